Background: an optimization exercise with open tools, aiming at small area, a short achievable clock period and few clock cycles per item. Do not read the settings as production practice. At most, simulation tests tie the RTL to the original design; equivalence was not proved. The runs stand in the order in which they began. Some may have run side by side, so a run need not build on the results above it, and the first need not be the original design. The series may have gaps, and a smaller design here may also do less where the tests do not look. Function not checked in runs 4 to 10, 12 to 14 and 17: the RTL went through the layout flow alone. The flow treats the clock pin as an ideal source, which a real chip does not have. Power and IR drop assume default switching activity.

<file path="design/flow/run.sh">
#!/bin/bash
# synth_recipe.tcl (not shown) runs the flow's synth.tcl, then flattens the netlist and writes it again
# the make line also repeats each setting of config.mk as NAME=value (left out here)
make -C /OpenROAD-flow-scripts/flow DESIGN_CONFIG=/design/flow/config.mk WORK_HOME=/design/flow/orfs CLKGATE_MAP_FILE= SYNTH_SCRIPT=/design/flow/synth_recipe.tcl finish
</file>
<file path="design/flow/config.mk">
export PLATFORM = sky130hd
export DESIGN_NAME = router_switch
export DESIGN_NICKNAME = router_switch
export VERILOG_FILES = /design/flow/design.v
export SDC_FILE = /design/flow/constraint.sdc
export NUM_CORES = 8
export LEC_CHECK = 0
export CAP_MARGIN = 20
export CORE_AREA = 5 5 645 645
export DIE_AREA = 0 0 650 650
export SLEW_MARGIN = 20
</file>
<file path="design/flow/constraint.sdc">
create_clock -name core_clock -period 5.0 [get_ports {clk}]
set_input_delay 1.0000 -clock core_clock [delete_from_list [all_inputs] [get_ports {clk}]]
set_output_delay 1.0000 -clock core_clock [all_outputs]
set_load 0.01 [all_outputs]
</file>
<file path="design/flow/design.v">
module switch
#(
    parameter ROUTER_WIDTH = 2,
    parameter AURORA_WIDTH = 256
)(
    input clk,
    input rst_n,
    input [ROUTER_WIDTH - 1:0] src_router,
    input empty_input_port_0,
    input [AURORA_WIDTH - 1:0] data_in_port_0,
    output reg rd_input_port_0,
    input empty_ack_fifo,
    input [AURORA_WIDTH - 1:0] ack_data,
    output reg rd_ack_fifo,
    input empty_input_port_1,
    input [AURORA_WIDTH - 1:0] data_in_port_1,
    output reg rd_input_port_1,
    input empty_input_port_2,
    input [AURORA_WIDTH - 1:0] data_in_port_2,
    output reg rd_input_port_2,
    output reg we_output_port_0,
    output reg [AURORA_WIDTH - 1:0] data_out_port_0,
    output reg we_output_port_1,
    output reg [AURORA_WIDTH - 1:0] data_out_port_1,
    output reg we_output_port_2,
    output reg [AURORA_WIDTH - 1:0] data_out_port_2,
    input [ROUTER_WIDTH - 1:0] next_router,
    output reg [ROUTER_WIDTH - 1:0] pkt_dst_router
);
reg [3:0] current_state;
reg [3:0] next_state;
localparam IDLE = 4'b0000;
localparam READ_ACK_FIFO = 4'b0001;
localparam READ_ACK_FIFO_DELAY = 4'b0010;
localparam READ_FIFO_IN0 = 4'b0011;
localparam READ_FIFO_IN0_DELAY = 4'b0100;
localparam READ_FIFO_IN1 = 4'b0101;
localparam READ_FIFO_IN1_DELAY = 4'b0110;
localparam READ_FIFO_IN2 = 4'b0111;
localparam READ_FIFO_IN2_DELAY = 4'b1000;
localparam PROCESS = 4'b1001;
localparam ROUTER0 = 2'b00;
localparam ROUTER1 = 2'b01;
localparam ROUTER2 = 2'b10;
localparam ROUTER3 = 2'b11;
always @(posedge clk or negedge rst_n) begin
    if(!rst_n) begin
        current_state <= IDLE;
    end
    else begin
        current_state <= next_state;
    end
end
always @(*) begin
    case(current_state)
        IDLE: begin
            if(!empty_input_port_2) begin
                next_state = READ_FIFO_IN2;
            end
            else if(!empty_input_port_1) begin
                next_state = READ_FIFO_IN1;
            end
            else if(!empty_ack_fifo) begin
                next_state = READ_ACK_FIFO;
            end
            else if(!empty_input_port_0) begin
                next_state = READ_FIFO_IN0;
            end
            else begin
                next_state = IDLE;
            end
        end
        READ_FIFO_IN2: begin
            next_state = READ_FIFO_IN2_DELAY;
        end
        READ_FIFO_IN2_DELAY: begin
            next_state = PROCESS;
        end
        READ_FIFO_IN1: begin
            next_state = READ_FIFO_IN1_DELAY;
        end
        READ_FIFO_IN1_DELAY: begin
            next_state = PROCESS;
        end
        READ_ACK_FIFO: begin
            next_state = READ_ACK_FIFO_DELAY;
        end
        READ_ACK_FIFO_DELAY: begin
            next_state = PROCESS;
        end
        READ_FIFO_IN0: begin
            next_state = READ_FIFO_IN0_DELAY;
        end
        READ_FIFO_IN0_DELAY: begin
            next_state = PROCESS;
        end
        PROCESS: begin
            next_state = IDLE;
        end
        default: next_state = IDLE;
    endcase
end
always @(posedge clk or negedge rst_n) begin
    if(!rst_n) begin
        rd_ack_fifo <= 0;
        rd_input_port_0 <= 0;
        rd_input_port_1 <= 0;
        rd_input_port_2 <= 0;
    end
    else begin
        case (current_state)
            IDLE: begin
                if(!empty_input_port_2) begin
                    rd_ack_fifo <= 0;
                    rd_input_port_0 <= 0;
                    rd_input_port_1 <= 0;
                    rd_input_port_2 <= 1;
                end
                else if(!empty_input_port_1) begin
                    rd_ack_fifo <= 0;
                    rd_input_port_0 <= 0;
                    rd_input_port_1 <= 1;
                    rd_input_port_2 <= 0;
                end
                else if(!empty_ack_fifo) begin
                    rd_ack_fifo <= 1;
                    rd_input_port_0 <= 0;
                    rd_input_port_1 <= 0;
                    rd_input_port_2 <= 0;
                end
                else if(!empty_input_port_0) begin
                    rd_ack_fifo <= 0;
                    rd_input_port_0 <= 1;
                    rd_input_port_1 <= 0;
                    rd_input_port_2 <= 0;
                end
                else begin
                    rd_ack_fifo <= 0;
                    rd_input_port_0 <= 0;
                    rd_input_port_1 <= 0;
                    rd_input_port_2 <= 0;
                end
            end
            default: begin
                rd_ack_fifo <= 0;
                rd_input_port_0 <= 0;
                rd_input_port_1 <= 0;
                rd_input_port_2 <= 0;
            end
        endcase
    end
end
reg [AURORA_WIDTH - 1:0] fifo_data_reg;
always @(posedge clk or negedge rst_n) begin
    if (!rst_n) begin
        fifo_data_reg <= 0;
    end
    else begin
        case(current_state)
            READ_FIFO_IN2_DELAY: begin
                fifo_data_reg <= data_in_port_2;
            end
            READ_FIFO_IN1_DELAY: begin
                fifo_data_reg <= data_in_port_1;
            end
            READ_ACK_FIFO_DELAY: begin
                fifo_data_reg <= ack_data;
            end
            READ_FIFO_IN0_DELAY: begin
                fifo_data_reg <= data_in_port_0;
            end
            default: fifo_data_reg <= 0;
        endcase
    end
end
always @(*) begin
    pkt_dst_router = fifo_data_reg[3:2];
end
always @(posedge clk or negedge rst_n) begin
    if(!rst_n) begin
        we_output_port_0 <= 0;
        data_out_port_0 <= 0;
        we_output_port_1 <= 0;
        data_out_port_1 <= 0;
        we_output_port_2 <= 0;
        data_out_port_2 <= 0;
    end
    else begin
        case (current_state)
            PROCESS: begin
                if(next_router == src_router + 2'd1) begin
                    we_output_port_0 <= 0;
                    data_out_port_0 <= 0;
                    we_output_port_1 <= 0;
                    data_out_port_1 <= 0;
                    we_output_port_2 <= 1;
                    data_out_port_2 <= fifo_data_reg;
                end
                else if(next_router == src_router - 2'd1) begin
                    we_output_port_0 <= 0;
                    data_out_port_0 <= 0;
                    we_output_port_1 <= 1;
                    data_out_port_1 <= fifo_data_reg;
                    we_output_port_2 <= 0;
                    data_out_port_2 <= 0;
                end
                else if(next_router == src_router) begin
                    we_output_port_0 <= 1;
                    data_out_port_0 <= fifo_data_reg;
                    we_output_port_1 <= 0;
                    data_out_port_1 <= 0;
                    we_output_port_2 <= 0;
                    data_out_port_2 <= 0;
                end
                else begin
                    we_output_port_0 <= 0;
                    data_out_port_0 <= 0;
                    we_output_port_1 <= 0;
                    data_out_port_1 <= 0;
                    we_output_port_2 <= 0;
                    data_out_port_2 <= 0;
                end
            end
            default: begin
                we_output_port_0 <= 0;
                data_out_port_0 <= 0;
                we_output_port_1 <= 0;
                data_out_port_1 <= 0;
                we_output_port_2 <= 0;
                data_out_port_2 <= 0;
            end
        endcase
    end
end
endmodule
module routing_table
#(
    parameter ROUTER_WIDTH = 2
)(
    input [ROUTER_WIDTH - 1:0] src_router,
    input [ROUTER_WIDTH - 1:0] pkt_dst_router,
    output reg [ROUTER_WIDTH - 1:0] next_router
);
localparam ROUTER0 = 2'b00;
localparam ROUTER1 = 2'b01;
localparam ROUTER2 = 2'b10;
localparam ROUTER3 = 2'b11;
always @(*) begin
    case (src_router)
        ROUTER0: begin
            if (pkt_dst_router == ROUTER1) begin
                next_router = ROUTER1; 
            end
            else if (pkt_dst_router == ROUTER2) begin
                next_router = ROUTER1; 
            end
            else if (pkt_dst_router == ROUTER3) begin
                next_router = ROUTER3; 
            end
            else begin
                next_router = ROUTER0; 
            end
        end
        ROUTER1: begin
            if (pkt_dst_router == ROUTER0) begin
                next_router = ROUTER0; 
            end
            else if (pkt_dst_router == ROUTER2) begin
                next_router = ROUTER2;
            end
            else if (pkt_dst_router == ROUTER3) begin
                next_router = ROUTER2;
            end
            else begin
                next_router = ROUTER1;
            end
        end
        ROUTER2: begin
            if (pkt_dst_router == ROUTER0) begin
                next_router = ROUTER3;
            end
            else if (pkt_dst_router == ROUTER1) begin
                next_router = ROUTER1;
            end
            else if (pkt_dst_router == ROUTER3) begin
                next_router = ROUTER3;
            end
            else begin
                next_router = ROUTER2;
            end
        end
        ROUTER3: begin
            if (pkt_dst_router == ROUTER0) begin
                next_router = ROUTER0;
            end
            else if (pkt_dst_router == ROUTER1) begin
                next_router = ROUTER0;
            end
            else if (pkt_dst_router == ROUTER2) begin
                next_router = ROUTER2;
            end
            else begin
                next_router = ROUTER3;
            end
        end
        default: begin
            next_router = src_router;  
        end
    endcase
end
endmodule
module router_switch
#(
    parameter ROUTER_WIDTH = 2,
    parameter AURORA_WIDTH = 256
)(
    input clk,
    input rst_n,
    input [ROUTER_WIDTH - 1:0] src_router,
    input empty_input_port_0,
    input [AURORA_WIDTH - 1:0] data_in_port_0,
    output rd_input_port_0,
    input empty_ack_fifo,
    input [AURORA_WIDTH - 1:0] ack_data,
    output rd_ack_fifo,
    input empty_input_port_1,
    input [AURORA_WIDTH - 1:0] data_in_port_1,
    output rd_input_port_1,
    input empty_input_port_2,
    input [AURORA_WIDTH - 1:0] data_in_port_2,
    output rd_input_port_2,
    output we_output_port_0,
    output [AURORA_WIDTH - 1:0] data_out_port_0,
    output we_output_port_1,
    output [AURORA_WIDTH - 1:0] data_out_port_1,
    output we_output_port_2,
    output [AURORA_WIDTH - 1:0] data_out_port_2
);
wire [ROUTER_WIDTH - 1:0] pkt_dst_router;
wire [ROUTER_WIDTH - 1:0] next_router;
switch #(
    .ROUTER_WIDTH(ROUTER_WIDTH),
    .AURORA_WIDTH(AURORA_WIDTH)
) switch_i (
    .clk(clk),
    .rst_n(rst_n),
    .src_router(src_router),
    .empty_input_port_0(empty_input_port_0),
    .data_in_port_0(data_in_port_0),
    .rd_input_port_0(rd_input_port_0),
    .empty_ack_fifo(empty_ack_fifo),
    .ack_data(ack_data),
    .rd_ack_fifo(rd_ack_fifo),
    .empty_input_port_1(empty_input_port_1),
    .data_in_port_1(data_in_port_1),
    .rd_input_port_1(rd_input_port_1),
    .empty_input_port_2(empty_input_port_2),
    .data_in_port_2(data_in_port_2),
    .rd_input_port_2(rd_input_port_2),
    .we_output_port_0(we_output_port_0),
    .data_out_port_0(data_out_port_0),
    .we_output_port_1(we_output_port_1),
    .data_out_port_1(data_out_port_1),
    .we_output_port_2(we_output_port_2),
    .data_out_port_2(data_out_port_2),
    .next_router(next_router),
    .pkt_dst_router(pkt_dst_router)
);
routing_table #(
    .ROUTER_WIDTH(ROUTER_WIDTH)
) routing_table_i (
    .src_router(src_router),
    .pkt_dst_router(pkt_dst_router),
    .next_router(next_router)
);
endmodule
</file>
==> impl_metrics.tcl, run 1 <==
set metrics [dict create \
    htree_levels 4 \
    grt_antenna_before_repair 121 \
    required_ns 5.64 \
    grt_use_met1_pct 18.11 \
    status "no timing/DRC/antenna violations" \
    cts_root_buffer "clkbuf_16" \
    fp.dieH_um 650 \
    ir_drop_v 0.0003331 \
    num-nets-final 6026 \
    grt_pass1_vias 38250 \
    clockPowerShare_pct 33.4 \
    start_kind "input pin" \
    syn_to_final_growth_pct 69.66 \
    top_usage_layer "met2" \
    routed_wl_um 330500 \
    synth_nets 4324 \
    layout_worst_path_cycle_share_pct 80.69 \
    post-route-min-period_ns 4.035 \
    clockBufferDepth 4 \
    regToRegSetupSlack_ns 1.46 \
    yosysWarnings 2 \
    syn_avg_cell_area_um2 13.01 \
    drv_slew 0 \
    final_common_cell "clkdlybuf4s50_1" \
    cts-hold-fix-buffers 0 \
    worst-path-max-fanout 47 \
    switchingPower_mw 11.77 \
    syn_inst 3288 \
    maxCapViolations 0 \
    place_area_mm2 0.06795 \
    crit_arrival_ns 4.67 \
    grt_use_met3_pct 3.919 \
    path_buf_inv 4 \
    clock-sinks 1035 \
    grt-ovfl-total 0 \
    p_seq_share_pct 33.9 \
    timing.rr.end "switch_i.data_out_port_0[253]" \
    hold_path.class "in2async" \
    ant_nets 0 \
    ios 1807 \
    p_leak_nw 34.21 \
    crit_slowest_cell "clkdlybuf4s50_1" \
    internal_power_mw 18.70 \
    wl_per_cell_um 31.24 \
    async_flop_share_pct 100.0 \
    max_slew_margin_pct 17.66 \
    detailed_place_hpwl_um 269600 \
    slowest_delay_ns 0.95 \
    mappedNetlistArea_mm2 0.04278 \
    timing.hold.ws_ns 0.1773 \
    clk_pin_slew_worst_paths_ns 0.06 \
    finalSetupViolCount 0 \
    drc 0 \
    core_region_area_mm2 0.4090 \
    cts.repair.resized 0 \
    stdcell_area_mm2 0.07258 \
    final_cells 10580 \
    post-cts-setup-buffers 0 \
    crit_path_end_kind "register" \
    swShare_pct 38.64 \
    critPathKind "in2reg" \
    initial_core_util_pct 10.46 \
    vias_per_cell 3.551 \
    fmax_mhz 247.9 \
    grt_pass1_wl_um 417800 \
    fin_skew_ns 0.07659 \
    drt-pass1-iter-count 7 \
    rows 235 \
    port_buffers 1806 \
    tritoncts "yes" \
    crit_chain "clkdlybuf4s50_1 > inv_1 > ha_1 > or4_1 > o211ai_1 > xnor2_4 > buf_12 > buf_12 > nor4b_1" \
    die-area_mm2 0.4225 \
    gp_congestion 0.9211 \
    yosys_most_used_dff "dfrtp_1" \
    synth-seq-cells 1035 \
    grt_max_degree 113 \
    fin_setup_tns_ns 0 \
    gr-usage-met2_pct 25.43 \
    power_density_mw_per_mm2 419.9 \
    hold_viol 0 \
    rsz0062_at_grt "no" \
    worstRegToRegCells 5 \
    max_slew.worst_pin.slew_ns 1.201 \
    clk_latency_ns 0.84 \
    cpMostUsedCell "buf_12" \
    vias 37570 \
    synth-edff-count 0 \
    num-fill-cells 44930 \
    yosysSeqAreaShare_pct 60.54 \
    reg2reg_from "switch_i.current_state[1]" \
    cts-buffers-inserted 139 \
    die_w_um 650 \
    grt_usage_pct 14.91 \
    drt_iter0_drc 3499 \
    post-place-cells 10300 \
    final_cell_mix "clkdlybuf4s50_1 (1803), dfrtp_1 (1033), o211a_1 (412), nor2_1 (262)" \
    p_comb_share_pct 32.7 \
    crit_family "buffers and inverters" \
    drive_above_1_share_pct 8.569 \
    synth_cell_types 42 \
]
## cell type report
cell class,count,area (µm²),share of cell area (%)
Sequential cell,1035,25910,35.70
Inverter,4,15.01,0.02069
Antenna cell,41,102.6,0.1414
Timing Repair Buffer,1961,19960,27.50
Tap cell,5451,6820,9.397
Clock inverter,61,651.9,0.8982
Clock buffer,178,3876,5.341
Multi-Input combinational cell,1849,15250,21.01
## worst register-to-register path, cell delays in order, from the launching register on
cell      delay (ns)
dfrtp_4         0.65
nand2b_1        0.31
nor3b_4         0.51
buf_12          0.31
and2_1          0.88
nor4b_1         0.69
## cell usage after synthesis (all sizes together) (2+ instances only)
cell type	n	share of area, %
and2	205	3.0
o211a	412	9.6
nor2	263	2.3
inv	4	0.035
ha	4	0.12
nor4b	208	4.4
or2	2	0.029
nor3b	3	0.064
buf	205	2.3
or4	2	0.035
nor4	54	0.80
o31a	2	0.041
mux2i	256	6.0
a221o	256	6.0
nand2b	2	0.029
a211oi	103	2.1
nor3	2	0.023
nor2b	2	0.029
clkbuf	195	1.7
dfrtp	1035	61
a21oi	3	0.035
nand2	56	0.49
and3	2	0.029
nand3b	2	0.035
## layer usage
| layer | part of all wire [%] | wire length, µm |
|---|---|---|
| met1 | 40 | 132700 |
| met2 | 48 | 160300 |
| met3 | 7.3 | 24110 |
| met4 | 4.0 | 13340 |
| met5 | 0.022 | 72 |
## worst max path at each step
stage	startpoint	end	cells after the start
2_1_floorplan	src_router[0]	switch_i.data_out_port_0[100]	8
3_3_place_gp	src_router[0]	switch_i.data_out_port_0[192]	9
3_5_place_dp	src_router[0]	switch_i.data_out_port_0[174]	9
4_1_cts	src_router[0]	switch_i.data_out_port_0[174]	9
5_1_grt	src_router[0]	switch_i.data_out_port_0[192]	9
6_report	src_router[0]	switch_i.data_out_port_0[192]	9
## logic make-up after synthesis
kind of cell | share of synthesized area, %
adder cells (fa/ha/maj) | 0.1170
AO/OA/AOI/OAI | 17.92
flip-flops | 60.54
AND/OR/NAND/NOR | 11.34
multiplexers | 5.990
XOR/XNOR | 0.02048
buffers and inverters | 4.077
## power by group through the flow
stage	Sequential [mW]	Clock (mW)	Combinational, mW
finish	10.3	10.2	9.97
global route	10.4	10.9	10.5
CTS	10.4	10.6	10.2
detailed placement	10.5	0	10.1
global placement	10.5	0	10.2
floorplan	9.83	0	4.92
## through the flow
step / power (mW) / utilization [%] / setup slack [ns]
floorplan: 14.75 / - / 2.092
global placement: 20.69 / 16.61 / 0.1044
detailed placement: 20.69 / 16.61 / 0.2088
CTS: 31.22 / 17.72 / 1.113
global route: 31.88 / 17.73 / 1.004
finish: 30.47 / 17.75 / 0.9654
Testbench counts, summed over its fixed seeds: cycles 7,680, items 1,920.
==> run 2: changes to the inputs <==
==> design/flow/design.v (replaced) <==
module switch
#(
    parameter ROUTER_WIDTH = 2,
    parameter AURORA_WIDTH = 256
)(
    input clk,
    input rst_n,
    input [ROUTER_WIDTH - 1:0] src_router,
    input empty_input_port_0,
    input [AURORA_WIDTH - 1:0] data_in_port_0,
    output rd_input_port_0,
    input empty_ack_fifo,
    input [AURORA_WIDTH - 1:0] ack_data,
    output rd_ack_fifo,
    input empty_input_port_1,
    input [AURORA_WIDTH - 1:0] data_in_port_1,
    output rd_input_port_1,
    input empty_input_port_2,
    input [AURORA_WIDTH - 1:0] data_in_port_2,
    output rd_input_port_2,
    output we_output_port_0,
    output [AURORA_WIDTH - 1:0] data_out_port_0,
    output we_output_port_1,
    output [AURORA_WIDTH - 1:0] data_out_port_1,
    output we_output_port_2,
    output [AURORA_WIDTH - 1:0] data_out_port_2
);
wire [AURORA_WIDTH - 1:0] din [0:3];
assign din[0] = data_in_port_0;
assign din[1] = ack_data;
assign din[2] = data_in_port_1;
assign din[3] = data_in_port_2;
wire [3:0] empty = {empty_input_port_2, empty_input_port_1, empty_ack_fifo, empty_input_port_0};
reg [3:0] held;    
reg [3:0] sel_a;   
reg [3:0] sel_b;   
reg [1:0] ptr;     
wire [3:0] is0, is1, is2;
genvar g;
generate
    for (g = 0; g < 4; g = g + 1) begin : g_route
        wire [1:0] rel = din[g][3:2] - src_router;
        assign is0[g] = (rel == 2'd0);
        assign is1[g] = (rel == 2'd3);
        assign is2[g] = rel[1] ^ rel[0];
    end
endgenerate
wire [3:0] wa  = sel_a & held & is2;
wire [3:0] wb0 = sel_b & held & is0;
wire [3:0] wb1 = sel_b & held & is1;
wire [3:0] wr  = wa | wb0 | wb1;
wire [3:0] rd  = ~held | wr;
assign rd_input_port_0 = rd[0];
assign rd_ack_fifo     = rd[1];
assign rd_input_port_1 = rd[2];
assign rd_input_port_2 = rd[3];
assign we_output_port_2 = |wa;
assign we_output_port_0 = |wb0;
assign we_output_port_1 = |wb1;
reg [AURORA_WIDTH - 1:0] out_a, out_b;
integer k;
always @(*) begin
    out_a = {AURORA_WIDTH{1'b0}};
    out_b = {AURORA_WIDTH{1'b0}};
    for (k = 0; k < 4; k = k + 1) begin
        out_a = out_a | (din[k] & {AURORA_WIDTH{sel_a[k]}});
        out_b = out_b | (din[k] & {AURORA_WIDTH{sel_b[k]}});
    end
end
assign data_out_port_2 = out_a;
assign data_out_port_0 = out_b;
assign data_out_port_1 = out_b;
wire [3:0] pop  = rd & ~empty;
wire [3:0] kept = held & ~wr;
wire [3:0] cand_a = kept & is2;
wire [3:0] cand_b = kept & ~is2;
function [3:0] pick_first(input [3:0] req, input [1:0] p);
    reg [7:0] d;
    reg [3:0] r, o;
    begin
        d = {req, req} >> p;
        r = d[3:0];
        o = r & ~(r - 4'd1);
        d = {o, o} << p;
        pick_first = d[7:4];
    end
endfunction
function [3:0] pick_last(input [3:0] req, input [1:0] p);
    reg [7:0] d;
    reg [3:0] r, o;
    begin
        d = {req, req} >> p;
        r = d[3:0];
        o = r[3] ? 4'b1000 : r[2] ? 4'b0100 : r[1] ? 4'b0010 : r[0] ? 4'b0001 : 4'b0000;
        d = {o, o} << p;
        pick_last = d[7:4];
    end
endfunction
wire [3:0] next_a = pick_first((|cand_a) ? cand_a : pop, ptr);
wire [3:0] next_b = (|cand_b) ? pick_first(cand_b, ptr) : pick_last(pop, ptr);
always @(posedge clk or negedge rst_n) begin
    if (!rst_n) begin
        held  <= 4'd0;
        sel_a <= 4'd0;
        sel_b <= 4'd0;
        ptr   <= 2'd0;
    end else begin
        held  <= pop | kept;
        sel_a <= next_a;
        sel_b <= next_b;
        ptr   <= ptr + 2'd1;
    end
end
endmodule
module routing_table
#(
    parameter ROUTER_WIDTH = 2
)(
    input [ROUTER_WIDTH - 1:0] src_router,
    input [ROUTER_WIDTH - 1:0] pkt_dst_router,
    output reg [ROUTER_WIDTH - 1:0] next_router
);
localparam ROUTER0 = 2'b00;
localparam ROUTER1 = 2'b01;
localparam ROUTER2 = 2'b10;
localparam ROUTER3 = 2'b11;
always @(*) begin
    case (src_router)
        ROUTER0: begin
            if (pkt_dst_router == ROUTER1) begin
                next_router = ROUTER1; 
            end
            else if (pkt_dst_router == ROUTER2) begin
                next_router = ROUTER1; 
            end
            else if (pkt_dst_router == ROUTER3) begin
                next_router = ROUTER3; 
            end
            else begin
                next_router = ROUTER0; 
            end
        end
        ROUTER1: begin
            if (pkt_dst_router == ROUTER0) begin
                next_router = ROUTER0; 
            end
            else if (pkt_dst_router == ROUTER2) begin
                next_router = ROUTER2;
            end
            else if (pkt_dst_router == ROUTER3) begin
                next_router = ROUTER2;
            end
            else begin
                next_router = ROUTER1;
            end
        end
        ROUTER2: begin
            if (pkt_dst_router == ROUTER0) begin
                next_router = ROUTER3;
            end
            else if (pkt_dst_router == ROUTER1) begin
                next_router = ROUTER1;
            end
            else if (pkt_dst_router == ROUTER3) begin
                next_router = ROUTER3;
            end
            else begin
                next_router = ROUTER2;
            end
        end
        ROUTER3: begin
            if (pkt_dst_router == ROUTER0) begin
                next_router = ROUTER0;
            end
            else if (pkt_dst_router == ROUTER1) begin
                next_router = ROUTER0;
            end
            else if (pkt_dst_router == ROUTER2) begin
                next_router = ROUTER2;
            end
            else begin
                next_router = ROUTER3;
            end
        end
        default: begin
            next_router = src_router;  
        end
    endcase
end
endmodule
module router_switch
#(
    parameter ROUTER_WIDTH = 2,
    parameter AURORA_WIDTH = 256
)(
    input clk,
    input rst_n,
    input [ROUTER_WIDTH - 1:0] src_router,
    input empty_input_port_0,
    input [AURORA_WIDTH - 1:0] data_in_port_0,
    output rd_input_port_0,
    input empty_ack_fifo,
    input [AURORA_WIDTH - 1:0] ack_data,
    output rd_ack_fifo,
    input empty_input_port_1,
    input [AURORA_WIDTH - 1:0] data_in_port_1,
    output rd_input_port_1,
    input empty_input_port_2,
    input [AURORA_WIDTH - 1:0] data_in_port_2,
    output rd_input_port_2,
    output we_output_port_0,
    output [AURORA_WIDTH - 1:0] data_out_port_0,
    output we_output_port_1,
    output [AURORA_WIDTH - 1:0] data_out_port_1,
    output we_output_port_2,
    output [AURORA_WIDTH - 1:0] data_out_port_2
);
switch #(
    .ROUTER_WIDTH(ROUTER_WIDTH),
    .AURORA_WIDTH(AURORA_WIDTH)
) switch_i (
    .clk(clk),
    .rst_n(rst_n),
    .src_router(src_router),
    .empty_input_port_0(empty_input_port_0),
    .data_in_port_0(data_in_port_0),
    .rd_input_port_0(rd_input_port_0),
    .empty_ack_fifo(empty_ack_fifo),
    .ack_data(ack_data),
    .rd_ack_fifo(rd_ack_fifo),
    .empty_input_port_1(empty_input_port_1),
    .data_in_port_1(data_in_port_1),
    .rd_input_port_1(rd_input_port_1),
    .empty_input_port_2(empty_input_port_2),
    .data_in_port_2(data_in_port_2),
    .rd_input_port_2(rd_input_port_2),
    .we_output_port_0(we_output_port_0),
    .data_out_port_0(data_out_port_0),
    .we_output_port_1(we_output_port_1),
    .data_out_port_1(data_out_port_1),
    .we_output_port_2(we_output_port_2),
    .data_out_port_2(data_out_port_2)
);
endmodule
--- a/design/flow/config.mk
+++ b/design/flow/config.mk
@@ -8,4 +8,4 @@
 export CAP_MARGIN = 20
-export CORE_AREA = 5 5 645 645
-export DIE_AREA = 0 0 650 650
+export CORE_AREA = 5 5 295 295
+export DIE_AREA = 0 0 300 300
 export SLEW_MARGIN = 20
==> impl_metrics.tcl, run 2 <==
set metrics [dict create \
    status "did not finish" \
    haltStage "3_2_place_iop" \
    stop_error "[ERROR PPL-0024] Number of IO pins (1807) exceeds maximum number of available positions (1082). Increase the die perimeter from 1200.00um to 2457.52um." \
    synth-adder-area-share_pct 1.074 \
    fp.dieH_um 300 \
    die_w_um 300 \
    async_flop_share_pct 100.0 \
    synth_cell_types 53 \
    initial_core_util_pct 16.74 \
    mappedNetlistArea_mm2 0.01398 \
    yosys_most_used_dff "dfrtp_1" \
    synth_top_family_by_area "compound AO/OA/AOI/OAI gates" \
    synth_compound_area_share_pct 58.44 \
    yosysWarnings 1 \
    yosysSeqAreaShare_pct 2.505 \
    synth_mux_area_share_pct 0 \
    synthXorXnorAreaFrac_pct 0.5011 \
    synth_top_area_share_pct 55.03 \
    rows 106 \
    synth_nets 3261 \
    yosysTopAreaCell "a22oi_1" \
    syn_avg_cell_area_um2 6.307 \
    synthSimpleGateAreaFrac_pct 16.76 \
    netlist_top_cells_count "a22oi_1 (1025), nand2_1 (526), buf_4 (261), clkbuf_1 (207), buf_1 (21)" \
    synth.area.top_cells "a22oi_1 (55%), nand2_1 (14%), buf_4 (14%)" \
    synth-edff-count 0 \
    yosysMostFrequentCell "a22oi_1" \
    syn_inst 2217 \
    synth-seq-cells 14 \
]
run 2: changes by cell type after synthesis, sizes merged, moves of 16 or more:
cell    previous run  this run
a22oi              0      1025
dfrtp           1035        14
nand2             56       527
o211a            412         0
mux2i            256         0
a221o            256         1
nor2             263        12
nor4b            208         0
and2             205         1
a211oi           103         6
buf              205       287
nor4              54         1
nand3              1        18
o21ai              1        17
run 2: cell families after synthesis:
logic type      after synthesis
simple gates                586
fa+ha+maj                    12
buf+inv                     509
xor+xnor                      8
flops                        14
compound gates             1088
Testbench counts for the RTL of run 2, summed over its fixed seeds: cycles 1,175, items 1,920.
==> run 3: changes to the inputs <==
--- a/design/flow/config.mk
+++ b/design/flow/config.mk
@@ -8,4 +8,4 @@
 export CAP_MARGIN = 20
-export CORE_AREA = 5 5 295 295
-export DIE_AREA = 0 0 300 300
+export CORE_AREA = 5 5 645 645
+export DIE_AREA = 0 0 650 650
 export SLEW_MARGIN = 20
==> impl_metrics.tcl, run 3 <==
set metrics [dict create \
    status "no timing/DRC/antenna violations" \
    tritoncts "yes" \
    rsz0062_at_grt "no" \
    fp.dieH_um 650 \
    cpMostUsedCell "clkdlybuf4s50_1" \
    synth_nets 3261 \
    cts-hold-fix-buffers 0 \
    clockBufferDepth 2 \
    grt_pass1_vias 26770 \
    top_regs "switch_i.held: 4 flops, switch_i.sel_a: 4 flops, switch_i.sel_b: 4 flops" \
    detailed_place_hpwl_um 395200 \
    die_w_um 650 \
    worst-path-max-fanout 2 \
    yosysMostFrequentCell "a22oi_1" \
    fmax_mhz 220.0 \
    vias 28910 \
    crit_path_end_kind "primary output" \
    grt-ovfl-total 0 \
    fin_skew_ns 0.007313 \
    critPathKind "in2out" \
    initial_core_util_pct 3.419 \
    cts.repair.resized 0 \
    place_area_mm2 0.03755 \
    gp_congestion 1.040 \
    netlist_top_cells_count "a22oi_1 (1025), nand2_1 (526), buf_4 (261), clkbuf_1 (207), buf_1 (21)" \
    num-nets-final 4757 \
    clk_latency_ns 0.25 \
    ios 1807 \
    stdcell_area_mm2 0.03785 \
    maxCapViolations 0 \
    p_leak_nw 12.76 \
    syn_inst 2217 \
    htree_levels 1 \
    max_slew.worst_pin.slew_ns 1.145 \
    hold_viol 0 \
    post-route-min-period_ns 4.546 \
    grt_usage_pct 18.96 \
    finalSetupViolCount 0 \
    slowest_delay_ns 0.85 \
    synth-seq-cells 14 \
    syn_avg_cell_area_um2 6.307 \
    yosys_most_used_dff "dfrtp_1" \
    drc 0 \
    total_power_mw 30.51 \
    grt_max_degree 81 \
    ant_nets 0 \
    synth_cell_types 53 \
    drive_above_1_share_pct 8.324 \
    vias_per_cell 3.127 \
    drv_slew 0 \
    grt_pass1_wl_um 484200 \
    die-area_mm2 0.4225 \
    rows 235 \
    layout_worst_path_cycle_share_pct 90.93 \
    hold_path.class "reg2reg" \
    final_cell_mix "clkdlybuf4s50_1 (1713), a22oi_1 (1025), nand2_1 (526), buf_4 (242), buf_12 (29)" \
    max_slew_margin_pct 23.68 \
    async_flop_share_pct 100.0 \
    ir_drop_v 0.0004647 \
    final_common_cell "clkdlybuf4s50_1" \
    cts_root_buffer "clkbuf_16" \
    clock-sinks 14 \
    drt_iter0_drc 3648 \
    crit_chain "clkdlybuf4s50_1 > a22oi_1 > nand2_1 > clkdlybuf4s50_1" \
    yosysTopAreaCell "a22oi_1" \
    power_density_mw_per_mm2 806.3 \
    crit_slowest_cell "a22oi_1" \
    synth-edff-count 0 \
    crit_arrival_ns 3.55 \
    yosysWarnings 1 \
    post-cts-setup-buffers 0 \
    clk_pin_slew_worst_paths_ns 0.06 \
    yosysSeqAreaShare_pct 2.505 \
    core_region_area_mm2 0.4090 \
    mappedNetlistArea_mm2 0.01398 \
    required_ns 4.00 \
    drt-pass1-iter-count 6 \
    final_cells 9244 \
    post-place-cells 9159 \
    synth_top_area_share_pct 55.03 \
    grt_antenna_before_repair 290 \
    fin_setup_tns_ns 0 \
    wl_per_cell_um 45.82 \
    routed_wl_um 423600 \
    synth.area.top_cells "a22oi_1 (55%), nand2_1 (14%), buf_4 (14%)" \
    cts-buffers-inserted 3 \
    syn_to_final_growth_pct 170.7 \
    start_kind "input pin" \
    port_buffers 1806 \
]
[run 3: kinds of logic after synthesis]
family                     share of synthesized area [%]
buffers and inverters                              20.72
DFF                                                2.505
adders and majority gates                          1.074
and+or+nand+nor                                    16.76
xor gates and xnor gates                          0.5011
AOI/OAI and AO/OA                                  58.44
[run 3: final cells by class]
class                           count  area, µm²
Multi-Input combinational cell   1694      10740
Fill cell                       47840     371200
Timing Repair Buffer             1986      19570
Tap cell                         5451       6820
Inverter                           14      52.55
Clock buffer                        4      88.84
Antenna cell                       81      202.7
Sequential cell                    14      380.4
[run 3: path summary, 6_finish.rpt]
kind	startpoint	end	slack, ns	cells past startpoint
worst max-delay path	data_in_port_1[247]	data_out_port_1[247]	0.45	4
worst min-delay path	switch_i.held[0]	switch_i.held[0]	0.71	2
worst max register to register	switch_i.sel_a[3]	switch_i.sel_b[0]	2.15	8
worst min register to register	switch_i.held[0]	switch_i.held[0]	0.71	2
max in group asynchronous	rst_n	switch_i.sel_b[2]	3.24	1
min in group asynchronous	rst_n	switch_i.held[1]	1.19	1
[run 3: through the flow]
| step | utilization [%] | setup slack, ns | hold slack, ns |
|---|---|---|---|
| global route | 9.220 | 0.4021 | 0.7570 |
| detailed placement | 9.182 | 0.3744 | 0.6896 |
| global placement | 9.177 | 0.3876 | 0.7243 |
| floorplan | - | 1.817 | 0.6683 |
| finish | 9.253 | 0.4536 | 0.7139 |
| CTS | 9.204 | 0.3743 | 0.7042 |
[run 3: power by group]
part           internal [mW]  total, mW  switching (mW)
registers              0.161      0.661           0.500
clock network          0.122      0.179          0.0571
logic                   9.68       29.7            20.0
total                   9.96       30.5            20.5
[run 3: per-layer routing]
metal	vias to the layer above	track usage [%]	share of wire, %
met5	-	0	0.25
met4	166	3.827	2.8
met3	589	11.64	14
met2	2425	33.71	49
met1	14230	18.81	33
li1	11500	-	-
[run 3: critical path: cells and delay by family]
| kind | cells | cell delay, ns |
|---|---|---|
| buffers and inverters | 2 | 1.25 |
| AOI/OAI and AO/OA | 1 | 0.85 |
| and+or+nand+nor | 1 | 0.42 |
==> run 4: changes to the inputs <==
--- a/design/flow/design.v
+++ b/design/flow/design.v
@@ -37,3 +37,12 @@
 reg [1:0] ptr;     
-wire [3:0] is0, is1, is2;
+reg [3:0] to2, to1;   
+always @(*) begin
+    case (src_router)
+        2'd0: begin to2 = 4'b0110; to1 = 4'b1000; end
+        2'd1: begin to2 = 4'b1100; to1 = 4'b0001; end
+        2'd2: begin to2 = 4'b1001; to1 = 4'b0010; end
+        default: begin to2 = 4'b0011; to1 = 4'b0100; end
+    endcase
+end
+wire [3:0] is1, is2;
 genvar g;
@@ -41,11 +50,9 @@
     for (g = 0; g < 4; g = g + 1) begin : g_route
-        wire [1:0] rel = din[g][3:2] - src_router;
-        assign is0[g] = (rel == 2'd0);
-        assign is1[g] = (rel == 2'd3);
-        assign is2[g] = rel[1] ^ rel[0];
+        assign is2[g] = to2[din[g][3:2]];
+        assign is1[g] = to1[din[g][3:2]];
     end
 endgenerate
-wire [3:0] wa  = sel_a & held & is2;
-wire [3:0] wb0 = sel_b & held & is0;
-wire [3:0] wb1 = sel_b & held & is1;
+wire [3:0] wa  = sel_a & is2;
+wire [3:0] wb1 = sel_b & is1;
+wire [3:0] wb0 = sel_b & ~is2 & ~is1;
 wire [3:0] wr  = wa | wb0 | wb1;
==> design/flow/flow/run.sh (new file) <==
#!/bin/bash
# Own layout flow: the standard ORFS flow with
#  - minimum-size port buffers (every port still gets its own buffer),
#  - pins grouped per data bit: bit j of the four inputs and three outputs
#    sit next to each other, so each bit's mux stays local.
set -euo pipefail
here=$(pwd)
export BUFFER_PORTS_ARGS="-buffer_cell sky130_fd_sc_hd__buf_1"
export PRE_IO_PLACEMENT_TCL="$here/flow/pins.tcl"
bash standard.sh > "$here/standard.log" 2>&1
==> design/flow/flow/pins.tcl (new file) <==
# Group the pins of each data bit so its mux can be placed next to them.
for {set j 0} {$j < 256} {incr j} {
  set names {}
  foreach p {data_in_port_0 ack_data data_in_port_1 data_in_port_2 data_out_port_2 data_out_port_0 data_out_port_1} {
    lappend names "$p\[$j\]"
  }
  set_io_pin_constraint -group -order -pin_names $names
}
==> design/flow/standard.sh (new file) <==
#!/bin/bash
# synth_recipe.tcl (not shown) runs the flow's synth.tcl, then flattens the netlist and writes it again
# the make line also repeats each setting of config.mk as NAME=value (left out here)
make -C /OpenROAD-flow-scripts/flow DESIGN_CONFIG=/design/flow/config.mk WORK_HOME=/design/flow/orfs CLKGATE_MAP_FILE= SYNTH_SCRIPT=/design/flow/synth_recipe.tcl "${@:-finish}"
--- a/design/flow/config.mk
+++ b/design/flow/config.mk
@@ -10,2 +10,3 @@
 export DIE_AREA = 0 0 650 650
+export SETUP_SLACK_MARGIN = 2.4
 export SLEW_MARGIN = 20
removed: design/flow/run.sh
==> impl_metrics.tcl, run 4 <==
set metrics [dict create \
    status "no timing/DRC/antenna violations" \
    die-area_mm2 0.4225 \
    syn_to_final_growth_pct 181.4 \
    gp_congestion 0.7148 \
    worst-path-max-fanout 4 \
    grt_usage_pct 6.567 \
    clockBufferDepth 2 \
    core_region_area_mm2 0.4090 \
    final_core_util_pct 9.714 \
    routed_wl_um 166100 \
    top_usage_layer "met2" \
    critPathKind "in2out" \
    timing.hold.ws_ns 0.7067 \
    top_regs "switch_i.held: 4 flops, switch_i.sel_a: 4 flops, switch_i.sel_b: 4 flops" \
    finalSetupViolCount 0 \
    yosysSeqAreaShare_pct 2.482 \
    clock-sinks 14 \
    clk_pin_slew_worst_paths_ns 0.05 \
    yosysWarnings 1 \
    num-nets-final 5013 \
    num-fill-cells 47120 \
    drv_slew 0 \
    reg2reg_from "switch_i.sel_b[0]" \
    initial_core_util_pct 3.452 \
    fp.dieH_um 650 \
    grt_use_met3_pct 1.680 \
    synth_top_area_share_pct 54.45 \
    grt-ovfl-total 0 \
    diodes 0 \
    tritoncts "yes" \
    port_buffers 1806 \
    synth-seq-cells 14 \
    rsz0062_at_grt "yes" \
    crit_path_end_kind "primary output" \
    fmax_mhz 245.3 \
    vias_per_cell 3.017 \
    grt_pass1_vias 27190 \
    hold_viol 0 \
    grt_use_met1_pct 7.370 \
    hold_path.class "reg2reg" \
    yosysTopAreaCell "a22oi_1" \
    yosysMostFrequentCell "a22oi_1" \
    total_power_mw 25.91 \
    drc 0 \
    drt-pass1-iter-count 6 \
    seq_area_um2 380.4 \
    grt_pass1_wl_um 199000 \
    htree_levels 1 \
    max_slew.worst_pin.slew_ns 1.021 \
    ant_nets 0 \
    ir_drop_v 0.0004389 \
    max_slew_margin_pct 31.96 \
    multi_input_area_mm2 0.01524 \
    final_common_cell "buf_1" \
    p_leak_nw 13.66 \
    drive_above_1_share_pct 50.29 \
    yosys_most_used_dff "dfrtp_1" \
    cts-hold-fix-buffers 0 \
    post-route-min-period_ns 4.076 \
    maxCapViolations 0 \
    worstRegToRegCells 10 \
    startpoint "src_router[0]" \
    synth.area.top_cells "a22oi_1 (54%), nand2_1 (14%), buf_4 (14%)" \
    endpoint "we_output_port_0" \
    syn_inst 2231 \
    start_kind "input pin" \
    grt_max_degree 53 \
    grt_antenna_before_repair 8 \
    synth-edff-count 0 \
    syn_avg_cell_area_um2 6.328 \
    cts-buffers-inserted 3 \
    drt_iter0_drc 2502 \
    required_ns 4.00 \
    regToRegSetupSlack_ns 2.22 \
    fin_skew_ns 0.002931 \
    timing.rr.end "switch_i.sel_b[2]" \
    netlist_top_cells_count "a22oi_1 (1024), nand2_1 (530), buf_4 (256), clkbuf_1 (216), buf_1 (21)" \
    cts_root_buffer "clkbuf_16" \
    wl_per_cell_um 17.62 \
    gr-usage-met2_pct 11.81 \
    synth_cell_types 73 \
    mappedNetlistArea_mm2 0.01412 \
    power_density_mw_per_mm2 652.1 \
    detailed_place_hpwl_um 62510 \
    synth_nets 3268 \
    fin_setup_tns_ns 0 \
    vias 28440 \
    ios 1807 \
    async_flop_share_pct 100.0 \
    crit_arrival_ns 3.08 \
    final_cell_mix "buf_1 (1119), a22oi_2 (779), nand2_1 (519), buf_2 (454), a22oi_1 (245)" \
    die_w_um 650 \
    rows 235 \
    layout_worst_path_cycle_share_pct 81.53 \
    clk_latency_ns 0.25 \
]
==> run 4: power by group <==
| part | switching, mW | internal (mW) | total, mW | leakage [nW] |
|---|---|---|---|---|
| logic | 13.9 | 11.6 | 25.5 | 13.5 |
| registers | 0.0888 | 0.169 | 0.258 | 0.155 |
| clock network | 0.0507 | 0.108 | 0.159 | 0.0382 |
| total | 14.1 | 11.9 | 25.9 | 13.7 |
==> run 4: stage by stage <==
stage | cells | setup slack [ns] | cell area, µm²
floorplan | 2231 | 1.618 | 14320
global placement | 9020 | 0.2727 | 25510
detailed placement | 9020 | 0.2444 | 25510
CTS | 9346 | 0.8221 | 36200
global route | 9426 | 0.8199 | 39730
finish | 9426 | 0.9237 | 39730
==> run 4: what timing repair did <==
action,CTS,global route
cloned,181,28
setup endpoints to repair,780,783
pin swaps,212,433
buffers inserted,141,52
gates resized for setup,1225,886
==> run 4: critical path, stage by stage <==
cell      delay, ns
buf_12         0.11
inv_12         0.03
buf_4          0.12
ha_1           0.24
o21bai_4       0.27
a211oi_4       0.11
or4b_4         0.58
nand4_1        0.37
buf_12         0.21
==> run 4: cells by family (layout without fill, tap and decap cells) <==
family,count (synthesis),in the layout,synth area share (%)
AOI/OAI and AO/OA,1098,1098,58.70
muxes,6,6,0.8686
and+or+nand+nor,595,595,16.90
buffers and inverters,510,2254,20.42
DFF,14,14,2.482
xor gates and xnor gates,3,3,0.1862
adders and majority gates,5,5,0.4431
==> run 4: metal layers <==
metal | up-vias | part of all wire [%]
li1 | 12100 | -
met1 | 13560 | 35
met2 | 2337 | 49
met3 | 440 | 11
met4 | 0 | 5.4
met5 | - | 0
==> run 4: worst min-delay path by stage <==
stage,cells after the start,from,endpoint,slack [ns]
global route,2,switch_i.held[1],switch_i.held[1],0.73
finish,2,switch_i.held[3],switch_i.held[3],0.71
CTS,2,switch_i.held[3],switch_i.held[3],0.68
floorplan,1,switch_i.ptr[0],switch_i.ptr[0],0.51
global placement,2,switch_i.held[1],switch_i.held[1],0.63
detailed placement,2,switch_i.held[1],switch_i.held[1],0.62
==> run 4: area by class of cell <==
type	count	area share [%]
inverter	11	0.1543
tap	5451	17.17
sequential	14	0.9574
clock buffer	4	0.1984
multi-input combinational	1707	38.37
timing repair buffer	2239	43.15
==> run 5: changes to the inputs <==
--- a/design/flow/flow/run.sh
+++ b/design/flow/flow/run.sh
@@ -8,2 +8,3 @@
 export BUFFER_PORTS_ARGS="-buffer_cell sky130_fd_sc_hd__buf_1"
+export PLACE_PINS_ARGS="-min_distance 1 -min_distance_in_tracks"
 export PRE_IO_PLACEMENT_TCL="$here/flow/pins.tcl"
--- a/design/flow/config.mk
+++ b/design/flow/config.mk
@@ -8,5 +8,4 @@
 export CAP_MARGIN = 20
-export CORE_AREA = 5 5 645 645
-export DIE_AREA = 0 0 650 650
-export SETUP_SLACK_MARGIN = 2.4
+export CORE_AREA = 5 5 355 355
+export DIE_AREA = 0 0 360 360
 export SLEW_MARGIN = 20
==> impl_metrics.tcl, run 5 <==
set metrics [dict create \
    die_w_um 360 \
    place_area_mm2 0.02064 \
    port_buffers 1806 \
    gp_congestion 0.9226 \
    grt-ovfl-total 2 \
    syn_avg_cell_area_um2 6.328 \
    syn_inst 2231 \
    clockBufferDepth 2 \
    yosys_most_used_dff "dfrtp_1" \
    cts-hold-fix-buffers 0 \
    grt_pass1_vias 26160 \
    htree_levels 1 \
    stop_error "[ERROR GRT-0116] Global routing finished with congestion. Check the congestion regions in the DRC Viewer." \
    initial_core_util_pct 11.60 \
    yosysWarnings 1 \
    cts_root_buffer "clkbuf_16" \
    mappedNetlistArea_mm2 0.01412 \
    async_flop_share_pct 100.0 \
    netlist_top_cells_count "a22oi_1 (1024), nand2_1 (530), buf_4 (256), clkbuf_1 (216), buf_1 (21)" \
    ios 1807 \
    synth-seq-cells 14 \
    detailed_place_hpwl_um 64120 \
    status "did not finish" \
    yosysSeqAreaShare_pct 2.482 \
    haltStage "5_1_grt" \
    yosysMostFrequentCell "a22oi_1" \
    post-place-cells 5206 \
    synth-edff-count 0 \
    rows 128 \
    yosysTopAreaCell "a22oi_1" \
    cts-buffers-inserted 3 \
    grt_pass1_wl_um 136200 \
    post-cts-setup-buffers 0 \
    clock-sinks 14 \
    synth_top_area_share_pct 54.45 \
    grt_usage_pct 12.56 \
    synth_cell_types 73 \
    synth_nets 3268 \
    fp.dieH_um 360 \
    cts.repair.resized 0 \
    grt_max_degree 133 \
    synth.area.top_cells "a22oi_1 (54%), nand2_1 (14%), buf_4 (14%)" \
]
[run 5: how the worst min path moves through the flow]
stage | endpoint | slack (ns) | depth (start not counted)
after global placement | switch_i.held[3] | 0.65 | 2
after detailed placement | switch_i.held[3] | 0.65 | 2
after CTS | switch_i.held[3] | 0.66 | 2
after floorplan | switch_i.ptr[0] | 0.51 | 1
[run 5: kinds of logic after synthesis]
logic type      count (synthesis)  share of synthesized area [%]
buf+inv                       510                          20.42
mux                             6                         0.8686
fa+ha+maj                       5                         0.4431
flops                          14                          2.482
compound gates               1098                          58.70
xor+xnor                        3                         0.1862
simple gates                  595                          16.90
[run 5: power groups by stage]
stage | clock (mW) | sequential (mW) | combinational [mW]
4_1_cts | 0.170 | 0.660 | 11.8
3_5_place_dp | 0 | 0.665 | 11.8
2_1_floorplan | 0 | 0.167 | 9.19
3_3_place_gp | 0 | 0.669 | 11.7
[run 5: per-stage QoR]
stage                     power, mW  setup slack (ns)
after floorplan               9.360             1.351
after global placement        12.40            0.8594
after detailed placement      12.47            0.8534
after CTS                     12.68            0.8395
[run 5: routing by layer]
metal / overflow / GRT usage (%)
met5: 0 / 1.235
met3: 0 / 5.906
met1: 0 / 14.22
met2: 2 / 18.21
met4: 0 / 9.388
==> run 6: changes to the inputs <==
--- a/design/flow/design.v
+++ b/design/flow/design.v
@@ -58,3 +58,4 @@
 wire [3:0] wr  = wa | wb0 | wb1;
-wire [3:0] rd  = ~held | wr;
+reg  [3:0] rd_a, rd_b;
+wire [3:0] rd  = (is2 & rd_a) | (~is2 & rd_b);
 assign rd_input_port_0 = rd[0];
@@ -113,2 +114,4 @@
         ptr   <= 2'd0;
+        rd_a  <= 4'b1111;
+        rd_b  <= 4'b1111;
     end else begin
@@ -118,2 +121,4 @@
         ptr   <= ptr + 2'd1;
+        rd_a  <= ~(pop | kept) | next_a;
+        rd_b  <= ~(pop | kept) | next_b;
     end
--- a/design/flow/flow/run.sh
+++ b/design/flow/flow/run.sh
@@ -8,3 +8,2 @@
 export BUFFER_PORTS_ARGS="-buffer_cell sky130_fd_sc_hd__buf_1"
-export PLACE_PINS_ARGS="-min_distance 1 -min_distance_in_tracks"
 export PRE_IO_PLACEMENT_TCL="$here/flow/pins.tcl"
--- a/design/flow/config.mk
+++ b/design/flow/config.mk
@@ -8,4 +8,5 @@
 export CAP_MARGIN = 20
-export CORE_AREA = 5 5 355 355
-export DIE_AREA = 0 0 360 360
+export CORE_AREA = 5 5 645 645
+export DIE_AREA = 0 0 650 650
+export SETUP_SLACK_MARGIN = 2.0
 export SLEW_MARGIN = 20
==> impl_metrics.tcl, run 6 <==
set metrics [dict create \
    status "no timing/DRC/antenna violations" \
    drc 0 \
    grt_max_degree 122 \
    syn_to_final_growth_pct 90.60 \
    syn_avg_cell_area_um2 6.395 \
    finalSetupViolCount 0 \
    ir_drop_v 0.0005223 \
    swShare_pct 63.30 \
    port_buffers 1806 \
    initial_core_util_pct 3.548 \
    yosysSeqAreaShare_pct 3.863 \
    grt_pass1_wl_um 116300 \
    p_comb_share_pct 95.1 \
    max_slew.worst_pin.slew_ns 0.8839 \
    p_leak_nw 8.023 \
    async_flop_share_pct 100.0 \
    path_buf_inv 4 \
    grt-ovfl-total 0 \
    yosysMostFrequentCell "a22oi_1" \
    fp.dieH_um 650 \
    switchingPower_mw 9.127 \
    clk_pin_slew_worst_paths_ns 0.06 \
    core_region_area_mm2 0.4090 \
    routed_wl_um 89920 \
    post-route-min-period_ns 3.597 \
    power_density_mw_per_mm2 521.3 \
    detailed_place_hpwl_um 62880 \
    multi_input_area_mm2 0.01167 \
    tritoncts "yes" \
    yosysTopAreaCell "a22oi_1" \
    cpMostUsedCell "buf_12" \
    rows 235 \
    dpl_worst_slack_ns 0.5458 \
    htree_levels 1 \
    grt_usage_pct 3.207 \
    drt_iter0_drc 1785 \
    layout_worst_path_cycle_share_pct 71.95 \
    final_cell_mix "buf_1 (1793), a22oi_1 (998), nand2_1 (536), buf_4 (69), a22oi_2 (29)" \
    fin_setup_tns_ns 0 \
    start_kind "input pin" \
    die-area_mm2 0.4225 \
    num-nets-final 4739 \
    ios 1807 \
    internal_power_mw 5.291 \
    hold_viol 0 \
    slowest_delay_ns 0.40 \
    num-fill-cells 48260 \
    diodes 0 \
    gp_congestion 0.7499 \
    synth_nets 3307 \
    wl_per_cell_um 9.827 \
    mappedNetlistArea_mm2 0.01451 \
    synth.area.top_cells "a22oi_1 (53%), nand2_1 (14%), buf_4 (13%)" \
    clockPowerShare_pct 1.6 \
    drive_above_1_share_pct 7.027 \
    clk_latency_ns 0.26 \
    worst-path-max-fanout 8 \
    final_common_cell "buf_1" \
    rsz0062_at_grt "yes" \
    fin_skew_ns 0.006122 \
    drt-pass1-iter-count 6 \
    seq_area_um2 590.6 \
    required_ns 4.00 \
    yosys_most_used_dff "dfrtp_1" \
    crit_family "simple AND/OR/NAND/NOR gates" \
    grt_pass1_vias 23070 \
    maxCapViolations 0 \
    clock-sinks 22 \
    synth_cell_types 60 \
    crit_arrival_ns 2.60 \
    syn_inst 2269 \
    hold_path.class "reg2reg" \
    crit_slowest_cell "or3_4" \
    vias 24340 \
    p_seq_share_pct 3.4 \
    yosysWarnings 1 \
    clockBufferDepth 2 \
    cts-buffers-inserted 3 \
    critPathKind "in2out" \
    fmax_mhz 278.0 \
    setup_slack_ns 1.403 \
    synth_top_area_share_pct 53.13 \
    synth-seq-cells 22 \
    max_slew_margin_pct 41.08 \
    crit_chain "buf_12 > inv_8 > ha_4 > or3_4 > a21oi_4 > nor2_4 > buf_12 > mux2_4 > buf_12" \
    vias_per_cell 2.659 \
    crit_path_end_kind "primary output" \
    ant_nets 0 \
    drv_slew 0 \
    cts_root_buffer "clkbuf_16" \
    grt_antenna_before_repair 6 \
    synth-edff-count 0 \
    die_w_um 650 \
    netlist_top_cells_count "a22oi_1 (1027), nand2_1 (543), buf_4 (257), clkbuf_1 (210), buf_1 (23)" \
]
==> run 6: repair_timing <==
action / 4_1_cts / 5_1_grt
pin swaps: 29 / 60
endpoints found under the setup margin: 436 / 214
resized for setup: 76 / 82
hold buffers: 0 / 0
buffers inserted: 37 / 41
endpoints found under the hold margin: 0 / 0
cloned: 1 / 8
==> run 6: worst reg2reg max path, delay by kind of cell (launching register included) <==
kind | cells | cell delay, ns
DFF | 1 | 0.92
and+or+nand+nor | 1 | 0.37
buffers and inverters | 1 | 0.46
AOI/OAI and AO/OA | 4 | 0.80
==> run 6: logic make-up after synthesis <==
| family | after synthesis | synth area share, % |
|---|---|---|
| and+or+nand+nor | 619 | 16.93 |
| buffers and inverters | 504 | 19.84 |
| DFF | 22 | 3.863 |
| muxes | 14 | 1.578 |
| adders and majority gates | 6 | 0.5174 |
| AOI/OAI and AO/OA | 1104 | 57.27 |
==> run 6: worst paths after layout <==
kind / start / end / slack (ns) / depth (start not counted)
hold / removal: switch_i.held[0] / switch_i.held[0] / 0.58 / 1
max in group asynchronous: rst_n / switch_i.rd_b[1] / 4.01 / 2
min in group asynchronous: rst_n / switch_i.sel_a[2] / 0.72 / 2
setup reg to reg: switch_i.ptr[1] / switch_i.sel_b[2] / 2.31 / 6
hold reg to reg: switch_i.held[0] / switch_i.held[0] / 0.58 / 1
setup / recovery: src_router[0] / rd_ack_fifo / 1.40 / 9
==> run 6: area by class of cell <==
class	instances	area share (%)
Timing Repair Buffer	1923	30.44
Tap cell	5451	24.66
Inverter	8	0.1945
Multi-Input combinational cell	1743	42.19
Sequential cell	22	2.135
Clock inverter	1	0.1086
Clock buffer	3	0.2714
==> run 6: metal layers <==
layer  global-route usage [%]  up-vias  wire [µm]
met4                   0.6362        2        992
met2                    6.336     1544      49270
met1                    3.615    11200      31850
met5                        0        -         13
met3                   0.4204      102       7798
li1                         -    11490          -
==> run 6: power by group through the flow <==
stage	registers, mW	clock network (mW)	logic (mW)
floorplan	0.303	0	9.62
global placement	0.609	0	12.2
detailed placement	0.605	0	12.3
CTS	0.499	0.227	13.0
global route	0.519	0.238	15.0
finish	0.486	0.224	13.7
==> run 6: stage by stage <==
stage | power (mW) | cell area (µm²) | std cells | hold WS [ns] | utilization [%]
after global routing | 15.78 | 27660 | 9151 | 0.5923 | 6.762
after detailed placement | 12.92 | 25900 | 9060 | 0.5490 | 6.332
after floorplan | 9.920 | 14650 | 2269 | 0.5039 | -
after global placement | 12.83 | 25900 | 9060 | 0.5757 | 6.332
after CTS | 13.71 | 26710 | 9102 | 0.5717 | 6.530
final | 14.42 | 27660 | 9151 | 0.5794 | 6.762
==> run 7: changes to the inputs <==
--- a/design/flow/config.mk
+++ b/design/flow/config.mk
@@ -10,3 +10,3 @@
 export DIE_AREA = 0 0 650 650
-export SETUP_SLACK_MARGIN = 2.0
+export SETUP_SLACK_MARGIN = 2.3
 export SLEW_MARGIN = 20
==> impl_metrics.tcl, run 7 <==
set metrics [dict create \
    status "no timing/DRC/antenna violations" \
    syn_avg_cell_area_um2 6.395 \
    hold_viol 0 \
    final_cell_mix "buf_1 (1126), a22oi_2 (704), nand2_1 (525), buf_2 (454), a22oi_1 (323)" \
    initial_core_util_pct 3.548 \
    max_slew_margin_pct 42.18 \
    drt-pass1-iter-count 6 \
    syn_inst 2269 \
    rsz0062_at_grt "yes" \
    regToRegSetupSlack_ns 2.21 \
    multi_input_area_mm2 0.01503 \
    yosysSeqAreaShare_pct 3.863 \
    fmax_mhz 273.9 \
    detailed_place_hpwl_um 63700 \
    grt_max_degree 60 \
    timing.rr.end "switch_i.sel_b[1]" \
    routed_wl_um 152600 \
    tritoncts "yes" \
    reg2reg_from "switch_i.sel_b[0]" \
    critPathKind "in2out" \
    post-place-cells 9058 \
    clk_latency_ns 0.26 \
    cts-buffers-inserted 3 \
    synth-seq-cells 22 \
    whs_path_depth 2 \
    drive_above_1_share_pct 47.02 \
    grt_pass1_wl_um 183100 \
    power_density_mw_per_mm2 623.0 \
    core_region_area_mm2 0.4090 \
    worstRegToRegCells 11 \
    grt-ovfl-total 0 \
    synth.area.top_cells "a22oi_1 (53%), nand2_1 (14%), buf_4 (13%)" \
    seq_area_um2 590.6 \
    vias_per_cell 2.929 \
    hp-start "switch_i.held[3]" \
    yosys_most_used_dff "dfrtp_1" \
    wl_per_cell_um 16.22 \
    clock-sinks 22 \
    final_common_cell "buf_1" \
    crit_arrival_ns 2.65 \
    synth_cell_types 60 \
    rows 235 \
    fp.dieH_um 650 \
    final_core_util_pct 9.314 \
    grt_antenna_before_repair 12 \
    clk_pin_slew_worst_paths_ns 0.06 \
    cts-hold-fix-buffers 0 \
    num-fill-cells 47380 \
    post-route-min-period_ns 3.651 \
    port_buffers 1806 \
    grt_pass1_vias 26450 \
    num-nets-final 4984 \
    ant_nets 0 \
    fin_setup_tns_ns 0 \
    clockBufferDepth 2 \
    grt_usage_pct 5.909 \
    start_kind "input pin" \
    setup_slack_ns 1.349 \
    drv_slew 0 \
    yosysWarnings 1 \
    async_flop_share_pct 100.0 \
    netlist_top_cells_count "a22oi_1 (1027), nand2_1 (543), buf_4 (257), clkbuf_1 (210), buf_1 (23)" \
    mappedNetlistArea_mm2 0.01451 \
    layout_worst_path_cycle_share_pct 73.01 \
    finalSetupViolCount 0 \
    yosysMostFrequentCell "a22oi_1" \
    holdPathEnd "switch_i.held[3]" \
    hold_path.class "reg2reg" \
    drt_iter0_drc 2133 \
    final_cells 9411 \
    p_leak_nw 13.13 \
    yosysTopAreaCell "a22oi_1" \
    ir_drop_v 0.0004222 \
    timing.hold.ws_ns 0.6136 \
    synth-edff-count 0 \
    synth_nets 3307 \
    gp_congestion 0.7426 \
    vias 27570 \
    worst-path-max-fanout 8 \
    ios 1807 \
    cts_root_buffer "clkbuf_16" \
    die_w_um 650 \
    drc 0 \
    fin_skew_ns 0.002276 \
    required_ns 4.00 \
    maxCapViolations 0 \
    die-area_mm2 0.4225 \
    syn_to_final_growth_pct 162.5 \
    synth_top_area_share_pct 53.13 \
    htree_levels 1 \
    crit_path_end_kind "primary output" \
    max_slew.worst_pin.slew_ns 0.8673 \
    dpl_worst_slack_ns 0.6300 \
]
==> run 7: changes by cell type in the layout (fill, tap and decap cells not counted), sizes merged <==
cell,change
diode,+15
clkbuf,+224
bufbuf,+1
buf,+20
==> run 7: worst max-delay path, cell delays in order <==
cell	delay (ns)
buf_12	0.13
ha_4	0.20
buf_4	0.14
mux4_2	0.48
nor2_1	0.16
a22oi_1	0.12
nand2_2	0.24
buf_6	0.15
==> run 7: worst max-delay path by stage <==
stage	start	to	slack [ns]	cells past startpoint
floorplan	src_router[0]	we_output_port_0	1.77	8
global placement	src_router[0]	we_output_port_0	0.67	9
detailed placement	src_router[0]	we_output_port_0	0.63	9
CTS	src_router[1]	rd_input_port_1	1.39	8
global route	src_router[1]	we_output_port_0	1.32	9
finish	src_router[1]	we_output_port_0	1.35	8
==> run 7: layout make-up <==
class	instances	share of cell area, %
clock buffers	3	0.1971
inverters	8	0.1544
repair buffers	2168	40.55
multi-input cells	1743	39.46
clock inverters	1	0.07883
diodes	15	0.09854
well taps	5451	17.90
flip-flops and latches	22	1.550
==> run 7: timing repair <==
| action | 4_1_cts | 5_1_grt |
|---|---|---|
| resized for setup | 1128 | 798 |
| buffers inserted | 135 | 30 |
| pin swaps | 416 | 460 |
| setup endpoints to repair | 795 | 789 |
| gates cloned | 134 | 35 |
==> run 7: layer usage <==
| layer | up-vias | track usage (%) | share of wire [%] |
|---|---|---|---|
| met4 | 0 | 2.322 | 3.8 |
| met3 | 248 | 0.6614 | 7.6 |
| met5 | - | 0 | 0 |
| met1 | 13330 | 6.726 | 37 |
| li1 | 12080 | - | - |
| met2 | 1910 | 11.14 | 52 |
==> run 7: cell families (layout without fill, tap and decap cells) <==
| kind of cell | count (synthesis) | after routing | share of synthesized area, % |
|---|---|---|---|
| adders and majority gates | 6 | 6 | 0.5174 |
| AOI/OAI and AO/OA | 1104 | 1104 | 57.27 |
| other | 0 | 15 | 0 |
| muxes | 14 | 14 | 1.578 |
| DFF | 22 | 22 | 3.863 |
| buffers and inverters | 504 | 2180 | 19.84 |
| and+or+nand+nor | 619 | 619 | 16.93 |
==> run 7: per-stage QoR <==
step | total power [mW] | area, µm²
after detailed placement | 12.89 | 25890
final | 23.73 | 38090
after global placement | 12.81 | 25890
after CTS | 21.47 | 35000
after floorplan | 9.946 | 14690
after global routing | 25.10 | 38090
==> run 7: power breakdown <==
group          internal, mW  switching, mW  leakage [nW]
logic                  10.2           12.9          12.8
clock network         0.159         0.0711        0.0512
registers             0.299         0.0870         0.245
total                  10.7           13.0          13.1
==> run 8: changes to the inputs <==
--- a/design/flow/design.v
+++ b/design/flow/design.v
@@ -38,8 +38,9 @@
 reg [3:0] to2, to1;   
+reg [3:0] to2_n, to1_n;
 always @(*) begin
     case (src_router)
-        2'd0: begin to2 = 4'b0110; to1 = 4'b1000; end
-        2'd1: begin to2 = 4'b1100; to1 = 4'b0001; end
-        2'd2: begin to2 = 4'b1001; to1 = 4'b0010; end
-        default: begin to2 = 4'b0011; to1 = 4'b0100; end
+        2'd0: begin to2_n = 4'b0110; to1_n = 4'b1000; end
+        2'd1: begin to2_n = 4'b1100; to1_n = 4'b0001; end
+        2'd2: begin to2_n = 4'b1001; to1_n = 4'b0010; end
+        default: begin to2_n = 4'b0011; to1_n = 4'b0100; end
     endcase
@@ -116,2 +117,4 @@
         rd_b  <= 4'b1111;
+        to2   <= 4'd0;
+        to1   <= 4'd0;
     end else begin
@@ -123,2 +126,4 @@
         rd_b  <= ~(pop | kept) | next_b;
+        to2   <= to2_n;
+        to1   <= to1_n;
     end
--- a/design/flow/config.mk
+++ b/design/flow/config.mk
@@ -10,3 +10,2 @@
 export DIE_AREA = 0 0 650 650
-export SETUP_SLACK_MARGIN = 2.3
 export SLEW_MARGIN = 20
==> impl_metrics.tcl, run 8 <==
set metrics [dict create \
    status "no timing/DRC/antenna violations" \
    slowest_delay_ns 0.63 \
    synth_nets 3286 \
    fin_setup_tns_ns 0 \
    mappedNetlistArea_mm2 0.01446 \
    yosysTopAreaCell "a22oi_1" \
    drive_above_1_share_pct 2.386 \
    tritoncts "yes" \
    grt_usage_pct 3.083 \
    crit_chain "buf_1 > mux4_2 > mux2i_1 > inv_1 > clkbuf_2" \
    crit_path_end_kind "primary output" \
    synth_top_area_share_pct 53.26 \
    fin_skew_ns 0.006075 \
    yosys_most_used_dff "dfrtp_1" \
    detailed_place_hpwl_um 63640 \
    grt-ovfl-total 0 \
    die-area_mm2 0.4225 \
    die_w_um 650 \
    wl_per_cell_um 8.487 \
    ant_nets 0 \
    power_density_mw_per_mm2 484.4 \
    drc 0 \
    cts-buffers-inserted 5 \
    grt_max_degree 119 \
    maxCapViolations 0 \
    cts.repair.resized 0 \
    ios 1807 \
    fmax_mhz 253.0 \
    async_flop_share_pct 100.0 \
    synth-edff-count 0 \
    place_area_mm2 0.02575 \
    final_core_util_pct 6.338 \
    required_ns 4.00 \
    num-nets-final 4640 \
    vias_per_cell 2.585 \
    vias 23410 \
    gr-usage-met2_pct 6.260 \
    final_common_cell "buf_1" \
    grt_pass1_wl_um 112500 \
    routed_wl_um 76860 \
    drt-pass1-iter-count 6 \
    ir_drop_v 0.0004383 \
    synth_cell_types 57 \
    gp_congestion 0.7213 \
    layout_worst_path_cycle_share_pct 79.05 \
    p_leak_nw 7.352 \
    crit_slowest_cell "mux4_2" \
    clk_pin_slew_worst_paths_ns 0.05 \
    yosysWarnings 1 \
    clockBufferDepth 2 \
    synth-seq-cells 30 \
    post-cts-setup-buffers 0 \
    yosysSeqAreaShare_pct 5.260 \
    crit_arrival_ns 2.95 \
    rsz0062_at_grt "no" \
    max_slew.worst_pin.slew_ns 1.086 \
    synth.area.top_cells "a22oi_1 (53%), nand2_1 (14%), buf_4 (13%)" \
    clock-sinks 30 \
    syn_to_final_growth_pct 79.23 \
    port_buffers 1806 \
    top_usage_layer "met2" \
    rows 235 \
    critPathKind "in2out" \
    drv_slew 0 \
    clk_latency_ns 0.28 \
    max_slew_margin_pct 27.62 \
    initial_core_util_pct 3.536 \
    grt_antenna_before_repair 6 \
    final_cell_mix "buf_1 (1802), a22oi_1 (1026), nand2_1 (533), nor2_1 (26), buf_4 (19)" \
    start_kind "input pin" \
    syn_avg_cell_area_um2 6.431 \
    cts-hold-fix-buffers 0 \
    core_region_area_mm2 0.4090 \
    netlist_top_cells_count "a22oi_1 (1026), nand2_1 (533), buf_4 (257), clkbuf_1 (217), nor2_1 (26)" \
    syn_inst 2249 \
    fp.dieH_um 650 \
    yosysMostFrequentCell "a22oi_1" \
    cts_root_buffer "clkbuf_16" \
    grt_pass1_vias 22500 \
    grt_use_met3_pct 0.4686 \
    htree_levels 2 \
    post-route-min-period_ns 3.953 \
    hold_path.class "reg2reg" \
    stdcell_area_mm2 0.02592 \
    drt_iter0_drc 1488 \
    grt_use_met1_pct 3.354 \
    finalSetupViolCount 0 \
    hold_viol 0 \
    worst-path-max-fanout 6 \
]
-- run 8: cell type report --
type | instances | area [µm²]
fill | 48450 | 383100
multi-input combinational | 1705 | 10810
timing repair buffer | 1843 | 7295
tap | 5451 | 6820
sequential | 30 | 790.8
clock buffer | 6 | 128.9
inverter | 18 | 67.56
clock inverter | 2 | 10.01
antenna | 1 | 2.502
-- run 8: power by group --
part           internal (mW)  switching, mW  total [mW]
registers              0.361          0.369       0.731
logic                   3.94           7.60        11.5
clock network          0.182          0.105       0.287
-- run 8: stage by stage --
stage | hold WS, ns | worst slack, ns | std cells | total power, mW
global route | 0.6096 | 0.8327 | 9055 | 13.84
detailed placement | 0.5564 | 0.9291 | 9046 | 12.37
global placement | 0.5572 | 0.9367 | 9046 | 12.31
floorplan | 0.5144 | 1.974 | 2249 | 9.345
finish | 0.5684 | 1.047 | 9056 | 12.56
CTS | 0.5671 | 0.9262 | 9054 | 12.69
-- run 8: cells by family after synthesis --
logic type / synth area share [%]
AOI/OAI and AO/OA: 56.29
xor gates and xnor gates: 0.06057
adders and majority gates: 0.4326
buffers and inverters: 20.02
DFF: 5.260
muxes: 1.575
and+or+nand+nor: 16.37
-- run 8: path summary, 6_finish.rpt --
| path | start | endpoint | slack (ns) | cells past startpoint |
|---|---|---|---|---|
| min | switch_i.held[1] | switch_i.held[1] | 0.57 | 1 |
| max in group asynchronous | rst_n | switch_i.rd_b[2] | 3.92 | 2 |
| min in group asynchronous | rst_n | switch_i.to2[0] | 0.75 | 2 |
| max | data_in_port_0[2] | rd_input_port_0 | 1.05 | 5 |
| min reg2reg | switch_i.held[1] | switch_i.held[1] | 0.57 | 1 |
| max reg2reg | switch_i.to2[3] | switch_i.rd_a[1] | 2.29 | 7 |
-- run 8: worst max-delay path: cells and delay by family --
family,cells,cell delay [ns]
muxes,2,1.10
buffers and inverters,3,0.81
-- run 8: layer usage --
| metal | part of all wire (%) | vias up | routed length, µm |
|---|---|---|---|
| met4 | 0.66 | 0 | 509 |
| met3 | 9.2 | 54 | 7056 |
| met2 | 54 | 1343 | 41750 |
| li1 | - | 11230 | - |
| met5 | 0 | - | 0 |
| met1 | 36 | 10790 | 27540 |
==> run 9: changes to the inputs <==
--- a/design/flow/config.mk
+++ b/design/flow/config.mk
@@ -10,2 +10,3 @@
 export DIE_AREA = 0 0 650 650
+export SETUP_SLACK_MARGIN = 2.0
 export SLEW_MARGIN = 20
==> impl_metrics.tcl, run 9 <==
set metrics [dict create \
    path_buf_inv 4 \
    max_slew.worst_pin.slew_ns 1.098 \
    synth_top_area_share_pct 53.26 \
    vias 24210 \
    final_cell_mix "buf_1 (1793), a22oi_1 (1005), nand2_1 (526), buf_4 (67), buf_12 (30)" \
    vias_per_cell 2.644 \
    drt-pass1-iter-count 6 \
    final_core_util_pct 6.812 \
    cts-hold-fix-buffers 0 \
    synth_mux_area_share_pct 1.575 \
    fin_setup_tns_ns 0 \
    hold_viol 0 \
    htree_levels 2 \
    clk_latency_ns 0.28 \
    yosysSeqAreaShare_pct 5.260 \
    layout_worst_path_cycle_share_pct 69.89 \
    fin_skew_ns 0.008601 \
    tritoncts "yes" \
    synthSimpleGateAreaFrac_pct 16.37 \
    final_common_cell "buf_1" \
    die_w_um 650 \
    crit_arrival_ns 2.49 \
    p_leak_nw 8.184 \
    crit_path_end_kind "primary output" \
    drive_above_1_share_pct 7.077 \
    required_ns 4.00 \
    yosys_most_used_dff "dfrtp_1" \
    synth_top_family_by_area "compound AO/OA/AOI/OAI gates" \
    synthXorXnorAreaFrac_pct 0.06056 \
    regToRegSetupSlack_ns 2.05 \
    netlist_top_cells_count "a22oi_1 (1026), nand2_1 (533), buf_4 (257), clkbuf_1 (217), nor2_1 (26)" \
    synth-adder-area-share_pct 0.4326 \
    finalSetupViolCount 0 \
    slowest_delay_ns 0.54 \
    synth.area.top_cells "a22oi_1 (53%), nand2_1 (14%), buf_4 (13%)" \
    crit_chain "buf_8 > mux4_2 > buf_6 > mux2i_4 > clkinvlp_4 > clkbuf_16" \
    core_region_area_mm2 0.4090 \
    status "no timing/DRC/antenna violations" \
    yosysMostFrequentCell "a22oi_1" \
    timing.hold.ws_ns 0.6169 \
    grt_pass1_wl_um 125700 \
    crit_family "multiplexers" \
    rows 235 \
    fp.dieH_um 650 \
    clk_pin_slew_worst_paths_ns 0.05 \
    yosysWarnings 1 \
    drv_slew 0 \
    initial_core_util_pct 3.536 \
    rsz0062_at_grt "yes" \
    grt_usage_pct 3.610 \
    cts_root_buffer "clkbuf_16" \
    drc 0 \
    die-area_mm2 0.4225 \
    fmax_mhz 286.2 \
    gp_congestion 0.7251 \
    syn_to_final_growth_pct 92.64 \
    final_cells 9156 \
    grt_pass1_vias 23270 \
    dpl_worst_slack_ns 0.9155 \
    synth_compound_area_share_pct 56.29 \
    grt_antenna_before_repair 8 \
    place_area_mm2 0.02574 \
    worst-path-max-fanout 4 \
    async_flop_share_pct 100.0 \
    synth_cell_types 57 \
    wl_per_cell_um 10.47 \
    port_buffers 1806 \
    hold_path.class "reg2reg" \
    clock-sinks 30 \
    synth-seq-cells 30 \
    drt_iter0_drc 1776 \
    power_density_mw_per_mm2 518.1 \
    post-route-min-period_ns 3.494 \
    max_slew_margin_pct 26.81 \
    routed_wl_um 95870 \
    syn_inst 2249 \
    critPathKind "in2out" \
    ant_nets 0 \
    syn_avg_cell_area_um2 6.431 \
    synth_nets 3286 \
    mappedNetlistArea_mm2 0.01446 \
    yosysTopAreaCell "a22oi_1" \
    post-place-cells 9044 \
    maxCapViolations 0 \
    ios 1807 \
    crit_slowest_cell "mux4_2" \
    start_kind "input pin" \
    stdcell_area_mm2 0.02786 \
    grt-ovfl-total 0 \
    synth-edff-count 0 \
    num-nets-final 4738 \
    cts-buffers-inserted 5 \
    setup_slack_ns 1.506 \
    ir_drop_v 0.0003784 \
    clockBufferDepth 2 \
    total_power_mw 14.44 \
    detailed_place_hpwl_um 64000 \
    grt_max_degree 113 \
]
## run 9: changes by cell type in the layout (fill, tap and decap cells not counted), sizes merged, moves of 2 or more
cell	before	now
bufinv	0	2
clkinv	3	1
clkbuf	10	22
diode	1	3
buf	1839	1925
## run 9: metal layers
metal  track usage [%]  routed length, µm  vias to the layer above  part of all wire (%)
li1                  -                  -                    11440                     -
met3            0.6207               8884                      136                   9.3
met2             7.109              50730                     1477                    53
met1             3.977              34400                    11160                    36
met5                 0                  0                        -                     0
met4            0.7708               1856                        0                   1.9
## run 9: worst paths after layout
path                       cells after the start               from           endpoint
min in group asynchronous                      2              rst_n  switch_i.sel_a[2]
max reg2reg                                    7    switch_i.ptr[1]   switch_i.rd_b[2]
max in group asynchronous                      2              rst_n   switch_i.rd_a[2]
max                                            6  data_in_port_1[2]    rd_input_port_1
min reg2reg                                    1   switch_i.held[1]   switch_i.held[1]
min                                            1   switch_i.held[1]   switch_i.held[1]
## run 9: logic make-up after synthesis
kind of cell,count (synthesis)
AOI/OAI and AO/OA,1087
and+or+nand+nor,600
buffers and inverters,514
DFF,30
muxes,12
adders and majority gates,5
xor gates and xnor gates,1
## run 9: area by class of cell
type	instances	area, µm²
clock buffer	6	138.9
inverter	18	71.32
clock inverter	2	60.06
fill	48250	381100
sequential	30	790.8
multi-input combinational	1705	11190
tap	5451	6820
timing repair buffer	1941	8786
antenna	3	7.507
## run 9: worst reg2reg max path: stages, from the launching register on
cell and delay, ns:
dfrtp_1 1.06, inv_1 0.50, nand2_1 0.25, nor3_1 0.11, or3_4 0.41, o22ai_2 0.27, a21oi_2 0.11, o21ai_1 0.18
## run 9: repair_timing
action                     CTS  global route
gates cloned                 1            13
gates resized for setup     83            67
pin swaps                   17            33
setup buffers               63            24
setup endpoints to repair  711           296
## run 9: where the power goes
part           internal, mW  switching, mW
Clock                 0.299          0.111
Sequential            0.369          0.108
Combinational          4.80           8.75
Total                  5.47           8.97
==> run 10: changes to the inputs <==
--- a/design/flow/design.v
+++ b/design/flow/design.v
@@ -47,2 +47,3 @@
 end
+wire [3:0] dec [0:3];
 wire [3:0] is1, is2;
@@ -51,4 +52,6 @@
     for (g = 0; g < 4; g = g + 1) begin : g_route
-        assign is2[g] = to2[din[g][3:2]];
-        assign is1[g] = to1[din[g][3:2]];
+        assign dec[g] = {din[g][3:2] == 2'd3, din[g][3:2] == 2'd2,
+                         din[g][3:2] == 2'd1, din[g][3:2] == 2'd0};
+        assign is2[g] = |(to2 & dec[g]);
+        assign is1[g] = |(to1 & dec[g]);
     end
@@ -59,4 +62,20 @@
 wire [3:0] wr  = wa | wb0 | wb1;
-reg  [3:0] rd_a, rd_b;
-wire [3:0] rd  = (is2 & rd_a) | (~is2 & rd_b);
+reg  [3:0] rd_tab [0:3];
+wire [3:0] rd;
+generate
+    for (g = 0; g < 4; g = g + 1) begin : g_rd
+        assign rd[g] = |(rd_tab[g] & dec[g]);
+    end
+endgenerate
+wire [3:0] to0 = ~to2 & ~to1;
+reg we2, we1, we0;
+integer m;
+always @(*) begin
+    we2 = 1'b0; we1 = 1'b0; we0 = 1'b0;
+    for (m = 0; m < 4; m = m + 1) begin
+        we2 = we2 | |(dec[m] & to2 & {4{sel_a[m]}});
+        we1 = we1 | |(dec[m] & to1 & {4{sel_b[m]}});
+        we0 = we0 | |(dec[m] & to0 & {4{sel_b[m]}});
+    end
+end
 assign rd_input_port_0 = rd[0];
@@ -65,5 +84,5 @@
 assign rd_input_port_2 = rd[3];
-assign we_output_port_2 = |wa;
-assign we_output_port_0 = |wb0;
-assign we_output_port_1 = |wb1;
+assign we_output_port_2 = we2;
+assign we_output_port_0 = we0;
+assign we_output_port_1 = we1;
 reg [AURORA_WIDTH - 1:0] out_a, out_b;
@@ -83,2 +102,3 @@
 wire [3:0] kept = held & ~wr;
+wire [3:0] held_n = pop | kept;
 wire [3:0] cand_a = kept & is2;
@@ -115,4 +135,3 @@
         ptr   <= 2'd0;
-        rd_a  <= 4'b1111;
-        rd_b  <= 4'b1111;
+        for (m = 0; m < 4; m = m + 1) rd_tab[m] <= 4'b1111;
         to2   <= 4'd0;
@@ -120,3 +139,3 @@
     end else begin
-        held  <= pop | kept;
+        held  <= held_n;
         sel_a <= next_a;
@@ -124,4 +143,4 @@
         ptr   <= ptr + 2'd1;
-        rd_a  <= ~(pop | kept) | next_a;
-        rd_b  <= ~(pop | kept) | next_b;
+        for (m = 0; m < 4; m = m + 1)
+            rd_tab[m] <= {4{~held_n[m]}} | (to2_n & {4{next_a[m]}}) | (~to2_n & {4{next_b[m]}});
         to2   <= to2_n;
==> design/flow/flow/run.sh (replaced) <==
#!/bin/bash
# Own layout flow: the standard ORFS flow with
#  - minimum-size port buffers (every port still gets its own buffer),
#  - pins grouped per data bit, so each bit's mux stays local, and the
#    destination bits grouped with the control pins,
#  - balanced fanout trees for the path-select registers.
set -euo pipefail
here=$(pwd)
export BUFFER_PORTS_ARGS="-buffer_cell sky130_fd_sc_hd__buf_1"
export PRE_IO_PLACEMENT_TCL="$here/flow/pins.tcl"
export PRE_RESIZE_TCL="$here/flow/resize_pre.tcl"
bash standard.sh > "$here/standard.log" 2>&1
==> design/flow/flow/pins.tcl (replaced) <==
# Group the pins of each data bit so its mux can be placed next to them.
# Bits 2 and 3 (the destination) go with the control pins.
proc bit_pins {j} {
  set names {}
  foreach p {data_in_port_0 ack_data data_in_port_1 data_in_port_2 data_out_port_2 data_out_port_0 data_out_port_1} {
    lappend names "$p\[$j\]"
  }
  return $names
}
for {set j 0} {$j < 256} {incr j} {
  if {$j == 2 || $j == 3} continue
  set_io_pin_constraint -group -order -pin_names [bit_pins $j]
}
set ctl [bit_pins 2]
foreach p {empty_input_port_0 rd_input_port_0 empty_ack_fifo rd_ack_fifo src_router[0] clk rst_n src_router[1]
           we_output_port_0 we_output_port_1 we_output_port_2 empty_input_port_1 rd_input_port_1 empty_input_port_2 rd_input_port_2} {
  lappend ctl $p
}
set ctl [concat $ctl [bit_pins 3]]
set_io_pin_constraint -group -order -pin_names $ctl
==> design/flow/flow/resize_pre.tcl (new file) <==
# Before repair_design: rebuild the select registers' fanout trees.
source [file join [file dirname [info script]] seltree.tcl]
foreach p {a b} {
  for {set i 0} {$i < 4} {incr i} {
    st_build "switch_i.sel_${p}\\\[$i\\\]" 16 sky130_fd_sc_hd__buf_4 4 sky130_fd_sc_hd__buf_8 sky130_fd_sc_hd__buf_16
  }
}
==> design/flow/flow/seltree.tcl (new file) <==
# Rebuild the buffer trees of the path-select registers: loads are sorted
# around the die (the data bits sit along its edge) and cut into runs, each
# driven by a buffer at the run's centre; the runs' buffers are grouped again.
proc st_is_buf {inst} {
  set m [[$inst getMaster] getName]
  return [regexp {__(buf|clkbuf)_[0-9]+$} $m]
}
proc st_sinks {net bufs_var} {
  upvar $bufs_var bufs
  set out {}
  foreach it [$net getITerms] {
    if {![$it isInputSignal]} continue
    set inst [$it getInst]
    if {[st_is_buf $inst] && ![string match "input*" [$inst getName]] && ![string match "output*" [$inst getName]]} {
      lappend bufs $inst
      foreach o [$inst getITerms] {
        if {[$o isOutputSignal] && [$o getNet] ne "NULL"} { set out [concat $out [st_sinks [$o getNet] bufs]] }
      }
    } else {
      lappend out $it
    }
  }
  return $out
}
proc st_angle_sort {items cx cy} {
  # items: list of {name x y}
  set k {}
  foreach it $items {
    lassign $it n x y
    lappend k [list [expr {atan2($y - $cy, $x - $cx)}] $it]
  }
  set r {}
  foreach e [lsort -real -index 0 $k] { lappend r [lindex $e 1] }
  return $r
}
proc st_centroid {items} {
  set sx 0; set sy 0
  foreach it $items { set sx [expr {$sx + [lindex $it 1]}]; set sy [expr {$sy + [lindex $it 2]}] }
  set n [llength $items]
  return [list [expr {$sx / $n}] [expr {$sy / $n}]]
}
proc st_build {netname leaf_size leaf_cell mid_size mid_cell {root_cell ""}} {
  set mids {}
  set block [ord::get_db_block]
  set dbu [$block getDbUnitsPerMicron]
  set die [$block getDieArea]
  set cx [expr {([$die xMin] + [$die xMax]) / 2.0 / $dbu}]
  set cy [expr {([$die yMin] + [$die yMax]) / 2.0 / $dbu}]
  set net [$block findNet $netname]
  set bufs {}
  st_sinks $net bufs
  if {[llength $bufs] > 0} {
    set names {}
    foreach b $bufs { lappend names [$b getName] }
    remove_buffers {*}$names
  }
  set net [$block findNet $netname]
  set items {}
  foreach it [$net getITerms] {
    if {![$it isInputSignal]} continue
    set inst [$it getInst]
    set b [$inst getBBox]
    lappend items [list "[$inst getName]/[[$it getMTerm] getName]" [expr {([$b xMin] + [$b xMax]) / 2.0 / $dbu}] [expr {([$b yMin] + [$b yMax]) / 2.0 / $dbu}]]
  }
  set items [st_angle_sort $items $cx $cy]
  set n [llength $items]
  set nleaf [expr {int(ceil(double($n) / $leaf_size))}]
  set leaves {}
  for {set g 0} {$g < $nleaf} {incr g} {
    set lo [expr {int(round(double($g) * $n / $nleaf))}]
    set hi [expr {int(round(double($g + 1) * $n / $nleaf)) - 1}]
    set chunk [lrange $items $lo $hi]
    set pins {}
    foreach c $chunk { lappend pins [lindex $c 0] }
    lassign [st_centroid $chunk] x y
    set bname "seltree_[regsub -all {[^A-Za-z0-9]} $netname _]_l$g"
    set rb [insert_buffer -buffer_cell $leaf_cell -net [get_nets $netname] -load_pins [get_pins $pins] -location [list $x $y] -buffer_name $bname]
    lappend leaves [list "[get_full_name $rb]/A" $x $y]
  }
  if {$mid_size > 0 && [llength $leaves] > $mid_size} {
    set leaves [st_angle_sort $leaves $cx $cy]
    set n [llength $leaves]
    set nmid [expr {int(ceil(double($n) / $mid_size))}]
    for {set g 0} {$g < $nmid} {incr g} {
      set lo [expr {int(round(double($g) * $n / $nmid))}]
      set hi [expr {int(round(double($g + 1) * $n / $nmid)) - 1}]
      set chunk [lrange $leaves $lo $hi]
      set pins {}
      foreach c $chunk { lappend pins [lindex $c 0] }
      lassign [st_centroid $chunk] x y
      set bname "seltree_[regsub -all {[^A-Za-z0-9]} $netname _]_m$g"
      set rb [insert_buffer -buffer_cell $mid_cell -net [get_nets $netname] -load_pins [get_pins $pins] -location [list $x $y] -buffer_name $bname]
      lappend mids [list "[get_full_name $rb]/A" $x $y]
    }
    if {$root_cell ne ""} {
      set pins {}
      foreach c $mids { lappend pins [lindex $c 0] }
      lassign [st_centroid $mids] x y
      set bname "seltree_[regsub -all {[^A-Za-z0-9]} $netname _]_r"
      insert_buffer -buffer_cell $root_cell -net [get_nets $netname] -load_pins [get_pins $pins] -location [list $x $y] -buffer_name $bname
    }
  }
}
--- a/design/flow/config.mk
+++ b/design/flow/config.mk
@@ -10,3 +10,2 @@
 export DIE_AREA = 0 0 650 650
-export SETUP_SLACK_MARGIN = 2.0
 export SLEW_MARGIN = 20
==> impl_metrics.tcl, run 10 <==
set metrics [dict create \
    status "no timing/DRC/antenna violations" \
    port_buffers 1806 \
    largest-register "switch_i.rd_tab" \
    cts_root_buffer "clkbuf_16" \
    post-cts-setup-buffers 0 \
    maxCapViolations 0 \
    num-fill-cells 48320 \
    clk_latency_ns 0.28 \
    drive_above_1_share_pct 6.649 \
    clk_pin_slew_worst_paths_ns 0.06 \
    final_common_cell "buf_1" \
    ant_nets 0 \
    yosys_most_used_dff "dfrtp_1" \
    mappedNetlistArea_mm2 0.01500 \
    fin_skew_ns 0.002661 \
    yosysMostFrequentCell "a22oi_1" \
    final_cells 9226 \
    place_area_mm2 0.02762 \
    yosysWarnings 2 \
    detailed_place_hpwl_um 86440 \
    netlist_top_cells_count "a22oi_1 (1028), nand2_1 (538), buf_4 (256), clkbuf_1 (222), dfrtp_1 (22)" \
    num-nets-final 4810 \
    timing.hold.ws_ns 0.6520 \
    synth.area.top_cells "a22oi_1 (51%), nand2_1 (13%), buf_4 (13%)" \
    drt-pass1-iter-count 6 \
    final_cell_mix "buf_1 (1805), a22oi_1 (1028), nand2_1 (538), buf_4 (136), buf_8 (40)" \
    fmax_mhz 291.7 \
    reg2reg_from "switch_i.sel_b[2]" \
    syn_to_final_growth_pct 85.16 \
    synth_nets 3312 \
    stdcell_area_mm2 0.02777 \
    setup_slack_ns 1.572 \
    rsz0062_at_grt "no" \
    post-place-cells 9218 \
    drv_slew 0 \
    routed_wl_um 101300 \
    worst-path-max-fanout 10 \
    syn_avg_cell_area_um2 6.590 \
    crit_path_end_kind "register" \
    cts.repair.resized 0 \
    max_slew_margin_pct 36.21 \
    diodes 0 \
    hp-start "switch_i.held[1]" \
    grt_usage_pct 4.200 \
    grt_pass1_vias 23920 \
    grt-ovfl-total 0 \
    p_leak_nw 8.376 \
    fp.dieH_um 650 \
    layout_worst_path_cycle_share_pct 68.56 \
    grt_max_degree 39 \
    ios 1807 \
    initial_core_util_pct 3.667 \
    syn_inst 2276 \
    hold_path.class "reg2reg" \
    grt_pass1_wl_um 140200 \
    rows 235 \
    wl_per_cell_um 10.98 \
    synth-edff-count 0 \
    max_slew.worst_pin.slew_ns 0.9569 \
    synth_cell_types 62 \
    final_core_util_pct 6.790 \
    total_power_mw 14.52 \
    die-area_mm2 0.4225 \
    hold_viol 0 \
    drc 0 \
    synth-seq-cells 38 \
    finalSetupViolCount 0 \
    cts-buffers-inserted 5 \
    clockBufferDepth 2 \
    required_ns 5.19 \
    htree_levels 2 \
    vias 24760 \
    synth_top_area_share_pct 51.46 \
    post-route-min-period_ns 3.428 \
    dpl_worst_slack_ns 1.295 \
    tritoncts "yes" \
    ir_drop_v 0.0002735 \
    gp_congestion 0.7699 \
    cts-hold-fix-buffers 0 \
    critPathKind "in2reg" \
    async_flop_share_pct 100.0 \
    clock-sinks 38 \
    crit_arrival_ns 3.62 \
    power_density_mw_per_mm2 522.8 \
    core_region_area_mm2 0.4090 \
    drt_iter0_drc 2141 \
    yosysTopAreaCell "a22oi_1" \
    vias_per_cell 2.684 \
    startpoint "ack_data[2]" \
    yosysSeqAreaShare_pct 6.474 \
    largest_reg_flops 16 \
    die_w_um 650 \
    grt_antenna_before_repair 4 \
    start_kind "input pin" \
    fin_setup_tns_ns 0 \
]
run 10: worst max-delay path: stages:
cell	delay (ns)
buf_1	0.33
mux4_2	0.61
nor3_2	0.50
nor4_2	0.20
a211oi_2	0.37
a211oi_2	0.08
a211oi_2	0.40
mux2i_1	0.13
run 10: cell type report:
class	instances	area [µm²]	share of cell area, %
flip-flops and latches	38	1001	3.604
inverters	15	56.30	0.2027
clock inverters	2	12.51	0.04506
repair buffers	1990	8622	31.05
clock buffers	6	138.9	0.5001
well taps	5451	6820	24.56
multi-input cells	1724	11120	40.04
run 10: logic make-up (layout without fill, tap and decap cells):
family,Yosys count,count (layout),share of synthesized area [%]
compound gates,1100,1100,55.13
simple gates,593,593,15.68
flops,38,38,6.474
fa+ha+maj,4,4,0.3337
mux,26,26,2.937
buf+inv,514,2013,19.39
xor+xnor,1,1,0.05841
run 10: power by group:
group	internal, mW	total, mW	switching [mW]	leakage, nW
Combinational	4.73	13.5	8.80	7.88
Sequential	0.493	0.669	0.176	0.428
Clock	0.197	0.321	0.124	0.0729
Total	5.42	14.5	9.10	8.38
run 10: path summary, 6_finish.rpt:
path                       slack (ns)  depth (start not counted)                     to
max                              1.57                          8  switch_i.rd_tab[0][0]
min                              0.65                          1       switch_i.held[1]
max reg2reg                      1.88                         10  switch_i.rd_tab[1][3]
min reg2reg                      0.65                          1       switch_i.held[1]
max in group asynchronous        3.43                          1      switch_i.sel_a[3]
min in group asynchronous        0.86                          1        switch_i.ptr[0]
run 10: routing by layer:
| metal | share of wire (%) | up-vias | track usage [%] |
|---|---|---|---|
| li1 | - | 11670 | - |
| met1 | 39 | 11510 | 5.145 |
| met2 | 52 | 1493 | 7.895 |
| met3 | 7.4 | 93 | 0.4204 |
| met4 | 1.5 | 0 | 0.8026 |
| met5 | 0 | - | 0 |
==> run 11: changes to the inputs <==
==> design/flow/design.v: back to that of run 2 <==
==> design/flow/flow/run.sh (replaced) <==
#!/bin/bash
# Own layout flow: the standard ORFS flow with
#  - minimum-size port buffers (every port still gets its own buffer),
#  - pins grouped per data bit: bit j of the four inputs and three outputs
#    sit next to each other, so each bit's mux stays local.
set -euo pipefail
here=$(pwd)
export BUFFER_PORTS_ARGS="-buffer_cell sky130_fd_sc_hd__buf_1"
export PRE_IO_PLACEMENT_TCL="$here/flow/pins.tcl"
bash standard.sh > "$here/standard.log" 2>&1
==> design/flow/flow/pins.tcl (replaced) <==
# Group the pins of each data bit so its mux can be placed next to them.
for {set j 0} {$j < 256} {incr j} {
  set names {}
  foreach p {data_in_port_0 ack_data data_in_port_1 data_in_port_2 data_out_port_2 data_out_port_0 data_out_port_1} {
    lappend names "$p\[$j\]"
  }
  set_io_pin_constraint -group -order -pin_names $names
}
removed: design/flow/flow/resize_pre.tcl
removed: design/flow/flow/seltree.tcl
==> impl_metrics.tcl, run 11 <==
set metrics [dict create \
    startpoint "data_in_port_1[2]" \
    max_slew_margin_pct 23.19 \
    grt_use_met3_pct 0.4294 \
    synth_cell_types 53 \
    setup_slack_ns 1.118 \
    mappedNetlistArea_mm2 0.01398 \
    regToRegSetupSlack_ns 2.16 \
    port_buffers 1806 \
    hold_viol 0 \
    drive_above_1_share_pct 2.103 \
    syn_avg_cell_area_um2 6.307 \
    multi_input_area_mm2 0.01074 \
    tritoncts "yes" \
    vias_per_cell 2.571 \
    crit_family "buffers and inverters" \
    clk_latency_ns 0.25 \
    critical_path_depth 9 \
    finalSetupViolCount 0 \
    num-fill-cells 48450 \
    grt_use_met1_pct 3.438 \
    die_w_um 650 \
    gp_congestion 0.7052 \
    yosysSeqAreaShare_pct 2.505 \
    synth-seq-cells 14 \
    die-area_mm2 0.4225 \
    grt_pass1_wl_um 110600 \
    maxCapViolations 0 \
    ios 1807 \
    rows 235 \
    p_leak_nw 7.044 \
    synth.area.top_cells "a22oi_1 (55%), nand2_1 (14%), buf_4 (14%)" \
    routed_wl_um 76080 \
    wl_per_cell_um 8.435 \
    worstRegToRegCells 7 \
    status "no timing/DRC/antenna violations" \
    start_kind "input pin" \
    clk_pin_slew_worst_paths_ns 0.05 \
    timing.rr.end "switch_i.sel_b[0]" \
    fmax_mhz 257.6 \
    seq_area_um2 380.4 \
    initial_core_util_pct 3.419 \
    cts-buffers-inserted 3 \
    syn_inst 2217 \
    layout_worst_path_cycle_share_pct 77.65 \
    synth-edff-count 0 \
    syn_to_final_growth_pct 81.05 \
    vias 23190 \
    clock-sinks 14 \
    crit_chain "buf_1 > inv_1 > ha_1 > xnor2_1 > xnor2_1 > ha_1 > nand2_1 > nand3_1 > buf_1" \
    num-nets-final 4612 \
    ant_nets 0 \
    grt_antenna_before_repair 6 \
    grt_usage_pct 3.041 \
    drt_iter0_drc 1689 \
    core_region_area_mm2 0.4090 \
    post-cts-setup-buffers 0 \
    top_usage_layer "met2" \
    yosys_most_used_dff "dfrtp_1" \
    ir_drop_v 0.0004442 \
    yosysMostFrequentCell "a22oi_1" \
    grt_pass1_vias 22200 \
    grt-ovfl-total 0 \
    netlist_top_cells_count "a22oi_1 (1025), nand2_1 (526), buf_4 (261), clkbuf_1 (207), buf_1 (21)" \
    cts-hold-fix-buffers 0 \
    cts_root_buffer "clkbuf_16" \
    crit_path_end_kind "primary output" \
    power_density_mw_per_mm2 494.4 \
    htree_levels 1 \
    yosysWarnings 1 \
    crit_slowest_cell "buf_1" \
    required_ns 4.00 \
    detailed_place_hpwl_um 63110 \
    final_cell_mix "buf_1 (1802), a22oi_1 (1025), nand2_1 (526), buf_4 (21), nand3_1 (18)" \
    rsz0062_at_grt "no" \
    cts.repair.resized 0 \
    post-route-min-period_ns 3.882 \
    dpl_worst_slack_ns 0.9509 \
    crit_arrival_ns 2.88 \
    fin_setup_tns_ns 0 \
    drv_slew 0 \
    fp.dieH_um 650 \
    reg2reg_from "switch_i.sel_a[1]" \
    clockBufferDepth 2 \
    hold_path.class "reg2reg" \
    drt-pass1-iter-count 6 \
    fin_skew_ns 0.003495 \
    path_buf_inv 3 \
    max_slew.worst_pin.slew_ns 1.152 \
    synth_top_area_share_pct 55.03 \
    synth_nets 3261 \
    top_regs "switch_i.held: 4 flops, switch_i.sel_a: 4 flops, switch_i.sel_b: 4 flops" \
    grt_max_degree 126 \
    final_common_cell "buf_1" \
    yosysTopAreaCell "a22oi_1" \
    endpoint "rd_input_port_1" \
    worst-path-max-fanout 4 \
    slowest_delay_ns 0.55 \
    gr-usage-met2_pct 5.763 \
    critPathKind "in2out" \
    async_flop_share_pct 100.0 \
    drc 0 \
]
-- run 11: changes by cell type after synthesis, sizes merged, moves of 11 or more --
| cell | delta |
|---|---|
| clkbuf | -14 |
| dfstp | -16 |
| mux2i | -11 |
| mux4 | -14 |
| nand2 | -11 |
| nand3 | +14 |
| o211ai | -12 |
-- run 11: cell families (layout without fill, tap and decap cells) --
family          after synthesis  count (layout)  share of synthesized area [%]
compound gates             1088            1088                          58.44
xor+xnor                      8               8                         0.5011
flops                        14              14                          2.505
simple gates                586             586                          16.76
buf+inv                     509            1859                          20.72
fa+ha+maj                    12              12                          1.074
other cells                   0               1                              0
-- run 11: worst register-to-register path, cell delays in order (launching register included) --
cell and delay (ns):
dfrtp_4 0.79, buf_12 0.35, nand2_1 0.30, a31oi_2 0.39
nor3_1 0.09, a211o_1 0.32, a2111o_1 0.36, o221a_2 0.12
-- run 11: metal layers --
metal  part of all wire, %  vias to the layer above
met5                     0                        -
met1                    37                    10710
met3                   8.5                       53
met2                    52                     1304
met4                   2.9                        0
li1                      -                    11120
-- run 11: cell type report --
class                   instances  area share [%]
well taps                    5451           26.94
clock buffers                   4          0.3509
diodes                          1        0.009884
multi-input cells            1694           42.40
inverters                      14          0.2076
repair buffers               1841           28.59
flip-flops and latches         14           1.502
-- run 11: power breakdown --
group | internal [mW] | switching, mW
clock | 0.121 | 0.0490
sequential | 0.160 | 0.519
combinational | 3.97 | 7.70
total | 4.25 | 8.27
-- run 11: worst min-delay path by stage --
stage | start | to | cells after the start
2_1_floorplan | switch_i.held[2] | switch_i.held[2] | 2
3_3_place_gp | switch_i.held[2] | switch_i.held[2] | 2
3_5_place_dp | switch_i.held[2] | switch_i.held[2] | 2
4_1_cts | switch_i.held[2] | switch_i.held[2] | 2
5_1_grt | switch_i.held[2] | switch_i.held[2] | 2
6_report | switch_i.held[2] | switch_i.held[2] | 2
-- run 11: per-stage QoR --
step / hold slack [ns] / cell area, µm² / power [mW] / instances / util [%]
after global routing: 0.7320 / 25310 / 13.78 / 9018 / 6.189
after CTS: 0.6930 / 25310 / 12.66 / 9018 / 6.189
after global placement: 0.6655 / 25230 / 12.37 / 9014 / 6.168
after detailed placement: 0.6828 / 25230 / 12.45 / 9014 / 6.168
after floorplan: 0.6683 / 13980 / 9.433 / 2217 / -
final: 0.6881 / 25320 / 12.52 / 9019 / 6.190
Testbench counts for the RTL of run 11, summed over its fixed seeds: cycles 1,175, items 1,920.
==> run 12: changes to the inputs <==
==> design/flow/design.v: back to that of run 10 <==
==> design/flow/flow/run.sh (replaced) <==
#!/bin/bash
# Own layout flow: the standard ORFS flow with
#  - minimum-size port buffers (every port still gets its own buffer),
#  - pins grouped per data bit, so each bit's mux stays local, and the
#    destination bits grouped with the control pins,
#  - balanced fanout trees for the path-select registers.
set -euo pipefail
here=$(pwd)
export BUFFER_PORTS_ARGS="-buffer_cell sky130_fd_sc_hd__buf_1"
export IO_PLACER_V="met2 met4"
export PRE_IO_PLACEMENT_TCL="$here/flow/pins.tcl"
export PRE_RESIZE_TCL="$here/flow/resize_pre.tcl"
bash standard.sh > "$here/standard.log" 2>&1
==> design/flow/flow/pins.tcl (replaced) <==
# Group the pins of each data bit so its mux can be placed next to them.
# Bits 2 and 3 (the destination) go with the control pins.
proc bit_pins {j} {
  set names {}
  foreach p {data_in_port_0 ack_data data_in_port_1 data_in_port_2 data_out_port_2 data_out_port_0 data_out_port_1} {
    lappend names "$p\[$j\]"
  }
  return $names
}
for {set j 0} {$j < 256} {incr j} {
  if {$j == 2 || $j == 3} continue
  set_io_pin_constraint -group -order -pin_names [bit_pins $j]
}
set ctl [bit_pins 2]
foreach p {empty_input_port_0 rd_input_port_0 empty_ack_fifo rd_ack_fifo src_router[0] clk rst_n src_router[1]
           we_output_port_0 we_output_port_1 we_output_port_2 empty_input_port_1 rd_input_port_1 empty_input_port_2 rd_input_port_2} {
  lappend ctl $p
}
set ctl [concat $ctl [bit_pins 3]]
set_io_pin_constraint -group -order -pin_names $ctl
==> design/flow/flow/resize_pre.tcl (new file) <==
# Before repair_design: rebuild the select registers' fanout trees.
source [file join [file dirname [info script]] seltree.tcl]
foreach p {a b} {
  for {set i 0} {$i < 4} {incr i} {
    st_build "switch_i.sel_${p}\\\[$i\\\]" 16 sky130_fd_sc_hd__buf_4 4 sky130_fd_sc_hd__buf_8 sky130_fd_sc_hd__buf_16
  }
}
==> design/flow/flow/seltree.tcl: back to that of run 10 <==
--- a/design/flow/config.mk
+++ b/design/flow/config.mk
@@ -8,4 +8,4 @@
 export CAP_MARGIN = 20
-export CORE_AREA = 5 5 645 645
-export DIE_AREA = 0 0 650 650
+export CORE_AREA = 5 5 445 445
+export DIE_AREA = 0 0 450 450
 export SLEW_MARGIN = 20
==> impl_metrics.tcl, run 12 <==
set metrics [dict create \
    status "did not finish" \
    haltStage "3_2_place_iop" \
    stop_error "[ERROR PPL-0086] Pin group of size 7 was not assigned." \
    yosysTopAreaCell "a22oi_1" \
    synthSimpleGateAreaFrac_pct 15.68 \
    netlist_top_cells_count "a22oi_1 (1028), nand2_1 (538), buf_4 (256), clkbuf_1 (222), dfrtp_1 (22)" \
    async_flop_share_pct 100.0 \
    synth-edff-count 0 \
    die_w_um 450 \
    synthXorXnorAreaFrac_pct 0.05840 \
    initial_core_util_pct 7.788 \
    synth-adder-area-share_pct 0.3337 \
    syn_avg_cell_area_um2 6.590 \
    synth_top_area_share_pct 51.46 \
    synth_top_family_by_area "compound AO/OA/AOI/OAI gates" \
    synth.area.top_cells "a22oi_1 (51%), nand2_1 (13%), buf_4 (13%)" \
    yosysMostFrequentCell "a22oi_1" \
    yosys_most_used_dff "dfrtp_1" \
    synth_cell_types 62 \
    mappedNetlistArea_mm2 0.01500 \
    synth-seq-cells 38 \
    rows 161 \
    yosysWarnings 2 \
    fp.dieH_um 450 \
    synth_nets 3312 \
    yosysSeqAreaShare_pct 6.474 \
    synth_mux_area_share_pct 2.937 \
    syn_inst 2276 \
    synth_compound_area_share_pct 55.13 \
]
## run 12: changes by cell type after synthesis, sizes merged, moves of 8 or more
cell	change
o211ai	+12
dfstp	+16
mux2i	+11
nand3	-14
nand2	+11
clkbuf	+14
mux4	+14
buf	-10
ha	-8
dfrtp	+8
xnor2	-8
## run 12: cells by family after synthesis
logic type | count (synthesis)
AOI/OAI and AO/OA | 1100
xor gates and xnor gates | 1
adders and majority gates | 4
buffers and inverters | 514
DFF | 38
muxes | 26
and+or+nand+nor | 593
==> run 13: changes to the inputs <==
--- a/design/flow/design.v
+++ b/design/flow/design.v
@@ -52,4 +52,3 @@
     for (g = 0; g < 4; g = g + 1) begin : g_route
-        assign dec[g] = {din[g][3:2] == 2'd3, din[g][3:2] == 2'd2,
-                         din[g][3:2] == 2'd1, din[g][3:2] == 2'd0};
+        dst_decode dec_i (.dst(din[g][3:2]), .dec(dec[g]));
         assign is2[g] = |(to2 & dec[g]);
@@ -149,2 +148,8 @@
 end
+endmodule
+module dst_decode (
+    input [1:0] dst,
+    output [3:0] dec
+);
+assign dec = {dst == 2'd3, dst == 2'd2, dst == 2'd1, dst == 2'd0};
 endmodule
--- a/design/flow/flow/run.sh
+++ b/design/flow/flow/run.sh
@@ -9,3 +9,2 @@
 export BUFFER_PORTS_ARGS="-buffer_cell sky130_fd_sc_hd__buf_1"
-export IO_PLACER_V="met2 met4"
 export PRE_IO_PLACEMENT_TCL="$here/flow/pins.tcl"
==> design/flow/flow/resize_pre.tcl (replaced) <==
# Before repair_design: rebuild the select registers' fanout trees.
source [file join [file dirname [info script]] seltree.tcl]
foreach p {a b} {
  for {set i 0} {$i < 4} {incr i} {
    st_build "switch_i.sel_${p}\\\[$i\\\]" 32 sky130_fd_sc_hd__buf_4 4 sky130_fd_sc_hd__buf_8 sky130_fd_sc_hd__buf_16
  }
}
--- a/design/flow/config.mk
+++ b/design/flow/config.mk
@@ -8,4 +8,5 @@
 export CAP_MARGIN = 20
-export CORE_AREA = 5 5 445 445
-export DIE_AREA = 0 0 450 450
+export CORE_AREA = 5 5 645 645
+export DIE_AREA = 0 0 650 650
 export SLEW_MARGIN = 20
+export SYNTH_HIERARCHICAL = 1
==> impl_metrics.tcl, run 13 <==
set metrics [dict create \
    vias_per_cell 2.717 \
    reg2reg_from "switch_i.sel_b[0]" \
    startpoint "data_in_port_0[2]" \
    gp_congestion 0.7912 \
    fmax_mhz 271.7 \
    die-area_mm2 0.4225 \
    drv_slew 0 \
    drc 0 \
    grt-ovfl-total 0 \
    stdcell_area_mm2 0.02732 \
    rows 235 \
    fin_setup_tns_ns 0 \
    regToRegSetupSlack_ns 1.62 \
    synth_nets 3378 \
    cts-hold-fix-buffers 0 \
    timing.rr.end "switch_i.rd_tab[3][2]" \
    drive_above_1_share_pct 4.176 \
    tritoncts "yes" \
    post-place-cells 9203 \
    total_power_mw 15.76 \
    power_density_mw_per_mm2 576.7 \
    cts-buffers-inserted 5 \
    ios 1807 \
    synth_top_area_share_pct 52.40 \
    synth-seq-cells 38 \
    synth.area.top_cells "a22oi_1 (52%), nand2_1 (13%), buf_4 (13%)" \
    crit_arrival_ns 2.68 \
    routed_wl_um 99800 \
    clockBufferDepth 2 \
    layout_worst_path_cycle_share_pct 73.61 \
    status "no timing/DRC/antenna violations" \
    max_slew.worst_pin.slew_ns 0.9592 \
    slowest_delay_ns 0.58 \
    core_region_area_mm2 0.4090 \
    endpoint "we_output_port_1" \
    yosysMostFrequentCell "a22oi_1" \
    htree_levels 2 \
    start_kind "input pin" \
    crit_slowest_cell "o21ai_0" \
    crit_chain "buf_1 > and2b_2 > a22o_1 > o21ai_0 > nand4_1 > buf_1" \
    hold_path.class "reg2reg" \
    required_ns 4.00 \
    crit_path_end_kind "primary output" \
    finalSetupViolCount 0 \
    yosysWarnings 9 \
    grt_antenna_before_repair 11 \
    rsz0062_at_grt "no" \
    cpMostUsedCell "buf_1" \
    final_cells 9217 \
    initial_core_util_pct 3.717 \
    grt_pass1_wl_um 137900 \
    largest_reg_flops 16 \
    detailed_place_hpwl_um 84740 \
    max_slew_margin_pct 36.05 \
    place_area_mm2 0.02711 \
    grt_pass1_vias 24110 \
    syn_inst 2341 \
    yosysTopAreaCell "a22oi_1" \
    syn_avg_cell_area_um2 6.493 \
    largest-register "switch_i.rd_tab" \
    fp.dieH_um 650 \
    synth-edff-count 0 \
    async_flop_share_pct 100.0 \
    hold_viol 0 \
    maxCapViolations 0 \
    p_leak_nw 8.114 \
    critPathKind "in2out" \
    final_common_cell "buf_1" \
    drt_iter0_drc 2256 \
    post-cts-setup-buffers 0 \
    fin_skew_ns 0.009932 \
    synth_cell_types 62 \
    grt_max_degree 39 \
    clk_latency_ns 0.29 \
    post-route-min-period_ns 3.680 \
    drt-pass1-iter-count 8 \
    netlist_top_cells_count "a22oi_1 (1061), nand2_1 (535), buf_4 (256), clkbuf_1 (217), nor2_1 (27)" \
    cts_root_buffer "clkbuf_16" \
    clock-sinks 38 \
    cts.repair.resized 0 \
    port_buffers 1806 \
    clk_pin_slew_worst_paths_ns 0.06 \
    num-nets-final 4796 \
    ant_nets 0 \
    yosysSeqAreaShare_pct 6.387 \
    wl_per_cell_um 10.83 \
    final_cell_mix "buf_1 (1805), a22oi_1 (1061), nand2_1 (535), buf_4 (72), nor2_1 (27)" \
    worst-path-max-fanout 6 \
    ir_drop_v 0.0002588 \
    worstRegToRegCells 9 \
    syn_to_final_growth_pct 79.72 \
    grt_usage_pct 4.070 \
    vias 25050 \
    mappedNetlistArea_mm2 0.01520 \
    yosys_most_used_dff "dfrtp_1" \
    die_w_um 650 \
    num-fill-cells 48450 \
]
run 13: how the worst min path moves through the flow:
stage / start / to / cells after the start
3_3_place_gp: switch_i.held[3] / switch_i.held[3] / 2
6_report: switch_i.held[3] / switch_i.held[3] / 2
4_1_cts: switch_i.held[3] / switch_i.held[3] / 2
3_5_place_dp: switch_i.held[3] / switch_i.held[3] / 2
2_1_floorplan: switch_i.ptr[0] / switch_i.ptr[0] / 1
5_1_grt: switch_i.held[0] / switch_i.held[0] / 2
run 13: metal layers:
layer	vias to the layer above	GRT usage [%]	share of wire (%)	wire length [µm]
met1	11670	4.599	36	36290
met3	100	0.4023	7.8	7763
met4	8	0.6803	1.0	1030
met2	1486	8.186	55	54680
met5	-	0	0.039	39
li1	11780	-	-	-
run 13: cells by family (layout without fill, tap and decap cells):
| kind of cell | count (synthesis) | in the layout | synth area share, % |
|---|---|---|---|
| other cells | 0 | 6 | 0 |
| simple gates | 618 | 618 | 16.37 |
| buf+inv | 515 | 1934 | 19.10 |
| compound gates | 1162 | 1162 | 57.54 |
| mux | 3 | 3 | 0.1976 |
| fa+ha+maj | 5 | 5 | 0.4116 |
| flops | 38 | 38 | 6.387 |
run 13: cell type report:
cell class	count	area, µm²	share of cell area, %
Clock inverter	3	68.82	0.2519
Sequential cell	38	1001	3.664
Clock buffer	5	125.1	0.4580
Timing Repair Buffer	1910	7901	28.92
Antenna cell	6	15.01	0.05496
Tap cell	5451	6820	24.97
Multi-Input combinational cell	1788	11330	41.46
Inverter	16	60.06	0.2198
run 13: where the power goes:
group	switching [mW]	internal, mW
registers	0.230	0.494
clock network	0.131	0.287
logic	9.80	4.82
run 13: worst max-delay path: cells and delay by family:
| kind | cells | cell delay (ns) |
|---|---|---|
| and+or+nand+nor | 2 | 0.51 |
| buffers and inverters | 2 | 0.36 |
| AOI/OAI and AO/OA | 2 | 0.80 |
run 13: metrics by stage:
stage / utilization, % / setup WS (ns) / hold slack, ns
2_1_floorplan: - / 1.778 / 0.4896
3_3_place_gp: 6.471 / 1.432 / 0.7348
3_5_place_dp: 6.628 / 1.397 / 0.7363
4_1_cts: 6.676 / 1.367 / 0.7486
5_1_grt: 6.676 / 1.247 / 0.8032
6_report: 6.679 / 1.320 / 0.7654
==> run 14: changes to the inputs <==
--- a/design/flow/design.v
+++ b/design/flow/design.v
@@ -63,18 +63,17 @@
 wire [3:0] rd;
+wire [3:0] to0 = ~to2 & ~to1;
+wire [15:0] dec_all = {dec[3], dec[2], dec[1], dec[0]};
+wire [15:0] t2 = {to2 & {4{sel_a[3]}}, to2 & {4{sel_a[2]}}, to2 & {4{sel_a[1]}}, to2 & {4{sel_a[0]}}};
+wire [15:0] t1 = {to1 & {4{sel_b[3]}}, to1 & {4{sel_b[2]}}, to1 & {4{sel_b[1]}}, to1 & {4{sel_b[0]}}};
+wire [15:0] t0 = {to0 & {4{sel_b[3]}}, to0 & {4{sel_b[2]}}, to0 & {4{sel_b[1]}}, to0 & {4{sel_b[0]}}};
+wire we2, we1, we0;
+and_or #(.N(16)) we2_i (.t(t2), .s(dec_all), .y(we2));
+and_or #(.N(16)) we1_i (.t(t1), .s(dec_all), .y(we1));
+and_or #(.N(16)) we0_i (.t(t0), .s(dec_all), .y(we0));
 generate
     for (g = 0; g < 4; g = g + 1) begin : g_rd
-        assign rd[g] = |(rd_tab[g] & dec[g]);
+        and_or #(.N(4)) rd_i (.t(rd_tab[g]), .s(dec[g]), .y(rd[g]));
     end
 endgenerate
-wire [3:0] to0 = ~to2 & ~to1;
-reg we2, we1, we0;
 integer m;
-always @(*) begin
-    we2 = 1'b0; we1 = 1'b0; we0 = 1'b0;
-    for (m = 0; m < 4; m = m + 1) begin
-        we2 = we2 | |(dec[m] & to2 & {4{sel_a[m]}});
-        we1 = we1 | |(dec[m] & to1 & {4{sel_b[m]}});
-        we0 = we0 | |(dec[m] & to0 & {4{sel_b[m]}});
-    end
-end
 assign rd_input_port_0 = rd[0];
@@ -154,2 +153,11 @@
 assign dec = {dst == 2'd3, dst == 2'd2, dst == 2'd1, dst == 2'd0};
+endmodule
+module and_or #(
+    parameter N = 4
+) (
+    input [N-1:0] t,
+    input [N-1:0] s,
+    output y
+);
+assign y = |(t & s);
 endmodule
--- a/design/flow/flow/run.sh
+++ b/design/flow/flow/run.sh
@@ -5,3 +5,4 @@
 #    destination bits grouped with the control pins,
-#  - balanced fanout trees for the path-select registers.
+#  - balanced fanout trees for the path-select registers,
+#  - after CTS, a timing repair of the control and select paths only.
 set -euo pipefail
@@ -11,2 +12,4 @@
 export PRE_RESIZE_TCL="$here/flow/resize_pre.tcl"
+export POST_CTS_TCL="$here/flow/cts_post.tcl"
+export TUNE_MARGIN=2.3
 bash standard.sh > "$here/standard.log" 2>&1
==> design/flow/flow/cts_post.tcl (new file) <==
# After CTS: repair the control and select paths toward a tighter target
# than the clock needs, holding the per-bit data-path cells as they are.
source [file join [file dirname [info script]] tune.tcl]
tn_hold_data_path
estimate_parasitics -placement
repair_timing -setup -setup_margin $::env(TUNE_MARGIN) -sequence "sizeup,swap" -verbose
tn_release
detailed_placement
estimate_parasitics -placement
report_wns
==> design/flow/flow/resize_pre.tcl (replaced) <==
# Before repair_design: rebuild the select registers' fanout trees.
source [file join [file dirname [info script]] seltree.tcl]
foreach p {a b} {
  for {set i 0} {$i < 4} {incr i} {
    st_build "switch_i.sel_${p}\\\[$i\\\]" 32 sky130_fd_sc_hd__buf_8 8 sky130_fd_sc_hd__buf_12
  }
}
==> design/flow/flow/tune.tcl (new file) <==
# Timing repair aimed at the control and select paths only: the data-path
# cells (port buffers and the per-bit mux gates) are held as they are, the
# rest is repaired toward a tighter target than the clock needs.
proc tn_driver_inst {net} {
  foreach it [$net getITerms] {
    if {[$it isOutputSignal]} { return [$it getInst] }
  }
  return ""
}
proc tn_hold_data_path {} {
  set block [ord::get_db_block]
  set held 0
  foreach bt [$block getBTerms] {
    set name [$bt getName]
    set net [$bt getNet]
    if {$net eq "NULL"} continue
    if {[regexp {^data_out_port_[0-9]\[([0-9]+)\]$} $name -> bit]} {
      # output buffer, the gate driving it, and that gate's drivers
      set ob [tn_driver_inst $net]
      if {$ob eq ""} continue
      set todo [list $ob]
      set level 0
      set frontier [list $ob]
      while {$level < 2} {
        set next {}
        foreach inst $frontier {
          foreach it [$inst getITerms] {
            if {![$it isInputSignal]} continue
            set n [$it getNet]
            if {$n eq "NULL"} continue
            set d [tn_driver_inst $n]
            if {$d ne "" && [[$d getMaster] isSequential] == 0 && ![string match "seltree*" [$d getName]] && [llength [$n getITerms]] <= 4} {
              lappend next $d
            }
          }
        }
        set todo [concat $todo $next]
        set frontier $next
        incr level
      }
      foreach inst $todo { $inst setDoNotTouch 1; incr held }
    } elseif {[regexp {^(data_in_port_[0-9]|ack_data)\[([0-9]+)\]$} $name -> p bit]} {
      if {$bit == 2 || $bit == 3} continue
      foreach it [$net getITerms] { [$it getInst] setDoNotTouch 1; incr held }
    }
  }
  puts "tune: holding $held data-path instances"
}
proc tn_release {} {
  foreach inst [[ord::get_db_block] getInsts] { if {[$inst isDoNotTouch]} { $inst setDoNotTouch 0 } }
}
==> impl_metrics.tcl, run 14 <==
set metrics [dict create \
    internal_power_mw 6.275 \
    crit_arrival_ns 3.57 \
    detailed_place_hpwl_um 82220 \
    syn_inst 2406 \
    ios 1807 \
    maxCapViolations 0 \
    stdcell_area_mm2 0.02928 \
    die-area_mm2 0.4225 \
    core_region_area_mm2 0.4090 \
    crit_path_end_kind "register" \
    port_buffers 1806 \
    final_cell_mix "buf_1 (1790), a22oi_1 (1046), nand2_1 (531), buf_16 (53), and2_1 (45)" \
    syn_to_final_growth_pct 86.06 \
    ant_nets 0 \
    synth-seq-cells 38 \
    diodes 0 \
    required_ns 5.20 \
    slowest_delay_ns 0.52 \
    layout_worst_path_cycle_share_pct 67.47 \
    finalSetupViolCount 0 \
    vias 25370 \
    drt-pass1-iter-count 6 \
    grt-ovfl-total 0 \
    fp.dieH_um 650 \
    clk_pin_slew_worst_paths_ns 0.06 \
    p_comb_share_pct 92.0 \
    crit_slowest_cell "nand4b_1" \
    final_common_cell "buf_1" \
    gp_congestion 0.8005 \
    place_area_mm2 0.02786 \
    async_flop_share_pct 100.0 \
    synth.area.top_cells "a22oi_1 (50%), nand2_1 (13%), buf_4 (12%)" \
    routed_wl_um 98870 \
    largest_reg_flops 16 \
    initial_core_util_pct 3.847 \
    p_seq_share_pct 5.3 \
    drv_slew 0 \
    worst-path-max-fanout 11 \
    fin_skew_ns 0.009372 \
    post-place-cells 9241 \
    swShare_pct 61.02 \
    drt_iter0_drc 2012 \
    p_leak_nw 8.708 \
    die_w_um 650 \
    post-route-min-period_ns 3.374 \
    grt_usage_pct 4.072 \
    timing.rr.end "switch_i.rd_tab[2][3]" \
    yosysWarnings 9 \
    num-fill-cells 48230 \
    timing.hold.ws_ns 0.7655 \
    clock-sinks 38 \
    wl_per_cell_um 10.69 \
    clk_latency_ns 0.29 \
    hp-start "switch_i.held[3]" \
    grt_pass1_wl_um 140000 \
    status "no timing/DRC/antenna violations" \
    clockPowerShare_pct 2.7 \
    hold_viol 0 \
    netlist_top_cells_count "a22oi_1 (1056), nand2_1 (535), buf_4 (256), clkbuf_1 (212), and2_1 (51)" \
    drc 0 \
    holdPathEnd "switch_i.held[3]" \
    rows 235 \
    reg2reg_from "switch_i.sel_b[0]" \
    ir_drop_v 0.0002820 \
    tritoncts "yes" \
    synth_top_area_share_pct 50.38 \
    grt_max_degree 39 \
    mappedNetlistArea_mm2 0.01574 \
    num-nets-final 4834 \
    yosysTopAreaCell "a22oi_1" \
    max_slew.worst_pin.slew_ns 0.8884 \
    start_kind "input pin" \
    drive_above_1_share_pct 6.082 \
    whs_path_depth 2 \
    hold_path.class "reg2reg" \
    final_cells 9249 \
    power_density_mw_per_mm2 549.9 \
    max_slew_margin_pct 40.78 \
    grt_antenna_before_repair 1 \
    fmax_mhz 296.4 \
    synth_nets 3443 \
    grt_pass1_vias 24590 \
    vias_per_cell 2.743 \
    critPathKind "in2reg" \
    worstRegToRegCells 8 \
    regToRegSetupSlack_ns 1.78 \
    synth_cell_types 69 \
    synth-edff-count 0 \
    yosysMostFrequentCell "a22oi_1" \
    switchingPower_mw 9.825 \
    syn_avg_cell_area_um2 6.540 \
    rsz0062_at_grt "no" \
    largest-register "switch_i.rd_tab" \
    crit_chain "buf_8 > and2b_2 > a22oi_2 > nand4b_1 > nor2_2 > a311oi_2 > nor4_4 > o32ai_4 > a22oi_1" \
    fin_setup_tns_ns 0 \
    yosysSeqAreaShare_pct 6.170 \
    yosys_most_used_dff "dfrtp_1" \
]
-- run 14: power by group through the flow --
stage | clock [mW] | combinational, mW | sequential (mW)
2_1_floorplan | 0 | 9.86 | 0.499
3_5_place_dp | 0 | 14.2 | 0.915
5_1_grt | 0.448 | 16.2 | 0.900
3_3_place_gp | 0 | 12.3 | 1.29
6_report | 0.430 | 14.8 | 0.851
-- run 14: through the flow --
step	power (mW)	setup slack (ns)	utilization, %
6_report	16.10	1.626	7.158
5_1_grt	17.60	1.469	7.158
3_5_place_dp	15.07	1.173	6.812
3_3_place_gp	13.60	1.240	6.628
2_1_floorplan	10.36	1.818	-
-- run 14: how the worst max path moves through the flow --
stage / from / endpoint / cells past startpoint
2_1_floorplan: ack_data[2] / switch_i.rd_tab[2][3] / 10
3_3_place_gp: data_in_port_1[2] / switch_i.rd_tab[0][3] / 11
3_5_place_dp: data_in_port_1[2] / switch_i.rd_tab[0][1] / 11
5_1_grt: data_in_port_0[2] / switch_i.rd_tab[0][1] / 9
6_report: data_in_port_0[2] / switch_i.rd_tab[2][3] / 9
-- run 14: cell families (layout without fill, tap and decap cells) --
group,count (synthesis),count (layout),synth area share [%]
AO/OA/AOI/OAI,1158,1158,56.46
adder cells (fa/ha/maj),5,5,0.3976
buffers and inverters,527,1919,18.88
flip-flops,38,38,6.170
multiplexers,1,1,0.1431
AND/OR/NAND/NOR,677,677,17.95
-- run 14: critical path: cells and delay by family --
kind	cells	cell delay [ns]
AND/OR/NAND/NOR	4	1.64
AO/OA/AOI/OAI	4	0.83
buffers and inverters	1	0.09
-- run 14: area by class of cell, without the clock buffers --
| class | instances | area, µm² | share of cell area, % |
|---|---|---|---|
| Multi-Input combinational cell | 1841 | 12160 | 41.54 |
| Sequential cell | 38 | 1002 | 3.423 |
| Timing Repair Buffer | 1894 | 9034 | 30.86 |
| Clock inverter | 3 | 68.82 | 0.2351 |
| Inverter | 17 | 63.81 | 0.2180 |
| Tap cell | 5451 | 6820 | 23.30 |
-- run 14: layer usage --
layer / global-route usage [%] / share of wire [%] / vias up
met5: 0 / 0 / -
met4: 0.7733 / 1.5 / 0
met3: 0.3993 / 6.8 / 117
met2: 7.699 / 52 / 1396
met1: 4.960 / 39 / 11920
li1: - / - / 11930
==> run 15: changes to the inputs <==
--- a/design/flow/design.v
+++ b/design/flow/design.v
@@ -33,7 +33,8 @@
 wire [3:0] empty = {empty_input_port_2, empty_input_port_1, empty_ack_fifo, empty_input_port_0};
-reg [3:0] held;    
-reg [3:0] sel_a;   
-reg [3:0] sel_b;   
-reg [1:0] ptr;     
-reg [3:0] to2, to1;   
+reg [3:0] held;     
+reg [3:0] sel_a;    
+reg [3:0] sel_b;    
+reg [3:0] first;    
+reg [3:0] rd_tab [0:3];   
+reg [3:0] to2, to1;       
 reg [3:0] to2_n, to1_n;
@@ -47,4 +48,5 @@
 end
+wire [3:0] to0 = ~to2 & ~to1;
 wire [3:0] dec [0:3];
-wire [3:0] is1, is2;
+wire [3:0] is2;
 genvar g;
@@ -53,13 +55,5 @@
         dst_decode dec_i (.dst(din[g][3:2]), .dec(dec[g]));
-        assign is2[g] = |(to2 & dec[g]);
-        assign is1[g] = |(to1 & dec[g]);
+        and_or #(.N(4)) is2_i (.t(to2), .s(dec[g]), .y(is2[g]));
     end
 endgenerate
-wire [3:0] wa  = sel_a & is2;
-wire [3:0] wb1 = sel_b & is1;
-wire [3:0] wb0 = sel_b & ~is2 & ~is1;
-wire [3:0] wr  = wa | wb0 | wb1;
-reg  [3:0] rd_tab [0:3];
-wire [3:0] rd;
-wire [3:0] to0 = ~to2 & ~to1;
 wire [15:0] dec_all = {dec[3], dec[2], dec[1], dec[0]};
@@ -68,6 +62,6 @@
 wire [15:0] t0 = {to0 & {4{sel_b[3]}}, to0 & {4{sel_b[2]}}, to0 & {4{sel_b[1]}}, to0 & {4{sel_b[0]}}};
-wire we2, we1, we0;
-and_or #(.N(16)) we2_i (.t(t2), .s(dec_all), .y(we2));
-and_or #(.N(16)) we1_i (.t(t1), .s(dec_all), .y(we1));
-and_or #(.N(16)) we0_i (.t(t0), .s(dec_all), .y(we0));
+and_or #(.N(16)) we2_i (.t(t2), .s(dec_all), .y(we_output_port_2));
+and_or #(.N(16)) we1_i (.t(t1), .s(dec_all), .y(we_output_port_1));
+and_or #(.N(16)) we0_i (.t(t0), .s(dec_all), .y(we_output_port_0));
+wire [3:0] rd;
 generate
@@ -77,3 +71,2 @@
 endgenerate
-integer m;
 assign rd_input_port_0 = rd[0];
@@ -82,5 +75,2 @@
 assign rd_input_port_2 = rd[3];
-assign we_output_port_2 = we2;
-assign we_output_port_0 = we0;
-assign we_output_port_1 = we1;
 reg [AURORA_WIDTH - 1:0] out_a, out_b;
@@ -98,31 +88,30 @@
 assign data_out_port_1 = out_b;
-wire [3:0] pop  = rd & ~empty;
-wire [3:0] kept = held & ~wr;
-wire [3:0] held_n = pop | kept;
-wire [3:0] cand_a = kept & is2;
-wire [3:0] cand_b = kept & ~is2;
-function [3:0] pick_first(input [3:0] req, input [1:0] p);
-    reg [7:0] d;
-    reg [3:0] r, o;
-    begin
-        d = {req, req} >> p;
-        r = d[3:0];
-        o = r & ~(r - 4'd1);
-        d = {o, o} << p;
-        pick_first = d[7:4];
-    end
-endfunction
-function [3:0] pick_last(input [3:0] req, input [1:0] p);
-    reg [7:0] d;
-    reg [3:0] r, o;
-    begin
-        d = {req, req} >> p;
-        r = d[3:0];
-        o = r[3] ? 4'b1000 : r[2] ? 4'b0100 : r[1] ? 4'b0010 : r[0] ? 4'b0001 : 4'b0000;
-        d = {o, o} << p;
-        pick_last = d[7:4];
-    end
-endfunction
-wire [3:0] next_a = pick_first((|cand_a) ? cand_a : pop, ptr);
-wire [3:0] next_b = (|cand_b) ? pick_first(cand_b, ptr) : pick_last(pop, ptr);
+wire [3:0] ka  = held & ~sel_a & is2;
+wire [3:0] kb  = held & ~sel_b & ~is2;
+wire [3:0] pop = ~empty & (~held | (is2 & sel_a) | (~is2 & sel_b));
+reg [3:0] ahead [0:3];    
+integer i, j, c;
+always @(*) begin
+    for (i = 0; i < 4; i = i + 1)
+        for (j = 0; j < 4; j = j + 1) begin
+            ahead[i][j] = 1'b0;
+            for (c = 0; c < 4; c = c + 1)
+                if (((j - c) & 3) < ((i - c) & 3))
+                    ahead[i][j] = ahead[i][j] | first[c];
+        end
+end
+reg [3:0] ka_first, kb_first, pop_first, pop_last;
+always @(*) begin
+    for (i = 0; i < 4; i = i + 1) begin
+        ka_first[i]  = ka[i]  & ~|(ka  & ahead[i]);
+        kb_first[i]  = kb[i]  & ~|(kb  & ahead[i]);
+        pop_first[i] = pop[i] & ~|(pop & ahead[i]);
+        pop_last[i]  = pop[i];
+        for (j = 0; j < 4; j = j + 1)
+            if (j != i) pop_last[i] = pop_last[i] & ~(pop[j] & ahead[j][i]);
+    end
+end
+wire [3:0] next_a = ka_first | ({4{~|ka}} & pop_first);
+wire [3:0] next_b = kb_first | ({4{~|kb}} & pop_last);
+wire [3:0] held_n = pop | ka | kb;
 always @(posedge clk or negedge rst_n) begin
@@ -132,6 +121,6 @@
         sel_b <= 4'd0;
-        ptr   <= 2'd0;
-        for (m = 0; m < 4; m = m + 1) rd_tab[m] <= 4'b1111;
+        first <= 4'b0001;
         to2   <= 4'd0;
         to1   <= 4'd0;
+        for (i = 0; i < 4; i = i + 1) rd_tab[i] <= 4'b1111;
     end else begin
@@ -140,7 +129,7 @@
         sel_b <= next_b;
-        ptr   <= ptr + 2'd1;
-        for (m = 0; m < 4; m = m + 1)
-            rd_tab[m] <= {4{~held_n[m]}} | (to2_n & {4{next_a[m]}}) | (~to2_n & {4{next_b[m]}});
+        first <= {first[2:0], first[3]};
         to2   <= to2_n;
         to1   <= to1_n;
+        for (i = 0; i < 4; i = i + 1)
+            rd_tab[i] <= {4{~held_n[i]}} | (to2_n & {4{next_a[i]}}) | (~to2_n & {4{next_b[i]}});
     end
--- a/design/flow/flow/run.sh
+++ b/design/flow/flow/run.sh
@@ -13,3 +13,3 @@
 export POST_CTS_TCL="$here/flow/cts_post.tcl"
-export TUNE_MARGIN=2.3
+export TUNE_MARGIN=2.2
 bash standard.sh > "$here/standard.log" 2>&1
==> impl_metrics.tcl, run 15 <==
set metrics [dict create \
    post-route-min-period_ns 3.298 \
    diodes 0 \
    num-fill-cells 48320 \
    timing.hold.ws_ns 0.5163 \
    worst-path-max-fanout 29 \
    fmax_mhz 303.2 \
    drt-pass1-iter-count 8 \
    clockPowerShare_pct 2.3 \
    yosys_most_used_dff "dfrtp_1" \
    grt_antenna_before_repair 0 \
    synth_nets 3386 \
    start_kind "register" \
    p_comb_share_pct 92.3 \
    maxCapViolations 0 \
    syn_inst 2349 \
    syn_avg_cell_area_um2 6.603 \
    layout_worst_path_cycle_share_pct 65.96 \
    hp-start "switch_i.first[0]" \
    fin_setup_tns_ns 0 \
    grt_pass1_wl_um 135100 \
    clock-sinks 40 \
    crit_slowest_cell "dfrtp_4" \
    clk_pin_slew_worst_paths_ns 0.06 \
    final_cell_mix "buf_1 (1792), a22oi_1 (1054), nand2_1 (524), and2_1 (47), buf_12 (43)" \
    yosysSeqAreaShare_pct 6.591 \
    p_leak_nw 8.411 \
    synth.area.top_cells "a22oi_1 (51%), nand2_1 (13%), buf_4 (12%)" \
    swShare_pct 61.81 \
    final_cells 9204 \
    grt-ovfl-total 0 \
    gp_congestion 0.7540 \
    vias_per_cell 2.685 \
    grt_max_degree 41 \
    status "no timing/DRC/antenna violations" \
    yosysWarnings 11 \
    post-place-cells 9196 \
    mappedNetlistArea_mm2 0.01551 \
    core_region_area_mm2 0.4090 \
    fin_skew_ns 0.006762 \
    routed_wl_um 95940 \
    die_w_um 650 \
    num-nets-final 4789 \
    power_density_mw_per_mm2 558.2 \
    max_slew.worst_pin.slew_ns 0.8792 \
    rows 235 \
    hold_path.class "reg2reg" \
    largest_reg_flops 16 \
    required_ns 4.00 \
    synth_top_area_share_pct 51.11 \
    internal_power_mw 6.065 \
    crit_path_end_kind "primary output" \
    setup_slack_ns 1.702 \
    critPathKind "reg2out" \
    switchingPower_mw 9.814 \
    ir_drop_v 0.0004702 \
    crit_chain "buf_16 > buf_16 > and2_1 > a22o_1 > a221oi_2 > nand4_1 > buf_2" \
    wl_per_cell_um 10.42 \
    die-area_mm2 0.4225 \
    cpMostUsedCell "buf_16" \
    grt_pass1_vias 23920 \
    vias 24710 \
    p_seq_share_pct 5.4 \
    hold_viol 0 \
    largest-register "switch_i.rd_tab" \
    syn_to_final_growth_pct 83.41 \
    final_common_cell "buf_1" \
    synth_cell_types 55 \
    ios 1807 \
    finalSetupViolCount 0 \
    ant_nets 0 \
    netlist_top_cells_count "a22oi_1 (1056), nand2_1 (528), buf_4 (258), clkbuf_1 (221), and2_1 (50)" \
    max_slew_margin_pct 41.39 \
    drv_slew 0 \
    synth-edff-count 0 \
    yosysTopAreaCell "a22oi_1" \
    dpl_worst_slack_ns 1.580 \
    rsz0062_at_grt "no" \
    tritoncts "yes" \
    slowest_delay_ns 0.61 \
    drc 0 \
    crit_arrival_ns 2.30 \
    port_buffers 1806 \
    drive_above_1_share_pct 5.516 \
    clk_latency_ns 0.28 \
    detailed_place_hpwl_um 79950 \
    reg2reg_from "switch_i.sel_a[2]" \
    synth-seq-cells 40 \
    yosysMostFrequentCell "a22oi_1" \
    async_flop_share_pct 100.0 \
    startpoint "switch_i.sel_a[2]" \
    grt_usage_pct 3.938 \
    final_core_util_pct 6.955 \
    drt_iter0_drc 1861 \
    fp.dieH_um 650 \
    initial_core_util_pct 3.792 \
]
## run 15: layer usage
metal  vias up  GRT usage, %  share of wire (%)
met3        81        0.4023                7.3
li1      11720             -                  -
met5         -             0                  0
met1     11490         4.810                 40
met2      1423         7.489                 52
met4         0        0.5922               0.99
## run 15: stage by stage
stage | power, mW | area [µm²]
3_3_place_gp | 13.35 | 26670
5_1_grt | 17.42 | 28450
3_5_place_dp | 15.35 | 27700
6_report | 15.88 | 28450
2_1_floorplan | 10.31 | 15510
## run 15: logic make-up after synthesis
family	after synthesis	synth area share, %
simple gates	653	17.90
buf+inv	516	18.78
flops	40	6.591
fa+ha+maj	5	0.4034
mux	8	0.5647
compound gates	1127	55.76
## run 15: final cells by class, without the clock buffers
| class | instances | area [µm²] | area share (%) |
|---|---|---|---|
| multi-input cells | 1793 | 11690 | 41.11 |
| flip-flops and latches | 40 | 1052 | 3.699 |
| well taps | 5451 | 6820 | 23.98 |
| clock inverters | 3 | 46.29 | 0.1627 |
| repair buffers | 1895 | 8645 | 30.39 |
| inverters | 17 | 63.81 | 0.2243 |
## run 15: path summary, 6_finish.rpt
path / end / depth (start not counted) / slack, ns
setup / recovery: we_output_port_2 / 7 / 1.70
hold / removal: switch_i.first[1] / 0 / 0.52
setup reg to reg: switch_i.rd_tab[0][2] / 7 / 2.39
hold reg to reg: switch_i.first[1] / 0 / 0.52
max in group asynchronous: switch_i.sel_a[3] / 1 / 3.51
min in group asynchronous: switch_i.to1[3] / 1 / 0.84
## run 15: power by group through the flow
stage	clock [mW]	sequential (mW)	combinational (mW)
after floorplan	0	0.525	9.78
after global placement	0	1.03	12.3
after detailed placement	0	0.948	14.4
after global routing	0.384	0.925	16.1
final	0.368	0.856	14.7
## run 15: worst max-delay path: cells and delay by family (launching register included)
family                 cells  cell delay, ns
flip-flops                 1            0.61
buffers and inverters      3            0.65
AO/OA/AOI/OAI              2            0.38
AND/OR/NAND/NOR            2            0.31
Testbench counts for the RTL of run 15, summed over its fixed seeds: cycles 1,175, items 1,920.
==> run 16: changes to the inputs <==
--- a/design/flow/flow/run.sh
+++ b/design/flow/flow/run.sh
@@ -3,4 +3,5 @@
 #  - minimum-size port buffers (every port still gets its own buffer),
-#  - pins grouped per data bit, so each bit's mux stays local, and the
-#    destination bits grouped with the control pins,
+#  - every pin placed by hand at one track pitch on a small die: the data
+#    bits in order around the edge, each bit's pins side by side, and the
+#    destination bits with the control pins,
 #  - balanced fanout trees for the path-select registers,
@@ -11,2 +12,3 @@
 export PRE_IO_PLACEMENT_TCL="$here/flow/pins.tcl"
+export PP_CORNER=5
 export PRE_RESIZE_TCL="$here/flow/resize_pre.tcl"
==> design/flow/flow/pinplace.tcl (new file) <==
# Place every pin by hand around the die: the data bits in order around the
# edge, each bit's seven pins side by side, and the control pins with the
# destination bits (2 and 3) in the middle of the bottom edge. One routing
# track between pins; the clock pin gets free tracks on both sides.
proc pp_bit_pins {j} {
  set names {}
  foreach p {data_in_port_0 ack_data data_in_port_1 data_in_port_2 data_out_port_2 data_out_port_0 data_out_port_1} {
    lappend names "$p\[$j\]"
  }
  return $names
}
proc pp_place_all {} {
  set block [ord::get_db_block]
  set dbu [$block getDbUnitsPerMicron]
  set die [$block getDieArea]
  set W [expr {double([$die xMax]) / $dbu}]
  set H [expr {double([$die yMax]) / $dbu}]
  set tech [ord::get_db_tech]
  set m2 [$tech findLayer met2]
  set m3 [$tech findLayer met3]
  # track grids
  set g2 [$block findTrackGrid $m2]
  set g3 [$block findTrackGrid $m3]
  set xs {}
  foreach x [$g2 getGridX] { lappend xs [expr {double($x) / $dbu}] }
  set ys {}
  foreach y [$g3 getGridY] { lappend ys [expr {double($y) / $dbu}] }
  set margin $::env(PP_CORNER)
  # slots counterclockwise from the middle of the bottom edge:
  # bottom (left to right from middle), right (bottom to top), top (right
  # to left), left (top to bottom), bottom (left to middle)
  set bot {}
  foreach x $xs { if {$x > $margin && $x < $W - $margin} { lappend bot $x } }
  set side {}
  foreach y $ys { if {$y > $margin && $y < $H - $margin} { lappend side $y } }
  set nb [llength $bot]
  set mid [expr {$nb / 2}]
  set slots {}
  foreach x [lrange $bot $mid end] { lappend slots [list met2 $x 0 B] }
  foreach y $side { lappend slots [list met3 $W $y R] }
  foreach x [lreverse $bot] { lappend slots [list met2 $x $H T] }
  foreach y [lreverse $side] { lappend slots [list met3 0 $y L] }
  foreach x [lrange $bot 0 [expr {$mid - 1}]] { lappend slots [list met2 $x 0 B] }
  set ns [llength $slots]
  # pin order: control group first (centred at the start), then the bits
  set ctl [pp_bit_pins 2]
  foreach p {empty_input_port_0 rd_input_port_0 empty_ack_fifo rd_ack_fifo src_router[0] - clk - rst_n src_router[1]
             we_output_port_0 we_output_port_1 we_output_port_2 empty_input_port_1 rd_input_port_1 empty_input_port_2 rd_input_port_2} {
    lappend ctl $p
  }
  set ctl [concat $ctl [pp_bit_pins 3]]
  set order {}
  for {set j 4} {$j < 256} {incr j} { set order [concat $order [pp_bit_pins $j]] }
  set order [concat $order [pp_bit_pins 0] [pp_bit_pins 1]]
  set n [expr {[llength $ctl] + [llength $order]}]
  if {$n > $ns} { error "pinplace: $n pins, $ns slots" }
  # spread the bit pins evenly over the slots left after the control group
  set nc [llength $ctl]
  set half [expr {$nc / 2}]
  set placed {}
  # control group: slots ns-half .. ns-1 and 0 .. nc-half-1
  for {set k 0} {$k < $nc} {incr k} {
    set s [expr {($ns - $half + $k) % $ns}]
    lappend placed [list [lindex $ctl $k] $s]
  }
  set first [expr {$nc - $half}]
  set last [expr {$ns - $half - 1}]
  set avail [expr {$last - $first + 1}]
  set nbits [llength $order]
  set nbit_groups [expr {$nbits / 7}]
  # each bit group keeps its pins on adjacent slots; groups are spread evenly
  set spare [expr {$avail - $nbits}]
  for {set gi 0} {$gi < $nbit_groups} {incr gi} {
    set base [expr {$first + $gi * 7 + int(double($gi) * $spare / $nbit_groups)}]
    for {set k 0} {$k < 7} {incr k} {
      lappend placed [list [lindex $order [expr {$gi * 7 + $k}]] [expr {$base + $k}]]
    }
  }
  foreach pr $placed {
    lassign $pr name s
    if {$name eq "-"} continue
    lassign [lindex $slots $s] layer x y edge
    if {$layer eq "met2"} { set sz {0.14 0.8} } else { set sz {0.8 0.3} }
    place_pin -pin_name $name -layer $layer -location [list $x $y] -pin_size $sz -force_to_die_boundary
  }
  puts "pinplace: placed [llength $placed] pins on $ns slots"
}
==> design/flow/flow/pins.tcl (replaced) <==
# Place every pin by hand (see pinplace.tcl); place_pins then has none left.
source [file join [file dirname [info script]] pinplace.tcl]
pp_place_all
--- a/design/flow/flow/seltree.tcl
+++ b/design/flow/flow/seltree.tcl
@@ -23,2 +23,21 @@
   return $out
+}
+# a load that belongs to a data bit's mux: its gate feeds one gate that
+# drives an output port buffer
+proc st_out_loads {inst} {
+  set r {}
+  foreach o [$inst getITerms] {
+    if {[$o isOutputSignal] && [$o getNet] ne "NULL"} {
+      foreach l [[$o getNet] getITerms] { if {[$l isInputSignal]} { lappend r [$l getInst] } }
+    }
+  }
+  return $r
+}
+proc st_is_data_load {inst} {
+  set l1 [st_out_loads $inst]
+  if {[llength $l1] != 1} { return 0 }
+  foreach l2 [st_out_loads [lindex $l1 0]] {
+    if {[string match "output*" [$l2 getName]]} { return 1 }
+  }
+  return 0
 }
@@ -61,2 +80,3 @@
     set inst [$it getInst]
+    if {![st_is_data_load $inst]} continue
     set b [$inst getBBox]
@@ -79,3 +99,3 @@
   }
-  if {$mid_size > 0 && [llength $leaves] > $mid_size} {
+  if {$mid_size > 0 && [llength $leaves] >= $mid_size} {
     set leaves [st_angle_sort $leaves $cx $cy]
--- a/design/flow/config.mk
+++ b/design/flow/config.mk
@@ -8,4 +8,4 @@
 export CAP_MARGIN = 20
-export CORE_AREA = 5 5 645 645
-export DIE_AREA = 0 0 650 650
+export CORE_AREA = 5 5 315 315
+export DIE_AREA = 0 0 320 320
 export SLEW_MARGIN = 20
==> impl_metrics.tcl, run 16 <==
set metrics [dict create \
    clk_pin_slew_worst_paths_ns 0.06 \
    num-fill-cells 10630 \
    die-area_mm2 0.1024 \
    synth-seq-cells 40 \
    syn_inst 2349 \
    fin_setup_tns_ns 0 \
    critPathKind "in2out" \
    grt_max_degree 41 \
    clk_latency_ns 0.28 \
    reg2reg_from "switch_i.to2[2]" \
    max_slew.worst_pin.slew_ns 0.9009 \
    hold_path.class "reg2reg" \
    yosysSeqAreaShare_pct 6.591 \
    die_w_um 320 \
    async_flop_share_pct 100.0 \
    largest-register "switch_i.rd_tab" \
    vias_per_cell 5.185 \
    port_buffers 1806 \
    max_slew_margin_pct 39.94 \
    timing.rr.end "switch_i.rd_tab[0][3]" \
    wl_per_cell_um 18.12 \
    vias 25940 \
    detailed_place_hpwl_um 69350 \
    setup_slack_ns 1.927 \
    synth_cell_types 55 \
    synth_top_area_share_pct 51.11 \
    start_kind "input pin" \
    clock-sinks 40 \
    drive_above_1_share_pct 4.524 \
    hold_viol 0 \
    rows 113 \
    grt_antenna_before_repair 0 \
    synth-edff-count 0 \
    whs_path_depth 0 \
    yosysTopAreaCell "a22oi_1" \
    drt-pass1-iter-count 13 \
    finalSetupViolCount 0 \
    rsz0062_at_grt "no" \
    grt_usage_pct 15.04 \
    fin_skew_ns 0.01066 \
    maxCapViolations 0 \
    ant_nets 0 \
    drc 0 \
    ios 0 \
    final_core_util_pct 23.78 \
    regToRegSetupSlack_ns 2.66 \
    post-route-min-period_ns 3.073 \
    yosysWarnings 11 \
    drt_iter0_drc 2564 \
    required_ns 4.00 \
    worstRegToRegCells 7 \
    grt_pass1_vias 24410 \
    core_region_area_mm2 0.09515 \
    crit_arrival_ns 2.07 \
    crit_path_end_kind "primary output" \
    total_power_mw 15.11 \
    grt_pass1_wl_um 130700 \
    initial_core_util_pct 16.30 \
    num-nets-final 4772 \
    routed_wl_um 90650 \
    layout_worst_path_cycle_share_pct 61.46 \
    fp.dieH_um 320 \
    dpl_worst_slack_ns 1.640 \
    p_leak_nw 8.184 \
    netlist_top_cells_count "a22oi_1 (1056), nand2_1 (528), buf_4 (258), clkbuf_1 (221), and2_1 (50)" \
    synth_nets 3386 \
    status "no timing/DRC/antenna violations" \
    grt-ovfl-total 0 \
    tritoncts "yes" \
    gp_congestion 0.9586 \
    syn_avg_cell_area_um2 6.603 \
    ir_drop_v 0.0004710 \
    power_density_mw_per_mm2 667.5 \
    largest_reg_flops 16 \
    fmax_mhz 325.4 \
    yosysMostFrequentCell "a22oi_1" \
    holdPathEnd "switch_i.first[1]" \
    drv_slew 0 \
    mappedNetlistArea_mm2 0.01551 \
    syn_to_final_growth_pct 45.92 \
    hp-start "switch_i.first[0]" \
    yosys_most_used_dff "dfrtp_1" \
    final_cell_mix "buf_1 (1792), a22oi_1 (1056), nand2_1 (528), and2_1 (50), buf_8 (40)" \
    worst-path-max-fanout 6 \
    synth.area.top_cells "a22oi_1 (51%), nand2_1 (13%), buf_4 (12%)" \
    final_common_cell "buf_1" \
    timing.hold.ws_ns 0.5162 \
]
## run 16: metal layers
layer	wire length [µm]	part of all wire, %	GRT usage [%]	vias to the layer above
met5	0	0	0	-
met3	9407	10	2.839	439
met4	6207	6.8	9.285	0
met1	31690	35	17.34	11830
li1	-	-	-	11680
met2	43350	48	25.75	1993
## run 16: how the worst max path moves through the flow
stage | end | cells past startpoint | slack [ns] | startpoint
detailed placement | switch_i.rd_tab[3][3] | 9 | 1.64 | data_in_port_0[2]
global placement | switch_i.rd_tab[3][3] | 9 | 1.64 | data_in_port_0[2]
global route | switch_i.rd_tab[3][3] | 9 | 1.80 | data_in_port_0[3]
floorplan | switch_i.rd_tab[3][0] | 8 | 2.18 | data_in_port_0[2]
finish | we_output_port_0 | 6 | 1.93 | data_in_port_0[2]
## run 16: cells by family (layout without fill, tap and decap cells)
| kind of cell | count (synthesis) | after routing | share of synthesized area, % |
|---|---|---|---|
| AOI/OAI and AO/OA | 1127 | 1127 | 55.76 |
| adders and majority gates | 5 | 5 | 0.4034 |
| and+or+nand+nor | 653 | 653 | 17.90 |
| DFF | 40 | 40 | 6.591 |
| other | 0 | 2 | 0 |
| muxes | 8 | 8 | 0.5647 |
| buffers and inverters | 516 | 1903 | 18.78 |
## run 16: critical path, stage by stage
cell,delay [ns]
buf_8,0.08
and2b_2,0.26
a22o_1,0.25
a221oi_2,0.16
nand4_1,0.14
buf_2,0.17
## run 16: area by class of cell, without the clock buffers
type                            count  area, µm²  area share, %
Sequential cell                    40       1052          4.649
Multi-Input combinational cell   1793      11630          51.40
Timing Repair Buffer             1878       8154          36.03
Tap cell                         1265       1583          6.994
Antenna cell                        2      5.005        0.02211
Clock inverter                      1      8.758        0.03870
Inverter                           17      63.81         0.2820
## run 16: stage by stage
stage,std cells,instance area (µm²)
2_1_floorplan,2349,15510
3_3_place_gp,4980,21730
3_5_place_dp,4993,22180
5_1_grt,5001,22630
6_report,5003,22630
## run 16: power breakdown
part           switching (mW)  leakage [nW]  total, mW  internal (mW)
sequential              0.244         0.451      0.751          0.507
clock                   0.123        0.0681      0.309          0.186
combinational            9.15          7.67       14.0           4.90
==> run 17: changes to the inputs <==
--- a/design/flow/design.v
+++ b/design/flow/design.v
@@ -37,13 +37,13 @@
 reg [3:0] first;    
-reg [3:0] rd_tab [0:3];   
-reg [3:0] to2, to1;       
-reg [3:0] to2_n, to1_n;
+reg [3:0] to2;            
+reg [3:0] to2_n;
 always @(*) begin
     case (src_router)
-        2'd0: begin to2_n = 4'b0110; to1_n = 4'b1000; end
-        2'd1: begin to2_n = 4'b1100; to1_n = 4'b0001; end
-        2'd2: begin to2_n = 4'b1001; to1_n = 4'b0010; end
-        default: begin to2_n = 4'b0011; to1_n = 4'b0100; end
+        2'd0: to2_n = 4'b0110;
+        2'd1: to2_n = 4'b1100;
+        2'd2: to2_n = 4'b1001;
+        default: to2_n = 4'b0011;
     endcase
 end
+wire [3:0] to1 = {to2[2:0], to2[3]} & ~to2;
 wire [3:0] to0 = ~to2 & ~to1;
@@ -65,3 +65,9 @@
 and_or #(.N(16)) we0_i (.t(t0), .s(dec_all), .y(we_output_port_0));
+wire [3:0] rd_tab [0:3];
 wire [3:0] rd;
+generate
+    for (g = 0; g < 4; g = g + 1) begin : g_rd_tab
+        assign rd_tab[g] = {4{~held[g]}} | (to2 & {4{sel_a[g]}}) | (~to2 & {4{sel_b[g]}});
+    end
+endgenerate
 generate
@@ -123,4 +129,2 @@
         to2   <= 4'd0;
-        to1   <= 4'd0;
-        for (i = 0; i < 4; i = i + 1) rd_tab[i] <= 4'b1111;
     end else begin
@@ -131,5 +135,2 @@
         to2   <= to2_n;
-        to1   <= to1_n;
-        for (i = 0; i < 4; i = i + 1)
-            rd_tab[i] <= {4{~held_n[i]}} | (to2_n & {4{next_a[i]}}) | (~to2_n & {4{next_b[i]}});
     end
==> impl_metrics.tcl, run 17 <==
set metrics [dict create \
    timing.hold.ws_ns 0.4926 \
    hold_path.class "reg2reg" \
    status "no timing/DRC/antenna violations" \
    p_comb_share_pct 95.7 \
    final_core_util_pct 22.79 \
    drt-pass1-iter-count 8 \
    crit_family "compound AO/OA/AOI/OAI gates" \
    num-nets-final 4721 \
    crit_arrival_ns 2.07 \
    die-area_mm2 0.1024 \
    layout_worst_path_cycle_share_pct 61.37 \
    rsz0062_at_grt "no" \
    p_seq_share_pct 2.8 \
    final_cell_mix "buf_1 (1792), a22oi_1 (1035), nand2_1 (532), buf_8 (49), and2_1 (35)" \
    crit_slowest_cell "a221oi_2" \
    slowest_delay_ns 0.23 \
    vias 25810 \
    hold_viol 0 \
    clk_pin_slew_worst_paths_ns 0.06 \
    async_flop_share_pct 100.0 \
    post-route-min-period_ns 3.069 \
    netlist_top_cells_count "a22oi_1 (1040), nand2_1 (534), buf_4 (258), clkbuf_1 (218)" \
    synth-seq-cells 20 \
    wl_per_cell_um 17.98 \
    die_w_um 320 \
    finalSetupViolCount 0 \
    num-fill-cells 10770 \
    synth_nets 3338 \
    fin_skew_ns 0.004684 \
    yosysMostFrequentCell "a22oi_1" \
    crit_chain "buf_2 > and2_4 > a22o_1 > a221oi_2 > nand4_1 > buf_2" \
    total_power_mw 14.19 \
    ant_nets 0 \
    drt_iter0_drc 2407 \
    final_common_cell "buf_1" \
    fmax_mhz 325.9 \
    grt-ovfl-total 0 \
    rows 113 \
    yosysWarnings 9 \
    yosysTopAreaCell "a22oi_1" \
    detailed_place_hpwl_um 67950 \
    synth_top_area_share_pct 53.25 \
    routed_wl_um 89000 \
    swShare_pct 64.26 \
    p_leak_nw 7.859 \
    syn_inst 2302 \
    mappedNetlistArea_mm2 0.01466 \
    grt_pass1_vias 24180 \
    synth-edff-count 0 \
    fp.dieH_um 320 \
    grt_usage_pct 14.63 \
    drc 0 \
    clock-sinks 20 \
    grt_max_degree 33 \
    ir_drop_v 0.0004411 \
    max_slew.worst_pin.slew_ns 0.7500 \
    yosys_most_used_dff "dfrtp_1" \
    drive_above_1_share_pct 4.180 \
    internal_power_mw 5.072 \
    ios 0 \
    gp_congestion 0.9433 \
    clockPowerShare_pct 1.6 \
    synth_cell_types 54 \
    tritoncts "yes" \
    clk_latency_ns 0.26 \
    syn_to_final_growth_pct 47.90 \
    initial_core_util_pct 15.41 \
    max_slew_margin_pct 49.30 \
    yosysSeqAreaShare_pct 3.422 \
    worst-path-max-fanout 6 \
    maxCapViolations 0 \
    fin_setup_tns_ns 0 \
    grt_antenna_before_repair 0 \
    cpMostUsedCell "buf_2" \
    synth.area.top_cells "a22oi_1 (53%), nand2_1 (14%), buf_4 (13%)" \
    syn_avg_cell_area_um2 6.370 \
    core_region_area_mm2 0.09515 \
    path_buf_inv 2 \
    power_density_mw_per_mm2 654.4 \
    critPathKind "in2out" \
    vias_per_cell 5.213 \
    port_buffers 1806 \
    grt_pass1_wl_um 127300 \
    drv_slew 0 \
    crit_path_end_kind "primary output" \
    required_ns 4.00 \
    start_kind "input pin" \
    switchingPower_mw 9.120 \
]
==> run 17: logic make-up after synthesis <==
kind of cell	count (synthesis)	share of synthesized area, %
flip-flops	20	3.422
adder cells (fa/ha/maj)	4	0.3413
AO/OA/AOI/OAI	1115	57.94
buffers and inverters	512	19.83
AND/OR/NAND/NOR	650	18.40
multiplexers	1	0.06827
==> run 17: stage by stage <==
stage / area, µm² / setup slack, ns / instances
2_1_floorplan: 14660 / 2.112 / 2302
3_3_place_gp: 20800 / 1.691 / 4920
3_5_place_dp: 21320 / 1.701 / 4945
5_1_grt: 21680 / 1.877 / 4949
6_report: 21690 / 1.931 / 4950
==> run 17: final cells by class, without the clock buffers <==
class | count | area (µm²) | area share (%)
clock inverters | 1 | 30.03 | 0.1385
multi-input cells | 1770 | 11360 | 52.38
diodes | 1 | 2.502 | 0.01154
repair buffers | 1879 | 8060 | 37.17
flip-flops and latches | 20 | 534.3 | 2.464
well taps | 1265 | 1583 | 7.299
inverters | 11 | 41.29 | 0.1904
==> run 17: worst register-to-register path: stages (launching register included) <==
cell     delay, ns
dfrtp_1       0.64
a22oi_1       0.15
nand2_2       0.18
nor3b_4       0.09
or4_1         0.59
a221o_1       0.33
o41ai_2       0.31
==> run 17: metal layers <==
layer  share of wire (%)  track usage (%)
met1                  35            16.63
met2                  48            25.44
met3                  10            2.732
met4                 6.6            8.839
met5                   0                0
==> run 17: path summary, 6_finish.rpt <==
check | from | end | slack (ns) | cells past startpoint
hold / removal | switch_i.first[2] | switch_i.first[3] | 0.49 | 0
max in group asynchronous | rst_n | switch_i.first[0] | 4.01 | 2
setup / recovery | ack_data[3] | we_output_port_2 | 1.93 | 6
setup reg to reg | switch_i.to2[1] | switch_i.sel_b[3] | 2.60 | 6
min in group asynchronous | rst_n | switch_i.held[0] | 0.70 | 2
hold reg to reg | switch_i.first[2] | switch_i.first[3] | 0.49 | 0
==> run 17: power groups by stage <==
stage | Combinational, mW | Sequential (mW) | Clock (mW)
detailed placement | 13.3 | 0.386 | 0
global placement | 12.1 | 0.935 | 0
finish | 13.6 | 0.393 | 0.222
floorplan | 9.49 | 0.222 | 0
global route | 14.6 | 0.403 | 0.233
==> run 18: changes to the inputs <==
--- a/design/flow/design.v
+++ b/design/flow/design.v
@@ -81,15 +81,10 @@
 assign rd_input_port_2 = rd[3];
-reg [AURORA_WIDTH - 1:0] out_a, out_b;
-integer k;
-always @(*) begin
-    out_a = {AURORA_WIDTH{1'b0}};
-    out_b = {AURORA_WIDTH{1'b0}};
-    for (k = 0; k < 4; k = k + 1) begin
-        out_a = out_a | (din[k] & {AURORA_WIDTH{sel_a[k]}});
-        out_b = out_b | (din[k] & {AURORA_WIDTH{sel_b[k]}});
-    end
-end
-assign data_out_port_2 = out_a;
-assign data_out_port_0 = out_b;
-assign data_out_port_1 = out_b;
+genvar b;
+generate
+    for (b = 0; b < AURORA_WIDTH; b = b + 1) begin : g_bit
+        mux4_onehot mux_a (.d({din[3][b], din[2][b], din[1][b], din[0][b]}), .s(sel_a), .y(data_out_port_2[b]));
+        mux4_onehot mux_b (.d({din[3][b], din[2][b], din[1][b], din[0][b]}), .s(sel_b), .y(data_out_port_0[b]));
+    end
+endgenerate
+assign data_out_port_1 = data_out_port_0;
 wire [3:0] ka  = held & ~sel_a & is2;
@@ -152,2 +147,27 @@
 assign y = |(t & s);
+endmodule
+module mux4_onehot (
+    input [3:0] d,
+    input [3:0] s,
+    output y
+);
+wire n012;
+wire n3;
+nor_and3 g0 (.d(d[2:0]), .s(s[2:0]), .y(n012));
+nand_2 g1 (.a(d[3]), .b(s[3]), .y(n3));
+assign y = ~(n012 & n3);
+endmodule
+module nand_2 (
+    input a,
+    input b,
+    output y
+);
+assign y = ~(a & b);
+endmodule
+module nor_and3 (
+    input [2:0] d,
+    input [2:0] s,
+    output y
+);
+assign y = ~|(d & s);
 endmodule
==> impl_metrics.tcl, run 18 <==
set metrics [dict create \
    yosysMostFrequentCell "nand2_1" \
    async_flop_share_pct 100.0 \
    yosys_most_used_dff "dfrtp_1" \
    haltStage "3_4_place_resized" \
    synth-adder-area-share_pct 0.3805 \
    synthXorXnorAreaFrac_pct 0 \
    fp.dieH_um 320 \
    synth_top_area_share_pct 38.96 \
    rows 113 \
    die_w_um 320 \
    synth_top_family_by_area "compound AO/OA/AOI/OAI gates" \
    initial_core_util_pct 13.82 \
    gp_congestion 0.9713 \
    yosysSeqAreaShare_pct 3.815 \
    synth-edff-count 0 \
    synth_nets 3106 \
    yosysTopAreaCell "a222oi_1" \
    syn_avg_cell_area_um2 6.354 \
    stop_error "Error: resize.tcl, 5 invalid command name \"NULL\"" \
    synth-seq-cells 20 \
    syn_inst 2070 \
    synth_compound_area_share_pct 45.11 \
    port_buffers 1806 \
    synth_mux_area_share_pct 0.07610 \
    synth_cell_types 54 \
    ios 0 \
    synth.area.top_cells "a222oi_1 (39%), nand2_1 (30%), buf_4 (15%)" \
    synthSimpleGateAreaFrac_pct 35.25 \
    yosysWarnings 9 \
    netlist_top_cells_count "nand2_1 (1046), a222oi_1 (512), buf_4 (256), and2_1 (35), nor2_1 (35)" \
    mappedNetlistArea_mm2 0.01315 \
    status "did not finish" \
]
==> run 18: cell count changes after synthesis, moves of 6 or more <==
cell / before / now
a22oi_1: 1040 / 16
a222oi_1: 0 / 512
buf_1: 16 / 0
buf_2: 8 / 2
clkbuf_1: 218 / 10
nand2_1: 534 / 1046
==> run 18: how the worst max path moves through the flow <==
stage | slack (ns) | from | endpoint
2_1_floorplan | 0.84 | switch_i.sel_b[3] | we_output_port_0
3_3_place_gp | 1.74 | ack_data[3] | switch_i.sel_b[3]
==> run 18: power groups by stage <==
| stage | clock, mW | combinational [mW] | sequential (mW) |
|---|---|---|---|
| after global placement | 0 | 11.9 | 0.742 |
| after floorplan | 0 | 7.80 | 1.62 |
==> run 18: metrics by stage <==
step | hold slack (ns) | instance area, µm²
after floorplan | 0.4101 | 13160
after global placement | 0.5033 | 19940
==> run 18: cells by family after synthesis <==
group / count (synthesis)
simple gates: 1162
fa+ha+maj: 4
mux: 1
flops: 20
compound gates: 603
buf+inv: 280
==> run 18: per-module statistics from Yosys (local to each module, per instance), a selection <==
| module | copies in the design | area [µm²] | cells |
|---|---|---|---|
| mux4_onehot | 512 | 3.754 | 1 |
| nand_2 | 512 | 3.754 | 1 |
| nor_and3 | 512 | 10.01 | 1 |
| dst_decode | 4 | 26.28 | 4 |
Testbench counts for the RTL of run 18, summed over its fixed seeds: cycles 1,175, items 1,920.
==> run 19: changes to the inputs <==
==> design/flow/flow/resize_pre.tcl (replaced) <==
# Before repair_design: rebuild the select registers' fanout trees.
source [file join [file dirname [info script]] seltree.tcl]
foreach inst [[ord::get_db_block] getInsts] {
  if {![regexp {^switch_i\.sel_[ab]\\\[[0-3]\\\]\$_DFF} [$inst getName]]} continue
  foreach it [$inst getITerms] {
    if {[$it isOutputSignal] && [$it getNet] ne "NULL"} {
      st_build [[$it getNet] getName] 32 sky130_fd_sc_hd__buf_8 8 sky130_fd_sc_hd__buf_12
    }
  }
}
==> impl_metrics.tcl, run 19 <==
set metrics [dict create \
    status "no timing/DRC/antenna violations" \
    whs_path_depth 0 \
    required_ns 4.00 \
    yosysWarnings 9 \
    finalSetupViolCount 0 \
    crit_arrival_ns 2.08 \
    reg2reg_from "switch_i.to2[1]" \
    drt-pass1-iter-count 17 \
    grt_antenna_before_repair 1 \
    dpl_worst_slack_ns 1.696 \
    start_kind "input pin" \
    p_leak_nw 7.762 \
    regToRegSetupSlack_ns 2.59 \
    worst-path-max-fanout 6 \
    die_w_um 320 \
    clk_latency_ns 0.25 \
    hold_path.class "reg2reg" \
    synth-seq-cells 20 \
    crit_slowest_cell "and2b_2" \
    drt_iter0_drc 4744 \
    mappedNetlistArea_mm2 0.01315 \
    clk_pin_slew_worst_paths_ns 0.06 \
    layout_worst_path_cycle_share_pct 61.65 \
    core_region_area_mm2 0.09515 \
    crit_family "compound AO/OA/AOI/OAI gates" \
    synth_cell_types 54 \
    maxCapViolations 0 \
    ant_nets 0 \
    grt-ovfl-total 0 \
    netlist_top_cells_count "nand2_1 (1046), a222oi_1 (512), buf_4 (256), and2_1 (35), nor2_1 (35)" \
    yosysTopAreaCell "a222oi_1" \
    synth_nets 3106 \
    path_buf_inv 2 \
    vias_per_cell 5.284 \
    syn_inst 2070 \
    grt_pass1_vias 24410 \
    drc 0 \
    worstRegToRegCells 6 \
    die-area_mm2 0.1024 \
    port_buffers 1806 \
    timing.rr.end "switch_i.sel_b[2]" \
    grt_max_degree 33 \
    rows 113 \
    grt_usage_pct 14.47 \
    fin_setup_tns_ns 0 \
    async_flop_share_pct 100.0 \
    wl_per_cell_um 17.99 \
    fmax_mhz 324.4 \
    holdPathEnd "switch_i.first[1]" \
    yosysSeqAreaShare_pct 3.815 \
    gp_congestion 0.9713 \
    yosysMostFrequentCell "nand2_1" \
    drv_slew 0 \
    fin_skew_ns 0.003861 \
    vias 26160 \
    synth_top_area_share_pct 38.96 \
    ios 0 \
    syn_to_final_growth_pct 59.56 \
    tritoncts "yes" \
    grt_pass1_wl_um 126300 \
    crit_path_end_kind "primary output" \
    fp.dieH_um 320 \
    initial_core_util_pct 13.82 \
    final_cell_mix "buf_1 (1793), nand2_1 (1044), a222oi_1 (512), buf_8 (60), and2_1 (35)" \
    setup_slack_ns 1.918 \
    num-nets-final 4721 \
    synth.area.top_cells "a222oi_1 (39%), nand2_1 (30%), buf_4 (15%)" \
    timing.hold.ws_ns 0.5166 \
    ir_drop_v 0.0004451 \
    syn_avg_cell_area_um2 6.354 \
    clock-sinks 20 \
    post-route-min-period_ns 3.082 \
    max_slew_margin_pct 55.25 \
    hp-start "switch_i.first[0]" \
    yosys_most_used_dff "dfrtp_1" \
    critPathKind "in2out" \
    max_slew.worst_pin.slew_ns 0.6661 \
    crit_chain "buf_8 > and2b_2 > a22o_1 > a221oi_2 > nand4_1 > buf_2" \
    power_density_mw_per_mm2 666.9 \
    final_common_cell "buf_1" \
    drive_above_1_share_pct 4.072 \
    detailed_place_hpwl_um 66800 \
    hold_viol 0 \
    slowest_delay_ns 0.24 \
    synth-edff-count 0 \
    rsz0062_at_grt "no" \
    routed_wl_um 89060 \
]
-- run 19: area by class of cell, without the clock buffers --
class	instances	area [µm²]
multi-input cells	1770	10720
well taps	1265	1583
diodes	1	2.502
fillers	10740	74170
inverters	11	41.29
repair buffers	1879	8014
flip-flops and latches	20	533.0
-- run 19: worst max path at each step --
stage | from | end | depth (start not counted)
3_3_place_gp | ack_data[3] | switch_i.sel_b[3] | 8
2_1_floorplan | switch_i.sel_b[3] | we_output_port_0 | 5
5_1_grt | switch_i.to2[1] | we_output_port_0 | 7
3_5_place_dp | data_in_port_1[2] | switch_i.sel_b[3] | 8
6_report | data_in_port_0[2] | we_output_port_2 | 6
-- run 19: metrics by stage --
step	area, µm²	std cells	total power, mW	utilization (%)
final	20990	4950	14.00	22.06
after global routing	20990	4950	14.93	22.06
after detailed placement	20690	4945	13.49	21.75
after global placement	19940	4897	12.63	20.95
after floorplan	13160	2070	9.422	-
-- run 19: report_power, final --
part           total (mW)  internal (mW)  switching [mW]
clock               0.181          0.122          0.0588
sequential          0.395          0.225           0.170
combinational        13.4           4.58            8.84
-- run 19: cells by family after synthesis --
logic type / count (synthesis) / share of synthesized area [%]
buffers and inverters: 280 / 15.37
AOI/OAI and AO/OA: 603 / 45.11
muxes: 1 / 0.07611
adders and majority gates: 4 / 0.3805
and+or+nand+nor: 1162 / 35.25
DFF: 20 / 3.815
-- run 19: modules after synthesis (local to each module, per instance), excerpt --
| module | cell area (µm²) | cells inside | copies in the design | flops+latches |
|---|---|---|---|---|
| dst_decode | 26.28 | 4 | 4 | 0 |
| nor_and3 | 10.01 | 1 | 512 | 0 |
| mux4_onehot | 3.754 | 1 | 512 | 0 |
| nand_2 | 3.754 | 1 | 512 | 0 |
-- run 19: layer usage --
metal | wire length [µm] | GRT usage, %
met5 | 0 | 0
met3 | 11000 | 2.985
met1 | 29570 | 16.05
met4 | 6099 | 9.285
met2 | 42390 | 25.18
==> run 20: changes to the inputs <==
--- a/design/flow/flow/run.sh
+++ b/design/flow/flow/run.sh
@@ -15,3 +15,3 @@
 export POST_CTS_TCL="$here/flow/cts_post.tcl"
-export TUNE_MARGIN=2.2
+export TUNE_MARGIN=1.97
 bash standard.sh > "$here/standard.log" 2>&1
--- a/design/flow/flow/resize_pre.tcl
+++ b/design/flow/flow/resize_pre.tcl
@@ -6,3 +6,3 @@
     if {[$it isOutputSignal] && [$it getNet] ne "NULL"} {
-      st_build [[$it getNet] getName] 32 sky130_fd_sc_hd__buf_8 8 sky130_fd_sc_hd__buf_12
+      st_build [[$it getNet] getName] 64 sky130_fd_sc_hd__buf_8 4 sky130_fd_sc_hd__buf_8
     }
==> impl_metrics.tcl, run 20 <==
set metrics [dict create \
    clk_latency_ns 0.25 \
    die_w_um 320 \
    rows 113 \
    maxCapViolations 0 \
    worst-path-max-fanout 6 \
    grt_pass1_vias 24100 \
    grt-ovfl-total 0 \
    yosysWarnings 9 \
    num-nets-final 4689 \
    clockPowerShare_pct 1.4 \
    grt_usage_pct 13.89 \
    switchingPower_mw 8.864 \
    max_slew_margin_pct 42.71 \
    regToRegSetupSlack_ns 2.50 \
    gp_congestion 0.9713 \
    p_comb_share_pct 95.7 \
    final_common_cell "buf_1" \
    whs_path_depth 0 \
    p_seq_share_pct 2.9 \
    power_density_mw_per_mm2 659.0 \
    fin_skew_ns 0.001311 \
    slowest_delay_ns 0.23 \
    reg2reg_from "switch_i.to2[3]" \
    rsz0062_at_grt "no" \
    final_cell_mix "buf_1 (1800), nand2_1 (1046), a222oi_1 (512), buf_8 (42)" \
    die-area_mm2 0.1024 \
    wl_per_cell_um 17.49 \
    holdPathEnd "switch_i.first[1]" \
    detailed_place_hpwl_um 64630 \
    drt_iter0_drc 4893 \
    drive_above_1_share_pct 2.601 \
    start_kind "input pin" \
    internal_power_mw 4.514 \
    synth_top_area_share_pct 38.96 \
    worstRegToRegCells 6 \
    max_slew.worst_pin.slew_ns 0.8529 \
    mappedNetlistArea_mm2 0.01315 \
    synth-edff-count 0 \
    syn_avg_cell_area_um2 6.354 \
    yosysTopAreaCell "a222oi_1" \
    synth.area.top_cells "a222oi_1 (39%), nand2_1 (30%), buf_4 (15%)" \
    clk_pin_slew_worst_paths_ns 0.05 \
    post-route-min-period_ns 3.129 \
    tritoncts "yes" \
    synth_cell_types 54 \
    synth_nets 3106 \
    crit_chain "buf_1 > nor2_1 > a22o_1 > a221oi_2 > nand4_1 > buf_2" \
    ant_nets 0 \
    ir_drop_v 0.0004650 \
    fp.dieH_um 320 \
    initial_core_util_pct 13.82 \
    hold_path.class "reg2reg" \
    crit_arrival_ns 2.13 \
    startpoint "data_in_port_2[2]" \
    vias 25990 \
    crit_slowest_cell "a221oi_2" \
    core_region_area_mm2 0.09515 \
    yosys_most_used_dff "dfrtp_1" \
    required_ns 4.00 \
    fin_setup_tns_ns 0 \
    layout_worst_path_cycle_share_pct 62.58 \
    hold_viol 0 \
    grt_pass1_wl_um 122800 \
    total_power_mw 13.38 \
    crit_path_end_kind "primary output" \
    p_leak_nw 7.458 \
    timing.rr.end "switch_i.sel_b[2]" \
    grt_max_degree 65 \
    drv_slew 0 \
    port_buffers 1806 \
    finalSetupViolCount 0 \
    syn_to_final_growth_pct 54.36 \
    fmax_mhz 319.6 \
    netlist_top_cells_count "nand2_1 (1046), a222oi_1 (512), buf_4 (256), and2_1 (35), nor2_1 (35)" \
    swShare_pct 66.26 \
    drt-pass1-iter-count 22 \
    yosysSeqAreaShare_pct 3.815 \
    critPathKind "in2out" \
    routed_wl_um 86040 \
    clock-sinks 20 \
    grt_antenna_before_repair 1 \
    ios 0 \
    vias_per_cell 5.285 \
    hp-start "switch_i.first[0]" \
    syn_inst 2070 \
    synth-seq-cells 20 \
    yosysMostFrequentCell "nand2_1" \
    status "no timing/DRC/antenna violations" \
    async_flop_share_pct 100.0 \
    drc 0 \
]
run 20: routing by layer:
| metal | GRT usage [%] | part of all wire (%) | up-vias |
|---|---|---|---|
| met5 | 0 | 0 | - |
| met4 | 9.130 | 7.1 | 0 |
| met3 | 2.820 | 13 | 491 |
| met2 | 24.13 | 48 | 2492 |
| met1 | 15.38 | 33 | 11600 |
| li1 | - | - | 11410 |
run 20: logic make-up after synthesis:
kind of cell | count (synthesis) | synth area share (%)
simple gates | 1162 | 35.25
compound gates | 603 | 45.11
buf+inv | 280 | 15.37
flops | 20 | 3.815
fa+ha+maj | 4 | 0.3805
mux | 1 | 0.07611
run 20: worst max-delay path: cells and delay by family:
kind | cells | cell delay [ns]
compound gates | 2 | 0.44
simple gates | 2 | 0.32
buf+inv | 2 | 0.37
run 20: worst max-delay path by stage:
stage | end | slack [ns] | cells past startpoint
5_1_grt | switch_i.sel_a[0] | 1.75 | 8
2_1_floorplan | we_output_port_0 | 0.84 | 5
3_5_place_dp | switch_i.sel_b[3] | 1.69 | 8
3_3_place_gp | switch_i.sel_b[3] | 1.74 | 8
6_report | we_output_port_2 | 1.87 | 6
run 20: power groups by stage:
| stage | logic, mW | registers, mW | clock network [mW] |
|---|---|---|---|
| floorplan | 7.80 | 1.62 | 0 |
| global route | 13.7 | 0.397 | 0.194 |
| global placement | 11.9 | 0.742 | 0 |
| finish | 12.8 | 0.391 | 0.181 |
| detailed placement | 12.5 | 0.391 | 0 |
run 20: cell type report, without the clock buffers:
class                      instances  area [µm²]
inverter                          11       41.29
multi-input combinational       1770       10640
timing repair buffer            1847        7415
antenna                            1       2.502
fill                           10870       74850
tap                             1265        1583
sequential                        20       531.8
run 20: metrics by stage:
stage          worst slack [ns]  hold slack (ns)  utilization (%)  area, µm²  std cells
3_5_place_dp              1.693           0.5025            21.20      20170       4913
6_report                  1.871           0.5190            21.34      20300       4918
3_3_place_gp              1.745           0.5033            20.95      19940       4897
5_1_grt                   1.754           0.5307            21.34      20300       4918
2_1_floorplan            0.8382           0.4101                -      13160       2070
run 20: modules after synthesis, one instance, submodules excluded, excerpt:
| module | flops+latches | cell area (µm²) |
|---|---|---|
| nor_and3 | 0 | 10.01 |
| mux4_onehot | 0 | 3.754 |
| nand_2 | 0 | 3.754 |
| dst_decode | 0 | 26.28 |
==> run 21: changes to the inputs <==
--- a/design/flow/flow/run.sh
+++ b/design/flow/flow/run.sh
@@ -3,3 +3,3 @@
 #  - minimum-size port buffers (every port still gets its own buffer),
-#  - every pin placed by hand at one track pitch on a small die: the data
+#  - every pin placed by hand, close together on a small die: the data
 #    bits in order around the edge, each bit's pins side by side, and the
@@ -13,2 +13,4 @@
 export PP_CORNER=5
+export PP_STEP2=1
+export PP_STEP3=1
 export PRE_RESIZE_TCL="$here/flow/resize_pre.tcl"
--- a/design/flow/flow/pinplace.tcl
+++ b/design/flow/flow/pinplace.tcl
@@ -3,3 +3,4 @@
 # destination bits (2 and 3) in the middle of the bottom edge. One routing
-# track between pins; the clock pin gets free tracks on both sides.
+# track (or PP_STEP2 / PP_STEP3 tracks on met2 / met3) between pins; the
+# clock pin gets free slots on both sides.
 proc pp_bit_pins {j} {
@@ -31,6 +32,10 @@
   # to left), left (top to bottom), bottom (left to middle)
+  set step2 $::env(PP_STEP2)
+  set step3 $::env(PP_STEP3)
   set bot {}
-  foreach x $xs { if {$x > $margin && $x < $W - $margin} { lappend bot $x } }
+  set k 0
+  foreach x $xs { if {$x > $margin && $x < $W - $margin} { if {$k % $step2 == 0} { lappend bot $x }; incr k } }
   set side {}
-  foreach y $ys { if {$y > $margin && $y < $H - $margin} { lappend side $y } }
+  set k 0
+  foreach y $ys { if {$y > $margin && $y < $H - $margin} { if {$k % $step3 == 0} { lappend side $y }; incr k } }
   set nb [llength $bot]
--- a/design/flow/config.mk
+++ b/design/flow/config.mk
@@ -10,2 +10,3 @@
 export DIE_AREA = 0 0 320 320
+export PLACE_DENSITY = 0.35
 export SLEW_MARGIN = 20
==> impl_metrics.tcl, run 21 <==
set metrics [dict create \
    status "no timing/DRC/antenna violations" \
    post-route-min-period_ns 3.145 \
    ios 0 \
    grt_usage_pct 18.94 \
    vias 26120 \
    fin_skew_ns 0.005747 \
    detailed_place_hpwl_um 85720 \
    fp.dieH_um 320 \
    clk_latency_ns 0.26 \
    fmax_mhz 318.0 \
    max_slew_margin_pct 52.53 \
    core_region_area_mm2 0.09515 \
    fin_setup_tns_ns 0 \
    num-fill-cells 11180 \
    netlist_top_cells_count "nand2_1 (1046), a222oi_1 (512), buf_4 (256), and2_1 (35), nor2_1 (35)" \
    yosys_most_used_dff "dfrtp_1" \
    drive_above_1_share_pct 2.875 \
    hold_path.class "reg2reg" \
    final_cell_mix "buf_1 (1796), nand2_1 (1045), a222oi_1 (512), and2_1 (35), nor2_1 (33)" \
    ant_nets 0 \
    drt-pass1-iter-count 19 \
    stdcell_area_mm2 0.02057 \
    maxCapViolations 0 \
    critical_path_depth 6 \
    dpl_worst_slack_ns 1.595 \
    hold_viol 0 \
    drv_slew 0 \
    path_buf_inv 2 \
    die_w_um 320 \
    crit_slowest_cell "and2b_2" \
    initial_core_util_pct 13.82 \
    ir_drop_v 0.0004106 \
    yosysSeqAreaShare_pct 3.815 \
    clock-sinks 20 \
    crit_family "compound AO/OA/AOI/OAI gates" \
    start_kind "input pin" \
    startpoint "data_in_port_0[2]" \
    yosysWarnings 9 \
    regToRegSetupSlack_ns 2.56 \
    yosysMostFrequentCell "nand2_1" \
    syn_inst 2070 \
    crit_arrival_ns 2.14 \
    timing.hold.ws_ns 0.5051 \
    seq_area_um2 531.8 \
    reg2reg_from "switch_i.to2[3]" \
    grt_max_degree 65 \
    synth.area.top_cells "a222oi_1 (39%), nand2_1 (30%), buf_4 (15%)" \
    die-area_mm2 0.1024 \
    crit_chain "buf_8 > and2b_2 > a22o_1 > a221oi_2 > nand4_1 > buf_2" \
    worstRegToRegCells 6 \
    worst-path-max-fanout 6 \
    p_leak_nw 7.500 \
    drc 0 \
    multi_input_area_mm2 0.01066 \
    wl_per_cell_um 22.66 \
    async_flop_share_pct 100.0 \
    tritoncts "yes" \
    synthXorXnorAreaFrac_pct 0 \
    port_buffers 1806 \
    num-nets-final 4689 \
    max_slew.worst_pin.slew_ns 0.7120 \
    finalSetupViolCount 0 \
    routed_wl_um 113000 \
    syn_to_final_growth_pct 56.42 \
    grt-ovfl-total 0 \
    rsz0062_at_grt "no" \
    endpoint "we_output_port_0" \
    synth_nets 3106 \
    crit_path_end_kind "primary output" \
    drt_iter0_drc 4543 \
    grt_pass1_wl_um 155000 \
    synthSimpleGateAreaFrac_pct 35.25 \
    synth_cell_types 54 \
    synth-adder-area-share_pct 0.3805 \
    clk_pin_slew_worst_paths_ns 0.06 \
    final_common_cell "buf_1" \
    layout_worst_path_cycle_share_pct 62.90 \
    setup_slack_ns 1.855 \
    synth-edff-count 0 \
    yosysTopAreaCell "a222oi_1" \
    syn_avg_cell_area_um2 6.354 \
    synth-seq-cells 20 \
    required_ns 4.00 \
    critPathKind "in2out" \
    mappedNetlistArea_mm2 0.01315 \
    timing.rr.end "switch_i.sel_a[2]" \
    vias_per_cell 5.237 \
    gp_congestion 0.9760 \
    total_power_mw 14.11 \
    synth_compound_area_share_pct 45.11 \
    synth_mux_area_share_pct 0.07610 \
    synth_top_family_by_area "compound AO/OA/AOI/OAI gates" \
    place_area_mm2 0.02017 \
    grt_antenna_before_repair 58 \
    slowest_delay_ns 0.25 \
    power_density_mw_per_mm2 686.0 \
    rows 113 \
    synth_top_area_share_pct 38.96 \
    grt_pass1_vias 24360 \
]
run 21: cell counts after synthesis:
Identical to the previous run, type by type.
run 21: kinds of logic after synthesis:
| kind of cell | Yosys count |
|---|---|
| fa+ha+maj | 4 |
| flops | 20 |
| simple gates | 1162 |
| compound gates | 603 |
| mux | 1 |
| buf+inv | 280 |
run 21: worst min path at each step:
stage | from | endpoint | slack (ns) | cells after the start
2_1_floorplan | switch_i.first[0] | switch_i.first[1] | 0.41 | 0
3_3_place_gp | switch_i.first[0] | switch_i.first[1] | 0.53 | 0
3_5_place_dp | switch_i.first[2] | switch_i.first[3] | 0.49 | 0
5_1_grt | switch_i.first[2] | switch_i.first[3] | 0.52 | 0
6_report | switch_i.first[2] | switch_i.first[3] | 0.51 | 0
run 21: power by group:
| group | switching [mW] | internal [mW] |
|---|---|---|
| combinational | 9.29 | 4.22 |
| clock | 0.0626 | 0.159 |
| sequential | 0.153 | 0.225 |
| total | 9.51 | 4.61 |
run 21: per-layer routing:
metal  up-vias  track usage, %  routed length (µm)
met4         0           13.69                8099
met5         -               0                   0
met3       357           4.091               11270
met1     12310           20.18               37490
met2      1960           33.10               56160
li1      11500               -                   -
run 21: area by class of cell, without the clock buffers:
| cell class | instances | area share (%) |
|---|---|---|
| multi-input cells | 1770 | 51.83 |
| well taps | 1265 | 7.693 |
| flip-flops and latches | 20 | 2.585 |
| clock inverters | 1 | 0.1460 |
| inverters | 11 | 0.2007 |
| diodes | 71 | 0.8636 |
| repair buffers | 1847 | 36.31 |
run 21: per-module statistics from Yosys, one instance, submodules excluded, excerpt:
module	flops+latches	area [µm²]	times used
dst_decode	0	26.28	4
nor_and3	0	10.01	512
mux4_onehot	0	3.754	512
nand_2	0	3.754	512
run 21: metrics by stage:
step	util (%)	std cells
2_1_floorplan	-	2070
3_3_place_gp	21.07	4905
3_5_place_dp	21.20	4913
5_1_grt	21.59	4975
6_report	21.62	4988
run 21: worst reg2reg max path: cells and delay by family, from the launching register on:
kind,cells,cell delay (ns)
DFF,1,0.57
and+or+nand+nor,3,1.02
AOI/OAI and AO/OA,3,0.77
==> run 22: changes to the inputs <==
--- a/design/flow/flow/run.sh
+++ b/design/flow/flow/run.sh
@@ -3,3 +3,3 @@
 #  - minimum-size port buffers (every port still gets its own buffer),
-#  - every pin placed by hand, close together on a small die: the data
+#  - every pin placed by hand at one track pitch on a small die: the data
 #    bits in order around the edge, each bit's pins side by side, and the
@@ -13,7 +13,5 @@
 export PP_CORNER=5
-export PP_STEP2=1
-export PP_STEP3=1
 export PRE_RESIZE_TCL="$here/flow/resize_pre.tcl"
 export POST_CTS_TCL="$here/flow/cts_post.tcl"
-export TUNE_MARGIN=1.97
+export TUNE_MARGIN=2.1
 bash standard.sh > "$here/standard.log" 2>&1
--- a/design/flow/flow/pinplace.tcl
+++ b/design/flow/flow/pinplace.tcl
@@ -3,4 +3,3 @@
 # destination bits (2 and 3) in the middle of the bottom edge. One routing
-# track (or PP_STEP2 / PP_STEP3 tracks on met2 / met3) between pins; the
-# clock pin gets free slots on both sides.
+# track between pins; the clock pin gets free tracks on both sides.
 proc pp_bit_pins {j} {
@@ -32,10 +31,6 @@
   # to left), left (top to bottom), bottom (left to middle)
-  set step2 $::env(PP_STEP2)
-  set step3 $::env(PP_STEP3)
   set bot {}
-  set k 0
-  foreach x $xs { if {$x > $margin && $x < $W - $margin} { if {$k % $step2 == 0} { lappend bot $x }; incr k } }
+  foreach x $xs { if {$x > $margin && $x < $W - $margin} { lappend bot $x } }
   set side {}
-  set k 0
-  foreach y $ys { if {$y > $margin && $y < $H - $margin} { if {$k % $step3 == 0} { lappend side $y }; incr k } }
+  foreach y $ys { if {$y > $margin && $y < $H - $margin} { lappend side $y } }
   set nb [llength $bot]
--- a/design/flow/flow/resize_pre.tcl
+++ b/design/flow/flow/resize_pre.tcl
@@ -6,3 +6,3 @@
     if {[$it isOutputSignal] && [$it getNet] ne "NULL"} {
-      st_build [[$it getNet] getName] 64 sky130_fd_sc_hd__buf_8 4 sky130_fd_sc_hd__buf_8
+      st_build [[$it getNet] getName] 32 sky130_fd_sc_hd__buf_8 8 sky130_fd_sc_hd__buf_12
     }
--- a/design/flow/config.mk
+++ b/design/flow/config.mk
@@ -10,3 +10,2 @@
 export DIE_AREA = 0 0 320 320
-export PLACE_DENSITY = 0.35
 export SLEW_MARGIN = 20
==> impl_metrics.tcl, run 22 <==
set metrics [dict create \
    crit_arrival_ns 2.08 \
    start_kind "input pin" \
    gp_congestion 0.9713 \
    maxCapViolations 0 \
    die_w_um 320 \
    hold_path.class "reg2reg" \
    max_slew_margin_pct 53.85 \
    clock-sinks 20 \
    num-fill-cells 10740 \
    mappedNetlistArea_mm2 0.01315 \
    layout_worst_path_cycle_share_pct 61.69 \
    fmax_mhz 324.2 \
    synth_top_area_share_pct 38.96 \
    synth_nets 3106 \
    finalSetupViolCount 0 \
    hp-start "switch_i.first[0]" \
    fin_skew_ns 0.003146 \
    drc 0 \
    rsz0062_at_grt "no" \
    status "no timing/DRC/antenna violations" \
    ir_drop_v 0.0004455 \
    fin_setup_tns_ns 0 \
    vias 26170 \
    drive_above_1_share_pct 3.827 \
    max_slew.worst_pin.slew_ns 0.6869 \
    netlist_top_cells_count "nand2_1 (1046), a222oi_1 (512), buf_4 (256), and2_1 (35), nor2_1 (35)" \
    holdPathEnd "switch_i.first[1]" \
    worst-path-max-fanout 6 \
    syn_to_final_growth_pct 59.03 \
    grt_max_degree 33 \
    port_buffers 1806 \
    ant_nets 0 \
    syn_inst 2070 \
    tritoncts "yes" \
    post-route-min-period_ns 3.085 \
    fp.dieH_um 320 \
    num-nets-final 4721 \
    initial_core_util_pct 13.82 \
    detailed_place_hpwl_um 66800 \
    whs_path_depth 0 \
    die-area_mm2 0.1024 \
    grt_usage_pct 14.43 \
    drt-pass1-iter-count 17 \
    synth-edff-count 0 \
    final_common_cell "buf_1" \
    yosys_most_used_dff "dfrtp_1" \
    timing.rr.end "switch_i.sel_a[2]" \
    total_power_mw 13.97 \
    syn_avg_cell_area_um2 6.354 \
    crit_path_end_kind "primary output" \
    regToRegSetupSlack_ns 2.62 \
    crit_slowest_cell "and2b_2" \
    routed_wl_um 88950 \
    critPathKind "in2out" \
    slowest_delay_ns 0.24 \
    hold_viol 0 \
    synth-seq-cells 20 \
    clk_pin_slew_worst_paths_ns 0.05 \
    crit_family "compound AO/OA/AOI/OAI gates" \
    yosysTopAreaCell "a222oi_1" \
    final_cell_mix "buf_1 (1795), nand2_1 (1045), a222oi_1 (512), buf_8 (58), and2_1 (35)" \
    core_region_area_mm2 0.09515 \
    vias_per_cell 5.286 \
    path_buf_inv 2 \
    critical_path_depth 6 \
    rows 113 \
    reg2reg_from "switch_i.to2[1]" \
    clk_latency_ns 0.26 \
    crit_chain "buf_8 > and2b_2 > a22o_1 > a221oi_2 > nand4_1 > buf_2" \
    grt-ovfl-total 0 \
    drt_iter0_drc 4452 \
    yosysWarnings 9 \
    grt_antenna_before_repair 1 \
    grt_pass1_vias 24400 \
    drv_slew 0 \
    power_density_mw_per_mm2 668.1 \
    yosysSeqAreaShare_pct 3.815 \
    grt_pass1_wl_um 126000 \
    worstRegToRegCells 6 \
    async_flop_share_pct 100.0 \
    synth_cell_types 54 \
    required_ns 4.00 \
    wl_per_cell_um 17.97 \
    yosysMostFrequentCell "nand2_1" \
    p_leak_nw 7.745 \
    synth.area.top_cells "a222oi_1 (39%), nand2_1 (30%), buf_4 (15%)" \
    ios 0 \
]
==> run 22: modules after synthesis, one instance, submodules excluded, excerpt <==
module	cell area [µm²]	flops+latches	copies in the design
nor_and3	10.01	0	512
mux4_onehot	3.754	0	512
dst_decode	26.28	0	4
nand_2	3.754	0	512
==> run 22: power breakdown <==
group	internal [mW]	leakage (nW)	switching, mW
clock network	0.122	0.0442	0.0587
logic	4.57	7.47	8.83
registers	0.225	0.231	0.170
==> run 22: worst max path at each step <==
stage                           start                 to  slack (ns)
floorplan           switch_i.sel_b[3]   we_output_port_0        0.84
finish              data_in_port_0[2]   we_output_port_2        1.92
global route          switch_i.to2[1]   we_output_port_0        1.86
detailed placement  data_in_port_1[2]  switch_i.sel_b[3]        1.70
global placement          ack_data[3]  switch_i.sel_b[3]        1.74
==> run 22: kinds of logic (layout without fill, tap and decap cells) <==
family,count (synthesis),after routing,share of synthesized area [%]
adder cells (fa/ha/maj),4,4,0.3805
flip-flops,20,20,3.815
AND/OR/NAND/NOR,1162,1162,35.25
other,0,1,0
multiplexers,1,1,0.07611
buffers and inverters,280,1894,15.37
AO/OA/AOI/OAI,603,603,45.11
==> run 22: final cells by class, without the clock buffers <==
cell class / count / area (µm²) / area share [%]
Antenna cell: 1 / 2.502 / 0.01196
Inverter: 11 / 41.29 / 0.1974
Multi-Input combinational cell: 1770 / 10680 / 51.06
Sequential cell: 20 / 533.0 / 2.548
Tap cell: 1265 / 1583 / 7.567
Timing Repair Buffer: 1879 / 7989 / 38.19
==> run 22: per-layer routing <==
layer / global-route usage [%] / routed length (µm)
met1: 15.98 / 29530
met2: 25.06 / 42310
met3: 3.016 / 11140
met4: 9.382 / 5976
met5: 0 / 0
==> run 22: stage by stage <==
step / instance area (µm²) / utilization, % / setup slack, ns / hold slack, ns / cells
after detailed placement: 20690 / 21.75 / 1.696 / 0.5009 / 4945
after floorplan: 13160 / - / 0.8382 / 0.4101 / 2070
after global routing: 20920 / 21.98 / 1.864 / 0.5220 / 4950
after global placement: 19940 / 20.95 / 1.745 / 0.5033 / 4897
final: 20920 / 21.98 / 1.915 / 0.5110 / 4950
==> run 23: changes to the inputs <==
--- a/design/flow/flow/run.sh
+++ b/design/flow/flow/run.sh
@@ -15,3 +15,3 @@
 export POST_CTS_TCL="$here/flow/cts_post.tcl"
-export TUNE_MARGIN=2.1
+export TUNE_MARGIN=2.15
 bash standard.sh > "$here/standard.log" 2>&1
--- a/design/flow/flow/resize_pre.tcl
+++ b/design/flow/flow/resize_pre.tcl
@@ -6,3 +6,3 @@
     if {[$it isOutputSignal] && [$it getNet] ne "NULL"} {
-      st_build [[$it getNet] getName] 32 sky130_fd_sc_hd__buf_8 8 sky130_fd_sc_hd__buf_12
+      st_build [[$it getNet] getName] 64 sky130_fd_sc_hd__buf_8 4 sky130_fd_sc_hd__buf_8
     }
==> impl_metrics.tcl, run 23 <==
set metrics [dict create \
    grt_pass1_wl_um 123000 \
    crit_family "compound AO/OA/AOI/OAI gates" \
    required_ns 4.00 \
    regToRegSetupSlack_ns 2.60 \
    synth.area.top_cells "a222oi_1 (39%), nand2_1 (30%), buf_4 (15%)" \
    crit_slowest_cell "a22o_1" \
    drive_above_1_share_pct 3.039 \
    rows 113 \
    critPathKind "in2out" \
    async_flop_share_pct 100.0 \
    tritoncts "yes" \
    final_cell_mix "buf_1 (1794), nand2_1 (1044), a222oi_1 (512), and2_1 (35), nor2_1 (33)" \
    grt_antenna_before_repair 1 \
    final_common_cell "buf_1" \
    fin_skew_ns 0.001950 \
    wl_per_cell_um 17.51 \
    maxCapViolations 0 \
    ant_nets 0 \
    drv_slew 0 \
    clk_latency_ns 0.25 \
    rsz0062_at_grt "no" \
    yosysSeqAreaShare_pct 3.815 \
    crit_path_end_kind "primary output" \
    max_slew.worst_pin.slew_ns 0.6350 \
    dpl_worst_slack_ns 1.693 \
    synth_nets 3106 \
    path_buf_inv 2 \
    hold_path.class "reg2reg" \
    netlist_top_cells_count "nand2_1 (1046), a222oi_1 (512), buf_4 (256), and2_1 (35), nor2_1 (35)" \
    slowest_delay_ns 0.24 \
    ios 0 \
    vias_per_cell 5.261 \
    port_buffers 1806 \
    max_slew_margin_pct 57.34 \
    fin_setup_tns_ns 0 \
    vias 25870 \
    routed_wl_um 86100 \
    post-route-min-period_ns 3.098 \
    yosysMostFrequentCell "nand2_1" \
    drc 0 \
    hold_viol 0 \
    synth_cell_types 54 \
    yosys_most_used_dff "dfrtp_1" \
    p_leak_nw 7.536 \
    syn_to_final_growth_pct 56.02 \
    mappedNetlistArea_mm2 0.01315 \
    detailed_place_hpwl_um 64630 \
    initial_core_util_pct 13.82 \
    die_w_um 320 \
    crit_arrival_ns 2.10 \
    die-area_mm2 0.1024 \
    fp.dieH_um 320 \
    status "no timing/DRC/antenna violations" \
    core_region_area_mm2 0.09515 \
    power_density_mw_per_mm2 660.3 \
    drt-pass1-iter-count 20 \
    setup_slack_ns 1.902 \
    synth-seq-cells 20 \
    crit_chain "buf_8 > and2b_2 > a22o_1 > a221oi_2 > nand4_1 > buf_2" \
    syn_inst 2070 \
    yosysTopAreaCell "a222oi_1" \
    num-nets-final 4689 \
    yosysWarnings 9 \
    synth-edff-count 0 \
    syn_avg_cell_area_um2 6.354 \
    layout_worst_path_cycle_share_pct 61.97 \
    drt_iter0_drc 4754 \
    ir_drop_v 0.0004671 \
    grt_max_degree 65 \
    clk_pin_slew_worst_paths_ns 0.05 \
    grt-ovfl-total 0 \
    synth_top_area_share_pct 38.96 \
    final_cells 4918 \
    post-place-cells 4913 \
    clock-sinks 20 \
    fmax_mhz 322.8 \
    start_kind "input pin" \
    worst-path-max-fanout 6 \
    gp_congestion 0.9713 \
    grt_usage_pct 13.90 \
    finalSetupViolCount 0 \
    grt_pass1_vias 24110 \
]
## run 23: per-layer routing
layer  vias up  part of all wire [%]  GRT usage (%)
met5         -                     0              0
met4         0                   6.9          9.236
met3       444                    12          2.814
met2      2411                    48          24.09
met1     11610                    33          15.39
li1      11410                     -              -
## run 23: area by class of cell, without the clock buffers
cell class | instances | area (µm²)
fill | 10850 | 74630
multi-input combinational | 1770 | 10700
timing repair buffer | 1847 | 7577
tap | 1265 | 1583
sequential | 20 | 533.0
inverter | 11 | 41.29
antenna | 1 | 2.502
## run 23: modules after synthesis, one instance, submodules excluded, a selection
module	flops+latches	area, µm²	cells
mux4_onehot	0	3.754	1
nor_and3	0	10.01	1
nand_2	0	3.754	1
dst_decode	0	26.28	4
## run 23: worst register-to-register path: stages, from the launching register on
cell and delay, ns:
dfrtp_1 0.55, a22oi_1 0.25, nand2_1 0.12, nor3b_2 0.48, nor3_1 0.23, a2111oi_0 0.49
a32o_1 0.21
## run 23: kinds of logic after synthesis
kind of cell             after synthesis  synth area share (%)
adder cells (fa/ha/maj)                4                0.3805
flip-flops                            20                 3.815
multiplexers                           1               0.07611
AO/OA/AOI/OAI                        603                 45.11
AND/OR/NAND/NOR                     1162                 35.25
buffers and inverters                280                 15.37
## run 23: worst paths after layout
kind / cells after the start / from / to
max in group asynchronous: 2 / rst_n / switch_i.first[0]
hold / removal: 0 / switch_i.first[0] / switch_i.first[1]
setup / recovery: 6 / data_in_port_0[3] / we_output_port_2
hold reg to reg: 0 / switch_i.first[0] / switch_i.first[1]
setup reg to reg: 6 / switch_i.to2[1] / switch_i.sel_b[2]
min in group asynchronous: 2 / rst_n / switch_i.held[0]
## run 23: power by group
group	switching (mW)	internal [mW]
logic	8.66	4.32
registers	0.165	0.225
clock network	0.0580	0.122
total	8.89	4.66
## run 23: through the flow
stage	hold WS [ns]	area [µm²]	util (%)	total power, mW
floorplan	0.4101	13160	-	9.422
global placement	0.5033	19940	20.95	12.63
detailed placement	0.5025	20170	21.20	12.93
global route	0.5307	20520	21.57	14.47
finish	0.5189	20520	21.57	13.55
==> run 24: changes to the inputs <==
--- a/design/flow/design.v
+++ b/design/flow/design.v
@@ -68,9 +68,5 @@
 generate
-    for (g = 0; g < 4; g = g + 1) begin : g_rd_tab
-        assign rd_tab[g] = {4{~held[g]}} | (to2 & {4{sel_a[g]}}) | (~to2 & {4{sel_b[g]}});
-    end
-endgenerate
-generate
     for (g = 0; g < 4; g = g + 1) begin : g_rd
-        and_or #(.N(4)) rd_i (.t(rd_tab[g]), .s(dec[g]), .y(rd[g]));
+        assign rd_tab[g] = (to2 & {4{sel_a[g]}}) | (~to2 & {4{sel_b[g]}});
+        and_or_or #(.N(4)) rd_i (.t(rd_tab[g]), .s(dec[g]), .e(~held[g]), .y(rd[g]));
     end
@@ -173,2 +169,12 @@
 endmodule
+module and_or_or #(
+    parameter N = 4
+) (
+    input [N-1:0] t,
+    input [N-1:0] s,
+    input e,
+    output y
+);
+assign y = |(t & s) | e;
+endmodule
 module routing_table
--- a/design/flow/flow/run.sh
+++ b/design/flow/flow/run.sh
@@ -15,3 +15,3 @@
 export POST_CTS_TCL="$here/flow/cts_post.tcl"
-export TUNE_MARGIN=2.15
+export TUNE_MARGIN=1.97
 bash standard.sh > "$here/standard.log" 2>&1
==> impl_metrics.tcl, run 24 <==
set metrics [dict create \
    yosysMostFrequentCell "nand2_1" \
    clk_latency_ns 0.25 \
    start_kind "register" \
    crit_arrival_ns 2.13 \
    final_common_cell "buf_1" \
    grt_usage_pct 13.95 \
    routed_wl_um 86640 \
    finalSetupViolCount 0 \
    crit_slowest_cell "dfrtp_1" \
    crit_family "flip-flops" \
    yosysSeqAreaShare_pct 3.816 \
    max_slew.worst_pin.slew_ns 0.7192 \
    drt-pass1-iter-count 22 \
    die-area_mm2 0.1024 \
    fp.dieH_um 320 \
    vias_per_cell 5.287 \
    num-nets-final 4692 \
    grt_pass1_wl_um 123200 \
    grt_antenna_before_repair 1 \
    mappedNetlistArea_mm2 0.01315 \
    fin_setup_tns_ns 0 \
    fmax_mhz 319.3 \
    final_core_util_pct 21.33 \
    port_buffers 1806 \
    num-fill-cells 10830 \
    initial_core_util_pct 13.82 \
    yosys_most_used_dff "dfrtp_1" \
    drc 0 \
    synth-seq-cells 20 \
    synth_top_area_share_pct 39.28 \
    multi_input_area_mm2 0.01063 \
    core_region_area_mm2 0.09515 \
    crit_path_end_kind "primary output" \
    ir_drop_v 0.0004524 \
    yosysWarnings 9 \
    rows 113 \
    crit_chain "nor2b_1 > and2_1 > a22o_1 > a221oi_2 > nand4_1 > buf_2" \
    vias 26020 \
    final_cell_mix "buf_1 (1795), nand2_1 (1045), a222oi_1 (516), buf_8 (42), and2_1 (31)" \
    timing.hold.ws_ns 0.4664 \
    critPathKind "reg2out" \
    slowest_delay_ns 0.74 \
    wl_per_cell_um 17.61 \
    synth_cell_types 57 \
    post-route-min-period_ns 3.132 \
    synth-edff-count 0 \
    grt-ovfl-total 0 \
    gp_congestion 0.9547 \
    seq_area_um2 531.8 \
    drv_slew 0 \
    ios 0 \
    path_buf_inv 1 \
    synth_nets 3108 \
    async_flop_share_pct 100.0 \
    syn_avg_cell_area_um2 6.346 \
    clock-sinks 20 \
    total_power_mw 13.36 \
    fin_skew_ns 0.004692 \
    grt_pass1_vias 23950 \
    netlist_top_cells_count "nand2_1 (1045), a222oi_1 (516), buf_4 (256), and2_1 (31), nor2_1 (28)" \
    yosysTopAreaCell "a222oi_1" \
    power_density_mw_per_mm2 658.4 \
    grt_max_degree 65 \
    p_leak_nw 7.499 \
    layout_worst_path_cycle_share_pct 62.64 \
    hold_path.class "reg2reg" \
    synth.area.top_cells "a222oi_1 (39%), nand2_1 (30%), buf_4 (15%)" \
    drt_iter0_drc 4680 \
    maxCapViolations 0 \
    required_ns 4.00 \
    max_slew_margin_pct 51.95 \
    tritoncts "yes" \
    drive_above_1_share_pct 2.845 \
    hold_viol 0 \
    detailed_place_hpwl_um 65220 \
    syn_to_final_growth_pct 54.37 \
    ant_nets 0 \
    worst-path-max-fanout 16 \
    regToRegSetupSlack_ns 2.42 \
    die_w_um 320 \
    syn_inst 2072 \
    clk_pin_slew_worst_paths_ns 0.06 \
    status "no timing/DRC/antenna violations" \
    rsz0062_at_grt "no" \
]
==> run 24: changes by cell type after synthesis, sizes merged, moves of 4 or more <==
| cell | delta |
|---|---|
| a211o | -8 |
| a21o | +7 |
| a22oi | -7 |
| nor2 | -7 |
| nand2b | +6 |
| a21oi | +5 |
| nand3b | -5 |
| a222oi | +4 |
| inv | +4 |
==> run 24: report_power, final <==
group / internal [mW] / switching (mW)
clock: 0.109 / 0.0574
combinational: 4.16 / 8.66
sequential: 0.225 / 0.152
==> run 24: metrics by stage <==
step,std cells,instance area (µm²),worst slack (ns)
6_report,4921,20300,1.868
3_3_place_gp,4905,19990,1.744
2_1_floorplan,2072,13160,0.8579
5_1_grt,4921,20300,1.785
3_5_place_dp,4916,20170,1.678
==> run 24: layer usage <==
metal	wire, µm	track usage [%]
met1	28870	15.49
met4	5949	9.120
met2	41080	24.04
met5	0	0
met3	10740	3.029
==> run 24: worst paths after layout <==
path / start / depth (start not counted) / to
worst max-delay path: switch_i.to2[3] / 6 / we_output_port_1
max in group asynchronous: rst_n / 2 / switch_i.first[0]
min in group asynchronous: rst_n / 2 / switch_i.held[0]
worst min register to register: switch_i.first[0] / 0 / switch_i.first[1]
worst max register to register: switch_i.to2[3] / 6 / switch_i.sel_b[1]
worst min-delay path: switch_i.first[0] / 0 / switch_i.first[1]
==> run 24: worst register-to-register path, stage by stage (launching register included) <==
cell and delay, ns:
dfrtp_1 0.61, a22oi_1 0.26, nand2_1 0.12, nor3b_2 0.54, nor3_1 0.20, o31a_1 0.34
o41ai_1 0.37
==> run 24: area by class of cell, without the clock buffers <==
cell class | count | share of cell area [%]
multi-input combinational | 1769 | 52.35
timing repair buffer | 1847 | 36.56
sequential | 20 | 2.620
tap | 1265 | 7.798
antenna | 1 | 0.01233
inverter | 15 | 0.2774
==> run 24: logic make-up (layout without fill, tap and decap cells) <==
family,after synthesis,after routing,share of synthesized area (%)
other,0,1,0
AND/OR/NAND/NOR,1160,1160,35.20
adder cells (fa/ha/maj),4,4,0.3806
buffers and inverters,283,1866,15.46
flip-flops,20,20,3.816
AO/OA/AOI/OAI,601,601,44.81
multiplexers,4,4,0.3330
==> run 24: Yosys stat by module, one instance, submodules excluded, excerpt <==
module	cells	flops+latches	cell area [µm²]	times used
dst_decode	4	0	26.28	4
nor_and3	1	0	10.01	512
mux4_onehot	1	0	3.754	512
nand_2	1	0	3.754	512
Testbench counts for the RTL of run 24, summed over its fixed seeds: cycles 1,175, items 1,920.
==> run 25: changes to the inputs <==
--- a/design/flow/flow/run.sh
+++ b/design/flow/flow/run.sh
@@ -15,3 +15,3 @@
 export POST_CTS_TCL="$here/flow/cts_post.tcl"
-export TUNE_MARGIN=1.97
+export TUNE_MARGIN=2.15
 bash standard.sh > "$here/standard.log" 2>&1
--- a/design/flow/config.mk
+++ b/design/flow/config.mk
@@ -8,2 +8,4 @@
 export CAP_MARGIN = 20
+export CELL_PAD_IN_SITES_DETAIL_PLACEMENT = 1
+export CELL_PAD_IN_SITES_GLOBAL_PLACEMENT = 1
 export CORE_AREA = 5 5 315 315
==> impl_metrics.tcl, run 25 <==
set metrics [dict create \
    status "no timing/DRC/antenna violations" \
    slowest_delay_ns 0.25 \
    post-place-cells 4916 \
    port_buffers 1806 \
    hold_path.class "reg2reg" \
    internal_power_mw 4.692 \
    power_density_mw_per_mm2 688.4 \
    ir_drop_v 0.0003423 \
    async_flop_share_pct 100.0 \
    gp_congestion 0.9549 \
    gr-usage-met2_pct 33.46 \
    drc 0 \
    drt_iter0_drc 4041 \
    ios 0 \
    finalSetupViolCount 0 \
    fin_skew_ns 0.001331 \
    syn_avg_cell_area_um2 6.346 \
    synth-edff-count 0 \
    p_leak_nw 7.584 \
    synth.area.top_cells "a222oi_1 (39%), nand2_1 (30%), buf_4 (15%)" \
    final_cells 4958 \
    wl_per_cell_um 22.84 \
    max_slew.worst_pin.slew_ns 0.7642 \
    p_seq_share_pct 2.7 \
    fmax_mhz 320.5 \
    rsz0062_at_grt "no" \
    clock-sinks 20 \
    clockPowerShare_pct 1.6 \
    yosysWarnings 9 \
    yosysSeqAreaShare_pct 3.816 \
    layout_worst_path_cycle_share_pct 62.39 \
    drive_above_1_share_pct 3.092 \
    p_comb_share_pct 95.8 \
    crit_slowest_cell "a22o_1" \
    grt_max_degree 65 \
    maxCapViolations 0 \
    crit_path_end_kind "primary output" \
    core_region_area_mm2 0.09515 \
    grt-ovfl-total 0 \
    yosysTopAreaCell "a222oi_1" \
    num-nets-final 4692 \
    fin_setup_tns_ns 0 \
    vias 26350 \
    mappedNetlistArea_mm2 0.01315 \
    drv_slew 0 \
    clk_latency_ns 0.25 \
    max_slew_margin_pct 48.94 \
    drt-pass1-iter-count 15 \
    required_ns 4.00 \
    tritoncts "yes" \
    synth_nets 3108 \
    crit_family "compound AO/OA/AOI/OAI gates" \
    die_w_um 320 \
    final_common_cell "buf_1" \
    worst-path-max-fanout 6 \
    critPathKind "in2out" \
    crit_chain "buf_6 > and2_4 > a22o_1 > a221oi_2 > nand4_1 > buf_2" \
    swShare_pct 66.98 \
    path_buf_inv 2 \
    crit_arrival_ns 2.12 \
    clk_pin_slew_worst_paths_ns 0.06 \
    initial_core_util_pct 13.82 \
    post-route-min-period_ns 3.120 \
    syn_to_final_growth_pct 57.01 \
    switchingPower_mw 9.520 \
    synth_cell_types 57 \
    yosysMostFrequentCell "nand2_1" \
    rows 113 \
    grt_antenna_before_repair 29 \
    routed_wl_um 113200 \
    grt_pass1_wl_um 158900 \
    detailed_place_hpwl_um 87700 \
    top_usage_layer "met2" \
    netlist_top_cells_count "nand2_1 (1045), a222oi_1 (516), buf_4 (256), and2_1 (31), nor2_1 (28)" \
    synth-seq-cells 20 \
    ant_nets 0 \
    syn_inst 2072 \
    grt_use_met1_pct 20.17 \
    grt_usage_pct 19.01 \
    yosys_most_used_dff "dfrtp_1" \
    vias_per_cell 5.315 \
    start_kind "input pin" \
    die-area_mm2 0.1024 \
    grt_pass1_vias 25990 \
    hold_viol 0 \
    final_cell_mix "buf_1 (1793), nand2_1 (1045), a222oi_1 (516), and2_1 (31), nor2_1 (26)" \
    synth_top_area_share_pct 39.28 \
    grt_use_met3_pct 4.774 \
    fp.dieH_um 320 \
]
run 25: cell families (layout without fill, tap and decap cells):
family	count (synthesis)	in the layout	synth area share (%)
other cells	0	38	0
buf+inv	283	1866	15.46
compound gates	601	601	44.81
fa+ha+maj	4	4	0.3806
mux	4	4	0.3330
simple gates	1160	1160	35.20
flops	20	20	3.816
run 25: per-stage QoR:
stage	area [µm²]	hold slack (ns)	power (mW)	worst slack [ns]	utilization [%]
after global placement	20080	0.4817	13.44	1.714	21.10
final	20640	0.4847	14.21	1.880	21.70
after global routing	20610	0.4945	15.09	1.833	21.66
after floorplan	13160	0.3519	9.388	0.8579	-
after detailed placement	20170	0.4759	13.60	1.694	21.20
run 25: metal layers:
| metal | share of wire, % | vias up |
|---|---|---|
| li1 | - | 11460 |
| met3 | 9.9 | 438 |
| met2 | 49 | 1865 |
| met5 | 0 | - |
| met4 | 7.0 | 0 |
| met1 | 34 | 12580 |
run 25: path summary, 6_finish.rpt:
kind / slack, ns / end / startpoint / depth (start not counted)
worst min register to register: 0.48 / switch_i.first[1] / switch_i.first[0] / 0
max in group asynchronous: 4.00 / switch_i.first[0] / rst_n / 2
worst min-delay path: 0.48 / switch_i.first[1] / switch_i.first[0] / 0
worst max register to register: 2.59 / switch_i.sel_b[1] / switch_i.to2[1] / 6
min in group asynchronous: 0.72 / switch_i.to2[2] / rst_n / 2
worst max-delay path: 1.88 / we_output_port_2 / ack_data[2] / 6
run 25: Yosys stat by module, one instance, submodules excluded, a selection:
module,cell area [µm²],flops+latches,times used
dst_decode,26.28,0,4
mux4_onehot,3.754,0,512
nand_2,3.754,0,512
nor_and3,10.01,0,512
run 25: power groups by stage:
stage,registers [mW],clock network (mW),logic (mW)
2_1_floorplan,1.62,0,7.77
3_3_place_gp,0.839,0,12.6
3_5_place_dp,0.382,0,13.2
5_1_grt,0.390,0.233,14.5
6_report,0.378,0.223,13.6
run 25: final cells by class, without the clock buffers:
type,count,area (µm²)
tap,1265,1583
inverter,15,56.30
antenna,38,95.09
fill,12700,74510
multi-input combinational,1769,10640
sequential,20,534.3
clock inverter,1,30.03
timing repair buffer,1847,7630
==> run 26: changes to the inputs <==
--- a/design/flow/flow/pinplace.tcl
+++ b/design/flow/flow/pinplace.tcl
@@ -2,4 +2,4 @@
 # edge, each bit's seven pins side by side, and the control pins with the
-# destination bits (2 and 3) in the middle of the bottom edge. One routing
-# track between pins; the clock pin gets free tracks on both sides.
+# destination bits (2 and 3) in the middle of the bottom edge. Pins sit on
+# adjacent routing tracks; the clock pin gets a free track on both sides.
 proc pp_bit_pins {j} {
==> impl_metrics.tcl, run 26 <==
set metrics [dict create \
    status "no timing/DRC/antenna violations" \
    power_density_mw_per_mm2 688.4 \
    crit_chain "buf_6 > and2_4 > a22o_1 > a221oi_2 > nand4_1 > buf_2" \
    final_common_cell "buf_1" \
    fmax_mhz 320.5 \
    fp.dieH_um 320 \
    worstRegToRegCells 6 \
    yosys_most_used_dff "dfrtp_1" \
    initial_core_util_pct 13.82 \
    die_w_um 320 \
    seq_area_um2 534.3 \
    drc 0 \
    mappedNetlistArea_mm2 0.01315 \
    core_region_area_mm2 0.09515 \
    synth-seq-cells 20 \
    start_kind "input pin" \
    drt_iter0_drc 4041 \
    detailed_place_hpwl_um 87700 \
    tritoncts "yes" \
    rsz0062_at_grt "no" \
    grt_antenna_before_repair 29 \
    swShare_pct 66.98 \
    grt_usage_pct 19.01 \
    vias_per_cell 5.315 \
    synth_cell_types 57 \
    final_cell_mix "buf_1 (1793), nand2_1 (1045), a222oi_1 (516), and2_1 (31), nor2_1 (26)" \
    clock-sinks 20 \
    critPathKind "in2out" \
    vias 26350 \
    clk_pin_slew_worst_paths_ns 0.06 \
    grt_max_degree 65 \
    required_ns 4.00 \
    synth.area.top_cells "a222oi_1 (39%), nand2_1 (30%), buf_4 (15%)" \
    clk_latency_ns 0.25 \
    num-fill-cells 12700 \
    grt-ovfl-total 0 \
    layout_worst_path_cycle_share_pct 62.39 \
    synth-edff-count 0 \
    ir_drop_v 0.0003423 \
    ios 0 \
    setup_slack_ns 1.880 \
    slowest_delay_ns 0.25 \
    syn_avg_cell_area_um2 6.346 \
    drv_slew 0 \
    total_power_mw 14.21 \
    p_comb_share_pct 95.8 \
    maxCapViolations 0 \
    max_slew_margin_pct 48.94 \
    p_leak_nw 7.584 \
    port_buffers 1806 \
    rows 113 \
    path_buf_inv 2 \
    ant_nets 0 \
    multi_input_area_mm2 0.01064 \
    gp_congestion 0.9549 \
    yosysWarnings 9 \
    reg2reg_from "switch_i.to2[1]" \
    internal_power_mw 4.692 \
    timing.rr.end "switch_i.sel_b[1]" \
    drt-pass1-iter-count 15 \
    crit_arrival_ns 2.12 \
    max_slew.worst_pin.slew_ns 0.7642 \
    yosysTopAreaCell "a222oi_1" \
    crit_slowest_cell "a22o_1" \
    crit_family "compound AO/OA/AOI/OAI gates" \
    regToRegSetupSlack_ns 2.59 \
    switchingPower_mw 9.520 \
    fin_setup_tns_ns 0 \
    drive_above_1_share_pct 3.092 \
    stdcell_area_mm2 0.02064 \
    crit_path_end_kind "primary output" \
    syn_inst 2072 \
    netlist_top_cells_count "nand2_1 (1045), a222oi_1 (516), buf_4 (256), and2_1 (31), nor2_1 (28)" \
    wl_per_cell_um 22.84 \
    whs_path_depth 0 \
    finalSetupViolCount 0 \
    synth_nets 3108 \
    grt_pass1_vias 25990 \
    num-nets-final 4692 \
    grt_pass1_wl_um 158900 \
    syn_to_final_growth_pct 57.01 \
    routed_wl_um 113200 \
    die-area_mm2 0.1024 \
    fin_skew_ns 0.001331 \
    place_area_mm2 0.02017 \
    clockPowerShare_pct 1.6 \
    hold_viol 0 \
    p_seq_share_pct 2.7 \
    yosysMostFrequentCell "nand2_1" \
    hp-start "switch_i.first[0]" \
    yosysSeqAreaShare_pct 3.816 \
    holdPathEnd "switch_i.first[1]" \
    final_core_util_pct 21.70 \
    worst-path-max-fanout 6 \
    post-route-min-period_ns 3.120 \
    dpl_worst_slack_ns 1.694 \
    async_flop_share_pct 100.0 \
    hold_path.class "reg2reg" \
    synth_top_area_share_pct 39.28 \
]
==> run 26: logic make-up (layout without fill, tap and decap cells) <==
logic type / count (synthesis) / after routing / synth area share (%)
AND/OR/NAND/NOR: 1160 / 1160 / 35.20
AO/OA/AOI/OAI: 601 / 601 / 44.81
buffers and inverters: 283 / 1866 / 15.46
flip-flops: 20 / 20 / 3.816
adder cells (fa/ha/maj): 4 / 4 / 0.3806
multiplexers: 4 / 4 / 0.3330
other: 0 / 38 / 0
==> run 26: layout make-up, without the clock buffers <==
| class | instances | area share [%] |
|---|---|---|
| clock inverter | 1 | 0.1455 |
| tap | 1265 | 7.667 |
| antenna | 38 | 0.4606 |
| timing repair buffer | 1847 | 36.96 |
| inverter | 15 | 0.2727 |
| multi-input combinational | 1769 | 51.55 |
| sequential | 20 | 2.588 |
==> run 26: stage by stage <==
| step | hold slack [ns] | instances |
|---|---|---|
| after global routing | 0.4945 | 4945 |
| after detailed placement | 0.4759 | 4916 |
| after floorplan | 0.3519 | 2072 |
| final | 0.4847 | 4958 |
| after global placement | 0.4817 | 4915 |
==> run 26: worst max-delay path by stage <==
stage	from	to	slack, ns	cells past startpoint
2_1_floorplan	switch_i.sel_b[3]	we_output_port_0	0.86	5
3_3_place_gp	data_in_port_2[2]	switch_i.sel_b[3]	1.71	8
3_5_place_dp	data_in_port_1[2]	switch_i.sel_b[1]	1.69	8
5_1_grt	switch_i.to2[1]	we_output_port_1	1.83	7
6_report	ack_data[2]	we_output_port_2	1.88	6
==> run 26: per-layer routing <==
metal  up-vias  global-route usage (%)  part of all wire [%]
met2      1865                   33.46                    49
li1      11460                       -                     -
met5         -                       0                     0
met4         0                   12.46                   7.0
met1     12580                   20.17                    34
met3       438                   4.774                   9.9
==> run 26: power by group through the flow <==
stage          Clock, mW  Combinational (mW)  Sequential, mW
6_report           0.223                13.6           0.378
5_1_grt            0.233                14.5           0.390
3_5_place_dp           0                13.2           0.382
3_3_place_gp           0                12.6           0.839
2_1_floorplan          0                7.77            1.62
==> run 26: modules after synthesis (local to each module, per instance), a selection <==
| module | cells | flip-flops and latches | area, µm² | copies in the design |
|---|---|---|---|---|
| dst_decode | 4 | 0 | 26.28 | 4 |
| nor_and3 | 1 | 0 | 10.01 | 512 |
| mux4_onehot | 1 | 0 | 3.754 | 512 |
| nand_2 | 1 | 0 | 3.754 | 512 |
==> run 27: changes to the inputs <==
--- a/design/flow/config.mk
+++ b/design/flow/config.mk
@@ -10,4 +10,4 @@
 export CELL_PAD_IN_SITES_GLOBAL_PLACEMENT = 1
-export CORE_AREA = 5 5 315 315
-export DIE_AREA = 0 0 320 320
+export CORE_AREA = 5 5 291 291
+export DIE_AREA = 0 0 296 296
 export SLEW_MARGIN = 20
==> impl_metrics.tcl, run 27 <==
set metrics [dict create \
    drive_above_1_share_pct 3.201 \
    seq_area_um2 535.5 \
    synth-seq-cells 20 \
    fin_skew_ns 0.002401 \
    grt_pass1_wl_um 162000 \
    gp_congestion 0.9758 \
    mappedNetlistArea_mm2 0.01315 \
    yosysTopAreaCell "a222oi_1" \
    num-fill-cells 11020 \
    synth_compound_area_share_pct 44.81 \
    yosys_most_used_dff "dfrtp_1" \
    synth_cell_types 57 \
    synth-edff-count 0 \
    die_w_um 296 \
    worstRegToRegCells 6 \
    grt_usage_pct 23.16 \
    drv_slew 0 \
    clk_pin_slew_worst_paths_ns 0.06 \
    yosysMostFrequentCell "nand2_1" \
    vias_per_cell 5.611 \
    rows 104 \
    port_buffers 1806 \
    drt-pass1-iter-count 19 \
    post-route-min-period_ns 3.129 \
    crit_arrival_ns 2.13 \
    grt_pass1_vias 26070 \
    ant_nets 0 \
    routed_wl_um 119300 \
    total_power_mw 14.40 \
    final_core_util_pct 25.35 \
    fin_setup_tns_ns 0 \
    synth_top_family_by_area "compound AO/OA/AOI/OAI gates" \
    synth_top_area_share_pct 39.28 \
    synthXorXnorAreaFrac_pct 0 \
    vias 26850 \
    die-area_mm2 0.08762 \
    reg2reg_from "switch_i.to2[0]" \
    initial_core_util_pct 16.27 \
    timing.hold.ws_ns 0.4868 \
    drt_iter0_drc 4024 \
    multi_input_area_mm2 0.01065 \
    max_slew_margin_pct 49.94 \
    rsz0062_at_grt "no" \
    hold_viol 0 \
    required_ns 4.00 \
    regToRegSetupSlack_ns 2.50 \
    fmax_mhz 319.6 \
    detailed_place_hpwl_um 92370 \
    clk_latency_ns 0.26 \
    start_kind "register" \
    maxCapViolations 0 \
    critPathKind "reg2out" \
    core_region_area_mm2 0.08081 \
    netlist_top_cells_count "nand2_1 (1045), a222oi_1 (516), buf_4 (256), and2_1 (31), nor2_1 (28)" \
    yosysWarnings 9 \
    syn_avg_cell_area_um2 6.346 \
    drc 0 \
    finalSetupViolCount 0 \
    grt-ovfl-total 0 \
    final_cell_mix "buf_1 (1792), nand2_1 (1045), a222oi_1 (516), and2_1 (31), nor2_1 (25)" \
    timing.rr.end "switch_i.sel_b[1]" \
    synth-adder-area-share_pct 0.3806 \
    syn_to_final_growth_pct 55.78 \
    tritoncts "yes" \
    final_common_cell "buf_1" \
    num-nets-final 4692 \
    crit_path_end_kind "primary output" \
    synthSimpleGateAreaFrac_pct 35.20 \
    endpoint "data_out_port_0[33]" \
    worst-path-max-fanout 64 \
    layout_worst_path_cycle_share_pct 62.57 \
    clock-sinks 20 \
    power_density_mw_per_mm2 702.9 \
    synth_nets 3108 \
    wl_per_cell_um 24.93 \
    yosysSeqAreaShare_pct 3.816 \
    async_flop_share_pct 100.0 \
    startpoint "switch_i.sel_b[0]" \
    ir_drop_v 0.0004116 \
    grt_antenna_before_repair 53 \
    hold_path.class "reg2reg" \
    fp.dieH_um 296 \
    synth.area.top_cells "a222oi_1 (39%), nand2_1 (30%), buf_4 (15%)" \
    max_slew.worst_pin.slew_ns 0.7492 \
    ios 0 \
    grt_max_degree 65 \
    p_leak_nw 7.594 \
    status "no timing/DRC/antenna violations" \
    synth_mux_area_share_pct 0.3330 \
    syn_inst 2072 \
]
[run 27: layout make-up, without the clock buffers]
type	instances	area share (%)
Timing Repair Buffer	1847	37.27
Sequential cell	20	2.614
Inverter	15	0.2749
Clock inverter	1	0.1466
Antenna cell	70	0.8552
Tap cell	1060	6.475
Multi-Input combinational cell	1769	51.99
[run 27: how the worst min path moves through the flow]
stage,to,cells past startpoint,slack [ns],from
floorplan,switch_i.first[3],0,0.35,switch_i.first[2]
global placement,switch_i.first[1],0,0.48,switch_i.first[0]
detailed placement,switch_i.first[1],0,0.48,switch_i.first[0]
global route,switch_i.first[1],0,0.50,switch_i.first[0]
finish,switch_i.first[1],0,0.49,switch_i.first[0]
[run 27: Yosys stat by module (local to each module, per instance), a selection]
module,flops+latches,times used,cells,area [µm²]
dst_decode,0,4,4,26.28
mux4_onehot,0,512,1,3.754
nand_2,0,512,1,3.754
nor_and3,0,512,1,10.01
[run 27: logic make-up after synthesis]
group / count (synthesis)
buffers and inverters: 283
AND/OR/NAND/NOR: 1160
AO/OA/AOI/OAI: 601
flip-flops: 20
multiplexers: 4
adder cells (fa/ha/maj): 4
[run 27: routing by layer]
| metal | GRT usage, % | routed length, µm | vias up |
|---|---|---|---|
| met5 | 0 | 66 | - |
| met4 | 19.10 | 10240 | 10 |
| met3 | 6.882 | 13270 | 532 |
| met2 | 38.28 | 56690 | 2053 |
| met1 | 24.42 | 39030 | 12760 |
| li1 | - | - | 11500 |
[run 27: metrics by stage]
step,area [µm²],std cells,setup slack (ns)
final,20480,4785,1.871
after global routing,20420,4760,1.848
after detailed placement,19920,4711,1.624
after global placement,19760,4699,1.727
after floorplan,13160,2072,0.8579
[run 27: report_power, final]
| part | internal (mW) | switching [mW] |
|---|---|---|
| registers | 0.225 | 0.153 |
| logic | 4.31 | 9.49 |
| clock network | 0.159 | 0.0675 |
[run 27: critical path: stages, from the launching register on]
cell and delay, ns:
dfrtp_4 0.58, buf_12 0.21, buf_12 0.22, a222oi_1 0.42
nand2_1 0.21, buf_1 0.18
==> run 28: changes to the inputs <==
--- a/design/flow/design.v
+++ b/design/flow/design.v
@@ -58,3 +58,2 @@
 endgenerate
-wire [15:0] dec_all = {dec[3], dec[2], dec[1], dec[0]};
 wire [15:0] t2 = {to2 & {4{sel_a[3]}}, to2 & {4{sel_a[2]}}, to2 & {4{sel_a[1]}}, to2 & {4{sel_a[0]}}};
@@ -62,5 +61,13 @@
 wire [15:0] t0 = {to0 & {4{sel_b[3]}}, to0 & {4{sel_b[2]}}, to0 & {4{sel_b[1]}}, to0 & {4{sel_b[0]}}};
-and_or #(.N(16)) we2_i (.t(t2), .s(dec_all), .y(we_output_port_2));
-and_or #(.N(16)) we1_i (.t(t1), .s(dec_all), .y(we_output_port_1));
-and_or #(.N(16)) we0_i (.t(t0), .s(dec_all), .y(we_output_port_0));
+wire [3:0] miss2, miss1, miss0;
+generate
+    for (g = 0; g < 4; g = g + 1) begin : g_we
+        nor_and #(.N(4)) m2 (.t(t2[4*g +: 4]), .s(dec[g]), .y(miss2[g]));
+        nor_and #(.N(4)) m1 (.t(t1[4*g +: 4]), .s(dec[g]), .y(miss1[g]));
+        nor_and #(.N(4)) m0 (.t(t0[4*g +: 4]), .s(dec[g]), .y(miss0[g]));
+    end
+endgenerate
+nand_4 we2_i (.a(miss2), .y(we_output_port_2));
+nand_4 we1_i (.a(miss1), .y(we_output_port_1));
+nand_4 we0_i (.a(miss0), .y(we_output_port_0));
 wire [3:0] rd_tab [0:3];
@@ -179,2 +186,17 @@
 endmodule
+module nor_and #(
+    parameter N = 4
+) (
+    input [N-1:0] t,
+    input [N-1:0] s,
+    output y
+);
+assign y = ~|(t & s);
+endmodule
+module nand_4 (
+    input [3:0] a,
+    output y
+);
+assign y = ~&a;
+endmodule
 module routing_table
--- a/design/flow/config.mk
+++ b/design/flow/config.mk
@@ -10,4 +10,4 @@
 export CELL_PAD_IN_SITES_GLOBAL_PLACEMENT = 1
-export CORE_AREA = 5 5 291 291
-export DIE_AREA = 0 0 296 296
+export CORE_AREA = 5 5 315 315
+export DIE_AREA = 0 0 320 320
 export SLEW_MARGIN = 20
==> impl_metrics.tcl, run 28 <==
set metrics [dict create \
    clock-sinks 20 \
    detailed_place_hpwl_um 87040 \
    mappedNetlistArea_mm2 0.01315 \
    final_cell_mix "buf_1 (1791), nand2_1 (1045), a222oi_1 (516), and2_1 (31)" \
    drt-pass1-iter-count 17 \
    grt_pass1_vias 26000 \
    ant_nets 0 \
    synth-edff-count 0 \
    required_ns 4.00 \
    post-place-cells 4916 \
    netlist_top_cells_count "nand2_1 (1045), a222oi_1 (516), buf_4 (256), and2_1 (31), nor2_1 (28)" \
    fin_setup_tns_ns 0 \
    p_comb_share_pct 96.3 \
    max_slew_margin_pct 49.96 \
    yosysTopAreaCell "a222oi_1" \
    wl_per_cell_um 22.71 \
    clk_pin_slew_worst_paths_ns 0.06 \
    p_seq_share_pct 2.6 \
    p_leak_nw 7.585 \
    switchingPower_mw 9.496 \
    internal_power_mw 4.648 \
    fin_skew_ns 0.001886 \
    rsz0062_at_grt "no" \
    post-route-min-period_ns 3.063 \
    ios 0 \
    clk_latency_ns 0.25 \
    status "no timing/DRC/antenna violations" \
    critPathKind "in2out" \
    drc 0 \
    swShare_pct 67.14 \
    place_area_mm2 0.02017 \
    synth.area.top_cells "a222oi_1 (39%), nand2_1 (30%), buf_4 (15%)" \
    drv_slew 0 \
    async_flop_share_pct 100.0 \
    final_common_cell "buf_1" \
    synth_cell_types 57 \
    gp_congestion 0.9998 \
    routed_wl_um 112900 \
    crit_arrival_ns 2.06 \
    hold_path.class "reg2reg" \
    grt_antenna_before_repair 45 \
    drive_above_1_share_pct 3.256 \
    fmax_mhz 326.5 \
    power_density_mw_per_mm2 684.4 \
    fp.dieH_um 320 \
    worst-path-max-fanout 6 \
    multi_input_area_mm2 0.01066 \
    crit_path_end_kind "primary output" \
    timing.hold.ws_ns 0.4904 \
    vias 26230 \
    vias_per_cell 5.277 \
    grt_pass1_wl_um 159100 \
    start_kind "input pin" \
    finalSetupViolCount 0 \
    tritoncts "yes" \
    maxCapViolations 0 \
    yosysWarnings 9 \
    initial_core_util_pct 13.82 \
    final_cells 4971 \
    yosys_most_used_dff "dfrtp_1" \
    ir_drop_v 0.0004053 \
    die_w_um 320 \
    core_region_area_mm2 0.09515 \
    syn_avg_cell_area_um2 6.346 \
    synth_top_area_share_pct 39.28 \
    die-area_mm2 0.1024 \
    seq_area_um2 535.5 \
    grt_max_degree 65 \
    yosysSeqAreaShare_pct 3.816 \
    port_buffers 1806 \
    rows 113 \
    grt_usage_pct 19.05 \
    hold_viol 0 \
    syn_to_final_growth_pct 57.18 \
    clockPowerShare_pct 1.2 \
    max_slew.worst_pin.slew_ns 0.7506 \
    synth_nets 3108 \
    num-fill-cells 12740 \
    drt_iter0_drc 4146 \
    syn_inst 2072 \
    yosysMostFrequentCell "nand2_1" \
    stdcell_area_mm2 0.02067 \
    grt-ovfl-total 0 \
    synth-seq-cells 20 \
    layout_worst_path_cycle_share_pct 61.26 \
    num-nets-final 4692 \
]
==> run 28: changes by cell type in the layout (fill, tap and decap cells not counted), moves of 2 or more <==
cell	before	now
diode_2	70	51
buf_8	20	16
nor2b_4	2	4
and2_2	5	8
and2_4	3	0
buf_6	4	7
==> run 28: Yosys stat by module, one instance, submodules excluded, a selection <==
module       cells  flops+latches
dst_decode       4              0
mux4_onehot      1              0
nand_2           1              0
nand_4           1              0
nor_and3         1              0
==> run 28: power by group through the flow <==
stage          registers (mW)  clock network [mW]  logic (mW)
2_1_floorplan            1.62                   0        7.77
3_3_place_gp            0.849                   0        12.6
3_5_place_dp            0.365                   0        13.2
5_1_grt                 0.374               0.180        14.5
6_report                0.361               0.168        13.6
==> run 28: layout make-up, without the clock buffers <==
| cell class | instances | area share [%] |
|---|---|---|
| Multi-Input combinational cell | 1769 | 51.56 |
| Sequential cell | 20 | 2.591 |
| Timing Repair Buffer | 1847 | 36.92 |
| Antenna cell | 51 | 0.6175 |
| Tap cell | 1265 | 7.658 |
| Inverter | 15 | 0.2724 |
==> run 28: logic make-up after synthesis <==
group | synth area share (%)
multiplexers | 0.3330
adder cells (fa/ha/maj) | 0.3806
AO/OA/AOI/OAI | 44.81
buffers and inverters | 15.46
flip-flops | 3.816
AND/OR/NAND/NOR | 35.20
==> run 28: critical path: stages <==
cell	delay (ns)
buf_8	0.09
and2b_2	0.26
a221oi_2	0.32
nand4_1	0.20
buf_2	0.19
==> run 28: stage by stage <==
stage | worst slack [ns] | utilization (%) | total power, mW
global placement | 1.755 | 21.10 | 13.46
finish | 1.937 | 21.72 | 14.14
floorplan | 0.8686 | - | 9.388
detailed placement | 1.754 | 21.20 | 13.60
global route | 1.869 | 21.70 | 15.05
==> run 28: final timing paths <==
kind                                    from  depth (start not counted)  slack (ns)           endpoint
min in group asynchronous              rst_n                          2        0.72    switch_i.to2[0]
max in group asynchronous              rst_n                          2        3.98  switch_i.first[0]
setup reg to reg             switch_i.to2[3]                          6        2.51  switch_i.sel_b[3]
hold reg to reg            switch_i.first[0]                          0        0.49  switch_i.first[1]
hold / removal             switch_i.first[0]                          0        0.49  switch_i.first[1]
setup / recovery                 ack_data[2]                          5        1.94   we_output_port_2
==> run 28: per-layer routing <==
| metal | wire length (µm) | part of all wire [%] | global-route usage [%] | up-vias |
|---|---|---|---|---|
| li1 | - | - | - | 11460 |
| met2 | 55680 | 49 | 33.07 | 1858 |
| met3 | 10490 | 9.3 | 4.028 | 421 |
| met4 | 8378 | 7.4 | 13.55 | 0 |
| met1 | 38340 | 34 | 20.61 | 12490 |
| met5 | 0 | 0 | 0 | - |
Testbench counts for the RTL of run 28, summed over its fixed seeds: cycles 1,175, items 1,920.
==> run 29: changes to the inputs <==
--- a/design/flow/flow/run.sh
+++ b/design/flow/flow/run.sh
@@ -15,3 +15,3 @@
 export POST_CTS_TCL="$here/flow/cts_post.tcl"
-export TUNE_MARGIN=2.15
+export TUNE_MARGIN=2.3
 bash standard.sh > "$here/standard.log" 2>&1
--- a/design/flow/flow/resize_pre.tcl
+++ b/design/flow/flow/resize_pre.tcl
@@ -6,3 +6,3 @@
     if {[$it isOutputSignal] && [$it getNet] ne "NULL"} {
-      st_build [[$it getNet] getName] 64 sky130_fd_sc_hd__buf_8 4 sky130_fd_sc_hd__buf_8
+      st_build [[$it getNet] getName] 64 sky130_fd_sc_hd__buf_12 4 sky130_fd_sc_hd__buf_8
     }
==> impl_metrics.tcl, run 29 <==
set metrics [dict create \
    async_flop_share_pct 100.0 \
    fp.dieH_um 320 \
    mappedNetlistArea_mm2 0.01315 \
    ir_drop_v 0.0003500 \
    die-area_mm2 0.1024 \
    maxCapViolations 0 \
    syn_inst 2072 \
    drt_iter0_drc 4237 \
    post-route-min-period_ns 3.063 \
    yosysWarnings 9 \
    clk_latency_ns 0.26 \
    ant_nets 0 \
    drv_slew 0 \
    vias 26330 \
    worst-path-max-fanout 64 \
    final_common_cell "buf_1" \
    synth-edff-count 0 \
    rsz0062_at_grt "no" \
    status "no timing/DRC/antenna violations" \
    fin_skew_ns 0.004940 \
    initial_core_util_pct 13.82 \
    yosys_most_used_dff "dfrtp_1" \
    syn_avg_cell_area_um2 6.346 \
    fmax_mhz 326.5 \
    drt-pass1-iter-count 17 \
    routed_wl_um 113400 \
    drive_above_1_share_pct 3.447 \
    critPathKind "reg2out" \
    hold_path.class "reg2reg" \
    yosysMostFrequentCell "nand2_1" \
    finalSetupViolCount 0 \
    worstRegToRegCells 6 \
    p_leak_nw 7.594 \
    crit_arrival_ns 2.06 \
    ios 0 \
    core_region_area_mm2 0.09515 \
    startpoint "switch_i.sel_a[0]" \
    synth_top_family_by_area "compound AO/OA/AOI/OAI gates" \
    synth_top_area_share_pct 39.28 \
    grt_usage_pct 19.14 \
    layout_worst_path_cycle_share_pct 61.25 \
    syn_to_final_growth_pct 57.81 \
    gp_congestion 0.9998 \
    synth_nets 3108 \
    synth-seq-cells 20 \
    vias_per_cell 5.290 \
    dpl_worst_slack_ns 1.755 \
    rows 113 \
    final_cell_mix "buf_1 (1792), nand2_1 (1045), a222oi_1 (516), buf_12 (32), and2_1 (31)" \
    grt_max_degree 65 \
    yosysSeqAreaShare_pct 3.816 \
    drc 0 \
    timing.hold.ws_ns 0.4878 \
    tritoncts "yes" \
    port_buffers 1806 \
    netlist_top_cells_count "nand2_1 (1045), a222oi_1 (516), buf_4 (256), and2_1 (31), nor2_1 (28)" \
    clock-sinks 20 \
    grt_antenna_before_repair 45 \
    whs_path_depth 0 \
    yosysTopAreaCell "a222oi_1" \
    synth_cell_types 57 \
    synthSimpleGateAreaFrac_pct 35.20 \
    detailed_place_hpwl_um 87540 \
    num-nets-final 4692 \
    synth_mux_area_share_pct 0.3330 \
    fin_setup_tns_ns 0 \
    reg2reg_from "switch_i.to2[2]" \
    endpoint "data_out_port_2[100]" \
    power_density_mw_per_mm2 684.9 \
    setup_slack_ns 1.937 \
    max_slew.worst_pin.slew_ns 0.7668 \
    max_slew_margin_pct 48.77 \
    synth.area.top_cells "a222oi_1 (39%), nand2_1 (30%), buf_4 (15%)" \
    hold_viol 0 \
    synthXorXnorAreaFrac_pct 0 \
    grt-ovfl-total 0 \
    synth_compound_area_share_pct 44.81 \
    grt_pass1_vias 26070 \
    regToRegSetupSlack_ns 2.70 \
    start_kind "register" \
    crit_path_end_kind "primary output" \
    die_w_um 320 \
    clk_pin_slew_worst_paths_ns 0.06 \
    wl_per_cell_um 22.78 \
    required_ns 4.00 \
    synth-adder-area-share_pct 0.3806 \
    timing.rr.end "switch_i.sel_b[1]" \
    grt_pass1_wl_um 159800 \
]
==> run 29: cell counts after synthesis <==
No cell type changed its count.
==> run 29: per-module statistics from Yosys, one instance, submodules excluded, a selection <==
module / copies in the design / flops+latches / cells / area [µm²]
dst_decode: 4 / 0 / 4 / 26.28
nor_and3: 512 / 0 / 1 / 10.01
nand_4: 3 / 0 / 1 / 6.256
mux4_onehot: 512 / 0 / 1 / 3.754
nand_2: 512 / 0 / 1 / 3.754
==> run 29: worst min path at each step <==
stage,end,slack (ns),from
after detailed placement,switch_i.first[1],0.48,switch_i.first[0]
after floorplan,switch_i.first[3],0.35,switch_i.first[2]
after global placement,switch_i.first[1],0.49,switch_i.first[0]
after global routing,switch_i.first[1],0.49,switch_i.first[0]
final,switch_i.first[1],0.49,switch_i.first[0]
==> run 29: routing by layer <==
layer	routed length, µm	global-route usage [%]	up-vias	part of all wire [%]
li1	-	-	11470	-
met1	37910	20.69	12560	33
met2	56390	33.25	1899	50
met3	10860	4.022	407	9.6
met4	8259	13.64	0	7.3
met5	0	0	-	0
==> run 29: cell type report, without the clock buffers <==
type	instances	area, µm²
repair buffers	1847	7664
flip-flops and latches	20	536.8
diodes	58	145.1
well taps	1265	1583
multi-input cells	1769	10690
fillers	12720	74400
inverters	15	56.30
==> run 29: metrics by stage <==
stage / area [µm²] / instances / util [%] / total power [mW]
3_3_place_gp: 20070 / 4913 / 21.10 / 13.46
5_1_grt: 20720 / 4966 / 21.78 / 15.10
3_5_place_dp: 20330 / 4916 / 21.37 / 13.77
2_1_floorplan: 13160 / 2072 / - / 9.388
6_report: 20750 / 4978 / 21.81 / 14.21
==> run 29: logic make-up (layout without fill, tap and decap cells) <==
family | after synthesis | after routing
buffers and inverters | 283 | 1866
DFF | 20 | 20
other | 0 | 58
and+or+nand+nor | 1160 | 1160
muxes | 4 | 4
adders and majority gates | 4 | 4
AOI/OAI and AO/OA | 601 | 601
==> run 29: critical path, cell delays in order, from the launching register on <==
cell	delay [ns]
dfrtp_4	0.55
buf_12	0.20
buf_16	0.21
a222oi_1	0.48
nand2_1	0.11
buf_1	0.19
==> run 29: report_power, final <==
group	internal, mW	switching, mW
Sequential	0.226	0.138
Combinational	4.35	9.33
Clock	0.109	0.0617
==> run 30: changes to the inputs <==
--- a/design/flow/flow/run.sh
+++ b/design/flow/flow/run.sh
@@ -15,3 +15,3 @@
 export POST_CTS_TCL="$here/flow/cts_post.tcl"
-export TUNE_MARGIN=2.3
+export TUNE_MARGIN=2.0
 bash standard.sh > "$here/standard.log" 2>&1
--- a/design/flow/flow/resize_pre.tcl
+++ b/design/flow/flow/resize_pre.tcl
@@ -6,3 +6,3 @@
     if {[$it isOutputSignal] && [$it getNet] ne "NULL"} {
-      st_build [[$it getNet] getName] 64 sky130_fd_sc_hd__buf_12 4 sky130_fd_sc_hd__buf_8
+      st_build [[$it getNet] getName] 64 sky130_fd_sc_hd__buf_8 4 sky130_fd_sc_hd__buf_8
     }
==> impl_metrics.tcl, run 30 <==
set metrics [dict create \
    status "no timing/DRC/antenna violations" \
    ant_nets 0 \
    setup_slack_ns 1.936 \
    finalSetupViolCount 0 \
    die-area_mm2 0.1024 \
    path_buf_inv 2 \
    port_buffers 1806 \
    syn_to_final_growth_pct 56.13 \
    ios 0 \
    synth-edff-count 0 \
    yosysWarnings 9 \
    syn_inst 2072 \
    clock-sinks 20 \
    drv_slew 0 \
    yosysMostFrequentCell "nand2_1" \
    core_region_area_mm2 0.09515 \
    async_flop_share_pct 100.0 \
    yosys_most_used_dff "dfrtp_1" \
    hold_path.class "reg2reg" \
    clk_pin_slew_worst_paths_ns 0.06 \
    hold_viol 0 \
    synth-seq-cells 20 \
    synth_cell_types 57 \
    drt_iter0_drc 4073 \
    initial_core_util_pct 13.82 \
    drc 0 \
    maxCapViolations 0 \
    wl_per_cell_um 22.71 \
    dpl_worst_slack_ns 1.754 \
    drive_above_1_share_pct 3.037 \
    syn_avg_cell_area_um2 6.346 \
    rows 113 \
    crit_family "simple AND/OR/NAND/NOR gates" \
    ir_drop_v 0.0004057 \
    synth_top_area_share_pct 39.28 \
    routed_wl_um 112900 \
    tritoncts "yes" \
    grt_pass1_vias 26010 \
    power_density_mw_per_mm2 682.7 \
    grt-ovfl-total 0 \
    layout_worst_path_cycle_share_pct 61.29 \
    fin_skew_ns 0.001765 \
    slowest_delay_ns 0.32 \
    synth_nets 3108 \
    required_ns 4.00 \
    rsz0062_at_grt "no" \
    post-route-min-period_ns 3.064 \
    max_slew_margin_pct 50.54 \
    worst-path-max-fanout 6 \
    mappedNetlistArea_mm2 0.01315 \
    vias 26190 \
    num-nets-final 4692 \
    fin_setup_tns_ns 0 \
    grt_usage_pct 19.04 \
    vias_per_cell 5.269 \
    die_w_um 320 \
    synth.area.top_cells "a222oi_1 (39%), nand2_1 (30%), buf_4 (15%)" \
    crit_slowest_cell "a221oi_2" \
    start_kind "input pin" \
    critPathKind "in2out" \
    fp.dieH_um 320 \
    grt_antenna_before_repair 43 \
    timing.hold.ws_ns 0.4884 \
    crit_arrival_ns 2.06 \
    max_slew.worst_pin.slew_ns 0.7418 \
    grt_max_degree 65 \
    detailed_place_hpwl_um 87040 \
    crit_chain "buf_8 > and2b_2 > a221oi_2 > nand4_1 > buf_2" \
    p_leak_nw 7.531 \
    final_cell_mix "buf_1 (1796), nand2_1 (1045), a222oi_1 (516), buf_8 (32), and2_1 (31)" \
    final_core_util_pct 21.58 \
    drt-pass1-iter-count 15 \
    gp_congestion 0.9998 \
    crit_path_end_kind "primary output" \
    clk_latency_ns 0.25 \
    yosysTopAreaCell "a222oi_1" \
    grt_pass1_wl_um 158900 \
    fmax_mhz 326.3 \
    netlist_top_cells_count "nand2_1 (1045), a222oi_1 (516), buf_4 (256), and2_1 (31), nor2_1 (28)" \
    yosysSeqAreaShare_pct 3.816 \
    final_common_cell "buf_1" \
]
-- run 30: cell types whose count changed in the layout (fill, tap and decap cells not counted), moves of 3 or more --
cell      before   now
and3b_2        3     0
clkbuf_2       3     0
buf_8          9    32
buf_12        32     8
and3b_1        1     4
diode_2       58    51
buf_1       1792  1796
-- run 30: cell type report, without the clock buffers --
class	instances	area, µm²
Multi-Input combinational cell	1769	10650
Tap cell	1265	1583
Sequential cell	20	534.3
Antenna cell	51	127.6
Timing Repair Buffer	1847	7498
Inverter	15	56.30
Fill cell	12750	74620
-- run 30: worst register-to-register path, delay by kind of cell (launching register included) --
family,cells,cell delay (ns)
AO/OA/AOI/OAI,3,0.92
flip-flops,1,0.61
AND/OR/NAND/NOR,3,0.87
-- run 30: worst paths after layout --
kind	from	slack, ns	cells past startpoint	endpoint
max	ack_data[2]	1.94	5	we_output_port_2
min	switch_i.first[0]	0.49	0	switch_i.first[1]
max reg2reg	switch_i.to2[3]	2.50	6	switch_i.sel_b[1]
min reg2reg	switch_i.first[0]	0.49	0	switch_i.first[1]
max in group asynchronous	rst_n	3.99	2	switch_i.first[0]
min in group asynchronous	rst_n	0.72	2	switch_i.to2[0]
-- run 30: through the flow --
step / power (mW) / area (µm²) / std cells
3_5_place_dp: 13.60 / 20170 / 4916
6_report: 14.02 / 20530 / 4971
5_1_grt: 14.92 / 20510 / 4963
3_3_place_gp: 13.46 / 20070 / 4913
2_1_floorplan: 9.388 / 13160 / 2072
-- run 30: where the power goes --
group	internal [mW]	switching, mW
clock network	0.109	0.0601
logic	4.21	9.28
registers	0.226	0.135
total	4.54	9.48
-- run 30: kinds of logic after synthesis --
group	Yosys count	share of synthesized area, %
compound gates	601	44.81
fa+ha+maj	4	0.3806
buf+inv	283	15.46
flops	20	3.816
mux	4	0.3330
simple gates	1160	35.20
-- run 30: per-module statistics from Yosys (local to each module, per instance), a selection --
module | cells inside | area [µm²] | flops+latches | copies in the design
mux4_onehot | 1 | 3.754 | 0 | 512
nor_and3 | 1 | 10.01 | 0 | 512
dst_decode | 4 | 26.28 | 0 | 4
nand_2 | 1 | 3.754 | 0 | 512
nand_4 | 1 | 6.256 | 0 | 3
-- run 30: routing by layer --
metal  track usage, %  part of all wire [%]  vias up
met2            33.08                    49     1864
met3            3.946                   9.3      420
li1                 -                     -    11470
met1            20.63                    34    12440
met5                0                     0        -
met4            13.54                   7.5        0
==> run 31: changes to the inputs <==
--- a/design/flow/flow/run.sh
+++ b/design/flow/flow/run.sh
@@ -15,3 +15,3 @@
 export POST_CTS_TCL="$here/flow/cts_post.tcl"
-export TUNE_MARGIN=2.0
+export TUNE_MARGIN=1.85
 bash standard.sh > "$here/standard.log" 2>&1
==> impl_metrics.tcl, run 31 <==
set metrics [dict create \
    routed_wl_um 113100 \
    synth_nets 3108 \
    ios 0 \
    status "no timing/DRC/antenna violations" \
    grt_usage_pct 19.01 \
    netlist_top_cells_count "nand2_1 (1045), a222oi_1 (516), buf_4 (256), and2_1 (31), nor2_1 (28)" \
    synth-edff-count 0 \
    place_area_mm2 0.02017 \
    startpoint "data_in_port_2[3]" \
    port_buffers 1806 \
    synth_mux_area_share_pct 0.3330 \
    grt_max_degree 65 \
    ant_nets 0 \
    grt_pass1_vias 25930 \
    gp_congestion 0.9998 \
    layout_worst_path_cycle_share_pct 63.41 \
    post-route-min-period_ns 3.171 \
    yosysMostFrequentCell "nand2_1" \
    hold_path.class "reg2reg" \
    ir_drop_v 0.0004057 \
    vias_per_cell 5.295 \
    critPathKind "in2out" \
    syn_inst 2072 \
    syn_avg_cell_area_um2 6.346 \
    synth_top_area_share_pct 39.28 \
    fin_setup_tns_ns 0 \
    yosysSeqAreaShare_pct 3.816 \
    wl_per_cell_um 22.75 \
    grt-ovfl-total 0 \
    synth_compound_area_share_pct 44.81 \
    yosysTopAreaCell "a222oi_1" \
    max_slew.worst_pin.slew_ns 0.7490 \
    synth-adder-area-share_pct 0.3806 \
    clk_latency_ns 0.25 \
    seq_area_um2 531.8 \
    num-nets-final 4692 \
    finalSetupViolCount 0 \
    final_cell_mix "buf_1 (1802), nand2_1 (1045), a222oi_1 (516), buf_8 (40), and2_1 (31)" \
    yosys_most_used_dff "dfrtp_1" \
    maxCapViolations 0 \
    total_power_mw 13.95 \
    yosysWarnings 9 \
    multi_input_area_mm2 0.01061 \
    drive_above_1_share_pct 2.599 \
    synthXorXnorAreaFrac_pct 0 \
    rsz0062_at_grt "no" \
    die-area_mm2 0.1024 \
    worst-path-max-fanout 6 \
    hold_viol 0 \
    timing.hold.ws_ns 0.4922 \
    drt-pass1-iter-count 23 \
    stdcell_area_mm2 0.02038 \
    synth_cell_types 57 \
    syn_to_final_growth_pct 54.98 \
    crit_path_end_kind "primary output" \
    start_kind "input pin" \
    rows 113 \
    vias 26310 \
    fp.dieH_um 320 \
    clock-sinks 20 \
    fmax_mhz 315.4 \
    die_w_um 320 \
    drv_slew 0 \
    initial_core_util_pct 13.82 \
    clk_pin_slew_worst_paths_ns 0.06 \
    grt_antenna_before_repair 42 \
    power_density_mw_per_mm2 684.8 \
    drt_iter0_drc 4218 \
    num-fill-cells 12760 \
    required_ns 4.00 \
    async_flop_share_pct 100.0 \
    synthSimpleGateAreaFrac_pct 35.20 \
    grt_pass1_wl_um 158700 \
    p_leak_nw 7.463 \
    max_slew_margin_pct 50.07 \
    mappedNetlistArea_mm2 0.01315 \
    drc 0 \
    final_common_cell "buf_1" \
    fin_skew_ns 0.002679 \
    detailed_place_hpwl_um 87040 \
    crit_arrival_ns 2.17 \
    hp-start "switch_i.first[0]" \
    reg2reg_from "switch_i.to2[2]" \
    core_region_area_mm2 0.09515 \
    synth_top_family_by_area "compound AO/OA/AOI/OAI gates" \
    synth-seq-cells 20 \
    synth.area.top_cells "a222oi_1 (39%), nand2_1 (30%), buf_4 (15%)" \
    tritoncts "yes" \
]
==> run 31: layout make-up, without the clock buffers <==
cell class	count	share of cell area (%)
Sequential cell	20	2.609
Multi-Input combinational cell	1769	52.08
Timing Repair Buffer	1847	36.27
Tap cell	1265	7.767
Antenna cell	49	0.6017
Inverter	15	0.2763
==> run 31: layer usage <==
| metal | wire (µm) | track usage, % | vias to the layer above |
|---|---|---|---|
| met3 | 10530 | 4.053 | 423 |
| met1 | 38630 | 20.59 | 12570 |
| met4 | 8450 | 13.49 | 0 |
| met5 | 0 | 0 | - |
| li1 | - | - | 11450 |
| met2 | 55450 | 32.98 | 1864 |
==> run 31: path summary, 6_finish.rpt <==
| check | endpoint | slack [ns] | cells past startpoint |
|---|---|---|---|
| setup reg to reg | switch_i.sel_a[0] | 2.50 | 6 |
| min in group asynchronous | switch_i.to2[0] | 0.72 | 2 |
| hold reg to reg | switch_i.first[1] | 0.49 | 0 |
| max in group asynchronous | switch_i.first[0] | 3.98 | 2 |
| setup / recovery | we_output_port_2 | 1.83 | 6 |
| hold / removal | switch_i.first[1] | 0.49 | 0 |
==> run 31: kinds of logic after synthesis <==
group,after synthesis
mux,4
simple gates,1160
fa+ha+maj,4
flops,20
compound gates,601
buf+inv,283
==> run 31: per-module statistics from Yosys, one instance, submodules excluded, excerpt <==
| module | flops+latches | cells | area (µm²) |
|---|---|---|---|
| nand_4 | 0 | 1 | 6.256 |
| nor_and3 | 0 | 1 | 10.01 |
| mux4_onehot | 0 | 1 | 3.754 |
| nand_2 | 0 | 1 | 3.754 |
| dst_decode | 0 | 4 | 26.28 |
==> run 31: where the power goes <==
group / switching [mW] / total (mW) / internal (mW)
clock: 0.0596 / 0.168 / 0.109
combinational: 9.28 / 13.4 / 4.15
sequential: 0.133 / 0.358 / 0.225
==> run 31: critical path, stage by stage <==
cell,delay [ns]
buf_1,0.20
nor2_1,0.14
a22o_1,0.24
a221oi_2,0.21
nand4_1,0.20
buf_1,0.18
==> run 31: per-stage QoR <==
step	instances	setup slack, ns	utilization [%]
after floorplan	2072	0.8686	-
after global placement	4913	1.755	21.10
after detailed placement	4916	1.754	21.20
after global routing	4962	1.721	21.40
final	4969	1.829	21.42

-- static timing again, ports no longer ideal --
Ports are ideal in the flow. The routed layouts listed here were re-timed in OpenROAD. Step 1 (the two cells are an assumption about what drives the block):
set clk [get_ports {clk}]
set_driving_cell -lib_cell sky130_fd_sc_hd__clkbuf_16 $clk
set_driving_cell -lib_cell sky130_fd_sc_hd__buf_2 [delete_from_list [all_inputs] $clk]
Step 2 times the ports against the registers' clock, not the clock port: input delays grow and output delays shrink by t, the midpoint of the rising clock arrivals with the driver on. Slacks: ideal ports / drivers / drivers and shift; pairs: ideal ports / drivers.
run | t, ns | slack for setup (ns) | worst register clock-pin slew, ns
run 1 | 0.885 | 0.965 / 1.022 / 0.138 | 0.07 / 0.07
run 3 | 0.314 | 0.454 / 0.373 / 0.373 | 0.06 / 0.06
run 4 | 0.295 | 0.924 / 0.724 / 0.724 | 0.05 / 0.05
run 6 | 0.299 | 1.403 / 1.096 / 1.001 | 0.06 / 0.06
run 7 | 0.310 | 1.349 / 1.138 / 1.138 | 0.06 / 0.06
run 8 | 0.312 | 1.047 / 1.023 / 1.023 | 0.05 / 0.05
run 9 | 0.318 | 1.506 / 1.443 / 1.421 | 0.05 / 0.05
run 10 | 0.313 | 1.572 / 1.578 / 1.265 | 0.06 / 0.06
run 11 | 0.305 | 1.118 / 1.084 / 1.084 | 0.05 / 0.05
run 13 | 0.316 | 1.320 / 1.293 / 1.293 | 0.07 / 0.07
run 14 | 0.320 | 1.626 / 1.606 / 1.286 | 0.07 / 0.07
run 15 | 0.318 | 1.702 / 1.664 / 1.768 | 0.06 / 0.06
run 16 | 0.314 | 1.927 / 1.871 / 1.693 | 0.06 / 0.06
run 17 | 0.296 | 1.931 / 1.873 / 1.815 | 0.06 / 0.06
run 19 | 0.291 | 1.918 / 1.851 / 1.826 | 0.06 / 0.06
run 20 | 0.287 | 1.871 / 1.833 / 1.646 | 0.05 / 0.05
run 21 | 0.300 | 1.855 / 1.781 / 1.692 | 0.06 / 0.06
run 22 | 0.293 | 1.915 / 1.858 / 1.785 | 0.05 / 0.05
run 23 | 0.287 | 1.902 / 1.829 / 1.825 | 0.05 / 0.05
run 24 | 0.293 | 1.868 / 1.826 / 1.643 | 0.06 / 0.06
run 25 | 0.295 | 1.880 / 1.803 / 1.668 | 0.06 / 0.06
run 26 | 0.295 | 1.880 / 1.803 / 1.668 | 0.06 / 0.06
run 27 | 0.302 | 1.871 / 1.829 / 1.695 | 0.06 / 0.06
run 28 | 0.292 | 1.937 / 1.861 / 1.790 | 0.06 / 0.06
run 29 | 0.299 | 1.937 / 1.889 / 1.865 | 0.06 / 0.06
run 30 | 0.293 | 1.936 / 1.859 / 1.763 | 0.06 / 0.06
run 31 | 0.292 | 1.829 / 1.782 / 1.696 | 0.06 / 0.06
After both steps setup and hold are still met in every run listed. For run 1, which loses most, drivers alone change the setup slack by +0.057 ns; drivers and shift together by -0.827 ns.
